What follows belongs to an exercise in optimizing a design on an open flow for small area; a production flow would make more cautious choices.
At most, simulation tests tie the RTL to the original design; equivalence was not proved.
Runs are listed by start time; runs that overlapped did not see each other's results, and the first one shown may already differ from the original design.
Some runs may be left out. An edit can pass the tests and still lose a function that they never use.
Only the layout flow was run in runs 7, 8 and 10 to 12; the RTL was not checked for function there.
Power and IR drop assume default switching activity.

[flow/run.sh]
#!/bin/bash
# synth_recipe.tcl (not shown) runs the flow's synth.tcl, then flattens the netlist and writes it again
# the make line also repeats each setting of config.mk as NAME=value (left out here)
make -C /OpenROAD-flow-scripts/flow DESIGN_CONFIG=/design/flow/config.mk WORK_HOME=/design/flow/orfs CLKGATE_MAP_FILE= SYNTH_SCRIPT=/design/flow/synth_recipe.tcl finish
[flow/config.mk]
export PLATFORM = sky130hd
export DESIGN_NAME = axisafety
export DESIGN_NICKNAME = axisafety
export VERILOG_FILES = /design/flow/design.v
export SDC_FILE = /design/flow/constraint.sdc
export NUM_CORES = 4
export LEC_CHECK = 0
export CAP_MARGIN = 20
export CORE_MARGIN = 2
export CORE_UTILIZATION = 40
export SLEW_MARGIN = 20
[flow/constraint.sdc]
create_clock -name core_clock -period 10.0 [get_ports {S_AXI_ACLK}]
set_input_delay 2.0000 -clock core_clock [delete_from_list [all_inputs] [get_ports {S_AXI_ACLK}]]
set_output_delay 2.0000 -clock core_clock [all_outputs]
set_load 0.01 [all_outputs]
[flow/design.v]
`default_nettype	none
module axisafety #(
	parameter C_S_AXI_ID_WIDTH	= 6,
	parameter C_S_AXI_DATA_WIDTH	= 32,
	parameter C_S_AXI_ADDR_WIDTH	= 28,
	parameter [0:0] OPT_SELF_RESET  = 1,
	parameter	OPT_TIMEOUT = 100000
	) (
		output	reg	o_read_fault,
		output	reg	o_write_fault,
		input	wire			S_AXI_ACLK,
		input	wire			S_AXI_ARESETN,
		output	reg			M_AXI_ARESETN,
		output  wire        comb_aresetn,
		input   wire        ext_resetn,
		output  wire        channel_up,
		input	wire [C_S_AXI_ID_WIDTH-1 : 0]		S_AXI_AWID,
		input	wire [C_S_AXI_ADDR_WIDTH-1 : 0]		S_AXI_AWADDR,
		input	wire [7 : 0]		S_AXI_AWLEN,
		input	wire [2 : 0]		S_AXI_AWSIZE,
		input	wire [1 : 0]		S_AXI_AWBURST,
		input	wire			S_AXI_AWLOCK,
		input	wire [3 : 0]		S_AXI_AWCACHE,
		input	wire [2 : 0]		S_AXI_AWPROT,
		input	wire [3 : 0]		S_AXI_AWQOS,
		input	wire			S_AXI_AWVALID,
		output	reg			S_AXI_AWREADY,
		input	wire [C_S_AXI_DATA_WIDTH-1 : 0]		S_AXI_WDATA,
		input	wire [(C_S_AXI_DATA_WIDTH/8)-1 : 0]	S_AXI_WSTRB,
		input	wire			S_AXI_WLAST,
		input	wire			S_AXI_WVALID,
		output	reg			S_AXI_WREADY,
		output	reg [C_S_AXI_ID_WIDTH-1 : 0]		S_AXI_BID,
		output	reg [1 : 0]		S_AXI_BRESP,
		output	reg			S_AXI_BVALID,
		input	wire			S_AXI_BREADY,
		input	wire [C_S_AXI_ID_WIDTH-1 : 0]		S_AXI_ARID,
		input	wire [C_S_AXI_ADDR_WIDTH-1 : 0]		S_AXI_ARADDR,
		input	wire [7 : 0]		S_AXI_ARLEN,
		input	wire [2 : 0]		S_AXI_ARSIZE,
		input	wire [1 : 0]		S_AXI_ARBURST,
		input	wire			S_AXI_ARLOCK,
		input	wire [3 : 0]		S_AXI_ARCACHE,
		input	wire [2 : 0]		S_AXI_ARPROT,
		input	wire [3 : 0]		S_AXI_ARQOS,
		input	wire			S_AXI_ARVALID,
		output	reg			S_AXI_ARREADY,
		output	reg [C_S_AXI_ID_WIDTH-1 : 0]		S_AXI_RID,
		output	reg [C_S_AXI_DATA_WIDTH-1 : 0]		S_AXI_RDATA,
		output	reg [1 : 0]		S_AXI_RRESP,
		output	reg			S_AXI_RLAST,
		output	reg			S_AXI_RVALID,
		input	wire			S_AXI_RREADY,
		output	reg [C_S_AXI_ID_WIDTH-1 : 0]		M_AXI_AWID,
		output	reg [C_S_AXI_ADDR_WIDTH-1 : 0]		M_AXI_AWADDR,
		output	reg [7 : 0]		M_AXI_AWLEN,
		output	reg [2 : 0]		M_AXI_AWSIZE,
		output	reg [1 : 0]		M_AXI_AWBURST,
		output	reg			M_AXI_AWLOCK,
		output	reg [3 : 0]		M_AXI_AWCACHE,
		output	reg [2 : 0]		M_AXI_AWPROT,
		output	reg [3 : 0]		M_AXI_AWQOS,
		output	reg			M_AXI_AWVALID,
		input	wire			M_AXI_AWREADY,
		output	reg [C_S_AXI_DATA_WIDTH-1 : 0]		M_AXI_WDATA,
		output	reg [(C_S_AXI_DATA_WIDTH/8)-1 : 0]	M_AXI_WSTRB,
		output	reg			M_AXI_WLAST,
		output	reg			M_AXI_WVALID,
		input	wire			M_AXI_WREADY,
		input	wire [C_S_AXI_ID_WIDTH-1 : 0]		M_AXI_BID,
		input	wire [1 : 0]		M_AXI_BRESP,
		input	wire			M_AXI_BVALID,
		output	wire			M_AXI_BREADY,
		output	reg [C_S_AXI_ID_WIDTH-1 : 0]		M_AXI_ARID,
		output	reg [C_S_AXI_ADDR_WIDTH-1 : 0]		M_AXI_ARADDR,
		output	reg [7 : 0]		M_AXI_ARLEN,
		output	reg [2 : 0]		M_AXI_ARSIZE,
		output	reg [1 : 0]		M_AXI_ARBURST,
		output	reg			M_AXI_ARLOCK,
		output	reg [3 : 0]		M_AXI_ARCACHE,
		output	reg [2 : 0]		M_AXI_ARPROT,
		output	reg [3 : 0]		M_AXI_ARQOS,
		output	reg			M_AXI_ARVALID,
		input	wire			M_AXI_ARREADY,
		input	wire [C_S_AXI_ID_WIDTH-1 : 0]		M_AXI_RID,
		input	wire [C_S_AXI_DATA_WIDTH-1 : 0]		M_AXI_RDATA,
		input	wire [1 : 0]		M_AXI_RRESP,
		input	wire			M_AXI_RLAST,
		input	wire			M_AXI_RVALID,
		output	wire			M_AXI_RREADY
	);
	reg			faulty_write_return, faulty_read_return;
	reg			clear_fault;
	reg	[($clog2(OPT_TIMEOUT+1))-1:0]	write_timer,   read_timer;
	reg			write_timeout, read_timeout;
	reg		r_awvalid, m_awvalid;
	reg	[C_S_AXI_ID_WIDTH-1:0] r_awid,   m_awid;
	reg	[C_S_AXI_ADDR_WIDTH-1:0] r_awaddr, m_awaddr;
	reg	[7:0]	r_awlen,   m_awlen;
	reg	[2:0]	r_awsize,  m_awsize;
	reg	[1:0]	r_awburst, m_awburst;
	reg		r_awlock,  m_awlock;
	reg	[3:0]	r_awcache, m_awcache;
	reg	[2:0]	r_awprot,  m_awprot;
	reg	[3:0]	r_awqos,   m_awqos;
	reg			r_wvalid,m_wvalid;
	reg	[C_S_AXI_DATA_WIDTH-1:0]	r_wdata, m_wdata;
	reg	[C_S_AXI_DATA_WIDTH/8-1:0]	r_wstrb, m_wstrb;
	reg			r_wlast, m_wlast;
	reg			m_bvalid;	 
	reg	[C_S_AXI_ID_WIDTH-1:0]	m_bid;
	reg	[1:0]		m_bresp;
	reg		r_arvalid, m_arvalid;
	reg	[C_S_AXI_ID_WIDTH-1:0]	r_arid,    m_arid;
	reg	[C_S_AXI_ADDR_WIDTH-1:0] r_araddr, m_araddr;
	reg	[7:0]	r_arlen,   m_arlen;
	reg	[2:0]	r_arsize,  m_arsize;
	reg	[1:0]	r_arburst, m_arburst;
	reg		r_arlock,  m_arlock;
	reg	[3:0]	r_arcache, m_arcache;
	reg	[2:0]	r_arprot,  m_arprot;
	reg	[3:0]	r_arqos,   m_arqos;
	reg			r_rvalid,m_rvalid;
	reg	[C_S_AXI_ID_WIDTH-1:0]	         m_rid;
	reg	[1:0]		r_rresp, m_rresp;
	reg			         m_rlast;
	reg	[C_S_AXI_DATA_WIDTH-1:0]	r_rdata, m_rdata;
	reg	[C_S_AXI_ID_WIDTH-1:0]	wfifo_id;
	reg			wfifo_lock;
	reg	[C_S_AXI_ID_WIDTH-1:0]	rfifo_id;
	reg			rfifo_lock;
	reg	[8:0]		rfifo_counter;
	reg			rfifo_empty, rfifo_last, rfifo_penultimate;
	reg	[0:0]	s_wbursts;
	reg	[8:0]	m_wpending;
	reg		m_wempty, m_wlastctr;
	reg		waddr_valid, raddr_valid;
	always @(posedge S_AXI_ACLK)
	if (!S_AXI_ARESETN)
		S_AXI_AWREADY <= !OPT_SELF_RESET;
	else if (S_AXI_AWVALID && S_AXI_AWREADY)
		S_AXI_AWREADY <= 0;
	else if (clear_fault)
		S_AXI_AWREADY <= 1;
	else if (!S_AXI_AWREADY)
		S_AXI_AWREADY <= !S_AXI_AWREADY && S_AXI_BVALID && S_AXI_BREADY;
	generate if (OPT_SELF_RESET)
	begin
		always @(posedge S_AXI_ACLK)
		if (!S_AXI_ARESETN)
			waddr_valid <= 0;
		else if (S_AXI_AWVALID && S_AXI_AWREADY)
			waddr_valid <= 1;
		else if (waddr_valid)
			waddr_valid <= !S_AXI_BVALID || !S_AXI_BREADY;
	end else begin
		always @(*)
			waddr_valid = !S_AXI_AWREADY;
	end endgenerate
	always @(posedge S_AXI_ACLK)
	begin
		if (S_AXI_AWVALID && S_AXI_AWREADY)
		begin
			r_awvalid <= 1'b0;
			r_awid    <= S_AXI_AWID;
			r_awaddr  <= S_AXI_AWADDR;
			r_awlen   <= S_AXI_AWLEN;
			r_awsize  <= S_AXI_AWSIZE;
			r_awburst <= S_AXI_AWBURST;
			r_awlock  <= S_AXI_AWLOCK;
			r_awcache <= S_AXI_AWCACHE;
			r_awprot  <= S_AXI_AWPROT;
			r_awqos   <= S_AXI_AWQOS;
		end else if (M_AXI_AWREADY)
			r_awvalid <= 0;
		if (!S_AXI_ARESETN)
			r_awvalid <= 0;
	end
	always @(*)
	if (r_awvalid)
	begin
		m_awvalid = r_awvalid;
		m_awid    = r_awid;
		m_awaddr  = r_awaddr;
		m_awlen   = r_awlen;
		m_awsize  = r_awsize;
		m_awburst = r_awburst;
		m_awlock  = r_awlock;
		m_awcache = r_awcache;
		m_awprot  = r_awprot;
		m_awqos   = r_awqos;
	end else begin
		m_awvalid = S_AXI_AWVALID && S_AXI_AWREADY;
		m_awid    = S_AXI_AWID;
		m_awaddr  = S_AXI_AWADDR;
		m_awlen   = S_AXI_AWLEN;
		m_awsize  = S_AXI_AWSIZE;
		m_awburst = S_AXI_AWBURST;
		m_awlock  = S_AXI_AWLOCK;
		m_awcache = S_AXI_AWCACHE;
		m_awprot  = S_AXI_AWPROT;
		m_awqos   = S_AXI_AWQOS;
	end
	always @(posedge S_AXI_ACLK)
	begin
		if (!M_AXI_AWVALID || M_AXI_AWREADY)
		begin
			if (o_write_fault)
				M_AXI_AWVALID <= 0;
			else
				M_AXI_AWVALID <= m_awvalid;
			M_AXI_AWID    <= m_awid;
			M_AXI_AWADDR  <= m_awaddr;
			M_AXI_AWLEN   <= m_awlen;
			M_AXI_AWSIZE  <= m_awsize;
			M_AXI_AWBURST <= m_awburst;
			M_AXI_AWLOCK  <= m_awlock;
			M_AXI_AWCACHE <= m_awcache;
			M_AXI_AWPROT  <= m_awprot;
			M_AXI_AWQOS   <= m_awqos;
		end
		if (!M_AXI_ARESETN)
			M_AXI_AWVALID <= 0;
	end
	always @(posedge S_AXI_ACLK)
	if (!S_AXI_ARESETN)
		s_wbursts <= 0;
	else if (S_AXI_WVALID && S_AXI_WREADY && S_AXI_WLAST)
		s_wbursts <= 1;
	else if (S_AXI_BVALID && S_AXI_BREADY)
		s_wbursts <= 0;
	always @(posedge S_AXI_ACLK)
	if (S_AXI_AWREADY && S_AXI_AWVALID)
	begin
		wfifo_id   <= S_AXI_AWID;
		wfifo_lock <= S_AXI_AWLOCK;
	end
	always @(posedge S_AXI_ACLK)
	if (!S_AXI_ARESETN || o_write_fault)
	begin
		m_wpending <= 0;
		m_wempty   <= 1;
		m_wlastctr <= 0;
	end else if (M_AXI_AWVALID && M_AXI_AWREADY)
	begin
		if (M_AXI_WVALID && M_AXI_WREADY)
		begin
			if (m_wpending == 0)
			begin
				m_wpending <= {1'b0, M_AXI_AWLEN};
				m_wempty   <= (M_AXI_AWLEN == 0);
				m_wlastctr <= (M_AXI_AWLEN == 1);
			end else begin
				m_wpending <= M_AXI_AWLEN+1;
				m_wempty   <= 0;
				m_wlastctr <= (M_AXI_AWLEN == 0);
			end
		end else begin
			m_wpending <= M_AXI_AWLEN+1;
			m_wempty   <= 0;
			m_wlastctr <= (M_AXI_AWLEN == 0);
		end
	end else if (M_AXI_WVALID && M_AXI_WREADY && (!m_wempty))
	begin
		m_wpending <= m_wpending - 1;
		m_wempty   <= (m_wpending <= 1);
		m_wlastctr <= (m_wpending == 2);
	end
	always @(posedge S_AXI_ACLK)
	if (!S_AXI_ARESETN)
		S_AXI_WREADY <= 0;
	else if (S_AXI_WVALID && S_AXI_WREADY)
	begin
		if (S_AXI_WLAST)
			S_AXI_WREADY <= 0;
		else if (o_write_fault)
			S_AXI_WREADY <= 1;
		else if (!M_AXI_WVALID || M_AXI_WREADY)
			S_AXI_WREADY <= 1;
		else
			S_AXI_WREADY <= 0;
	end else if ((s_wbursts == 0)&&(waddr_valid)
				&&(o_write_fault || M_AXI_WREADY))
		S_AXI_WREADY <= 1;
	else if (S_AXI_AWVALID && S_AXI_AWREADY)
		S_AXI_WREADY <= 1;
	always @(posedge S_AXI_ACLK)
	if (!S_AXI_ARESETN)
		r_wvalid <= 0;
	else if (!r_wvalid)
	begin
		r_wvalid <= (S_AXI_WVALID && S_AXI_WREADY
				&& M_AXI_WVALID && !M_AXI_WREADY);
		r_wdata <= S_AXI_WDATA;
		r_wstrb <= S_AXI_WSTRB;
		r_wlast <= S_AXI_WLAST;
	end else if (o_write_fault || M_AXI_WREADY || !M_AXI_ARESETN)
		r_wvalid <= 0;
	always @(*)
	if (o_write_fault)
	begin
		m_wvalid = !m_wempty;
		m_wlast  = m_wlastctr;
		m_wstrb  = 0;
	end else if (r_wvalid)
	begin
		m_wvalid = 1;
		m_wstrb  = r_wstrb;
		m_wlast  = r_wlast;
	end else begin
		m_wvalid = S_AXI_WVALID && S_AXI_WREADY;
		m_wstrb  = S_AXI_WSTRB;
		m_wlast  = S_AXI_WLAST;
	end
	always @(*)
	if (r_wvalid)
		m_wdata = r_wdata;
	else
		m_wdata = S_AXI_WDATA;
	always @(posedge S_AXI_ACLK)
	begin
		if (!M_AXI_WVALID || M_AXI_WREADY)
		begin
			M_AXI_WVALID <= m_wvalid;
			M_AXI_WDATA  <= m_wdata;
			M_AXI_WSTRB  <= m_wstrb;
			M_AXI_WLAST  <= m_wlast;
		end
		if (!M_AXI_ARESETN)
			M_AXI_WVALID <= 0;
	end
	always @(posedge S_AXI_ACLK)
	if (!S_AXI_ARESETN || !waddr_valid)
		write_timer <= 0;
	else if (!o_write_fault && M_AXI_BVALID)
		write_timer <= 0;
	else if (S_AXI_WREADY)
		write_timer <= 0;
	else if (!(&write_timer))
		write_timer <= write_timer + 1;
	always @(posedge S_AXI_ACLK)
	if (!S_AXI_ARESETN || clear_fault)
		write_timeout <= 0;
	else if (M_AXI_BVALID)
		write_timeout <= write_timeout;
	else if (S_AXI_WVALID && S_AXI_WREADY)
		write_timeout <= write_timeout;
	else if (write_timer >= OPT_TIMEOUT)
		write_timeout <= 1;
	always @(*)
	begin
		faulty_write_return = 0;
		if (M_AXI_WVALID && M_AXI_WREADY
				&& M_AXI_AWVALID && !M_AXI_AWREADY)
			faulty_write_return = 1;
		if (M_AXI_BVALID)
		begin
			if (M_AXI_AWVALID || M_AXI_WVALID)
				faulty_write_return = 1;
			if (!m_wempty)
				faulty_write_return = 1;
			if (s_wbursts <= (S_AXI_BVALID ? 1:0))
				faulty_write_return = 1;
			if (M_AXI_BID != wfifo_id)
				faulty_write_return = 1;
			if (M_AXI_BRESP == 2'b01 && !wfifo_lock)
				faulty_write_return = 1;
		end
	end
	always @(posedge S_AXI_ACLK)
	if (!S_AXI_ARESETN || clear_fault)
		o_write_fault <= 0;
	else if ((!M_AXI_ARESETN&&o_read_fault) || write_timeout)
		o_write_fault <= 1;
	else if (M_AXI_BVALID && M_AXI_BREADY)
		o_write_fault <= (o_write_fault) || faulty_write_return;
	else if (M_AXI_WVALID && M_AXI_WREADY
			&& M_AXI_AWVALID && !M_AXI_AWREADY)
		o_write_fault <= 1;
	always @(*)
	if (o_write_fault)
	begin
		m_bvalid = (s_wbursts > (S_AXI_BVALID ? 1:0));
		m_bid    = wfifo_id;
		m_bresp  = 2'b10;
	end else begin
		m_bvalid = M_AXI_BVALID;
		if (faulty_write_return)
			m_bvalid = 0;
		m_bid    = wfifo_id;
		m_bresp  = M_AXI_BRESP;
	end
	assign M_AXI_BREADY = 1;
	always @(posedge S_AXI_ACLK)
	if (!S_AXI_ARESETN)
		S_AXI_BVALID <= 0;
	else if (!S_AXI_BVALID || S_AXI_BREADY)
		S_AXI_BVALID <= m_bvalid;
	always @(posedge S_AXI_ACLK)
	if (!S_AXI_BVALID || S_AXI_BREADY)
	begin
		S_AXI_BID    <= m_bid;
		S_AXI_BRESP  <= m_bresp;
	end
	always @(posedge S_AXI_ACLK)
	if (!S_AXI_ARESETN)
		S_AXI_ARREADY <= !OPT_SELF_RESET;
	else if (S_AXI_ARVALID && S_AXI_ARREADY)
		S_AXI_ARREADY <= 0;
	else if (clear_fault)
		S_AXI_ARREADY <= 1;
	else if (!S_AXI_ARREADY)
		S_AXI_ARREADY <= (S_AXI_RVALID && S_AXI_RLAST && S_AXI_RREADY);
	always @(*)
	if (OPT_SELF_RESET)
		raddr_valid = !rfifo_empty;
	else
		raddr_valid = !S_AXI_ARREADY;
	always @(posedge S_AXI_ACLK)
	begin
		if (S_AXI_ARVALID && S_AXI_ARREADY)
		begin
			r_arvalid <= (M_AXI_ARVALID && !M_AXI_ARREADY);
			r_arid    <= S_AXI_ARID;
			r_araddr  <= S_AXI_ARADDR;
			r_arlen   <= S_AXI_ARLEN;
			r_arsize  <= S_AXI_ARSIZE;
			r_arburst <= S_AXI_ARBURST;
			r_arlock  <= S_AXI_ARLOCK;
			r_arcache <= S_AXI_ARCACHE;
			r_arprot  <= S_AXI_ARPROT;
			r_arqos   <= S_AXI_ARQOS;
		end else if (M_AXI_ARREADY)
			r_arvalid <= 0;
		if (!M_AXI_ARESETN)
			r_arvalid <= 0;
	end
	always @(*)
	if (r_arvalid)
	begin
		m_arvalid = r_arvalid;
		m_arid    = r_arid;
		m_araddr  = r_araddr;
		m_arlen   = r_arlen;
		m_arsize  = r_arsize;
		m_arburst = r_arburst;
		m_arlock  = r_arlock;
		m_arcache = r_arcache;
		m_arprot  = r_arprot;
		m_arqos   = r_arqos;
	end else begin
		m_arvalid = S_AXI_ARVALID && S_AXI_ARREADY;
		m_arid    = S_AXI_ARID;
		m_araddr  = S_AXI_ARADDR;
		m_arlen   = S_AXI_ARLEN;
		m_arsize  = S_AXI_ARSIZE;
		m_arburst = S_AXI_ARBURST;
		m_arlock  = S_AXI_ARLOCK;
		m_arcache = S_AXI_ARCACHE;
		m_arprot  = S_AXI_ARPROT;
		m_arqos   = S_AXI_ARQOS;
	end
	always @(posedge S_AXI_ACLK)
	begin
		if (!M_AXI_ARVALID || M_AXI_ARREADY)
		begin
			if (o_read_fault)
				M_AXI_ARVALID <= 0;
			else
				M_AXI_ARVALID <= m_arvalid;
			M_AXI_ARID    <= m_arid;
			M_AXI_ARADDR  <= m_araddr;
			M_AXI_ARLEN   <= m_arlen;
			M_AXI_ARSIZE  <= m_arsize;
			M_AXI_ARBURST <= m_arburst;
			M_AXI_ARLOCK  <= m_arlock;
			M_AXI_ARCACHE <= m_arcache;
			M_AXI_ARPROT  <= m_arprot;
			M_AXI_ARQOS   <= m_arqos;
		end
		if (!M_AXI_ARESETN)
			M_AXI_ARVALID <= 0;
	end
	always @(posedge S_AXI_ACLK)
	if (!S_AXI_ARESETN || clear_fault)
		read_timer <= 0;
	else if (rfifo_empty||(S_AXI_RVALID))
		read_timer <= 0;
	else if (M_AXI_RVALID)
		read_timer <= 0;
	else if (!(&read_timer))
		read_timer <= read_timer + 1;
	always @(posedge S_AXI_ACLK)
	if (!S_AXI_ARESETN || clear_fault)
		read_timeout <= 0;
	else if (rfifo_empty||S_AXI_RVALID)
		read_timeout <= read_timeout;
	else if (M_AXI_RVALID)
		read_timeout <= read_timeout;
	else if (read_timer == OPT_TIMEOUT)
		read_timeout <= 1;
	always @(*)
	begin
		faulty_read_return = 0;
		if (M_AXI_RVALID)
		begin
			if (M_AXI_ARVALID)
				faulty_read_return = 1;
			if (M_AXI_RID != rfifo_id)
				faulty_read_return = 1;
			if (rfifo_last && (S_AXI_RVALID || !M_AXI_RLAST))
				faulty_read_return = 1;
			if (rfifo_penultimate && S_AXI_RVALID && (r_rvalid || !M_AXI_RLAST))
				faulty_read_return = 1;
			if (M_AXI_RRESP == 2'b01 && !rfifo_lock)
				faulty_read_return = 1;
		end
	end
	always @(posedge S_AXI_ACLK)
	if (!S_AXI_ARESETN || clear_fault)
		o_read_fault <= 0;
	else if ((!M_AXI_ARESETN && o_write_fault) || read_timeout)
		o_read_fault <= 1;
	else if (M_AXI_RVALID)
	begin
		if (faulty_read_return)
			o_read_fault <= 1;
		if (!raddr_valid)
			o_read_fault <= 1;
	end
	always @(posedge S_AXI_ACLK)
	if (!S_AXI_ARESETN || o_read_fault)
		r_rvalid <= 0;
	else if (!r_rvalid)
	begin
		if (faulty_read_return)
			r_rvalid <= 0;
		else if (o_read_fault)
			r_rvalid <= 0;
		r_rvalid <= M_AXI_RVALID && M_AXI_RREADY
				&& (S_AXI_RVALID && !S_AXI_RREADY);
	end else if (S_AXI_RREADY)
		r_rvalid <= 0;
	always @(posedge S_AXI_ACLK)
	if (!r_rvalid)
	begin
		r_rresp  <= M_AXI_RRESP;
		r_rdata  <= M_AXI_RDATA;
	end
	assign M_AXI_RREADY = !r_rvalid;
	always @(posedge S_AXI_ACLK)
	if (S_AXI_ARVALID && S_AXI_ARREADY)
	begin
		rfifo_id   <= S_AXI_ARID;
		rfifo_lock <= S_AXI_ARLOCK;
	end
	always @(posedge S_AXI_ACLK)
	if (!S_AXI_ARESETN)
	begin
		rfifo_counter    <= 0;
		rfifo_empty      <= 1;
		rfifo_last       <= 0;
		rfifo_penultimate<= 0;
	end else if (S_AXI_ARVALID && S_AXI_ARREADY)
	begin
		rfifo_counter <= S_AXI_ARLEN+1;
		rfifo_empty   <= 0;
		rfifo_last    <= (S_AXI_ARLEN == 0);
		rfifo_penultimate <= (S_AXI_ARLEN == 1);
	end else if (!rfifo_empty)
	begin
		if (S_AXI_RVALID && S_AXI_RREADY)
		begin
			rfifo_counter <= rfifo_counter - 1;
			rfifo_empty   <= (rfifo_counter <= 1);
			rfifo_last    <= (rfifo_counter == 2);
			rfifo_penultimate <= (rfifo_counter == 3);
		end
	end
	always @(*)
	if (o_read_fault || (!M_AXI_ARESETN && OPT_SELF_RESET))
	begin
		m_rvalid = !rfifo_empty;
		if (S_AXI_RVALID && rfifo_last)
			m_rvalid = 0;
		m_rresp  = 2'b10;
	end else if (r_rvalid)
	begin
		m_rvalid = r_rvalid;
		m_rresp  = r_rresp;
	end else begin
		m_rvalid = M_AXI_RVALID && raddr_valid && !faulty_read_return;
		m_rresp  = M_AXI_RRESP;
	end
	always @(*)
		m_rid = rfifo_id;
	always @(*)
	if (S_AXI_RVALID)
		m_rlast = rfifo_penultimate;
	else
		m_rlast = (rfifo_last);
	always @(*)
	if (r_rvalid)
		m_rdata = r_rdata;
	else
		m_rdata = M_AXI_RDATA;
	always @(posedge S_AXI_ACLK)
	if (!S_AXI_ARESETN)
		S_AXI_RVALID <= 0;
	else if (!S_AXI_RVALID || S_AXI_RREADY)
		S_AXI_RVALID <= m_rvalid;
	always @(posedge S_AXI_ACLK)
	if (!S_AXI_RVALID || S_AXI_RREADY)
	begin
		S_AXI_RID    <= m_rid;
		S_AXI_RRESP  <= m_rresp;
		S_AXI_RLAST  <= m_rlast;
		S_AXI_RDATA  <= m_rdata;
	end
	(* async_reg *) reg [2:0] ext_resetn_r;
	(* async_reg *) reg [1023:0] channel_up_r;
	always @(posedge S_AXI_ACLK)
	begin
	   ext_resetn_r = {ext_resetn_r[1:0], ext_resetn};
	   channel_up_r = {channel_up_r[1022:0], ext_resetn};
	end
	assign channel_up = channel_up_r[1023];
	assign comb_aresetn = M_AXI_ARESETN & ext_resetn_r[2];
	generate if (OPT_SELF_RESET)
	begin
		reg	[4:0]	reset_counter;
		reg		reset_timeout, r_clear_fault;
		always @(posedge S_AXI_ACLK)
		if (S_AXI_ARESETN == 1'b0) 
			M_AXI_ARESETN <= 0;
		else if (clear_fault)
			M_AXI_ARESETN <= 1;
		else if (o_read_fault || o_write_fault)
			M_AXI_ARESETN <= 0;
		always @(posedge S_AXI_ACLK)
		if (M_AXI_ARESETN)
			reset_counter <= 0;
		else if (!reset_timeout)
			reset_counter <= reset_counter+1;
		always @(*)
			reset_timeout <= reset_counter[4];
		always @(posedge S_AXI_ACLK)
		if (!S_AXI_ARESETN)
			r_clear_fault <= 1;
		else if (!M_AXI_ARESETN && !reset_timeout)
			r_clear_fault <= 0;
		else if (!o_read_fault && !o_write_fault)
			r_clear_fault <= 0;
		else if (raddr_valid || waddr_valid)
			r_clear_fault <= 0;
		else
			r_clear_fault <= 1;
		always @(*)
		if (S_AXI_AWVALID || S_AXI_ARVALID)
			clear_fault = 0;
		else if (raddr_valid || waddr_valid)
			clear_fault = 0;
		else
			clear_fault = r_clear_fault;
	end else begin
		always @(*)
			M_AXI_ARESETN = S_AXI_ARESETN;
		always @(*)
			clear_fault = 0;
	end endgenerate
	/*verilator lint_off UNUSED*/
	wire	unused;
	assign	unused = &{ 1'b0 };
	/*verilator lint_on UNUSED*/
endmodule
`default_nettype wire
==> key figures, run 1 <==
Outcome
  • Outcome: no timing/DRC/antenna violations

Flow run
  • Max-cap violation count: 0

Critical path
  • Reg2Reg Depth: 10
  • R2R setup slack: 7.26 ns
  • Required time of the critical path: 8.00 ns
  • Worst Setup End Kind: output port
  • CP arrival: 2.27 ns
  • Critical Path Start Type: flop
  • Crit path launch: o_write_fault
  • Reg-to-Reg End: write_timer[11]
  • Ordered cell list for the critical path: clkdlybuf4s50_1
  • CP peak stage delay: 0.88 ns
  • Cell family with most CP delay: flip-flops
  • Worst reg2reg path startpoint: write_timer[6]
  • Critical path's slowest cell: dfxtp_1
  • Worst Path Max Fanout: 23
  • Crit Path Category: flop to output port
  • Worst path buffer plus inverter count: 1

Place
  • Final HPWL DP: 39.02 mm
  • GP Congestion: 0.8127
  • # port buffers: 434
  • Cell total after placement: 3,636

Clock tree
  • Root Driver: clkbuf_16
  • Clock buffer depth: 3
  • CTS tree: built
  • TritonCTS Buffers: 143
  • Post-cts sizing count: 0
  • Clock sink count: 1,446
  • Setup repair bufs after CTS: 0
  • Worst-Skew Late Latency: 0.71 ns
  • Clock transition at path regs: 0.06 ns
  • CTS Hold Bufs: 0
  • H-tree depth: 4

Hold path
  • Worst min-delay path startpoint: channel_up_r[98]
  • Hold WC Path Type: flop to flop
  • Worst hold endpoint: channel_up_r[99]
  • Min-Delay Path Depth: 0

Drt
  • Drt total wl: 62.65 mm
  • Routed WL per cell: 16.06 um
  • Vias per cell: 4.289
  • DRC: 0
  • Detailed Route Iter0 Violations: 757
  • Via count: 16.73k
  • Final ANT Viol Nets: 0
  • DR pass1 iterations: 4

Synth
  • Register area share after synthesis: 87.94%
  • Yosys reg bits: 1,446
  • Fraction of registers with async set or reset after synthesis: 0%
  • Dominant cell type by area after synthesis: dfxtp_1
  • Top_reg_cell synth: dfxtp_1
  • Adder-Cell Fraction of Synth Area: 0.6872%
  • Number of synthesized flops with an enable pin: 307
  • Cells after Synth: 2,048
  • Largest family of logic cells by synthesized area: multiplexers
  • Synth Area in Simple Gates: 3.498%
  • Xor/xnor share of the synthesized area: 1.708%
  • Synth warnings: 1
  • Post-synthesis compound-gate area fraction: 1.385%
  • Multiplexer share of the synthesized area: 4.240%
  • Yosys top cell area share: 62.62%
  • Syn_area_per_cell: 17.78 um^2
  • Synthesized cell area: 0.03641 mm^2
  • Count leader, synth: dfxtp_1
  • Top cells by area, synth: dfxtp_1, edfxtp_1, mux2_2
  • Post-synth cell types: 57
  • Post-synth top cells: dfxtp_1, edfxtp_1, mux2_2, nor2_1, nand2_1
  • Mapped Nets: 2,285

GRT
  • Total grt overflow: 0
  • Vias in the first global route: 18.21k
  • Tot GR Track Use: 13.57%
  • Initial antenna violation count: 7
  • Largest net degree at the start of global routing: 68
  • First-pass GRT wire length: 99.95 mm

Floorplanning
  • Die Y-Extent: 305.7 um
  • Core Region: 0.09015 mm^2
  • DIE WIDTH: 305.7 um
  • Row cnt: 110
  • I/O pins: 436
  • Die area: 0.09346 mm^2
  • Initial Utilization: 40.39%

STA
  • Setup Skew: 0.02875 ns
  • Hold WS: 0.3012 ns
  • Maximum clock rate: 0.2342 GHz
  • Hold Violations, Final: 0
  • Max-slew violation count: 0
  • Shortest period the worst path allows: 4.270 ns
  • Unrepaired setup endpoints after global routing: false
  • Setup TNS: 0 ns
  • Slew Limit Headroom: 31.60%
  • Final setup viols: 0
  • Slew @ Worst Pin: 1.026 ns
  • Final period utilization: 42.70%

Layout
  • Layout area overhead: 28.94%
  • Final std cells w/o fill: 3,901
  • Share of layout cells above drive strength 1: 13.85%
  • Nets: 2,842

Pwr
  • Pwr Density: 249.0 mW/mm^2
  • Total power: 0.01169 W
  • Peak VDD IR: 0.1609 mV
  • Lkg Pwr: 17.83 nW
area by class of cell:
type,instances,area (um^2)
diodes,2,5.005
clock inverters,47,528.0
fillers,7227,43200
flip-flops and latches,1446,32020
well taps,1176,1471
repair buffers,442,4399
inverters,20,75.07
clock buffers,216,4242
multi-input cells,552,4208
cell families (layout without fill, tap and decap cells):
| kind of cell | count (synthesis) | in the layout |
|---|---|---|
| DFF | 1446 | 1446 |
| adders and majority gates | 20 | 20 |
| xor gates and xnor gates | 71 | 71 |
| and+or+nand+nor | 246 | 246 |
| AOI/OAI and AO/OA | 76 | 76 |
| other | 1 | 3 |
| buffers and inverters | 50 | 725 |
| muxes | 138 | 138 |
worst max-delay path by stage:
stage | to | slack, ns | cells past startpoint
2_1_floorplan | o_write_fault | 6.02 | 4
3_5_place_dp | r_arvalid | 5.73 | 6
4_1_cts | o_write_fault | 5.64 | 1
3_3_place_gp | r_arvalid | 5.72 | 6
6_report | o_write_fault | 5.73 | 1
5_1_grt | o_write_fault | 5.56 | 1
placed cells by master (no fill, tap or decap), types with 9 or more instances in the layout:
cell             Yosys  routed
nor3_1               9       9
clkbuf_16            0     147
dfxtp_1           1139    1137
edfxtp_1           307     307
and3_1              10      10
nor2_1              69      69
nor4_1              12      12
xor2_1              42      42
clkbuf_8             0      30
xnor2_1             29      29
nand4_1              9       9
clkbuf_1            21      36
inv_1               19      19
ha_1                20      20
clkdlybuf4s50_1      0     433
nand3_1             24      24
a21oi_1             17      17
mux2_2             130     130
nor2b_1             16      16
o21ai_0             17      17
nand2_1             49      49
clkinv_2             0      22
where the power goes:
part,internal (W),switching (W)
registers,0.00606,0.0000494
logic,0.000211,0.000140
clock network,0.00307,0.00216
state kept, by name, indices dropped and copies added, names as in the netlist, 28 cells and up:
name and flops:
M_AXI_AWADDR 28, r_araddr 28, M_AXI_ARADDR 28, r_wdata 32, channel_up_r 1024, M_AXI_WDATA 32
S_AXI_RDATA 32, r_rdata 32
per-stage QoR:
| stage | utilization (%) | area [um^2] | worst slack (ns) |
|---|---|---|---|
| after floorplan | - | 36410 | 6.021 |
| after global placement | 46.79 | 42180 | 5.719 |
| after detailed placement | 46.79 | 42180 | 5.728 |
| after CTS | 52.08 | 46950 | 5.637 |
| after global routing | 52.08 | 46950 | 5.563 |
| final | 52.08 | 46950 | 5.730 |
per-layer routing:
metal / up-vias / track usage [%] / wire (um)
met4: 10 / 6.335 / 2015
met5: - / 0 / 69
met1: 8019 / 16.14 / 26540
met2: 431 / 21.33 / 28670
li1: 8106 / - / -
met3: 167 / 5.720 / 5349
==> run 2, diff against run 1 <==
==> flow/design.v (replaced) <==
`default_nettype	none
module axisafety (
		output	reg		o_read_fault,
		output	reg		o_write_fault,
		input	wire		S_AXI_ACLK,
		input	wire		S_AXI_ARESETN,
		output	reg		M_AXI_ARESETN,
		output	wire		comb_aresetn,
		input	wire		ext_resetn,
		output	wire		channel_up,
		input	wire [5:0]	S_AXI_AWID,
		input	wire [27:0]	S_AXI_AWADDR,
		input	wire [7:0]	S_AXI_AWLEN,
		input	wire [2:0]	S_AXI_AWSIZE,
		input	wire [1:0]	S_AXI_AWBURST,
		input	wire		S_AXI_AWLOCK,
		input	wire [3:0]	S_AXI_AWCACHE,
		input	wire [2:0]	S_AXI_AWPROT,
		input	wire [3:0]	S_AXI_AWQOS,
		input	wire		S_AXI_AWVALID,
		output	reg		S_AXI_AWREADY,
		input	wire [31:0]	S_AXI_WDATA,
		input	wire [3:0]	S_AXI_WSTRB,
		input	wire		S_AXI_WLAST,
		input	wire		S_AXI_WVALID,
		output	reg		S_AXI_WREADY,
		output	wire [5:0]	S_AXI_BID,
		output	reg [1:0]	S_AXI_BRESP,
		output	reg		S_AXI_BVALID,
		input	wire		S_AXI_BREADY,
		input	wire [5:0]	S_AXI_ARID,
		input	wire [27:0]	S_AXI_ARADDR,
		input	wire [7:0]	S_AXI_ARLEN,
		input	wire [2:0]	S_AXI_ARSIZE,
		input	wire [1:0]	S_AXI_ARBURST,
		input	wire		S_AXI_ARLOCK,
		input	wire [3:0]	S_AXI_ARCACHE,
		input	wire [2:0]	S_AXI_ARPROT,
		input	wire [3:0]	S_AXI_ARQOS,
		input	wire		S_AXI_ARVALID,
		output	reg		S_AXI_ARREADY,
		output	wire [5:0]	S_AXI_RID,
		output	reg [31:0]	S_AXI_RDATA,
		output	reg [1:0]	S_AXI_RRESP,
		output	reg		S_AXI_RLAST,
		output	reg		S_AXI_RVALID,
		input	wire		S_AXI_RREADY,
		output	reg [5:0]	M_AXI_AWID,
		output	reg [27:0]	M_AXI_AWADDR,
		output	reg [7:0]	M_AXI_AWLEN,
		output	reg [2:0]	M_AXI_AWSIZE,
		output	reg [1:0]	M_AXI_AWBURST,
		output	reg		M_AXI_AWLOCK,
		output	reg [3:0]	M_AXI_AWCACHE,
		output	reg [2:0]	M_AXI_AWPROT,
		output	reg [3:0]	M_AXI_AWQOS,
		output	reg		M_AXI_AWVALID,
		input	wire		M_AXI_AWREADY,
		output	reg [31:0]	M_AXI_WDATA,
		output	reg [3:0]	M_AXI_WSTRB,
		output	reg		M_AXI_WLAST,
		output	reg		M_AXI_WVALID,
		input	wire		M_AXI_WREADY,
		input	wire [5:0]	M_AXI_BID,
		input	wire [1:0]	M_AXI_BRESP,
		input	wire		M_AXI_BVALID,
		output	wire		M_AXI_BREADY,
		output	reg [5:0]	M_AXI_ARID,
		output	reg [27:0]	M_AXI_ARADDR,
		output	reg [7:0]	M_AXI_ARLEN,
		output	reg [2:0]	M_AXI_ARSIZE,
		output	reg [1:0]	M_AXI_ARBURST,
		output	reg		M_AXI_ARLOCK,
		output	reg [3:0]	M_AXI_ARCACHE,
		output	reg [2:0]	M_AXI_ARPROT,
		output	reg [3:0]	M_AXI_ARQOS,
		output	reg		M_AXI_ARVALID,
		input	wire		M_AXI_ARREADY,
		input	wire [5:0]	M_AXI_RID,
		input	wire [31:0]	M_AXI_RDATA,
		input	wire [1:0]	M_AXI_RRESP,
		input	wire		M_AXI_RLAST,
		input	wire		M_AXI_RVALID,
		output	wire		M_AXI_RREADY
	);
	localparam	OPT_TIMEOUT = 100000;
	localparam [1:0] EXOKAY = 2'b01, SLAVE_ERROR = 2'b10;
	reg		faulty_write_return, faulty_read_return;
	reg		clear_fault;
	reg	[16:0]	write_timer, read_timer;
	reg		write_timeout, read_timeout;
	reg		r_wvalid, m_wvalid;
	reg	[31:0]	r_wdata, m_wdata;
	reg	[3:0]	r_wstrb, m_wstrb;
	reg		r_wlast, m_wlast;
	reg		m_bvalid;
	reg	[1:0]	m_bresp;
	reg		r_rvalid, m_rvalid;
	reg	[1:0]	r_rresp, m_rresp;
	reg		m_rlast;
	reg	[31:0]	r_rdata, m_rdata;
	reg	[8:0]	rfifo_counter;
	reg		rfifo_empty, rfifo_last, rfifo_penultimate;
	reg		s_wbursts;
	reg	[8:0]	m_wpending;
	reg		m_wempty, m_wlastctr;
	reg		waddr_valid;
	wire		raddr_valid;
	wire		aw_accept = S_AXI_AWVALID && S_AXI_AWREADY;
	wire		ar_accept = S_AXI_ARVALID && S_AXI_ARREADY;
	wire	[5:0]	wfifo_id   = M_AXI_AWID;
	wire		wfifo_lock = M_AXI_AWLOCK;
	wire	[5:0]	rfifo_id   = M_AXI_ARID;
	wire		rfifo_lock = M_AXI_ARLOCK;
	always @(posedge S_AXI_ACLK)
	if (!S_AXI_ARESETN)
		S_AXI_AWREADY <= 0;
	else if (aw_accept)
		S_AXI_AWREADY <= 0;
	else if (clear_fault)
		S_AXI_AWREADY <= 1;
	else if (!S_AXI_AWREADY)
		S_AXI_AWREADY <= S_AXI_BVALID && S_AXI_BREADY;
	always @(posedge S_AXI_ACLK)
	if (!S_AXI_ARESETN)
		waddr_valid <= 0;
	else if (aw_accept)
		waddr_valid <= 1;
	else if (waddr_valid)
		waddr_valid <= !S_AXI_BVALID || !S_AXI_BREADY;
	always @(posedge S_AXI_ACLK)
	if (aw_accept)
	begin
		M_AXI_AWID    <= S_AXI_AWID;
		M_AXI_AWADDR  <= S_AXI_AWADDR;
		M_AXI_AWLEN   <= S_AXI_AWLEN;
		M_AXI_AWSIZE  <= S_AXI_AWSIZE;
		M_AXI_AWBURST <= S_AXI_AWBURST;
		M_AXI_AWLOCK  <= S_AXI_AWLOCK;
		M_AXI_AWCACHE <= S_AXI_AWCACHE;
		M_AXI_AWPROT  <= S_AXI_AWPROT;
		M_AXI_AWQOS   <= S_AXI_AWQOS;
	end
	always @(posedge S_AXI_ACLK)
	if (!M_AXI_ARESETN)
		M_AXI_AWVALID <= 0;
	else if (!M_AXI_AWVALID || M_AXI_AWREADY)
		M_AXI_AWVALID <= !o_write_fault && aw_accept;
	always @(posedge S_AXI_ACLK)
	if (!S_AXI_ARESETN)
		s_wbursts <= 0;
	else if (S_AXI_WVALID && S_AXI_WREADY && S_AXI_WLAST)
		s_wbursts <= 1;
	else if (S_AXI_BVALID && S_AXI_BREADY)
		s_wbursts <= 0;
	always @(posedge S_AXI_ACLK)
	if (!S_AXI_ARESETN || o_write_fault)
	begin
		m_wpending <= 0;
		m_wempty   <= 1;
		m_wlastctr <= 0;
	end else if (M_AXI_AWVALID && M_AXI_AWREADY)
	begin
		if (M_AXI_WVALID && M_AXI_WREADY && (m_wpending == 0))
		begin
			m_wpending <= {1'b0, M_AXI_AWLEN};
			m_wempty   <= (M_AXI_AWLEN == 0);
			m_wlastctr <= (M_AXI_AWLEN == 1);
		end else begin
			m_wpending <= M_AXI_AWLEN+1;
			m_wempty   <= 0;
			m_wlastctr <= (M_AXI_AWLEN == 0);
		end
	end else if (M_AXI_WVALID && M_AXI_WREADY && (!m_wempty))
	begin
		m_wpending <= m_wpending - 1;
		m_wempty   <= (m_wpending <= 1);
		m_wlastctr <= (m_wpending == 2);
	end
	always @(posedge S_AXI_ACLK)
	if (!S_AXI_ARESETN)
		S_AXI_WREADY <= 0;
	else if (S_AXI_WVALID && S_AXI_WREADY)
	begin
		if (S_AXI_WLAST)
			S_AXI_WREADY <= 0;
		else if (o_write_fault)
			S_AXI_WREADY <= 1;
		else if (!M_AXI_WVALID || M_AXI_WREADY)
			S_AXI_WREADY <= 1;
		else
			S_AXI_WREADY <= 0;
	end else if ((!s_wbursts)&&(waddr_valid)
				&&(o_write_fault || M_AXI_WREADY))
		S_AXI_WREADY <= 1;
	else if (aw_accept)
		S_AXI_WREADY <= 1;
	always @(posedge S_AXI_ACLK)
	if (!S_AXI_ARESETN)
		r_wvalid <= 0;
	else if (!r_wvalid)
	begin
		r_wvalid <= (S_AXI_WVALID && S_AXI_WREADY
				&& M_AXI_WVALID && !M_AXI_WREADY);
		r_wdata <= S_AXI_WDATA;
		r_wstrb <= S_AXI_WSTRB;
		r_wlast <= S_AXI_WLAST;
	end else if (o_write_fault || M_AXI_WREADY || !M_AXI_ARESETN)
		r_wvalid <= 0;
	always @(*)
	if (o_write_fault)
	begin
		m_wvalid = !m_wempty;
		m_wlast  = m_wlastctr;
		m_wstrb  = 0;
	end else if (r_wvalid)
	begin
		m_wvalid = 1;
		m_wstrb  = r_wstrb;
		m_wlast  = r_wlast;
	end else begin
		m_wvalid = S_AXI_WVALID && S_AXI_WREADY;
		m_wstrb  = S_AXI_WSTRB;
		m_wlast  = S_AXI_WLAST;
	end
	always @(*)
	if (r_wvalid)
		m_wdata = r_wdata;
	else
		m_wdata = S_AXI_WDATA;
	always @(posedge S_AXI_ACLK)
	begin
		if (!M_AXI_WVALID || M_AXI_WREADY)
		begin
			M_AXI_WVALID <= m_wvalid;
			M_AXI_WDATA  <= m_wdata;
			M_AXI_WSTRB  <= m_wstrb;
			M_AXI_WLAST  <= m_wlast;
		end
		if (!M_AXI_ARESETN)
			M_AXI_WVALID <= 0;
	end
	always @(posedge S_AXI_ACLK)
	if (!S_AXI_ARESETN || !waddr_valid)
		write_timer <= 0;
	else if (!o_write_fault && M_AXI_BVALID)
		write_timer <= 0;
	else if (S_AXI_WREADY)
		write_timer <= 0;
	else if (!(&write_timer))
		write_timer <= write_timer + 1;
	always @(posedge S_AXI_ACLK)
	if (!S_AXI_ARESETN || clear_fault)
		write_timeout <= 0;
	else if (M_AXI_BVALID)
		write_timeout <= write_timeout;
	else if (S_AXI_WVALID && S_AXI_WREADY)
		write_timeout <= write_timeout;
	else if (write_timer >= OPT_TIMEOUT)
		write_timeout <= 1;
	always @(*)
	begin
		faulty_write_return = 0;
		if (M_AXI_WVALID && M_AXI_WREADY
				&& M_AXI_AWVALID && !M_AXI_AWREADY)
			faulty_write_return = 1;
		if (M_AXI_BVALID)
		begin
			if (M_AXI_AWVALID || M_AXI_WVALID)
				faulty_write_return = 1;
			if (!m_wempty)
				faulty_write_return = 1;
			if (s_wbursts <= (S_AXI_BVALID ? 1'b1:1'b0))
				faulty_write_return = 1;
			if (M_AXI_BID != wfifo_id)
				faulty_write_return = 1;
			if (M_AXI_BRESP == EXOKAY && !wfifo_lock)
				faulty_write_return = 1;
		end
	end
	always @(posedge S_AXI_ACLK)
	if (!S_AXI_ARESETN || clear_fault)
		o_write_fault <= 0;
	else if ((!M_AXI_ARESETN&&o_read_fault) || write_timeout)
		o_write_fault <= 1;
	else if (M_AXI_BVALID && M_AXI_BREADY)
		o_write_fault <= (o_write_fault) || faulty_write_return;
	else if (M_AXI_WVALID && M_AXI_WREADY
			&& M_AXI_AWVALID && !M_AXI_AWREADY)
		o_write_fault <= 1;
	always @(*)
	if (o_write_fault)
	begin
		m_bvalid = s_wbursts && !S_AXI_BVALID;
		m_bresp  = SLAVE_ERROR;
	end else begin
		m_bvalid = M_AXI_BVALID && !faulty_write_return;
		m_bresp  = M_AXI_BRESP;
	end
	assign M_AXI_BREADY = 1;
	always @(posedge S_AXI_ACLK)
	if (!S_AXI_ARESETN)
		S_AXI_BVALID <= 0;
	else if (!S_AXI_BVALID || S_AXI_BREADY)
		S_AXI_BVALID <= m_bvalid;
	always @(posedge S_AXI_ACLK)
	if (!S_AXI_BVALID || S_AXI_BREADY)
		S_AXI_BRESP  <= m_bresp;
	assign	S_AXI_BID = wfifo_id;
	always @(posedge S_AXI_ACLK)
	if (!S_AXI_ARESETN)
		S_AXI_ARREADY <= 0;
	else if (ar_accept)
		S_AXI_ARREADY <= 0;
	else if (clear_fault)
		S_AXI_ARREADY <= 1;
	else if (!S_AXI_ARREADY)
		S_AXI_ARREADY <= (S_AXI_RVALID && S_AXI_RLAST && S_AXI_RREADY);
	assign	raddr_valid = !rfifo_empty;
	always @(posedge S_AXI_ACLK)
	if (ar_accept)
	begin
		M_AXI_ARID    <= S_AXI_ARID;
		M_AXI_ARADDR  <= S_AXI_ARADDR;
		M_AXI_ARLEN   <= S_AXI_ARLEN;
		M_AXI_ARSIZE  <= S_AXI_ARSIZE;
		M_AXI_ARBURST <= S_AXI_ARBURST;
		M_AXI_ARLOCK  <= S_AXI_ARLOCK;
		M_AXI_ARCACHE <= S_AXI_ARCACHE;
		M_AXI_ARPROT  <= S_AXI_ARPROT;
		M_AXI_ARQOS   <= S_AXI_ARQOS;
	end
	always @(posedge S_AXI_ACLK)
	if (!M_AXI_ARESETN)
		M_AXI_ARVALID <= 0;
	else if (!M_AXI_ARVALID || M_AXI_ARREADY)
		M_AXI_ARVALID <= !o_read_fault && ar_accept;
	always @(posedge S_AXI_ACLK)
	if (!S_AXI_ARESETN || clear_fault)
		read_timer <= 0;
	else if (rfifo_empty||(S_AXI_RVALID))
		read_timer <= 0;
	else if (M_AXI_RVALID)
		read_timer <= 0;
	else if (!(&read_timer))
		read_timer <= read_timer + 1;
	always @(posedge S_AXI_ACLK)
	if (!S_AXI_ARESETN || clear_fault)
		read_timeout <= 0;
	else if (rfifo_empty||S_AXI_RVALID)
		read_timeout <= read_timeout;
	else if (M_AXI_RVALID)
		read_timeout <= read_timeout;
	else if (read_timer == OPT_TIMEOUT)
		read_timeout <= 1;
	always @(*)
	begin
		faulty_read_return = 0;
		if (M_AXI_RVALID)
		begin
			if (M_AXI_ARVALID)
				faulty_read_return = 1;
			if (M_AXI_RID != rfifo_id)
				faulty_read_return = 1;
			if (rfifo_last && (S_AXI_RVALID || !M_AXI_RLAST))
				faulty_read_return = 1;
			if (rfifo_penultimate && S_AXI_RVALID && (r_rvalid || !M_AXI_RLAST))
				faulty_read_return = 1;
			if (M_AXI_RRESP == EXOKAY && !rfifo_lock)
				faulty_read_return = 1;
		end
	end
	always @(posedge S_AXI_ACLK)
	if (!S_AXI_ARESETN || clear_fault)
		o_read_fault <= 0;
	else if ((!M_AXI_ARESETN && o_write_fault) || read_timeout)
		o_read_fault <= 1;
	else if (M_AXI_RVALID && (faulty_read_return || !raddr_valid))
		o_read_fault <= 1;
	always @(posedge S_AXI_ACLK)
	if (!S_AXI_ARESETN || o_read_fault)
		r_rvalid <= 0;
	else if (!r_rvalid)
		r_rvalid <= M_AXI_RVALID && S_AXI_RVALID && !S_AXI_RREADY;
	else if (S_AXI_RREADY)
		r_rvalid <= 0;
	always @(posedge S_AXI_ACLK)
	if (!r_rvalid)
	begin
		r_rresp  <= M_AXI_RRESP;
		r_rdata  <= M_AXI_RDATA;
	end
	assign M_AXI_RREADY = !r_rvalid;
	always @(posedge S_AXI_ACLK)
	if (!S_AXI_ARESETN)
	begin
		rfifo_counter    <= 0;
		rfifo_empty      <= 1;
		rfifo_last       <= 0;
		rfifo_penultimate<= 0;
	end else if (ar_accept)
	begin
		rfifo_counter <= S_AXI_ARLEN+1;
		rfifo_empty   <= 0;
		rfifo_last    <= (S_AXI_ARLEN == 0);
		rfifo_penultimate <= (S_AXI_ARLEN == 1);
	end else if (!rfifo_empty && S_AXI_RVALID && S_AXI_RREADY)
	begin
		rfifo_counter <= rfifo_counter - 1;
		rfifo_empty   <= (rfifo_counter <= 1);
		rfifo_last    <= (rfifo_counter == 2);
		rfifo_penultimate <= (rfifo_counter == 3);
	end
	always @(*)
	if (o_read_fault || !M_AXI_ARESETN)
	begin
		m_rvalid = !rfifo_empty && !(S_AXI_RVALID && rfifo_last);
		m_rresp  = SLAVE_ERROR;
	end else if (r_rvalid)
	begin
		m_rvalid = 1;
		m_rresp  = r_rresp;
	end else begin
		m_rvalid = M_AXI_RVALID && raddr_valid && !faulty_read_return;
		m_rresp  = M_AXI_RRESP;
	end
	always @(*)
	if (S_AXI_RVALID)
		m_rlast = rfifo_penultimate;
	else
		m_rlast = rfifo_last;
	always @(*)
	if (r_rvalid)
		m_rdata = r_rdata;
	else
		m_rdata = M_AXI_RDATA;
	always @(posedge S_AXI_ACLK)
	if (!S_AXI_ARESETN)
		S_AXI_RVALID <= 0;
	else if (!S_AXI_RVALID || S_AXI_RREADY)
		S_AXI_RVALID <= m_rvalid;
	always @(posedge S_AXI_ACLK)
	if (!S_AXI_RVALID || S_AXI_RREADY)
	begin
		S_AXI_RRESP  <= m_rresp;
		S_AXI_RLAST  <= m_rlast;
		S_AXI_RDATA  <= m_rdata;
	end
	assign	S_AXI_RID = rfifo_id;
	reg	[2:0]	ext_resetn_r;
	reg	[9:0]	chup_count;
	always @(posedge S_AXI_ACLK)
		ext_resetn_r <= {ext_resetn_r[1:0], ext_resetn};
	always @(posedge S_AXI_ACLK)
	if (ext_resetn != ext_resetn_r[0])
		chup_count <= 0;
	else if (!(&chup_count))
		chup_count <= chup_count + 1;
	assign channel_up = ext_resetn_r[0] ^ !(&chup_count);
	assign comb_aresetn = M_AXI_ARESETN & ext_resetn_r[2];
	reg	[4:0]	reset_counter;
	reg		r_clear_fault;
	wire		reset_timeout = reset_counter[4];
	always @(posedge S_AXI_ACLK)
	if (!S_AXI_ARESETN)
		M_AXI_ARESETN <= 0;
	else if (clear_fault)
		M_AXI_ARESETN <= 1;
	else if (o_read_fault || o_write_fault)
		M_AXI_ARESETN <= 0;
	always @(posedge S_AXI_ACLK)
	if (M_AXI_ARESETN)
		reset_counter <= 0;
	else if (!reset_timeout)
		reset_counter <= reset_counter+1;
	always @(posedge S_AXI_ACLK)
	if (!S_AXI_ARESETN)
		r_clear_fault <= 1;
	else if (!M_AXI_ARESETN && !reset_timeout)
		r_clear_fault <= 0;
	else if (!o_read_fault && !o_write_fault)
		r_clear_fault <= 0;
	else if (raddr_valid || waddr_valid)
		r_clear_fault <= 0;
	else
		r_clear_fault <= 1;
	always @(*)
	if (S_AXI_AWVALID || S_AXI_ARVALID)
		clear_fault = 0;
	else if (raddr_valid || waddr_valid)
		clear_fault = 0;
	else
		clear_fault = r_clear_fault;
endmodule
==> run 2 against run 1 <==
Against the previous run: still clean on timing, DRC and antenna; die area down 62%; register-to-register slack better by 0.51 ns; hold slack better by 0.023 ns; synthesized cell count down 53%; synthesized area down 62%; maximum frequency down 11%; largest power group unchanged.
==> key figures, run 2 <==
Outcome
  • Outcome: no timing/DRC/antenna violations

Place
  • Final HPWL DP: 25.26 mm (-35%)
  • Cell total after placement: 1,819 (-50%)
  • Placed instance area: 0.01845 mm^2 (-56%)
  • Post-Place Setup Slack: 5.771 ns (+0.04338 ns)
  • GP Congestion: 0.8231 (+1.3%)
  • # port buffers: 434 (unchanged)

Drt
  • Final ANT Viol Nets: 0 (unchanged)
  • DR pass1 iterations: 5 (+1)
  • Detailed Route Iter0 Violations: 470 (-38%)
  • DRC: 0 (unchanged)
  • Vias per cell: 4.925 (+15%)
  • Via count: 9,318 (-44%)
  • Routed WL per cell: 18.37 um (+14%)
  • Drt total wl: 34.76 mm (-45%)

Layout
  • Final std cells w/o fill: 1,892 (-51%)
  • Finished Cell Area: 0.01967 mm^2 (-58%)
  • Share of layout cells above drive strength 1: 10.53% (-3.3 points)
  • Layout area overhead: 43.58%
  • Nets: 1,650 (-42%)
  • Most frequent cells in the layout: clkdlybuf4s50_1, edfxtp_1, dfxtp_1
  • Commonest non-fill, non-tap cell in the layout: clkdlybuf4s50_1

Clock tree
  • Clock sink count: 356 (-75%)
  • Worst-Skew Late Latency: 0.53 ns (-0.18 ns)
  • CTS tree: built
  • H-tree depth: 2 (-2)
  • CTS Hold Bufs: 0 (unchanged)
  • Clock buffer depth: 3 (unchanged)
  • Root Driver: clkbuf_16
  • Clock transition at path regs: 0.06 ns (about the same)
  • Setup repair bufs after CTS: 0 (unchanged)
  • Post-cts sizing count: 0 (unchanged)
  • TritonCTS Buffers: 39 (-73%)

STA
  • Slew Limit Headroom: 29.01% (-2.6 points)
  • Final period utilization: 47.72% (+5.0 points)
  • Setup Skew: 0.01539 ns (-0.01336 ns)
  • Maximum clock rate: 0.2095 GHz (-11%)
  • Shortest period the worst path allows: 4.772 ns (+0.5022 ns)
  • Slew @ Worst Pin: 1.065 ns (+0.03874 ns)
  • Final setup viols: 0 (unchanged)
  • Max-slew violation count: 0 (unchanged)
  • Unrepaired setup endpoints after global routing: false
  • Setup ws final: 5.228 ns (-0.5022 ns)
  • Setup TNS: 0 ns (unchanged)
  • Hold Violations, Final: 0 (unchanged)

Critical path
  • Ordered cell list for the critical path: ha_1 -> nand3_1 -> nor3_1 -> xnor2_1 -> clkdlybuf4s50_1
  • CP arrival: 2.77 ns (+0.50 ns)
  • Required time of the critical path: 8.00 ns (about the same)
  • Critical path's slowest cell: nor3_1
  • Worst Path Max Fanout: 7 (-70%)
  • Critical Path Start Type: flop
  • Worst Setup End Kind: output port
  • CP peak stage delay: 0.64 ns (-0.24 ns)
  • Crit Path Category: flop to output port

Pwr
  • Lkg Pwr: 6.839 nW (-62%)
  • Clock network fraction of design power: 40.5% (-4.2 points)
  • Peak VDD IR: 0.1370 mV (-15%)
  • Share of power burned in combinational logic: 9.3% (+6.3 points)
  • Sw Ratio: 21.74% (+1.7 points)
  • P_sw: 0.0007304 W (-69%)
  • Seq pwr share: 50.3% (-2.0 points)
  • Cell internal pwr: 0.002629 W (-72%)
  • Pwr Density: 170.8 mW/mm^2 (-31%)

Hold path
  • Hold WC Path Type: flop to flop

Synth
  • Count leader, synth: edfxtp_1
  • Yosys top cell area share: 50.21% (-12 points)
  • Syn_area_per_cell: 14.12 um^2 (-21%)
  • Top_reg_cell synth: edfxtp_1
  • Synthesized cell area: 0.01370 mm^2 (-62%)
  • Register area share after synthesis: 68.77% (-19 points)
  • Yosys reg bits: 356 (-75%)
  • Number of synthesized flops with an enable pin: 229 (-25%)
  • Mapped Nets: 1,208 (-47%)
  • Dominant cell type by area after synthesis: edfxtp_1
  • Post-synth top cells: edfxtp_1, dfxtp_1, mux2_2, nor2_1, xnor2_1
  • Fraction of registers with async set or reset after synthesis: 0% (unchanged)
  • Top cells by area, synth: edfxtp_1, dfxtp_1, mux2_2
  • Post-synth cell types: 68 (+19%)
  • Cells after Synth: 970 (-53%)
  • Synth warnings: 1 (unchanged)

Floorplanning
  • Core Region: 0.03362 mm^2 (-63%)
  • Initial Utilization: 40.75% (+0.35 points)
  • DIE WIDTH: 189.0 um (-38%)
  • I/O pins: 436 (unchanged)
  • Die area: 0.03574 mm^2 (-62%)
  • Die Y-Extent: 189.0 um (-38%)
  • Row cnt: 67 (-39%)

GRT
  • First-pass GRT wire length: 52.79 mm (-47%)
  • Tot GR Track Use: 18.88% (+5.3 points)
  • Largest net degree at the start of global routing: 63 (-7.4%)
  • Initial antenna violation count: 1 (-6)
  • Vias in the first global route: 9,213 (-49%)
  • Total grt overflow: 0 (unchanged)

Flow run
  • Max-cap violation count: 0 (unchanged)
[run 2: changes by cell type after synthesis, sizes merged, moves of 11 or more]
cell | before | now
edfxtp | 307 | 229
buf | 9 | 20
mux2 | 130 | 73
nand2 | 49 | 32
xor2 | 42 | 25
dfxtp | 1139 | 127
[run 2: metal layers]
layer | vias up | part of all wire [%] | GRT usage (%)
li1 | 4499 | - | -
met1 | 4441 | 42 | 23.54
met2 | 325 | 47 | 31.90
met3 | 51 | 9.0 | 6.302
met4 | 2 | 1.5 | 4.056
met5 | - | 0.037 | 0
[run 2: critical path: cells and delay by family (launching register included)]
family,cells,cell delay [ns]
flops,1,0.38
fa+ha+maj,1,0.21
simple gates,2,0.88
xor+xnor,1,0.19
buf+inv,1,0.58
[run 2: logic make-up (layout without fill, tap and decap cells)]
group	Yosys count	in the layout	synth area share [%]
AO/OA/AOI/OAI	113	113	5.664
XOR/XNOR	60	60	3.837
adder cells (fa/ha/maj)	21	21	1.918
buffers and inverters	70	543	2.338
flip-flops	356	356	68.77
multiplexers	82	82	6.659
other	1	2	0.02738
AND/OR/NAND/NOR	267	267	10.79
[run 2: through the flow]
stage	power [W]	hold WS (ns)	utilization (%)
4_1_cts	0.003406	0.3286	58.50
6_report	0.003360	0.3242	58.50
2_1_floorplan	0.001827	0.3096	-
3_5_place_dp	0.002034	0.3193	54.87
3_3_place_gp	0.002029	0.3135	54.87
5_1_grt	0.003493	0.3372	58.50
[run 2: worst paths after layout]
| kind | start | endpoint | slack, ns | cells past startpoint |
|---|---|---|---|---|
| worst max register to register | write_timer[9] | write_timer[15] | 7.77 | 8 |
| worst min register to register | ext_resetn_r[1] | ext_resetn_r[2] | 0.32 | 0 |
| worst min-delay path | ext_resetn_r[1] | ext_resetn_r[2] | 0.32 | 0 |
| worst max-delay path | chup_count[0] | channel_up | 5.23 | 5 |
[run 2: final cells by class]
class | instances | area [um^2]
Antenna cell | 1 | 2.502
Clock buffer | 54 | 1095
Clock inverter | 18 | 122.6
Fill cell | 2760 | 13950
Inverter | 31 | 116.4
Multi-Input combinational cell | 544 | 3964
Sequential cell | 356 | 9422
Tap cell | 448 | 560.5
Timing Repair Buffer | 440 | 4384
[run 2: power by group through the flow]
| stage | combinational [W] | sequential [W] | clock (W) |
|---|---|---|---|
| 3_5_place_dp | 0.000314 | 0.00172 | 0 |
| 3_3_place_gp | 0.000311 | 0.00172 | 0 |
| 4_1_cts | 0.000315 | 0.00169 | 0.00140 |
| 2_1_floorplan | 0.0000967 | 0.00173 | 0 |
| 6_report | 0.000311 | 0.00169 | 0.00136 |
| 5_1_grt | 0.000339 | 0.00170 | 0.00146 |
==> run 3, diff against run 2 <==
==> flow/flow/run.sh (new file) <==
#!/bin/bash
# Standard ORFS layout, with the port buffers made of the smallest buffer cell.
set -euo pipefail
bash standard.sh "BUFFER_PORTS_ARGS=-buffer_cell sky130_fd_sc_hd__buf_1" finish > orfs_make.log 2>&1
==> flow/standard.sh (new file) <==
#!/bin/bash
# synth_recipe.tcl (not shown) runs the flow's synth.tcl, then flattens the netlist and writes it again
# the make line also repeats each setting of config.mk as NAME=value (left out here)
make -C /OpenROAD-flow-scripts/flow DESIGN_CONFIG=/design/flow/config.mk WORK_HOME=/design/flow/orfs CLKGATE_MAP_FILE= SYNTH_SCRIPT=/design/flow/synth_recipe.tcl "${@:-finish}"
removed: flow/run.sh
==> run 3 against run 2 <==
Against the previous run: first-iteration DRC count increased by 11%; register-to-register slack better by 0.03 ns; critical path depth stayed put; power shrank 0.66%; clock skew rose by 0.0076 ns; synthesized cell count is the same; global-route usage fell by 1.6 points; sequential power about the same; die area did not move; worst setup slack better by 0.36 ns; flip-flop and latch count did not move; non-clock buffer count grew 2; highest routed layer is now met4.
==> key figures, run 3 <==
Outcome
  • Outcome: no timing/DRC/antenna violations

Synth
  • Post-synth cell types: 68 (unchanged)
  • Number of synthesized flops with an enable pin: 229 (unchanged)
  • Mapped Nets: 1,208 (unchanged)
  • Synthesized cell area: 0.01370 mm^2 (unchanged)
  • Fraction of registers with async set or reset after synthesis: 0% (unchanged)
  • Yosys reg bits: 356 (unchanged)
  • Xor/xnor share of the synthesized area: 3.837% (unchanged)
  • Top_reg_cell synth: edfxtp_1
  • Synth Area in Simple Gates: 10.79% (unchanged)
  • Post-synth top cells: edfxtp_1, dfxtp_1, mux2_2, nor2_1, xnor2_1
  • Largest family of logic cells by synthesized area: simple AND/OR/NAND/NOR gates
  • Register area share after synthesis: 68.77% (unchanged)
  • Post-synthesis compound-gate area fraction: 5.664% (unchanged)
  • Yosys top cell area share: 50.21% (unchanged)
  • Top cells by area, synth: edfxtp_1, dfxtp_1, mux2_2
  • Cells after Synth: 970 (unchanged)
  • Dominant cell type by area after synthesis: edfxtp_1
  • Synth warnings: 1 (unchanged)
  • Multiplexer share of the synthesized area: 6.659% (unchanged)
  • Syn_area_per_cell: 14.12 um^2 (unchanged)
  • Adder-Cell Fraction of Synth Area: 1.918% (unchanged)
  • Count leader, synth: edfxtp_1

STA
  • Setup TNS: 0 ns (unchanged)
  • Max-slew violation count: 0 (unchanged)
  • Unrepaired setup endpoints after global routing: false
  • Shortest period the worst path allows: 4.416 ns (-0.3566 ns)
  • Hold Violations, Final: 0 (unchanged)
  • Slew Limit Headroom: 38.14% (+9.1 points)
  • Setup ws final: 5.584 ns (+0.3566 ns)
  • Slew @ Worst Pin: 0.9046 ns (-0.1602 ns)
  • Setup Skew: 0.02301 ns (+0.007621 ns)
  • Final period utilization: 44.16% (-3.6 points)
  • Maximum clock rate: 0.2265 GHz (+8.1%)
  • Final setup viols: 0 (unchanged)

Drt
  • DR pass1 iterations: 5 (unchanged)
  • Detailed Route Iter0 Violations: 524 (+11%)
  • Final ANT Viol Nets: 0 (unchanged)
  • Routed WL per cell: 17.21 um (-6.3%)
  • Met1 wire length: 13.81 mm (-5.6%)
  • Routed wl met2: 15.57 mm (-5.5%)
  • Vias per cell: 4.922 (about the same)
  • Top sig layer: met4
  • Drt total wl: 32.61 mm (-6.2%)
  • Via count: 9,327 (+0.097%)
  • Met3 wire len: 2.483 mm (-20%)
  • DRC: 0 (unchanged)

Clock tree
  • CTS tree: built
  • Clock buffer depth: 3 (unchanged)
  • Worst-Skew Late Latency: 0.55 ns (+0.02 ns)
  • TritonCTS Buffers: 40 (+2.6%)
  • CTS Hold Bufs: 0 (unchanged)
  • Root Driver: clkbuf_16
  • Post-cts sizing count: 0 (unchanged)
  • Clock sink count: 356 (unchanged)
  • Clock transition at path regs: 0.05 ns (about the same)
  • H-tree depth: 2 (unchanged)
  • Setup repair bufs after CTS: 0 (unchanged)

Layout
  • Layout area overhead: 24.66%
  • Nets: 1,653 (+0.18%)
  • Commonest non-fill, non-tap cell in the layout: buf_1
  • Number of fill cells in the layout: 3,021 (+9.5%)
  • Most frequent cells in the layout: buf_1, edfxtp_1, dfxtp_1
  • Final std cells w/o fill: 1,895 (+0.16%)
  • Share of layout cells above drive strength 1: 10.93% (+0.39 points)

Pwr
  • Pwr Density: 195.5 mW/mm^2 (+14%)
  • Peak VDD IR: 0.1174 mV (-14%)
  • Lkg Pwr: 5.707 nW (-17%)

GRT
  • Vias in the first global route: 9,078 (-1.5%)
  • First-pass GRT wire length: 48.82 mm (-7.5%)
  • Largest net degree at the start of global routing: 60 (-4.8%)
  • Total grt overflow: 0 (unchanged)
  • Tot GR Track Use: 17.32% (-1.6 points)
  • Initial antenna violation count: 1 (unchanged)

Critical path
  • CP arrival: 2.42 ns (-0.35 ns)
  • Worst Path Max Fanout: 7 (unchanged)
  • Crit Path Category: flop to output port
  • Ordered cell list for the critical path: ha_1 -> nand3_1 -> nor3_1 -> xnor2_1 -> buf_1
  • Required time of the critical path: 8.00 ns (about the same)
  • Worst Setup End Kind: output port
  • Worst path buffer plus inverter count: 1 (unchanged)
  • Critical Path Start Type: flop
  • Critical path's slowest cell: nor3_1
  • Cell family with most CP delay: simple AND/OR/NAND/NOR gates
  • CP peak stage delay: 0.68 ns (+0.04 ns)
  • R2R setup slack: 7.80 ns (+0.03 ns)

Place
  • GP Congestion: 0.8091 (-1.7%)
  • # port buffers: 434 (unchanged)
  • Cell total after placement: 1,821 (+0.11%)
  • Final HPWL DP: 23.31 mm (-7.7%)
  • Post-Place Setup Slack: 6.038 ns (+0.2667 ns)

Floorplanning
  • Initial Utilization: 40.75% (unchanged)
  • Row cnt: 67 (unchanged)
  • Core Region: 0.03362 mm^2 (unchanged)
  • I/O pins: 436 (unchanged)
  • DIE WIDTH: 189.0 um (unchanged)
  • Die area: 0.03574 mm^2 (unchanged)
  • Die Y-Extent: 189.0 um (unchanged)

Hold path
  • Hold WC Path Type: flop to flop

Flow run
  • Max-cap violation count: 0 (unchanged)
==> run 3: per-layer routing <==
metal  up-vias  GRT usage (%)
met2       327          29.25
met1      4432          21.79
met5         -              0
met4         0          5.319
met3        56          4.578
li1       4512              -
==> run 3: final timing paths <==
path	start	end	cells past startpoint
setup / recovery	chup_count[0]	channel_up	5
hold / removal	ext_resetn_r[1]	ext_resetn_r[2]	0
setup reg to reg	write_timer[9]	write_timer[15]	8
hold reg to reg	ext_resetn_r[1]	ext_resetn_r[2]	0
==> run 3: cell families (layout without fill, tap and decap cells) <==
| logic type | Yosys count | after routing |
|---|---|---|
| other | 1 | 2 |
| AOI/OAI and AO/OA | 113 | 113 |
| and+or+nand+nor | 267 | 267 |
| xor gates and xnor gates | 60 | 60 |
| DFF | 356 | 356 |
| muxes | 82 | 82 |
| buffers and inverters | 70 | 546 |
| adders and majority gates | 21 | 21 |
==> run 3: cell type report <==
cell class | instances | area [um^2] | share of cell area, %
Inverter | 31 | 116.4 | 0.6815
Antenna cell | 1 | 2.502 | 0.01466
Timing Repair Buffer | 442 | 1690 | 9.900
Tap cell | 448 | 560.5 | 3.283
Clock buffer | 53 | 1100 | 6.441
Multi-Input combinational cell | 544 | 3968 | 23.24
Clock inverter | 20 | 216.5 | 1.268
Sequential cell | 356 | 9420 | 55.17
==> run 3: power breakdown <==
group	switching, W	total [W]	internal [W]
Sequential	0.0000394	0.00169	0.00165
Clock	0.000582	0.00144	0.000857
Combinational	0.000124	0.000210	0.0000860
Total	0.000746	0.00334	0.00259
==> run 3: per-stage QoR <==
step	hold WS (ns)	power [W]	area, um^2	util, %
after global routing	0.3443	0.003458	17070	50.78
after global placement	0.3099	0.001924	15750	46.85
after floorplan	0.3096	0.001827	13700	-
final	0.3243	0.003337	17070	50.79
after detailed placement	0.3138	0.001931	15750	46.85
after CTS	0.3271	0.003381	17070	50.77
==> run 3: worst reg2reg max path: cells and delay by family, from the launching register on <==
family | cells | cell delay [ns]
flops | 1 | 0.40
fa+ha+maj | 1 | 0.36
simple gates | 6 | 1.25
compound gates | 1 | 0.05
==> run 4, diff against run 3 <==
--- a/flow/config.mk
+++ b/flow/config.mk
@@ -5,6 +5,7 @@
 export SDC_FILE = /design/flow/constraint.sdc
 export NUM_CORES = 4
 export LEC_CHECK = 0
+export ABC_AREA = 1
 export CAP_MARGIN = 20
 export CORE_MARGIN = 2
 export CORE_UTILIZATION = 40
==> run 4 against run 3 <==
Against the previous run: maximum frequency rose by 8.7%; non-clock buffer count did not move; power fell by 0.51%; critical path depth rose by 1; first-iteration DRC count fell by 8.2%; wire length rose by 6.2%; largest power group unchanged.
==> key figures, run 4 <==
Outcome
  • Outcome: no timing/DRC/antenna violations

Clock tree
  • Root Driver: clkbuf_16
  • CTS Hold Bufs: 0 (unchanged)
  • Worst-Skew Late Latency: 0.54 ns (about the same)
  • Post-cts sizing count: 0 (unchanged)
  • Clock transition at path regs: 0.05 ns (about the same)
  • Clock sink count: 356 (unchanged)
  • Setup repair bufs after CTS: 0 (unchanged)
  • Clock buffer depth: 3 (unchanged)
  • TritonCTS Buffers: 40 (unchanged)
  • H-tree depth: 2 (unchanged)
  • CTS tree: built

Critical path
  • Worst Path Max Fanout: 7 (unchanged)
  • Crit Path Category: flop to output port
  • Critical Path Start Type: flop
  • CP arrival: 2.06 ns (-0.36 ns)
  • Worst Setup End Kind: output port
  • Required time of the critical path: 8.00 ns (about the same)

Synth
  • Register area share after synthesis: 67.56% (-1.2 points)
  • Count leader, synth: nand2_1
  • Multiplexer share of the synthesized area: 0% (-6.7 points)
  • Dominant cell type by area after synthesis: edfxtp_1
  • Largest family of logic cells by synthesized area: simple AND/OR/NAND/NOR gates
  • Adder-Cell Fraction of Synth Area: 1.885% (-0.034 points)
  • Top cells by area, synth: edfxtp_1, dfxtp_1, nand2_1
  • Post-synthesis compound-gate area fraction: 6.632% (+0.97 points)
  • Synth Area in Simple Gates: 17.28% (+6.5 points)
  • Yosys top cell area share: 49.32% (-0.88 points)
  • Synthesized cell area: 0.01394 mm^2 (+1.8%)
  • Number of synthesized flops with an enable pin: 229 (unchanged)
  • Xor/xnor share of the synthesized area: 1.194% (-2.6 points)
  • Yosys reg bits: 356 (unchanged)
  • Cells after Synth: 1,313 (+35%)
  • Post-synth cell types: 53 (-22%)
  • Mapped Nets: 1,551 (+28%)
  • Fraction of registers with async set or reset after synthesis: 0% (unchanged)
  • Syn_area_per_cell: 10.62 um^2 (-25%)
  • Synth warnings: 1 (unchanged)
  • Top_reg_cell synth: edfxtp_1
  • Post-synth top cells: nand2_1, edfxtp_1, inv_1, dfxtp_1, nor2_1

STA
  • Unrepaired setup endpoints after global routing: false
  • Slew Limit Headroom: 35.73% (-2.4 points)
  • Slew @ Worst Pin: 0.9561 ns (+0.05155 ns)
  • Maximum clock rate: 0.2461 GHz (+8.7%)
  • Final setup viols: 0 (unchanged)
  • Final period utilization: 40.63% (-3.5 points)
  • Max-slew violation count: 0 (unchanged)
  • Hold Violations, Final: 0 (unchanged)
  • Setup TNS: 0 ns (unchanged)
  • Shortest period the worst path allows: 4.063 ns (-0.3528 ns)
  • Setup Skew: 0.01005 ns (-0.01296 ns)

Place
  • Final HPWL DP: 25.29 mm (+8.5%)
  • GP Congestion: 0.8569 (+5.9%)
  • Placed instance area: 0.01599 mm^2 (+1.5%)
  • # port buffers: 434 (unchanged)

GRT
  • First-pass GRT wire length: 52.51 mm (+7.5%)
  • Vias in the first global route: 10.11k (+11%)
  • Tot GR Track Use: 18.51% (+1.2 points)
  • Initial antenna violation count: 3 (+2)
  • Largest net degree at the start of global routing: 63 (+5.0%)
  • Total grt overflow: 0 (unchanged)

Floorplanning
  • Die area: 0.03636 mm^2 (+1.8%)
  • DIE WIDTH: 190.7 um (+0.87%)
  • Initial Utilization: 40.46% (-0.28 points)
  • Row cnt: 68 (+1.5%)
  • I/O pins: 436 (unchanged)
  • Core Region: 0.03446 mm^2 (+2.5%)
  • Die Y-Extent: 190.7 um (+0.87%)

Drt
  • DRC: 0 (unchanged)
  • DR pass1 iterations: 5 (unchanged)
  • Drt total wl: 34.65 mm (+6.2%)
  • Detailed Route Iter0 Violations: 481 (-8.2%)
  • Vias per cell: 4.712 (-4.3%)
  • Via count: 10.57k (+13%)
  • Final ANT Viol Nets: 0 (unchanged)
  • Routed WL per cell: 15.44 um (-10%)

Flow run
  • Max-cap violation count: 0 (unchanged)

Layout
  • Layout area overhead: 23.93%
  • Final core occ: 50.14% (-0.65 points)
  • Commonest non-fill, non-tap cell in the layout: buf_1
  • Finished Cell Area: 0.01728 mm^2 (+1.2%)
  • Most frequent cells in the layout: buf_1, nand2_1, edfxtp_1
  • Nets: 1,996 (+21%)
  • Share of layout cells above drive strength 1: 5.313% (-5.6 points)

Pwr
  • Pwr Density: 192.2 mW/mm^2 (-1.7%)
  • Peak VDD IR: 0.1903 mV (+62%)
  • Lkg Pwr: 6.591 nW (+15%)

Hold path
  • Hold WC Path Type: flop to flop
==> run 4: changes by cell type in the layout (fill, tap and decap cells not counted), moves of 29 or more <==
| cell | previous run | this run |
|---|---|---|
| o21ai_0 | 17 | 64 |
| xnor2_1 | 35 | 6 |
| a21oi_1 | 23 | 68 |
| nand3_1 | 25 | 56 |
| mux2_2 | 73 | 0 |
| nand2_1 | 32 | 355 |
| inv_1 | 29 | 139 |
==> run 4: cell type report <==
cell class              instances  area, um^2
well taps                     455       569.3
inverters                     145       544.3
flip-flops and latches        356        9419
multi-input cells             773        3770
diodes                          1       2.502
clock inverters                21       209.0
clock buffers                  51        1074
fillers                      3267       17180
repair buffers                442        1690
==> run 4: final timing paths <==
check                   from              end  slack [ns]  depth (start not counted)
min          ext_resetn_r[1]  ext_resetn_r[2]        0.33                          0
max            chup_count[0]       channel_up        5.94                          6
max reg2reg    read_timer[8]   read_timer[15]        7.79                         16
min reg2reg  ext_resetn_r[1]  ext_resetn_r[2]        0.33                          0
==> run 4: cell families after synthesis <==
group / count (synthesis)
AOI/OAI and AO/OA: 167
xor gates and xnor gates: 19
adders and majority gates: 21
buffers and inverters: 184
DFF: 356
other: 1
and+or+nand+nor: 565
==> run 4: power by group <==
part	internal (W)	switching [W]	total [W]	leakage [nW]
clock	0.000863	0.000571	0.00143	0.628
combinational	0.0000727	0.000135	0.000208	2.70
sequential	0.00164	0.0000361	0.00168	3.26
total	0.00258	0.000743	0.00332	6.59
==> run 4: routing by layer <==
metal | part of all wire (%) | GRT usage, %
met4 | 3.0 | 7.513
met5 | 0.046 | 0
met2 | 47 | 30.76
met1 | 42 | 22.72
met3 | 7.0 | 5.190
==> run 4: critical path: stages, from the launching register on <==
cell     delay, ns
dfxtp_1       0.37
ha_1          0.21
nand3_1       0.12
nor3b_2       0.24
nand2_1       0.22
xor2_1        0.19
buf_1         0.18
==> run 4: per-stage QoR <==
| stage | instances | power, W | hold WS (ns) | worst slack, ns |
|---|---|---|---|---|
| CTS | 2243 | 0.003367 | 0.3287 | 5.901 |
| floorplan | 1313 | 0.001815 | 0.3096 | 6.243 |
| finish | 2244 | 0.003321 | 0.3260 | 5.937 |
| global placement | 2171 | 0.001911 | 0.3149 | 5.496 |
| detailed placement | 2171 | 0.001918 | 0.3157 | 5.445 |
| global route | 2243 | 0.003446 | 0.3343 | 5.667 |
==> run 5, diff against run 4 <==
--- a/flow/config.mk
+++ b/flow/config.mk
@@ -5,8 +5,10 @@
 export SDC_FILE = /design/flow/constraint.sdc
 export NUM_CORES = 4
 export LEC_CHECK = 0
-export ABC_AREA = 1
 export CAP_MARGIN = 20
 export CORE_MARGIN = 2
 export CORE_UTILIZATION = 40
+export CTS_BUF_LIST = sky130_fd_sc_hd__clkbuf_4 sky130_fd_sc_hd__clkbuf_8
+export CTS_CLUSTER_DIAMETER = 60
+export CTS_CLUSTER_SIZE = 12
 export SLEW_MARGIN = 20
==> run 5 against run 4 <==
Against the previous run: sequential share of layout area increased by 2.2 points; synthesized area shrank 1.8%; flip-flop and latch count unchanged; final area down 3.9%; synthesized cell count decreased by 26%; cell count down 16%; sequential power hardly changed; first-iteration DRC count shrank 1.9%; power down 12%; clock-buffer cell count is 8 higher; wire length down 5.9%; global-route usage shrank 1.2 points; critical path type unchanged; highest routed layer is now met4.
==> key figures, run 5 <==
STA
  • Slew Limit Headroom: 34.06% (-1.7 points)
  • Setup TNS: 0 ns (unchanged)
  • Final setup viols: 0 (unchanged)
  • Unrepaired setup endpoints after global routing: false
  • Setup ws final: 5.554 ns (-0.3835 ns)
  • Shortest period the worst path allows: 4.446 ns (+0.3835 ns)
  • Maximum clock rate: 0.2249 GHz (-8.6%)
  • Slew @ Worst Pin: 0.9642 ns (+0.008134 ns)
  • Hold Violations, Final: 0 (unchanged)
  • Final period utilization: 44.46% (+3.8 points)
  • Hold WS: 0.3327 ns (+0.006675 ns)
  • Setup Skew: 0.01859 ns (+0.008536 ns)
  • Max-slew violation count: 0 (unchanged)

GRT
  • Vias in the first global route: 9,014 (-11%)
  • Met1 GRT Util: 21.75% (-0.97 points)
  • Largest net degree at the start of global routing: 60 (-4.8%)
  • GR peak layer: met2
  • First-pass GRT wire length: 48.80 mm (-7.1%)
  • Total grt overflow: 0 (unchanged)
  • Tot GR Track Use: 17.33% (-1.2 points)
  • GR Util met3: 4.856% (-0.33 points)
  • Initial antenna violation count: 1 (-2)
  • Met2 Use GR: 29.18% (-1.6 points)

Critical path
  • Worst Setup End Kind: output port
  • Ordered cell list for the critical path: ha_1 -> nand3_1 -> nor3_1 -> xnor2_1 -> buf_1
  • Critical path's slowest cell: nor3_1
  • CP arrival: 2.45 ns (+0.39 ns)
  • Worst path buffer plus inverter count: 1 (unchanged)
  • Crit Path Category: flop to output port
  • Critical Path Start Type: flop
  • Cell family with most CP delay: simple AND/OR/NAND/NOR gates
  • Required time of the critical path: 8.00 ns (about the same)
  • CP peak stage delay: 0.65 ns (+0.28 ns)
  • Worst Path Max Fanout: 7 (unchanged)
  • R2R setup slack: 7.80 ns (about the same)

Synth
  • Multiplexer share of the synthesized area: 6.659% (+6.7 points)
  • Syn_area_per_cell: 14.12 um^2 (+33%)
  • Yosys reg bits: 356 (unchanged)
  • Synthesized cell area: 0.01370 mm^2 (-1.8%)
  • Post-synth top cells: edfxtp_1, dfxtp_1, mux2_2, nor2_1, xnor2_1
  • Largest family of logic cells by synthesized area: simple AND/OR/NAND/NOR gates
  • Top cells by area, synth: edfxtp_1, dfxtp_1, mux2_2
  • Synth warnings: 1 (unchanged)
  • Yosys top cell area share: 50.21% (+0.88 points)
  • Top_reg_cell synth: edfxtp_1
  • Mapped Nets: 1,208 (-22%)
  • Number of synthesized flops with an enable pin: 229 (unchanged)
  • Post-synth cell types: 68 (+28%)
  • Dominant cell type by area after synthesis: edfxtp_1
  • Post-synthesis compound-gate area fraction: 5.664% (-0.97 points)
  • Xor/xnor share of the synthesized area: 3.837% (+2.6 points)
  • Count leader, synth: edfxtp_1
  • Cells after Synth: 970 (-26%)
  • Register area share after synthesis: 68.77% (+1.2 points)
  • Synth Area in Simple Gates: 10.79% (-6.5 points)
  • Adder-Cell Fraction of Synth Area: 1.918% (+0.034 points)
  • Fraction of registers with async set or reset after synthesis: 0% (unchanged)

Layout
  • Layout area overhead: 21.17%
  • Most frequent cells in the layout: buf_1, edfxtp_1, dfxtp_1
  • Commonest non-fill, non-tap cell in the layout: buf_1
  • Share of layout cells above drive strength 1: 11.58% (+6.3 points)
  • Final core occ: 49.37% (-0.77 points)
  • Number of fill cells in the layout: 3,051 (-6.6%)
  • Nets: 1,651 (-17%)

Hold path
  • Hold WC Path Type: flop to flop

Pwr
  • Peak VDD IR: 0.1057 mV (-44%)
  • Total power: 0.002938 W (-12%)
  • Lkg Pwr: 5.516 nW (-16%)
  • Pwr Density: 177.0 mW/mm^2 (-7.9%)

Clock tree
  • CTS Hold Bufs: 0 (unchanged)
  • Worst-Skew Late Latency: 0.57 ns (+0.03 ns)
  • TritonCTS Buffers: 38 (-5.0%)
  • H-tree depth: 2 (unchanged)
  • Clock sink count: 356 (unchanged)
  • CTS tree: built
  • Clock transition at path regs: 0.09 ns (+0.04 ns)
  • Root Driver: clkbuf_8
  • Clock buffer depth: 3 (unchanged)
  • Setup repair bufs after CTS: 0 (unchanged)
  • Post-cts sizing count: 0 (unchanged)

Place
  • GP Congestion: 0.8091 (-5.6%)
  • # port buffers: 434 (unchanged)
  • Final HPWL DP: 23.31 mm (-7.8%)
  • Post-Place Setup Slack: 6.038 ns (+0.5931 ns)

Drt
  • Via count: 9,327 (-12%)
  • Vias per cell: 4.932 (+4.7%)
  • Detailed Route Iter0 Violations: 472 (-1.9%)
  • DR pass1 iterations: 5 (unchanged)
  • Routed WL per cell: 17.24 um (+12%)
  • Final ANT Viol Nets: 0 (unchanged)
  • DRC: 0 (unchanged)
  • Drt total wl: 32.60 mm (-5.9%)

Floorplanning
  • Die Y-Extent: 189.0 um (-0.87%)
  • Initial Utilization: 40.75% (+0.28 points)
  • Row cnt: 67 (-1.5%)
  • I/O pins: 436 (unchanged)
  • Core Region: 0.03362 mm^2 (-2.4%)
  • Die area: 0.03574 mm^2 (-1.7%)
  • DIE WIDTH: 189.0 um (-0.87%)

Outcome
  • Outcome: no timing/DRC/antenna violations

Flow run
  • Max-cap violation count: 0 (unchanged)
==> run 5: changes by cell type after synthesis, moves of 29 or more <==
cell	change
a21oi_1	-45
inv_1	-111
mux2_2	+73
nand2_1	-324
nand3_1	-31
o21ai_0	-47
xnor2_1	+29
==> run 5: power by group <==
part | leakage [nW] | switching [W] | total, W | internal (W)
combinational | 1.82 | 0.000124 | 0.000210 | 0.0000860
sequential | 3.26 | 0.0000392 | 0.00169 | 0.00165
clock | 0.439 | 0.000516 | 0.00104 | 0.000527
total | 5.52 | 0.000679 | 0.00294 | 0.00226
==> run 5: path summary, 6_finish.rpt <==
path,startpoint,to,cells after the start
setup / recovery,chup_count[1],channel_up,5
hold reg to reg,ext_resetn_r[1],ext_resetn_r[2],0
setup reg to reg,write_timer[9],write_timer[15],8
hold / removal,ext_resetn_r[1],ext_resetn_r[2],0
==> run 5: worst reg2reg max path, stage by stage, from the launching register on <==
cell	delay, ns
dfxtp_1	0.40
and3_1	0.22
nand4_1	0.20
nor4_1	0.33
ha_1	0.36
and3b_1	0.24
nand2b_1	0.14
or4_1	0.12
a21oi_1	0.05
==> run 5: logic make-up after synthesis <==
family                   after synthesis
AO/OA/AOI/OAI                        113
XOR/XNOR                              60
adder cells (fa/ha/maj)               21
buffers and inverters                 70
flip-flops                           356
multiplexers                          82
other                                  1
AND/OR/NAND/NOR                      267
==> run 5: final cells by class <==
class                      count  area (um^2)  share of cell area [%]
sequential                   356         9420                   56.76
multi-input combinational    544         3968                   23.91
timing repair buffer         442         1690                   10.19
clock buffer                  59        693.2                   4.177
tap                          448        560.5                   3.378
clock inverter                10        145.1                  0.8745
inverter                      31        116.4                  0.7011
antenna                        1        2.502                 0.01508
==> run 5: through the flow <==
stage	area, um^2	cells
floorplan	13700	970
global placement	15750	1821
detailed placement	15750	1821
CTS	16590	1890
global route	16590	1890
finish	16600	1891
==> run 5: metal layers <==
metal  wire length [um]  up-vias
met5                  0        -
met1              13680     4420
li1                   -     4500
met2              15580      350
met3               2627       57
met4                707        0
==> run 6, diff against run 5 <==
--- a/flow/config.mk
+++ b/flow/config.mk
@@ -8,7 +8,7 @@
 export CAP_MARGIN = 20
 export CORE_MARGIN = 2
 export CORE_UTILIZATION = 40
-export CTS_BUF_LIST = sky130_fd_sc_hd__clkbuf_4 sky130_fd_sc_hd__clkbuf_8
+export CTS_BUF_LIST = sky130_fd_sc_hd__clkbuf_16
 export CTS_CLUSTER_DIAMETER = 60
-export CTS_CLUSTER_SIZE = 12
+export CTS_CLUSTER_SIZE = 40
 export SLEW_MARGIN = 20
==> run 6 against run 5 <==
Against the previous run: maximum frequency is 0.51% lower; hold slack lost 0.0044 ns; die area did not move; global-route usage is 0.31 points lower; clock-buffer cell count is 28 lower; largest power group unchanged.
==> key figures, run 6 <==
STA
  • Hold WS: 0.3283 ns (-0.004411 ns)
  • Setup TNS: 0 ns (unchanged)
  • Hold Violations, Final: 0 (unchanged)
  • Slew Limit Headroom: 36.38% (+2.3 points)
  • Slew @ Worst Pin: 0.9542 ns (-0.009990 ns)
  • Max-slew violation count: 0 (unchanged)
  • Final setup viols: 0 (unchanged)
  • Shortest period the worst path allows: 4.469 ns (+0.02283 ns)
  • Setup ws final: 5.531 ns (-0.02283 ns)
  • Final period utilization: 44.69% (+0.23 points)
  • Maximum clock rate: 0.2238 GHz (-0.51%)
  • Setup Skew: 0.02346 ns (+0.004872 ns)
  • Unrepaired setup endpoints after global routing: false

Critical path
  • R2R setup slack: 7.80 ns (about the same)
  • CP arrival: 2.47 ns (+0.02 ns)
  • Worst path buffer plus inverter count: 1 (unchanged)
  • Reg2Reg Depth: 8 (unchanged)
  • Cell family with most CP delay: simple AND/OR/NAND/NOR gates
  • Worst reg2reg path startpoint: write_timer[9]
  • Crit Path Category: flop to output port
  • Ordered cell list for the critical path: ha_1 -> nand3_1 -> nor3_1 -> xnor2_1 -> buf_1
  • Required time of the critical path: 8.00 ns (about the same)
  • Worst Path Max Fanout: 7 (unchanged)
  • Critical path's slowest cell: nor3_1
  • CP peak stage delay: 0.68 ns (+0.03 ns)
  • Reg-to-Reg End: write_timer[15]
  • Critical Path Start Type: flop
  • Worst Setup End Kind: output port

Synth
  • Post-synthesis compound-gate area fraction: 5.664% (unchanged)
  • Yosys reg bits: 356 (unchanged)
  • Xor/xnor share of the synthesized area: 3.837% (unchanged)
  • Synthesized cell area: 0.01370 mm^2 (unchanged)
  • Multiplexer share of the synthesized area: 6.659% (unchanged)
  • Count leader, synth: edfxtp_1
  • Yosys top cell area share: 50.21% (unchanged)
  • Synth warnings: 1 (unchanged)
  • Syn_area_per_cell: 14.12 um^2 (unchanged)
  • Top cells by area, synth: edfxtp_1, dfxtp_1, mux2_2
  • Post-synth cell types: 68 (unchanged)
  • Fraction of registers with async set or reset after synthesis: 0% (unchanged)
  • Number of synthesized flops with an enable pin: 229 (unchanged)
  • Largest family of logic cells by synthesized area: simple AND/OR/NAND/NOR gates
  • Mapped Nets: 1,208 (unchanged)
  • Top_reg_cell synth: edfxtp_1
  • Register area share after synthesis: 68.77% (unchanged)
  • Post-synth top cells: edfxtp_1, dfxtp_1, mux2_2, nor2_1, xnor2_1
  • Adder-Cell Fraction of Synth Area: 1.918% (unchanged)
  • Synth Area in Simple Gates: 10.79% (unchanged)
  • Dominant cell type by area after synthesis: edfxtp_1
  • Cells after Synth: 970 (unchanged)

Pwr
  • Clock network fraction of design power: 40.0% (+4.5 points)
  • Pwr Density: 187.1 mW/mm^2 (+5.7%)
  • Total power: 0.003156 W (+7.4%)
  • Seq pwr share: 53.4% (-4.0 points)
  • Cell internal pwr: 0.002372 W (+5.0%)
  • Share of power burned in combinational logic: 6.6% (-0.5 points)
  • Peak VDD IR: 0.1363 mV (+29%)
  • Lkg Pwr: 5.598 nW (+1.5%)
  • Sw Ratio: 24.83% (+1.7 points)
  • P_sw: 0.0007836 W (+15%)

Flow run
  • Max-cap violation count: 0 (unchanged)

Clock tree
  • Clock transition at path regs: 0.07 ns (-0.02 ns)
  • CTS tree: built
  • Post-cts sizing count: 0 (unchanged)
  • H-tree depth: 1 (-1)
  • Clock sink count: 356 (unchanged)
  • Worst-Skew Late Latency: 0.57 ns (about the same)
  • CTS Hold Bufs: 0 (unchanged)
  • Setup repair bufs after CTS: 0 (unchanged)
  • Clock buffer depth: 3 (unchanged)
  • TritonCTS Buffers: 31 (-18%)
  • Root Driver: clkbuf_16

Layout
  • Finished Cell Area: 0.01686 mm^2 (+1.6%)
  • Share of layout cells above drive strength 1: 10.76% (-0.82 points)
  • Commonest non-fill, non-tap cell in the layout: buf_1
  • Layout area overhead: 23.11%
  • Most frequent cells in the layout: buf_1, edfxtp_1, dfxtp_1
  • Number of fill cells in the layout: 3,018 (-1.1%)
  • Nets: 1,644 (-0.42%)

Floorplanning
  • I/O pins: 436 (unchanged)
  • Die area: 0.03574 mm^2 (unchanged)
  • Die Y-Extent: 189.0 um (unchanged)
  • Row cnt: 67 (unchanged)
  • Initial Utilization: 40.75% (unchanged)
  • Core Region: 0.03362 mm^2 (unchanged)
  • DIE WIDTH: 189.0 um (unchanged)

Hold path
  • Worst min-delay path startpoint: ext_resetn_r[1]
  • Min-Delay Path Depth: 0 (unchanged)
  • Worst hold endpoint: ext_resetn_r[2]
  • Hold WC Path Type: flop to flop

Drt
  • Via count: 9,293 (-0.36%)
  • DR pass1 iterations: 4 (-1)
  • DRC: 0 (unchanged)
  • Detailed Route Iter0 Violations: 501 (+6.1%)
  • Routed WL per cell: 17.12 um (-0.71%)
  • Final ANT Viol Nets: 0 (unchanged)
  • Vias per cell: 4.943 (+0.22%)
  • Drt total wl: 32.18 mm (-1.3%)

Place
  • GP Congestion: 0.8091 (unchanged)
  • # port buffers: 434 (unchanged)
  • Final HPWL DP: 23.31 mm (unchanged)
  • Placed instance area: 0.01575 mm^2 (unchanged)
  • Post-Place Setup Slack: 6.038 ns (unchanged)

GRT
  • Largest net degree at the start of global routing: 60 (unchanged)
  • Initial antenna violation count: 1 (unchanged)
  • First-pass GRT wire length: 48.50 mm (-0.61%)
  • Vias in the first global route: 8,967 (-0.52%)
  • Tot GR Track Use: 17.02% (-0.31 points)
  • Total grt overflow: 0 (unchanged)

Outcome
  • Outcome: no timing/DRC/antenna violations
## run 6: area by class of cell
type	count	area, um^2	area share [%]
multi-input cells	544	3968	23.53
clock inverters	27	329.1	1.951
repair buffers	442	1690	10.02
diodes	1	2.502	0.01484
inverters	31	116.4	0.6901
flip-flops and latches	356	9420	55.87
well taps	448	560.5	3.324
clock buffers	31	775.7	4.600
## run 6: per-stage QoR
stage / std cells / utilization [%]
after floorplan: 970 / -
after global placement: 1821 / 46.85
after detailed placement: 1821 / 46.85
after CTS: 1879 / 50.14
after global routing: 1879 / 50.15
final: 1880 / 50.16
## run 6: how the worst max path moves through the flow
stage | start | end | cells after the start
3_3_place_gp | S_AXI_ARESETN | o_read_fault | 7
5_1_grt | chup_count[0] | channel_up | 5
6_report | chup_count[0] | channel_up | 5
3_5_place_dp | S_AXI_ARESETN | o_read_fault | 7
4_1_cts | chup_count[0] | channel_up | 5
2_1_floorplan | S_AXI_ARVALID | rfifo_penultimate | 5
## run 6: cell families (layout without fill, tap and decap cells)
logic type | Yosys count | count (layout)
compound gates | 113 | 113
xor+xnor | 60 | 60
fa+ha+maj | 21 | 21
buf+inv | 70 | 531
flops | 356 | 356
mux | 82 | 82
other cells | 1 | 2
simple gates | 267 | 267
## run 6: power by group through the flow
| stage | registers, W | logic [W] | clock network [W] |
|---|---|---|---|
| CTS | 0.00169 | 0.000213 | 0.00130 |
| detailed placement | 0.00172 | 0.000212 | 0 |
| global route | 0.00169 | 0.000233 | 0.00135 |
| floorplan | 0.00173 | 0.0000967 | 0 |
| finish | 0.00169 | 0.000210 | 0.00126 |
| global placement | 0.00172 | 0.000207 | 0 |
## run 6: per-layer routing
layer / GRT usage [%] / up-vias / wire length [um]
met5: 0 / - / 0
met2: 29.25 / 328 / 15420
met1: 21.86 / 4424 / 13820
met3: 3.855 / 44 / 2386
met4: 4.026 / 0 / 552
li1: - / 4497 / -
==> run 7, diff against run 6 <==
--- a/flow/design.v
+++ b/flow/design.v
@@ -83,7 +83,7 @@
 		input	wire		M_AXI_RVALID,
 		output	wire		M_AXI_RREADY
 	);
-	localparam	OPT_TIMEOUT = 100000;
+	localparam [16:0] TIMER_DONE = 17'h0a8d7;
 	localparam [1:0] EXOKAY = 2'b01, SLAVE_ERROR = 2'b10;
 	reg		faulty_write_return, faulty_read_return;
 	reg		clear_fault;
@@ -99,11 +99,11 @@
 	reg	[1:0]	r_rresp, m_rresp;
 	reg		m_rlast;
 	reg	[31:0]	r_rdata, m_rdata;
-	reg	[8:0]	rfifo_counter;
-	reg		rfifo_empty, rfifo_last, rfifo_penultimate;
+	reg		rfifo_empty;
+	wire		rfifo_last, rfifo_penultimate;
 	reg		s_wbursts;
-	reg	[8:0]	m_wpending;
-	reg		m_wempty, m_wlastctr;
+	reg		m_wempty;
+	wire		m_wlastctr;
 	reg		waddr_valid;
 	wire		raddr_valid;
 	wire		aw_accept = S_AXI_AWVALID && S_AXI_AWREADY;
@@ -133,7 +133,6 @@
 	begin
 		M_AXI_AWID    <= S_AXI_AWID;
 		M_AXI_AWADDR  <= S_AXI_AWADDR;
-		M_AXI_AWLEN   <= S_AXI_AWLEN;
 		M_AXI_AWSIZE  <= S_AXI_AWSIZE;
 		M_AXI_AWBURST <= S_AXI_AWBURST;
 		M_AXI_AWLOCK  <= S_AXI_AWLOCK;
@@ -153,30 +152,20 @@
 		s_wbursts <= 1;
 	else if (S_AXI_BVALID && S_AXI_BREADY)
 		s_wbursts <= 0;
+	wire	w_beat = M_AXI_WVALID && M_AXI_WREADY;
+	wire	m_aw_hs = M_AXI_AWVALID && M_AXI_AWREADY;
+	wire	w_dec = w_beat && (m_aw_hs == m_wempty);
+	always @(posedge S_AXI_ACLK)
+	if (aw_accept)
+		M_AXI_AWLEN <= S_AXI_AWLEN;
+	else if (w_dec && S_AXI_ARESETN && !o_write_fault)
+		M_AXI_AWLEN <= M_AXI_AWLEN - 1;
 	always @(posedge S_AXI_ACLK)
 	if (!S_AXI_ARESETN || o_write_fault)
-	begin
-		m_wpending <= 0;
-		m_wempty   <= 1;
-		m_wlastctr <= 0;
-	end else if (M_AXI_AWVALID && M_AXI_AWREADY)
-	begin
-		if (M_AXI_WVALID && M_AXI_WREADY && (m_wpending == 0))
-		begin
-			m_wpending <= {1'b0, M_AXI_AWLEN};
-			m_wempty   <= (M_AXI_AWLEN == 0);
-			m_wlastctr <= (M_AXI_AWLEN == 1);
-		end else begin
-			m_wpending <= M_AXI_AWLEN+1;
-			m_wempty   <= 0;
-			m_wlastctr <= (M_AXI_AWLEN == 0);
-		end
-	end else if (M_AXI_WVALID && M_AXI_WREADY && (!m_wempty))
-	begin
-		m_wpending <= m_wpending - 1;
-		m_wempty   <= (m_wpending <= 1);
-		m_wlastctr <= (m_wpending == 2);
-	end
+		m_wempty <= 1;
+	else if (m_aw_hs || w_dec)
+		m_wempty <= w_dec && (M_AXI_AWLEN == 0);
+	assign	m_wlastctr = !m_wempty && (M_AXI_AWLEN == 0);
 	always @(posedge S_AXI_ACLK)
 	if (!S_AXI_ARESETN)
 		S_AXI_WREADY <= 0;
@@ -241,14 +230,12 @@
 			M_AXI_WVALID <= 0;
 	end
 	always @(posedge S_AXI_ACLK)
-	if (!S_AXI_ARESETN || !waddr_valid)
-		write_timer <= 0;
-	else if (!o_write_fault && M_AXI_BVALID)
+	if (!S_AXI_ARESETN || !waddr_valid
+			|| (!o_write_fault && M_AXI_BVALID) || S_AXI_WREADY)
 		write_timer <= 0;
-	else if (S_AXI_WREADY)
-		write_timer <= 0;
-	else if (!(&write_timer))
-		write_timer <= write_timer + 1;
+	else
+		write_timer <= { write_timer[15:0],
+				!(write_timer[16] ^ write_timer[13]) };
 	always @(posedge S_AXI_ACLK)
 	if (!S_AXI_ARESETN || clear_fault)
 		write_timeout <= 0;
@@ -256,7 +243,7 @@
 		write_timeout <= write_timeout;
 	else if (S_AXI_WVALID && S_AXI_WREADY)
 		write_timeout <= write_timeout;
-	else if (write_timer >= OPT_TIMEOUT)
+	else if (write_timer == TIMER_DONE)
 		write_timeout <= 1;
 	always @(*)
 	begin
@@ -322,7 +309,6 @@
 	begin
 		M_AXI_ARID    <= S_AXI_ARID;
 		M_AXI_ARADDR  <= S_AXI_ARADDR;
-		M_AXI_ARLEN   <= S_AXI_ARLEN;
 		M_AXI_ARSIZE  <= S_AXI_ARSIZE;
 		M_AXI_ARBURST <= S_AXI_ARBURST;
 		M_AXI_ARLOCK  <= S_AXI_ARLOCK;
@@ -336,14 +322,12 @@
 	else if (!M_AXI_ARVALID || M_AXI_ARREADY)
 		M_AXI_ARVALID <= !o_read_fault && ar_accept;
 	always @(posedge S_AXI_ACLK)
-	if (!S_AXI_ARESETN || clear_fault)
-		read_timer <= 0;
-	else if (rfifo_empty||(S_AXI_RVALID))
+	if (!S_AXI_ARESETN || clear_fault || rfifo_empty || S_AXI_RVALID
+			|| M_AXI_RVALID)
 		read_timer <= 0;
-	else if (M_AXI_RVALID)
-		read_timer <= 0;
-	else if (!(&read_timer))
-		read_timer <= read_timer + 1;
+	else
+		read_timer <= { read_timer[15:0],
+				!(read_timer[16] ^ read_timer[13]) };
 	always @(posedge S_AXI_ACLK)
 	if (!S_AXI_ARESETN || clear_fault)
 		read_timeout <= 0;
@@ -351,7 +335,7 @@
 		read_timeout <= read_timeout;
 	else if (M_AXI_RVALID)
 		read_timeout <= read_timeout;
-	else if (read_timer == OPT_TIMEOUT)
+	else if (read_timer == TIMER_DONE)
 		read_timeout <= 1;
 	always @(*)
 	begin
@@ -391,26 +375,21 @@
 		r_rdata  <= M_AXI_RDATA;
 	end
 	assign M_AXI_RREADY = !r_rvalid;
+	wire	r_dec = !rfifo_empty && S_AXI_RVALID && S_AXI_RREADY;
+	always @(posedge S_AXI_ACLK)
+	if (ar_accept)
+		M_AXI_ARLEN <= S_AXI_ARLEN;
+	else if (r_dec)
+		M_AXI_ARLEN <= M_AXI_ARLEN - 1;
 	always @(posedge S_AXI_ACLK)
 	if (!S_AXI_ARESETN)
-	begin
-		rfifo_counter    <= 0;
-		rfifo_empty      <= 1;
-		rfifo_last       <= 0;
-		rfifo_penultimate<= 0;
-	end else if (ar_accept)
-	begin
-		rfifo_counter <= S_AXI_ARLEN+1;
-		rfifo_empty   <= 0;
-		rfifo_last    <= (S_AXI_ARLEN == 0);
-		rfifo_penultimate <= (S_AXI_ARLEN == 1);
-	end else if (!rfifo_empty && S_AXI_RVALID && S_AXI_RREADY)
-	begin
-		rfifo_counter <= rfifo_counter - 1;
-		rfifo_empty   <= (rfifo_counter <= 1);
-		rfifo_last    <= (rfifo_counter == 2);
-		rfifo_penultimate <= (rfifo_counter == 3);
-	end
+		rfifo_empty <= 1;
+	else if (ar_accept)
+		rfifo_empty <= 0;
+	else if (r_dec)
+		rfifo_empty <= (M_AXI_ARLEN == 0);
+	assign	rfifo_last        = !rfifo_empty && (M_AXI_ARLEN == 0);
+	assign	rfifo_penultimate = !rfifo_empty && (M_AXI_ARLEN == 1);
 	always @(*)
 	if (o_read_fault || !M_AXI_ARESETN)
 	begin
--- a/flow/config.mk
+++ b/flow/config.mk
@@ -8,7 +8,7 @@
 export CAP_MARGIN = 20
 export CORE_MARGIN = 2
 export CORE_UTILIZATION = 40
-export CTS_BUF_LIST = sky130_fd_sc_hd__clkbuf_16
+export CTS_BUF_LIST = sky130_fd_sc_hd__clkbuf_4 sky130_fd_sc_hd__clkbuf_8
 export CTS_CLUSTER_DIAMETER = 60
-export CTS_CLUSTER_SIZE = 40
+export CTS_CLUSTER_SIZE = 12
 export SLEW_MARGIN = 20
==> run 7 against run 6 <==
Against the previous run: clock-buffer cell count increased by 28; register-to-register slack worse by 0.25 ns; power is 14% lower; via count is 19% lower; final area down 14%.
==> key figures, run 7 <==
Clock tree
  • Worst-Skew Late Latency: 0.54 ns (-0.03 ns)
  • Clock sink count: 335 (-5.9%)
  • TritonCTS Buffers: 35 (+13%)
  • Setup repair bufs after CTS: 0 (unchanged)
  • Post-cts sizing count: 0 (unchanged)
  • CTS Hold Bufs: 0 (unchanged)
  • Root Driver: clkbuf_8
  • Clock transition at path regs: 0.08 ns (about the same)
  • Clock buffer depth: 3 (unchanged)
  • CTS tree: built
  • H-tree depth: 2 (+1)

Drt
  • Drt total wl: 25.98 mm (-19%)
  • DR pass1 iterations: 4 (unchanged)
  • Routed WL per cell: 16.29 um (-4.9%)
  • Final ANT Viol Nets: 0 (unchanged)
  • DRC: 0 (unchanged)
  • Vias per cell: 4.692 (-5.1%)
  • Detailed Route Iter0 Violations: 395 (-21%)
  • Via count: 7,484 (-19%)

Critical path
  • Worst Setup End Kind: output port
  • Required time of the critical path: 8.00 ns (about the same)
  • Critical Path Start Type: flop
  • R2R setup slack: 7.55 ns (-0.25 ns)
  • CP arrival: 2.27 ns (-0.20 ns)
  • Worst Path Max Fanout: 8 (+1)
  • Crit Path Category: flop to output port

GRT
  • Vias in the first global route: 7,470 (-17%)
  • Initial antenna violation count: 0 (-1)
  • Largest net degree at the start of global routing: 55 (-8.3%)
  • Tot GR Track Use: 16.03% (-0.99 points)
  • First-pass GRT wire length: 39.22 mm (-19%)
  • Total grt overflow: 0 (unchanged)

Place
  • Final HPWL DP: 18.65 mm (-20%)
  • GP Congestion: 0.8091 (unchanged)
  • # port buffers: 434 (unchanged)

Layout
  • Nets: 1,408 (-14%)
  • Layout area overhead: 23.16% (about the same)
  • Diodes inserted: 0 (-1)
  • Multi-input gate area: 0.002619 mm^2 (-34%)
  • Register area: 0.009001 mm^2 (-4.4%)
  • Share of layout cells above drive strength 1: 12.63% (+1.9 points)
  • Number of fill cells in the layout: 2,589 (-14%)
  • Most frequent cells in the layout: buf_1, edfxtp_1, dfxtp_1
  • Commonest non-fill, non-tap cell in the layout: buf_1
  • Final core occ: 50.40% (+0.24 points)

Synth
  • Synth warnings: 1 (unchanged)
  • Post-synth cell types: 58 (-15%)
  • Cells after Synth: 739 (-24%)
  • Count leader, synth: edfxtp_1
  • Top cells by area, synth: edfxtp_1, dfxtp_1, mux2_2
  • Mapped Nets: 962 (-20%)
  • Yosys reg bits: 335 (-5.9%)
  • Syn_area_per_cell: 16.02 um^2 (+13%)
  • Yosys top cell area share: 58.08% (+7.9 points)
  • Post-synth top cells: edfxtp_1, dfxtp_1, mux2_2, nor2_1, a21oi_1
  • Synthesized cell area: 0.01184 mm^2 (-14%)
  • Fraction of registers with async set or reset after synthesis: 0% (unchanged)
  • Dominant cell type by area after synthesis: edfxtp_1
  • Top_reg_cell synth: edfxtp_1
  • Number of synthesized flops with an enable pin: 229 (unchanged)
  • Register area share after synthesis: 76.00% (+7.2 points)

STA
  • Final period utilization: 42.72% (-2.0 points)
  • Slew Limit Headroom: 31.47% (-4.9 points)
  • Maximum clock rate: 0.2341 GHz (+4.6%)
  • Slew @ Worst Pin: 1.028 ns (+0.07363 ns)
  • Shortest period the worst path allows: 4.272 ns (-0.1974 ns)
  • Max-slew violation count: 0 (unchanged)
  • Setup Skew: 0.02058 ns (-0.002883 ns)
  • Hold WS: 0.3404 ns (+0.01205 ns)
  • Hold Violations, Final: 0 (unchanged)
  • Unrepaired setup endpoints after global routing: false
  • Final setup viols: 0 (unchanged)
  • Setup TNS: 0 ns (unchanged)

Pwr
  • Total power: 0.002702 W (-14%)
  • Pwr Density: 185.3 mW/mm^2 (-0.99%)
  • Peak VDD IR: 0.1122 mV (-18%)
  • Lkg Pwr: 5.003 nW (-11%)

Floorplanning
  • Die Y-Extent: 176.0 um (-6.9%)
  • Initial Utilization: 40.92% (+0.17 points)
  • Core Region: 0.02894 mm^2 (-14%)
  • Row cnt: 62 (-7.5%)
  • I/O pins: 436 (unchanged)
  • DIE WIDTH: 176.0 um (-6.9%)
  • Die area: 0.03099 mm^2 (-13%)

Flow run
  • Max-cap violation count: 0 (unchanged)

Hold path
  • Hold WC Path Type: flop to flop

Outcome
  • Outcome: no timing/DRC/antenna violations
[run 7: metrics by stage]
| step | cell area (um^2) | std cells | setup slack, ns |
|---|---|---|---|
| 2_1_floorplan | 11840 | 739 | 6.359 |
| 3_3_place_gp | 13830 | 1531 | 5.841 |
| 3_5_place_dp | 13840 | 1532 | 5.850 |
| 4_1_cts | 14580 | 1595 | 5.693 |
| 5_1_grt | 14580 | 1595 | 5.482 |
| 6_report | 14580 | 1595 | 5.728 |
[run 7: routing by layer]
metal / global-route usage (%) / vias to the layer above / routed length (um) / part of all wire (%)
met2: 26.98 / 314 / 12460 / 48
met4: 5.751 / 0 / 857 / 3.3
met1: 19.53 / 3501 / 10450 / 40
li1: - / 3612 / - / -
met3: 4.888 / 57 / 2215 / 8.5
met5: 0 / - / 0 / 0
[run 7: cells by family (layout without fill, tap and decap cells)]
| logic type | count (synthesis) | count (layout) | share of synthesized area [%] |
|---|---|---|---|
| other | 1 | 1 | 0.03167 |
| XOR/XNOR | 32 | 32 | 2.367 |
| AND/OR/NAND/NOR | 174 | 174 | 8.126 |
| multiplexers | 77 | 77 | 7.260 |
| flip-flops | 335 | 335 | 76.00 |
| buffers and inverters | 48 | 520 | 1.934 |
| adder cells (fa/ha/maj) | 6 | 6 | 0.6340 |
| AO/OA/AOI/OAI | 66 | 66 | 3.646 |
[run 7: final timing paths]
| check | start | cells past startpoint | endpoint |
|---|---|---|---|
| max | chup_count[0] | 5 | channel_up |
| min | ext_resetn_r[1] | 0 | ext_resetn_r[2] |
| max reg2reg | S_AXI_AWREADY | 3 | S_AXI_WREADY |
| min reg2reg | ext_resetn_r[1] | 0 | ext_resetn_r[2] |
[run 7: area by class of cell]
class,instances,share of cell area (%)
Tap cell,384,3.295
Inverter,17,0.4547
Clock buffer,59,4.753
Multi-Input combinational cell,356,17.96
Sequential cell,335,61.72
Clock inverter,4,0.3432
Timing Repair Buffer,440,11.47
[run 7: critical path, stage by stage (launching register included)]
cell	delay [ns]
dfxtp_1	0.39
ha_1	0.21
nand3_1	0.21
nor3_2	0.58
xnor2_1	0.18
buf_1	0.17
[run 7: report_power, final]
part | internal [W] | switching, W | leakage [nW]
logic | 0.0000787 | 0.000109 | 1.51
registers | 0.00156 | 0.0000361 | 3.09
clock network | 0.000466 | 0.000452 | 0.402
==> run 8, diff against run 7 <==
--- a/flow/config.mk
+++ b/flow/config.mk
@@ -8,7 +8,7 @@
 export CAP_MARGIN = 20
 export CORE_MARGIN = 2
 export CORE_UTILIZATION = 40
-export CTS_BUF_LIST = sky130_fd_sc_hd__clkbuf_4 sky130_fd_sc_hd__clkbuf_8
-export CTS_CLUSTER_DIAMETER = 60
-export CTS_CLUSTER_SIZE = 12
+export CTS_BUF_LIST = sky130_fd_sc_hd__clkbuf_4
+export CTS_CLUSTER_DIAMETER = 50
+export CTS_CLUSTER_SIZE = 10
 export SLEW_MARGIN = 20
==> run 8 against run 7 <==
Against the previous run: sequential share of layout area up 0.60 points; critical path depth unchanged; non-clock buffer count unchanged; core utilization down 0.49 points; sequential power about the same; power down 4.1%; clock skew up 0.015 ns; maximum frequency down 3.2%; register-to-register slack worse by 0.03 ns; global-route usage about the same; combinational power about the same; clock power down 12%.
==> key figures, run 8 <==
Outcome
  • Outcome: no timing/DRC/antenna violations

Drt
  • Final ANT Viol Nets: 0 (unchanged)
  • DR pass1 iterations: 4 (unchanged)
  • Vias per cell: 4.704 (+0.26%)
  • Routed WL per cell: 16.15 um (-0.84%)
  • DRC: 0 (unchanged)
  • Via count: 7,569 (+1.1%)
  • Detailed Route Iter0 Violations: 337 (-15%)
  • Drt total wl: 25.99 mm (about the same)

Floorplanning
  • I/O pins: 436 (unchanged)
  • Initial Utilization: 40.92% (unchanged)
  • Die Y-Extent: 176.0 um (unchanged)
  • Die area: 0.03099 mm^2 (unchanged)
  • Row cnt: 62 (unchanged)
  • DIE WIDTH: 176.0 um (unchanged)
  • Core Region: 0.02894 mm^2 (unchanged)

Synth
  • Register area share after synthesis: 76.00% (unchanged)
  • Post-synth cell types: 58 (unchanged)
  • Fraction of registers with async set or reset after synthesis: 0% (unchanged)
  • Mapped Nets: 962 (unchanged)
  • Number of synthesized flops with an enable pin: 229 (unchanged)
  • Cells after Synth: 739 (unchanged)
  • Yosys top cell area share: 58.08% (unchanged)
  • Top cells by area, synth: edfxtp_1, dfxtp_1, mux2_2
  • Count leader, synth: edfxtp_1
  • Yosys reg bits: 335 (unchanged)
  • Syn_area_per_cell: 16.02 um^2 (unchanged)
  • Synth warnings: 1 (unchanged)
  • Top_reg_cell synth: edfxtp_1
  • Dominant cell type by area after synthesis: edfxtp_1
  • Synthesized cell area: 0.01184 mm^2 (unchanged)
  • Post-synth top cells: edfxtp_1, dfxtp_1, mux2_2, nor2_1, a21oi_1

STA
  • Setup TNS: 0 ns (unchanged)
  • Maximum clock rate: 0.2266 GHz (-3.2%)
  • Hold Violations, Final: 0 (unchanged)
  • Slew @ Worst Pin: 1.027 ns (-0.001256 ns)
  • Slew Limit Headroom: 31.56% (+0.084 points)
  • Setup Skew: 0.03524 ns (+0.01466 ns)
  • Shortest period the worst path allows: 4.413 ns (+0.1416 ns)
  • Final setup viols: 0 (unchanged)
  • Final period utilization: 44.13% (+1.4 points)
  • Max-slew violation count: 0 (unchanged)
  • Unrepaired setup endpoints after global routing: false

Hold path
  • Hold WC Path Type: flop to flop
  • Min-Delay Path Depth: 0 (unchanged)
  • Worst min-delay path startpoint: ext_resetn_r[1]
  • Worst hold endpoint: ext_resetn_r[2]

Clock tree
  • Setup repair bufs after CTS: 0 (unchanged)
  • Clock buffer depth: 3 (unchanged)
  • Clock sink count: 335 (unchanged)
  • Clock transition at path regs: 0.11 ns (+0.03 ns)
  • Worst-Skew Late Latency: 0.66 ns (+0.12 ns)
  • Post-cts sizing count: 0 (unchanged)
  • TritonCTS Buffers: 42 (+20%)
  • CTS Hold Bufs: 0 (unchanged)
  • Root Driver: clkbuf_4
  • H-tree depth: 2 (unchanged)
  • CTS tree: built

GRT
  • Initial antenna violation count: 1 (+1)
  • Total grt overflow: 0 (unchanged)
  • Tot GR Track Use: 16.06% (+0.030 points)
  • Vias in the first global route: 7,510 (+0.54%)
  • Largest net degree at the start of global routing: 55 (unchanged)
  • First-pass GRT wire length: 39.21 mm (about the same)

Critical path
  • CP peak stage delay: 0.58 ns (about the same)
  • Critical Path Start Type: flop
  • Worst reg2reg path startpoint: S_AXI_AWREADY
  • Worst Path Max Fanout: 8 (unchanged)
  • CP arrival: 2.41 ns (+0.14 ns)
  • Required time of the critical path: 8.00 ns (about the same)
  • Ordered cell list for the critical path: ha_1 -> nand3_1 -> nor3_2 -> xnor2_1 -> buf_1
  • Crit Path Category: flop to output port
  • Reg-to-Reg End: S_AXI_WREADY
  • Critical path's slowest cell: nor3_2
  • R2R setup slack: 7.52 ns (-0.03 ns)
  • Reg2Reg Depth: 3 (unchanged)
  • Worst Setup End Kind: output port

Layout
  • Nets: 1,415 (+0.50%)
  • Commonest non-fill, non-tap cell in the layout: buf_1
  • Share of layout cells above drive strength 1: 13.31% (+0.67 points)
  • Diodes inserted: 0 (unchanged)
  • Finished Cell Area: 0.01444 mm^2 (-0.97%)
  • Layout area overhead: 21.97%
  • Most frequent cells in the layout: buf_1, edfxtp_1, dfxtp_1

Pwr
  • Cell internal pwr: 0.001997 W (-5.1%)
  • Total power: 0.002590 W (-4.1%)
  • Sw Ratio: 22.88% (+0.77 points)
  • Lkg Pwr: 4.953 nW (-1.0%)
  • Pwr Density: 179.3 mW/mm^2 (-3.2%)
  • Peak VDD IR: 0.09170 mV (-18%)
  • Share of power burned in combinational logic: 7.2% (+0.3 points)
  • P_sw: 0.0005927 W (-0.79%)
  • Clock network fraction of design power: 31.1% (-2.9 points)
  • Seq pwr share: 61.6% (+2.5 points)

Place
  • Placed instance area: 0.01384 mm^2 (unchanged)
  • Final HPWL DP: 18.65 mm (unchanged)
  • # port buffers: 434 (unchanged)
  • GP Congestion: 0.8091 (unchanged)

Flow run
  • Max-cap violation count: 0 (unchanged)
==> run 8: kinds of logic (layout without fill, tap and decap cells) <==
group	Yosys count	in the layout	share of synthesized area [%]
adder cells (fa/ha/maj)	6	6	0.6340
other	1	1	0.03167
XOR/XNOR	32	32	2.367
AND/OR/NAND/NOR	174	174	8.126
flip-flops	335	335	76.00
buffers and inverters	48	534	1.934
AO/OA/AOI/OAI	66	66	3.646
multiplexers	77	77	7.260
==> run 8: cell type report <==
cell class	count	area, um^2
tap	384	480.5
inverter	17	66.31
multi-input combinational	356	2619
timing repair buffer	440	1673
clock inverter	10	98.84
sequential	335	9001
clock buffer	67	503.0
fill	2608	14490
==> run 8: critical path, delay by kind of cell, from the launching register on <==
kind / cells / cell delay (ns)
adder cells (fa/ha/maj): 1 / 0.21
AND/OR/NAND/NOR: 2 / 0.79
XOR/XNOR: 1 / 0.18
buffers and inverters: 1 / 0.17
flip-flops: 1 / 0.40
==> run 8: layer usage <==
metal / global-route usage, % / vias up / wire (um)
li1: - / 3638 / -
met1: 19.73 / 3550 / 10550
met4: 5.992 / 2 / 861
met5: 0 / - / 20
met2: 26.55 / 312 / 12380
met3: 5.125 / 67 / 2167
==> run 8: through the flow <==
step                      cells  worst slack (ns)  hold WS, ns  utilization (%)
after floorplan             739             6.359       0.3096                -
after global placement     1531             5.841       0.3129            47.80
after detailed placement   1532             5.850       0.3261            47.82
after CTS                  1609             5.515       0.3687            49.90
after global routing       1609             5.302       0.3836            49.91
final                      1609             5.587       0.3603            49.91
==> run 8: worst max path at each step <==
stage                  startpoint       endpoint
finish              chup_count[0]     channel_up
global route        chup_count[0]     channel_up
CTS                 chup_count[0]     channel_up
detailed placement  S_AXI_ARESETN   o_read_fault
global placement    S_AXI_ARESETN   o_read_fault
floorplan           S_AXI_AWVALID  M_AXI_AWVALID
==> run 8: power by group through the flow <==
stage | Combinational (W) | Sequential (W) | Clock (W)
global placement | 0.000187 | 0.00163 | 0
CTS | 0.000192 | 0.00160 | 0.000846
floorplan | 0.0000853 | 0.00164 | 0
finish | 0.000188 | 0.00160 | 0.000806
detailed placement | 0.000191 | 0.00163 | 0
global route | 0.000212 | 0.00161 | 0.000901
==> run 9, diff against run 8 <==
--- a/flow/design.v
+++ b/flow/design.v
@@ -427,15 +427,21 @@
 	end
 	assign	S_AXI_RID = rfifo_id;
 	reg	[2:0]	ext_resetn_r;
-	reg	[9:0]	chup_count;
+	reg	[9:0]	chup_lfsr;
+	reg		chup_done;
 	always @(posedge S_AXI_ACLK)
 		ext_resetn_r <= {ext_resetn_r[1:0], ext_resetn};
 	always @(posedge S_AXI_ACLK)
 	if (ext_resetn != ext_resetn_r[0])
-		chup_count <= 0;
-	else if (!(&chup_count))
-		chup_count <= chup_count + 1;
-	assign channel_up = ext_resetn_r[0] ^ !(&chup_count);
+	begin
+		chup_lfsr <= 0;
+		chup_done <= 0;
+	end else begin
+		chup_lfsr <= { chup_lfsr[8:0], !(chup_lfsr[9] ^ chup_lfsr[6]) };
+		chup_done <= chup_done || (chup_lfsr == 10'h200)
+				|| (chup_lfsr == 10'h3ff);
+	end
+	assign channel_up = ext_resetn_r[0] ^ !chup_done;
 	assign comb_aresetn = M_AXI_ARESETN & ext_resetn_r[2];
 	reg	[4:0]	reset_counter;
 	reg		r_clear_fault;
==> run 9 against run 8 <==
Against the previous run: still clean; cell count decreased by 1.2%; register-to-register slack improved by 0.08 ns; clock skew decreased by 0.010 ns; die area decreased by 0.93%; critical path depth decreased by 3; power decreased by 0.65%; wire length increased by 0.99%; critical path type unchanged; highest routed layer unchanged.
==> key figures, run 9 <==
Drt
  • Via count: 7,404 (-2.2%)
  • DRC: 0 (unchanged)
  • Routed WL per cell: 16.51 um (+2.3%)
  • Final ANT Viol Nets: 0 (unchanged)
  • Drt total wl: 26.24 mm (+0.99%)
  • DR pass1 iterations: 5 (+1)
  • Detailed Route Iter0 Violations: 407 (+21%)
  • Vias per cell: 4.660 (-0.95%)

Layout
  • Final core occ: 49.68% (-0.23 points)
  • Share of layout cells above drive strength 1: 13.47% (+0.16 points)
  • Final std cells w/o fill: 1,589 (-1.2%)
  • Number of fill cells in the layout: 2,631 (+0.88%)
  • Nets: 1,392 (-1.6%)
  • Register area: 0.009021 mm^2 (+0.22%)
  • Commonest non-fill, non-tap cell in the layout: buf_1
  • Multi-input gate area: 0.002480 mm^2 (-5.3%)
  • Layout area overhead: 21.92% (about the same)
  • Most frequent cells in the layout: buf_1, edfxtp_1, dfxtp_1

Synth
  • Register area share after synthesis: 76.90% (+0.90 points)
  • Mapped Nets: 942 (-2.1%)
  • Post-synthesis compound-gate area fraction: 3.179% (-0.47 points)
  • Post-synth top cells: edfxtp_1, dfxtp_1, mux2_2, nor2_1, and2_1
  • Yosys top cell area share: 58.64% (+0.56 points)
  • Count leader, synth: edfxtp_1
  • Synth Area in Simple Gates: 7.980% (-0.15 points)
  • Synthesized cell area: 0.01173 mm^2 (-0.95%)
  • Adder-Cell Fraction of Synth Area: 0.5334% (-0.10 points)
  • Number of synthesized flops with an enable pin: 229 (unchanged)
  • Dominant cell type by area after synthesis: edfxtp_1
  • Top_reg_cell synth: edfxtp_1
  • Fraction of registers with async set or reset after synthesis: 0% (unchanged)
  • Post-synth cell types: 56 (-3.4%)
  • Synth warnings: 1 (unchanged)
  • Multiplexer share of the synthesized area: 6.988% (-0.27 points)
  • Cells after Synth: 720 (-2.6%)
  • Xor/xnor share of the synthesized area: 2.390% (+0.023 points)
  • Syn_area_per_cell: 16.29 um^2 (+1.7%)
  • Yosys reg bits: 336 (+0.30%)
  • Largest family of logic cells by synthesized area: simple AND/OR/NAND/NOR gates
  • Top cells by area, synth: edfxtp_1, dfxtp_1, mux2_2

Pwr
  • Total power: 0.002573 W (-0.65%)
  • Lkg Pwr: 4.922 nW (-0.63%)
  • Pwr Density: 180.0 mW/mm^2 (+0.34%)
  • Peak VDD IR: 0.09145 mV (-0.27%)

STA
  • Slew Limit Headroom: 33.29% (+1.7 points)
  • Slew @ Worst Pin: 1.001 ns (-0.02593 ns)
  • Setup Skew: 0.02503 ns (-0.01021 ns)
  • Final setup viols: 0 (unchanged)
  • Final period utilization: 37.35% (-6.8 points)
  • Max-slew violation count: 0 (unchanged)
  • Unrepaired setup endpoints after global routing: false
  • Maximum clock rate: 0.2678 GHz (+18%)
  • Setup ws final: 6.265 ns (+0.6788 ns)
  • Hold Violations, Final: 0 (unchanged)
  • Shortest period the worst path allows: 3.735 ns (-0.6788 ns)
  • Setup TNS: 0 ns (unchanged)

Clock tree
  • Clock buffer depth: 3 (unchanged)
  • Clock sink count: 336 (+0.30%)
  • Root Driver: clkbuf_4
  • H-tree depth: 2 (unchanged)
  • CTS tree: built
  • Post-cts sizing count: 0 (unchanged)
  • Setup repair bufs after CTS: 0 (unchanged)
  • CTS Hold Bufs: 0 (unchanged)
  • Worst-Skew Late Latency: 0.66 ns (about the same)
  • TritonCTS Buffers: 42 (unchanged)
  • Clock transition at path regs: 0.10 ns (about the same)

Critical path
  • Worst Path Max Fanout: 13 (+5)
  • Critical Path Start Type: flop
  • Reg-to-Reg End: S_AXI_WREADY
  • R2R setup slack: 7.60 ns (+0.08 ns)
  • Reg2Reg Depth: 3 (unchanged)
  • Crit Path Category: flop to output port
  • Required time of the critical path: 8.00 ns (about the same)
  • Worst reg2reg path startpoint: S_AXI_AWREADY
  • Critical path endpoint: comb_aresetn
  • CP arrival: 1.73 ns (-0.68 ns)
  • Worst Setup End Kind: output port
  • Crit path launch: M_AXI_ARESETN

Place
  • Cell total after placement: 1,510 (-1.4%)
  • GP Congestion: 0.8064 (-0.33%)
  • # port buffers: 434 (unchanged)
  • Post-Place Setup Slack: 5.994 ns (+0.1439 ns)
  • Final HPWL DP: 18.67 mm (about the same)

Hold path
  • Hold WC Path Type: flop to flop

GRT
  • Total grt overflow: 0 (unchanged)
  • Tot GR Track Use: 16.28% (+0.22 points)
  • First-pass GRT wire length: 39.37 mm (+0.41%)
  • Initial antenna violation count: 3 (+2)
  • Largest net degree at the start of global routing: 62 (+13%)
  • Vias in the first global route: 7,337 (-2.3%)

Floorplanning
  • Core Region: 0.02878 mm^2 (-0.54%)
  • Die Y-Extent: 175.2 um (-0.47%)
  • I/O pins: 436 (unchanged)
  • Row cnt: 62 (unchanged)
  • DIE WIDTH: 175.2 um (-0.47%)
  • Die area: 0.03070 mm^2 (-0.93%)
  • Initial Utilization: 40.75% (-0.17 points)

Outcome
  • Outcome: no timing/DRC/antenna violations

Flow run
  • Max-cap violation count: 0 (unchanged)
## run 9: cells by family (layout without fill, tap and decap cells)
group	Yosys count	after routing
DFF	336	336
AOI/OAI and AO/OA	58	58
other	1	3
buffers and inverters	49	532
adders and majority gates	5	5
muxes	73	73
xor gates and xnor gates	32	32
and+or+nand+nor	166	166
## run 9: area by class of cell
type	count	share of cell area (%)
Timing Repair Buffer	438	11.61
Sequential cell	336	63.09
Inverter	17	0.4638
Clock inverter	8	0.4725
Tap cell	384	3.360
Multi-Input combinational cell	335	17.34
Antenna cell	2	0.03500
Clock buffer	69	3.623
## run 9: layer usage
metal | global-route usage [%] | vias up | part of all wire (%)
met3 | 5.135 | 58 | 9.1
met1 | 20.99 | 3462 | 42
met5 | 0 | - | 0.050
met4 | 5.139 | 2 | 2.7
li1 | - | 3576 | -
met2 | 26.23 | 306 | 46
## run 9: worst max-delay path: stages, from the launching register on
cell	delay (ns)
dfxtp_1	0.72
and2_1	0.22
buf_1	0.16
## run 9: metrics by stage
stage          area, um^2  hold WS (ns)
6_report            14300        0.3441
5_1_grt             14300        0.3496
4_1_cts             14290        0.3441
3_5_place_dp        13710        0.3179
3_3_place_gp        13710        0.3108
2_1_floorplan       11730        0.3096
## run 9: worst min path at each step
| stage | from | end | slack (ns) | cells past startpoint |
|---|---|---|---|---|
| 5_1_grt | ext_resetn_r[1] | ext_resetn_r[2] | 0.35 | 0 |
| 6_report | ext_resetn_r[1] | ext_resetn_r[2] | 0.34 | 0 |
| 4_1_cts | ext_resetn_r[1] | ext_resetn_r[2] | 0.34 | 0 |
| 3_5_place_dp | ext_resetn_r[1] | ext_resetn_r[2] | 0.32 | 0 |
| 2_1_floorplan | ext_resetn_r[1] | ext_resetn_r[2] | 0.31 | 0 |
| 3_3_place_gp | ext_resetn_r[1] | ext_resetn_r[2] | 0.31 | 0 |
## run 9: report_power, final
| group | total, W | switching, W | leakage [nW] | internal, W |
|---|---|---|---|---|
| clock network | 0.000801 | 0.000459 | 0.359 | 0.000342 |
| logic | 0.000176 | 0.000101 | 1.46 | 0.0000746 |
| registers | 0.00160 | 0.0000358 | 3.10 | 0.00156 |
| total | 0.00257 | 0.000596 | 4.92 | 0.00198 |
==> run 10, diff against run 9 <==
--- a/flow/design.v
+++ b/flow/design.v
@@ -42,7 +42,7 @@
 		output	wire [5:0]	S_AXI_RID,
 		output	reg [31:0]	S_AXI_RDATA,
 		output	reg [1:0]	S_AXI_RRESP,
-		output	reg		S_AXI_RLAST,
+		output	wire		S_AXI_RLAST,
 		output	reg		S_AXI_RVALID,
 		input	wire		S_AXI_RREADY,
 		output	reg [5:0]	M_AXI_AWID,
@@ -97,7 +97,6 @@
 	reg	[1:0]	m_bresp;
 	reg		r_rvalid, m_rvalid;
 	reg	[1:0]	r_rresp, m_rresp;
-	reg		m_rlast;
 	reg	[31:0]	r_rdata, m_rdata;
 	reg		rfifo_empty;
 	wire		rfifo_last, rfifo_penultimate;
@@ -404,11 +403,6 @@
 		m_rresp  = M_AXI_RRESP;
 	end
 	always @(*)
-	if (S_AXI_RVALID)
-		m_rlast = rfifo_penultimate;
-	else
-		m_rlast = rfifo_last;
-	always @(*)
 	if (r_rvalid)
 		m_rdata = r_rdata;
 	else
@@ -422,26 +416,22 @@
 	if (!S_AXI_RVALID || S_AXI_RREADY)
 	begin
 		S_AXI_RRESP  <= m_rresp;
-		S_AXI_RLAST  <= m_rlast;
 		S_AXI_RDATA  <= m_rdata;
 	end
 	assign	S_AXI_RID = rfifo_id;
+	assign	S_AXI_RLAST = rfifo_last;
 	reg	[2:0]	ext_resetn_r;
 	reg	[9:0]	chup_lfsr;
-	reg		chup_done;
+	wire		chup_ones = &chup_lfsr[8:0];
 	always @(posedge S_AXI_ACLK)
 		ext_resetn_r <= {ext_resetn_r[1:0], ext_resetn};
 	always @(posedge S_AXI_ACLK)
 	if (ext_resetn != ext_resetn_r[0])
-	begin
-		chup_lfsr <= 0;
-		chup_done <= 0;
-	end else begin
-		chup_lfsr <= { chup_lfsr[8:0], !(chup_lfsr[9] ^ chup_lfsr[6]) };
-		chup_done <= chup_done || (chup_lfsr == 10'h200)
-				|| (chup_lfsr == 10'h3ff);
-	end
-	assign channel_up = ext_resetn_r[0] ^ !chup_done;
+		chup_lfsr <= 10'h3fe;
+	else
+		chup_lfsr <= { chup_lfsr[8:0],
+			!(chup_lfsr[9] ^ chup_lfsr[6]) || (chup_ones && !chup_lfsr[9]) };
+	assign channel_up = ext_resetn_r[0] ^ !(chup_ones && chup_lfsr[9]);
 	assign comb_aresetn = M_AXI_ARESETN & ext_resetn_r[2];
 	reg	[4:0]	reset_counter;
 	reg		r_clear_fault;
==> flow/flow/run.sh (replaced) <==
#!/bin/bash
# Standard ORFS layout (standard.sh), with two changes:
#  - synthesis maps the logic with an area-oriented ABC script (flow/synth.tcl);
#  - the port buffers are the smallest buffer cell, sky130_fd_sc_hd__buf_1.
# All of the ORFS tools' output goes to orfs_make.log here, and each step's
# own log stays under orfs/logs/.
set -euo pipefail
export FLOW_WORK="$PWD"
bash standard.sh "SYNTH_SCRIPT=$FLOW_WORK/flow/synth.tcl" \
  "BUFFER_PORTS_ARGS=-buffer_cell sky130_fd_sc_hd__buf_1" finish > orfs_make.log 2>&1
==> flow/flow/abc_area.script (new file) <==
strash
dch -f
amap -F 5 -A 5
mfs2
strash
dch -f
amap -F 5 -A 5
==> flow/flow/synth.tcl (new file) <==
# The standard flow's synthesis (synth_recipe.tcl, unchanged), with ABC's technology
# mapping run with an area-oriented script (flow/abc_area.script) in place
# of ORFS's default one.  Registers are mapped before ABC runs, so they
# are the standard synthesis's, with the same names and cells.
proc abc {args} {
  set i [lsearch -exact $args -script]
  if {$i >= 0} {
    lset args [expr {$i + 1}] $::env(FLOW_WORK)/flow/abc_area.script
  }
  yosys abc {*}$args
}
source $::env(FLOW_WORK)/synth_recipe.tcl
==> run 10 against run 9 <==
Against the previous run: core utilization is 0.44 points higher; wire length increased by 7.9%; register-to-register slack worse by 0.06 ns; clock-buffer cell count shrank 1; cell count grew 2.1%; non-clock buffer count grew 5; via count increased by 3.1%; critical path depth grew 1; flip-flop and latch count decreased by 2; largest cell class unchanged.
==> key figures, run 10 <==
STA
  • Unrepaired setup endpoints after global routing: false
  • Hold WS: 0.3360 ns (-0.008055 ns)
  • Setup TNS: 0 ns (unchanged)
  • Max-slew violation count: 0 (unchanged)
  • Slew @ Worst Pin: 1.057 ns (+0.05675 ns)
  • Shortest period the worst path allows: 4.095 ns (+0.3602 ns)
  • Final period utilization: 40.95% (+3.6 points)
  • Setup Skew: 0.05483 ns (+0.02980 ns)
  • Final setup viols: 0 (unchanged)
  • Hold Violations, Final: 0 (unchanged)
  • Slew Limit Headroom: 29.50% (-3.8 points)
  • Maximum clock rate: 0.2442 GHz (-8.8%)

Critical path
  • Critical path's slowest cell: dfxtp_1
  • CP peak stage delay: 0.52 ns (-0.20 ns)
  • CP arrival: 2.09 ns (+0.36 ns)
  • Required time of the critical path: 8.00 ns (about the same)
  • Worst Path Max Fanout: 10 (-3)
  • Worst path buffer plus inverter count: 2 (+1)
  • Critical Path Start Type: flop
  • Crit Path Category: flop to output port
  • Worst Setup End Kind: output port
  • Ordered cell list for the critical path: clkinv_1 -> nor2b_1 -> buf_1
  • Cell family with most CP delay: buffers and inverters

Outcome
  • Outcome: no timing/DRC/antenna violations

GRT
  • First-pass GRT wire length: 41.20 mm (+4.6%)
  • Met2 Use GR: 31.29% (+5.1 points)
  • Met1 GRT Util: 22.30% (+1.3 points)
  • Largest net degree at the start of global routing: 50 (-19%)
  • Vias in the first global route: 7,339 (+0.027%)
  • GR Util met3: 5.539% (+0.40 points)
  • Initial antenna violation count: 3 (unchanged)
  • GR peak layer: met2
  • Tot GR Track Use: 18.20% (+1.9 points)
  • Total grt overflow: 0 (unchanged)

Clock tree
  • Post-cts sizing count: 0 (unchanged)
  • Clock sink count: 334 (-0.60%)
  • Clock buffer depth: 3 (unchanged)
  • Worst-Skew Late Latency: 0.66 ns (about the same)
  • CTS Hold Bufs: 0 (unchanged)
  • Setup repair bufs after CTS: 0 (unchanged)
  • Root Driver: clkbuf_4
  • Clock transition at path regs: 0.10 ns (about the same)
  • H-tree depth: 2 (unchanged)
  • CTS tree: built
  • TritonCTS Buffers: 41 (-2.4%)

Drt
  • Final ANT Viol Nets: 0 (unchanged)
  • Via count: 7,637 (+3.1%)
  • Routed WL per cell: 17.45 um (+5.7%)
  • Vias per cell: 4.708 (+1.0%)
  • DRC: 0 (unchanged)
  • DR pass1 iterations: 6 (+1)
  • Drt total wl: 28.31 mm (+7.9%)
  • Detailed Route Iter0 Violations: 516 (+27%)

Synth
  • Top_reg_cell synth: edfxtp_1
  • Post-synth top cells: edfxtp_1, dfxtp_1, o22a_1, nor2_1, clkinv_1
  • Dominant cell type by area after synthesis: edfxtp_1
  • Syn_area_per_cell: 15.36 um^2 (-5.7%)
  • Register area share after synthesis: 79.13% (+2.2 points)
  • Cells after Synth: 738 (+2.5%)
  • Synthesized cell area: 0.01133 mm^2 (-3.4%)
  • Yosys top cell area share: 60.41% (+1.8 points)
  • Count leader, synth: edfxtp_1
  • Fraction of registers with async set or reset after synthesis: 0% (unchanged)
  • Top cells by area, synth: edfxtp_1, dfxtp_1, o22a_1
  • Synth warnings: 1 (unchanged)
  • Post-synth cell types: 39 (-30%)
  • Number of synthesized flops with an enable pin: 228 (-0.44%)
  • Mapped Nets: 960 (+1.9%)
  • Yosys reg bits: 334 (-0.60%)

Place
  • GP Congestion: 0.8040 (-0.30%)
  • Final HPWL DP: 20.62 mm (+10%)
  • Placed instance area: 0.01342 mm^2 (-2.1%)
  • # port buffers: 434 (unchanged)

Layout
  • Commonest non-fill, non-tap cell in the layout: buf_1
  • Most frequent cells in the layout: buf_1, edfxtp_1, dfxtp_1
  • Multi-input gate area: 0.002043 mm^2 (-18%)
  • Finished Cell Area: 0.01396 mm^2 (-2.3%)
  • Register area: 0.008969 mm^2 (-0.58%)
  • Number of fill cells in the layout: 2,532 (-3.8%)
  • Nets: 1,433 (+2.9%)
  • Share of layout cells above drive strength 1: 6.999% (-6.5 points)
  • Layout area overhead: 23.21%

Floorplanning
  • I/O pins: 436 (unchanged)
  • Core Region: 0.02786 mm^2 (-3.2%)
  • Die Y-Extent: 172.3 um (-1.7%)
  • Initial Utilization: 40.68% (-0.066 points)
  • DIE WIDTH: 172.3 um (-1.7%)
  • Row cnt: 61 (-1.6%)
  • Die area: 0.02970 mm^2 (-3.3%)

Pwr
  • Pwr Density: 180.2 mW/mm^2 (+0.16%)
  • Lkg Pwr: 4.571 nW (-7.1%)
  • Peak VDD IR: 0.1040 mV (+14%)

Hold path
  • Hold WC Path Type: flop to flop

Flow run
  • Max-cap violation count: 0 (unchanged)
-- run 10: path summary, 6_finish.rpt --
kind | to | slack [ns] | cells past startpoint | startpoint
worst max-delay path | comb_aresetn | 5.91 | 3 | M_AXI_ARESETN
worst min-delay path | ext_resetn_r[2] | 0.34 | 0 | ext_resetn_r[1]
worst max register to register | o_read_fault | 7.54 | 10 | M_AXI_ARID[3]
worst min register to register | ext_resetn_r[2] | 0.34 | 0 | ext_resetn_r[1]
-- run 10: cell families after synthesis --
kind of cell    Yosys count  synth area share (%)
simple gates            167                 7.033
compound gates          151                 9.947
flops                   334                 79.13
other cells               1               0.03309
fa+ha+maj                 5                0.5520
buf+inv                  75                 2.914
xor+xnor                  5                0.3864
-- run 10: stage by stage --
stage | cells | worst slack [ns] | utilization (%) | power, W
after floorplan | 738 | 5.776 | - | 0.001704
after global placement | 1546 | 5.896 | 48.13 | 0.001794
after detailed placement | 1546 | 5.852 | 48.16 | 0.001799
after CTS | 1621 | 5.811 | 50.11 | 0.002550
after global routing | 1622 | 5.739 | 50.12 | 0.002632
final | 1622 | 5.905 | 50.12 | 0.002517
-- run 10: power by group --
group | internal, W | switching, W
clock network | 0.000310 | 0.000442
registers | 0.00155 | 0.0000338
logic | 0.0000727 | 0.000110
-- run 10: layout make-up --
class	count	share of cell area, %
clock buffer	68	3.656
antenna	1	0.01792
timing repair buffer	443	12.16
multi-input combinational	329	14.63
tap	378	3.387
sequential	334	64.23
inverter	62	1.667
clock inverter	7	0.2509
-- run 10: routing by layer --
layer	up-vias	routed length, um
met1	3537	11330
li1	3730	-
met4	4	510
met2	320	14020
met3	46	2415
met5	-	29
==> run 11, diff against run 10 <==
--- a/flow/config.mk
+++ b/flow/config.mk
@@ -8,7 +8,7 @@
 export CAP_MARGIN = 20
 export CORE_MARGIN = 2
 export CORE_UTILIZATION = 40
-export CTS_BUF_LIST = sky130_fd_sc_hd__clkbuf_4
-export CTS_CLUSTER_DIAMETER = 50
-export CTS_CLUSTER_SIZE = 10
+export CTS_BUF_LIST = sky130_fd_sc_hd__clkbuf_16
+export CTS_CLUSTER_DIAMETER = 40
+export CTS_CLUSTER_SIZE = 30
 export SLEW_MARGIN = 20
==> run 11 against run 10 <==
Against the previous run: critical endpoint unchanged; largest power group unchanged; largest cell class unchanged; still clean; maximum frequency is 4.1% higher; highest routed layer unchanged; clock power is 100% higher; combinational power about the same; first-iteration DRC count down 22%.
==> key figures, run 11 <==
Synth
  • Post-synthesis compound-gate area fraction: 9.947% (unchanged)
  • Fraction of registers with async set or reset after synthesis: 0% (unchanged)
  • Syn_area_per_cell: 15.36 um^2 (unchanged)
  • Register area share after synthesis: 79.13% (unchanged)
  • Top cells by area, synth: edfxtp_1, dfxtp_1, o22a_1
  • Yosys reg bits: 334 (unchanged)
  • Mapped Nets: 960 (unchanged)
  • Yosys top cell area share: 60.41% (unchanged)
  • Cells after Synth: 738 (unchanged)
  • Xor/xnor share of the synthesized area: 0.3864% (unchanged)
  • Number of synthesized flops with an enable pin: 228 (unchanged)
  • Dominant cell type by area after synthesis: edfxtp_1
  • Adder-Cell Fraction of Synth Area: 0.5520% (unchanged)
  • Post-synth top cells: edfxtp_1, dfxtp_1, o22a_1, nor2_1, clkinv_1
  • Top_reg_cell synth: edfxtp_1
  • Synth warnings: 1 (unchanged)
  • Multiplexer share of the synthesized area: 0% (unchanged)
  • Post-synth cell types: 39 (unchanged)
  • Synthesized cell area: 0.01133 mm^2 (unchanged)
  • Largest family of logic cells by synthesized area: compound AO/OA/AOI/OAI gates
  • Synth Area in Simple Gates: 7.032% (unchanged)
  • Count leader, synth: edfxtp_1

GRT
  • First-pass GRT wire length: 41.81 mm (+1.5%)
  • Total grt overflow: 0 (unchanged)
  • Initial antenna violation count: 1 (-2)
  • Tot GR Track Use: 18.40% (+0.20 points)
  • Vias in the first global route: 7,443 (+1.4%)
  • Largest net degree at the start of global routing: 50 (unchanged)

Floorplanning
  • DIE WIDTH: 172.3 um (unchanged)
  • Die Y-Extent: 172.3 um (unchanged)
  • Initial Utilization: 40.68% (unchanged)
  • Row cnt: 61 (unchanged)
  • Core Region: 0.02786 mm^2 (unchanged)
  • Die area: 0.02970 mm^2 (unchanged)
  • I/O pins: 436 (unchanged)

STA
  • Unrepaired setup endpoints after global routing: false
  • Setup Skew: 0.01512 ns (-0.03971 ns)
  • Maximum clock rate: 0.2543 GHz (+4.1%)
  • Final period utilization: 39.33% (-1.6 points)
  • Slew @ Worst Pin: 1.079 ns (+0.02157 ns)
  • Setup TNS: 0 ns (unchanged)
  • Setup ws final: 6.067 ns (+0.1621 ns)
  • Shortest period the worst path allows: 3.933 ns (-0.1621 ns)
  • Final setup viols: 0 (unchanged)
  • Slew Limit Headroom: 28.07% (-1.4 points)
  • Max-slew violation count: 0 (unchanged)
  • Hold Violations, Final: 0 (unchanged)

Flow run
  • Max-cap violation count: 0 (unchanged)

Clock tree
  • H-tree depth: 2 (unchanged)
  • Post-cts sizing count: 0 (unchanged)
  • CTS tree: built
  • TritonCTS Buffers: 44 (+7.3%)
  • Worst-Skew Late Latency: 0.52 ns (-0.14 ns)
  • CTS Hold Bufs: 0 (unchanged)
  • Clock buffer depth: 3 (unchanged)
  • Clock sink count: 334 (unchanged)
  • Root Driver: clkbuf_16
  • Setup repair bufs after CTS: 0 (unchanged)
  • Clock transition at path regs: 0.06 ns (-0.04 ns)

Layout
  • Number of fill cells in the layout: 2,430 (-4.0%)
  • Commonest non-fill, non-tap cell in the layout: buf_1
  • Most frequent cells in the layout: buf_1, edfxtp_1, dfxtp_1
  • Layout area overhead: 31.47%
  • Nets: 1,436 (+0.21%)
  • Diodes inserted: 0 (-1)
  • Finished Cell Area: 0.01490 mm^2 (+6.7%)
  • Final std cells w/o fill: 1,628 (+0.37%)
  • Share of layout cells above drive strength 1: 6.560% (-0.44 points)

Place
  • # port buffers: 434 (unchanged)
  • GP Congestion: 0.8040 (unchanged)
  • Post-Place Setup Slack: 5.852 ns (unchanged)
  • Final HPWL DP: 20.62 mm (unchanged)
  • Placed instance area: 0.01342 mm^2 (unchanged)
  • Cell total after placement: 1,546 (unchanged)

Critical path
  • CP peak stage delay: 0.50 ns (-0.02 ns)
  • Reg-to-Reg End: o_read_fault
  • Crit path launch: M_AXI_ARESETN
  • Crit Path Category: flop to output port
  • Worst Path Max Fanout: 10 (unchanged)
  • Critical path's slowest cell: dfxtp_1
  • Reg2Reg Depth: 10 (unchanged)
  • Required time of the critical path: 8.00 ns (about the same)
  • Ordered cell list for the critical path: clkinv_1 -> nor2b_1 -> buf_1
  • Worst Setup End Kind: output port
  • Worst reg2reg path startpoint: M_AXI_ARID[3]
  • R2R setup slack: 7.56 ns (+0.02 ns)
  • Critical Path Start Type: flop
  • CP arrival: 1.93 ns (-0.16 ns)

Drt
  • Detailed Route Iter0 Violations: 403 (-22%)
  • Final ANT Viol Nets: 0 (unchanged)
  • Drt total wl: 28.58 mm (+0.94%)
  • Via count: 7,668 (+0.41%)
  • Routed WL per cell: 17.55 um (+0.56%)
  • DRC: 0 (unchanged)
  • Vias per cell: 4.710 (about the same)
  • DR pass1 iterations: 4 (-2)

Pwr
  • Peak VDD IR: 0.1410 mV (+36%)
  • Pwr Density: 222.3 mW/mm^2 (+23%)
  • Total power: 0.003312 W (+32%)
  • Lkg Pwr: 4.974 nW (+8.8%)

Outcome
  • Outcome: no timing/DRC/antenna violations

Hold path
  • Min-Delay Path Depth: 0 (unchanged)
  • Worst min-delay path startpoint: ext_resetn_r[1]
  • Worst hold endpoint: ext_resetn_r[2]
  • Hold WC Path Type: flop to flop
==> run 11: cell counts after synthesis <==
Identical to the previous run, type by type.
==> run 11: final cells by class <==
cell class | count | area [um^2] | share of cell area (%)
sequential | 334 | 8969 | 60.19
clock inverter | 35 | 309.0 | 2.074
tap | 378 | 473.0 | 3.174
timing repair buffer | 443 | 1698 | 11.39
inverter | 62 | 232.7 | 1.562
multi-input combinational | 329 | 2043 | 13.71
clock buffer | 47 | 1176 | 7.893
==> run 11: metrics by stage <==
step	util [%]	hold slack [ns]
after global placement	48.13	0.3117
after detailed placement	48.16	0.3132
after floorplan	-	0.3096
after global routing	53.49	0.3500
after CTS	53.49	0.3275
final	53.49	0.3248
==> run 11: worst max path at each step <==
| stage | to | slack (ns) | depth (start not counted) |
|---|---|---|---|
| floorplan | M_AXI_AWLEN[2] | 5.78 | 3 |
| global placement | o_read_fault | 5.90 | 11 |
| detailed placement | o_read_fault | 5.85 | 11 |
| CTS | comb_aresetn | 5.99 | 3 |
| global route | comb_aresetn | 5.93 | 3 |
| finish | comb_aresetn | 6.07 | 3 |
==> run 11: worst max-delay path, delay by kind of cell, from the launching register on <==
family / cells / cell delay, ns
DFF: 1 / 0.50
and+or+nand+nor: 1 / 0.24
buffers and inverters: 2 / 0.68
==> run 11: cells by family after synthesis <==
family | count (synthesis)
compound gates | 151
xor+xnor | 5
fa+ha+maj | 5
buf+inv | 75
flops | 334
other cells | 1
simple gates | 167
==> run 11: power by group <==
group	switching (W)	leakage [nW]	internal [W]
clock	0.000583	0.740	0.000961
sequential	0.0000340	3.08	0.00155
combinational	0.000110	1.15	0.0000727
total	0.000726	4.97	0.00259
==> run 11: routing by layer <==
layer | track usage (%) | routed length, um | up-vias
met2 | 31.41 | 14190 | 306
met5 | 0 | 13 | -
met4 | 5.298 | 590 | 2
met3 | 5.333 | 2308 | 50
met1 | 22.76 | 11470 | 3580
li1 | - | - | 3730
==> run 12, diff against run 11 <==
--- a/flow/config.mk
+++ b/flow/config.mk
@@ -8,7 +8,7 @@
 export CAP_MARGIN = 20
 export CORE_MARGIN = 2
 export CORE_UTILIZATION = 40
-export CTS_BUF_LIST = sky130_fd_sc_hd__clkbuf_16
+export CTS_BUF_LIST = sky130_fd_sc_hd__clkbuf_8
 export CTS_CLUSTER_DIAMETER = 40
-export CTS_CLUSTER_SIZE = 30
+export CTS_CLUSTER_SIZE = 20
 export SLEW_MARGIN = 20
==> run 12 against run 11 <==
Against the previous run: still clean; global-route usage is 0.12 points lower; synthesized area unchanged; final area decreased by 3.1%; clock-buffer cell count up 5; register-to-register slack hardly changed; sequential share of layout area is 1.9 points higher; power shrank 12%; flip-flop and latch count stayed put; non-clock buffer count unchanged; die area did not move; first-iteration DRC count up 6.5%; wire length fell by 0.64%; largest cell class unchanged.
==> key figures, run 12 <==
Floorplanning
  • Die Y-Extent: 172.3 um (unchanged)
  • DIE WIDTH: 172.3 um (unchanged)
  • Initial Utilization: 40.68% (unchanged)
  • Die area: 0.02970 mm^2 (unchanged)
  • I/O pins: 436 (unchanged)
  • Row cnt: 61 (unchanged)
  • Core Region: 0.02786 mm^2 (unchanged)

Drt
  • DR pass1 iterations: 4 (unchanged)
  • DRC: 0 (unchanged)
  • Vias per cell: 4.695 (-0.31%)
  • Met1 wire length: 11.29 mm (-1.6%)
  • Met3 wire len: 2.355 mm (+2.0%)
  • Routed WL per cell: 17.44 um (-0.64%)
  • Routed wl met2: 13.99 mm (-1.4%)
  • Detailed Route Iter0 Violations: 429 (+6.5%)
  • Drt total wl: 28.39 mm (-0.64%)
  • Final ANT Viol Nets: 0 (unchanged)
  • Via count: 7,644 (-0.31%)
  • Top sig layer: met5

Hold path
  • Worst hold endpoint: ext_resetn_r[2]
  • Hold WC Path Type: flop to flop
  • Min-Delay Path Depth: 0 (unchanged)
  • Worst min-delay path startpoint: ext_resetn_r[1]

Layout
  • Layout area overhead: 27.41%
  • Nets: 1,436 (unchanged)
  • Number of fill cells in the layout: 2,474 (+1.8%)
  • Diodes inserted: 0 (unchanged)
  • Final std cells w/o fill: 1,628 (unchanged)
  • Commonest non-fill, non-tap cell in the layout: buf_1
  • Most frequent cells in the layout: buf_1, edfxtp_1, dfxtp_1
  • Share of layout cells above drive strength 1: 7.040% (+0.48 points)

Synth
  • Post-synth cell types: 39 (unchanged)
  • Yosys reg bits: 334 (unchanged)
  • Synthesized cell area: 0.01133 mm^2 (unchanged)
  • Post-synth top cells: edfxtp_1, dfxtp_1, o22a_1, nor2_1, clkinv_1
  • Dominant cell type by area after synthesis: edfxtp_1
  • Register area share after synthesis: 79.13% (unchanged)
  • Mapped Nets: 960 (unchanged)
  • Fraction of registers with async set or reset after synthesis: 0% (unchanged)
  • Cells after Synth: 738 (unchanged)
  • Count leader, synth: edfxtp_1
  • Syn_area_per_cell: 15.36 um^2 (unchanged)
  • Synth warnings: 1 (unchanged)
  • Number of synthesized flops with an enable pin: 228 (unchanged)
  • Top_reg_cell synth: edfxtp_1
  • Top cells by area, synth: edfxtp_1, dfxtp_1, o22a_1
  • Yosys top cell area share: 60.41% (unchanged)

STA
  • Shortest period the worst path allows: 3.960 ns (+0.02687 ns)
  • Final setup viols: 0 (unchanged)
  • Setup Skew: 0.02614 ns (+0.01102 ns)
  • Max-slew violation count: 0 (unchanged)
  • Maximum clock rate: 0.2525 GHz (-0.68%)
  • Hold Violations, Final: 0 (unchanged)
  • Slew Limit Headroom: 30.47% (+2.4 points)
  • Slew @ Worst Pin: 1.043 ns (-0.03601 ns)
  • Unrepaired setup endpoints after global routing: false
  • Setup TNS: 0 ns (unchanged)
  • Hold WS: 0.3298 ns (+0.004977 ns)
  • Setup ws final: 6.040 ns (-0.02687 ns)
  • Final period utilization: 39.60% (+0.27 points)

Critical path
  • Required time of the critical path: 8.00 ns (about the same)
  • CP Depth: 3 (unchanged)
  • Critical path's slowest cell: dfxtp_1
  • Worst Path Max Fanout: 10 (unchanged)
  • Reg-to-Reg End: o_read_fault
  • CP arrival: 1.96 ns (+0.03 ns)
  • Worst Setup End Kind: output port
  • Ordered cell list for the critical path: clkinv_1 -> nor2b_1 -> buf_1
  • CP peak stage delay: 0.51 ns (about the same)
  • Worst path buffer plus inverter count: 2 (unchanged)
  • Crit Path Category: flop to output port
  • Critical Path Start Type: flop
  • R2R setup slack: 7.56 ns (about the same)
  • Cell family with most CP delay: buffers and inverters
  • Worst reg2reg path startpoint: M_AXI_ARID[3]
  • Reg2Reg Depth: 10 (unchanged)

Clock tree
  • Clock buffer depth: 3 (unchanged)
  • H-tree depth: 2 (unchanged)
  • Post-cts sizing count: 0 (unchanged)
  • Clock transition at path regs: 0.08 ns (+0.02 ns)
  • CTS tree: built
  • TritonCTS Buffers: 44 (unchanged)
  • Worst-Skew Late Latency: 0.55 ns (+0.03 ns)
  • Clock sink count: 334 (unchanged)
  • Root Driver: clkbuf_8
  • CTS Hold Bufs: 0 (unchanged)
  • Setup repair bufs after CTS: 0 (unchanged)

Flow run
  • Max-cap violation count: 0 (unchanged)

GRT
  • Vias in the first global route: 7,418 (-0.34%)
  • Tot GR Track Use: 18.28% (-0.12 points)
  • Largest net degree at the start of global routing: 50 (unchanged)
  • Total grt overflow: 0 (unchanged)
  • First-pass GRT wire length: 41.46 mm (-0.84%)
  • Initial antenna violation count: 2 (+1)

Place
  • Post-Place Setup Slack: 5.852 ns (unchanged)
  • # port buffers: 434 (unchanged)
  • Cell total after placement: 1,546 (unchanged)
  • GP Congestion: 0.8040 (unchanged)
  • Final HPWL DP: 20.62 mm (unchanged)

Pwr
  • Peak VDD IR: 0.1183 mV (-16%)
  • Pwr Density: 201.8 mW/mm^2 (-9.2%)
  • Lkg Pwr: 4.771 nW (-4.1%)
  • Total power: 0.002914 W (-12%)

Outcome
  • Outcome: no timing/DRC/antenna violations
## run 12: cell types whose count changed in the layout (fill, tap and decap cells not counted)
| cell | delta |
|---|---|
| clkinv_1 | -6 |
| clkbuf_8 | +52 |
| clkbuf_16 | -47 |
| clkinv_8 | -1 |
| bufinv_16 | +1 |
| inv_6 | +1 |
## run 12: cell families after synthesis
kind of cell | count (synthesis) | synth area share (%)
AND/OR/NAND/NOR | 167 | 7.033
buffers and inverters | 75 | 2.914
adder cells (fa/ha/maj) | 5 | 0.5520
other | 1 | 0.03309
XOR/XNOR | 5 | 0.3864
AO/OA/AOI/OAI | 151 | 9.947
flip-flops | 334 | 79.13
## run 12: area by class of cell
type / count / area, um^2 / share of cell area (%)
Sequential cell: 334 / 8969 / 62.11
Multi-Input combinational cell: 329 / 2043 / 14.15
Timing Repair Buffer: 443 / 1698 / 11.76
Clock buffer: 52 / 715.7 / 4.956
Tap cell: 378 / 473.0 / 3.275
Clock inverter: 30 / 309.0 / 2.140
Inverter: 62 / 232.7 / 1.612
## run 12: metrics by stage
step | utilization (%) | area [um^2]
finish | 51.83 | 14440
detailed placement | 48.16 | 13420
floorplan | - | 11330
global route | 51.83 | 14440
global placement | 48.13 | 13410
CTS | 51.83 | 14440
## run 12: layer usage
metal  up-vias  GRT usage (%)
met4         4          6.065
met3        65          5.447
met2       311          31.08
met5         -              0
li1       3718              -
met1      3546          22.30
## run 12: how the worst max path moves through the flow
stage | startpoint | endpoint | slack (ns)
final | M_AXI_ARESETN | comb_aresetn | 6.04
after global routing | M_AXI_ARESETN | comb_aresetn | 5.87
after CTS | M_AXI_ARESETN | comb_aresetn | 5.94
after detailed placement | M_AXI_RID[3] | o_read_fault | 5.85
after global placement | M_AXI_RID[3] | o_read_fault | 5.90
after floorplan | S_AXI_AWVALID | M_AXI_AWLEN[2] | 5.78
## run 12: worst register-to-register path, cell delays in order (launching register included)
cell and delay (ns):
edfxtp_1 0.44, nor2_1 0.13, a21oi_1 0.07, nor4_1 0.40
nand2_1 0.09, nor3_1 0.21, nand3_1 0.11, nor4_1 0.33
nor2_1 0.07, a2111oi_0 0.38, nor3_1 0.08
## run 12: report_power, final
part	switching (W)	leakage [nW]	internal, W
clock network	0.000527	0.537	0.000622
logic	0.000109	1.15	0.0000727
registers	0.0000339	3.08	0.00155
==> run 13, diff against run 12 <==
--- a/flow/design.v
+++ b/flow/design.v
@@ -85,6 +85,9 @@
 	);
 	localparam [16:0] TIMER_DONE = 17'h0a8d7;
 	localparam [1:0] EXOKAY = 2'b01, SLAVE_ERROR = 2'b10;
+	function [63:0] sel(input s, input [63:0] a, input [63:0] b);
+		sel = (a & {64{s}}) | (b & {64{!s}});
+	endfunction
 	reg		faulty_write_return, faulty_read_return;
 	reg		clear_fault;
 	reg	[16:0]	write_timer, read_timer;
@@ -155,10 +158,8 @@
 	wire	m_aw_hs = M_AXI_AWVALID && M_AXI_AWREADY;
 	wire	w_dec = w_beat && (m_aw_hs == m_wempty);
 	always @(posedge S_AXI_ACLK)
-	if (aw_accept)
-		M_AXI_AWLEN <= S_AXI_AWLEN;
-	else if (w_dec && S_AXI_ARESETN && !o_write_fault)
-		M_AXI_AWLEN <= M_AXI_AWLEN - 1;
+		M_AXI_AWLEN <= sel(aw_accept, S_AXI_AWLEN, M_AXI_AWLEN
+				- (w_dec && S_AXI_ARESETN && !o_write_fault));
 	always @(posedge S_AXI_ACLK)
 	if (!S_AXI_ARESETN || o_write_fault)
 		m_wempty <= 1;
@@ -187,46 +188,39 @@
 	if (!S_AXI_ARESETN)
 		r_wvalid <= 0;
 	else if (!r_wvalid)
-	begin
 		r_wvalid <= (S_AXI_WVALID && S_AXI_WREADY
 				&& M_AXI_WVALID && !M_AXI_WREADY);
-		r_wdata <= S_AXI_WDATA;
-		r_wstrb <= S_AXI_WSTRB;
-		r_wlast <= S_AXI_WLAST;
-	end else if (o_write_fault || M_AXI_WREADY || !M_AXI_ARESETN)
+	else if (o_write_fault || M_AXI_WREADY || !M_AXI_ARESETN)
 		r_wvalid <= 0;
+	wire	[36:0]	w_beat_data = sel(r_wvalid,
+				{ r_wdata, r_wstrb, r_wlast },
+				{ S_AXI_WDATA, S_AXI_WSTRB, S_AXI_WLAST });
+	always @(posedge S_AXI_ACLK)
+		{ r_wdata, r_wstrb, r_wlast } <= w_beat_data;
 	always @(*)
 	if (o_write_fault)
 	begin
 		m_wvalid = !m_wempty;
 		m_wlast  = m_wlastctr;
 		m_wstrb  = 0;
-	end else if (r_wvalid)
-	begin
-		m_wvalid = 1;
-		m_wstrb  = r_wstrb;
-		m_wlast  = r_wlast;
 	end else begin
-		m_wvalid = S_AXI_WVALID && S_AXI_WREADY;
-		m_wstrb  = S_AXI_WSTRB;
-		m_wlast  = S_AXI_WLAST;
+		m_wvalid = r_wvalid || (S_AXI_WVALID && S_AXI_WREADY);
+		m_wstrb  = w_beat_data[4:1];
+		m_wlast  = w_beat_data[0];
 	end
 	always @(*)
-	if (r_wvalid)
-		m_wdata = r_wdata;
-	else
-		m_wdata = S_AXI_WDATA;
+		m_wdata = w_beat_data[36:5];
 	always @(posedge S_AXI_ACLK)
-	begin
-		if (!M_AXI_WVALID || M_AXI_WREADY)
-		begin
-			M_AXI_WVALID <= m_wvalid;
-			M_AXI_WDATA  <= m_wdata;
-			M_AXI_WSTRB  <= m_wstrb;
-			M_AXI_WLAST  <= m_wlast;
-		end
-		if (!M_AXI_ARESETN)
-			M_AXI_WVALID <= 0;
+	if (!M_AXI_ARESETN)
+		M_AXI_WVALID <= 0;
+	else if (!M_AXI_WVALID || M_AXI_WREADY)
+		M_AXI_WVALID <= m_wvalid;
+	always @(posedge S_AXI_ACLK)
+	if (!M_AXI_WVALID || M_AXI_WREADY)
+	begin
+		M_AXI_WDATA  <= m_wdata;
+		M_AXI_WSTRB  <= m_wstrb;
+		M_AXI_WLAST  <= m_wlast;
 	end
 	always @(posedge S_AXI_ACLK)
 	if (!S_AXI_ARESETN || !waddr_valid
@@ -367,19 +361,14 @@
 		r_rvalid <= M_AXI_RVALID && S_AXI_RVALID && !S_AXI_RREADY;
 	else if (S_AXI_RREADY)
 		r_rvalid <= 0;
+	wire	[33:0]	r_beat_data = sel(r_rvalid, { r_rdata, r_rresp },
+					{ M_AXI_RDATA, M_AXI_RRESP });
 	always @(posedge S_AXI_ACLK)
-	if (!r_rvalid)
-	begin
-		r_rresp  <= M_AXI_RRESP;
-		r_rdata  <= M_AXI_RDATA;
-	end
+		{ r_rdata, r_rresp } <= r_beat_data;
 	assign M_AXI_RREADY = !r_rvalid;
 	wire	r_dec = !rfifo_empty && S_AXI_RVALID && S_AXI_RREADY;
 	always @(posedge S_AXI_ACLK)
-	if (ar_accept)
-		M_AXI_ARLEN <= S_AXI_ARLEN;
-	else if (r_dec)
-		M_AXI_ARLEN <= M_AXI_ARLEN - 1;
+		M_AXI_ARLEN <= sel(ar_accept, S_AXI_ARLEN, M_AXI_ARLEN - r_dec);
 	always @(posedge S_AXI_ACLK)
 	if (!S_AXI_ARESETN)
 		rfifo_empty <= 1;
@@ -394,19 +383,13 @@
 	begin
 		m_rvalid = !rfifo_empty && !(S_AXI_RVALID && rfifo_last);
 		m_rresp  = SLAVE_ERROR;
-	end else if (r_rvalid)
-	begin
-		m_rvalid = 1;
-		m_rresp  = r_rresp;
 	end else begin
-		m_rvalid = M_AXI_RVALID && raddr_valid && !faulty_read_return;
-		m_rresp  = M_AXI_RRESP;
+		m_rvalid = r_rvalid
+			|| (M_AXI_RVALID && raddr_valid && !faulty_read_return);
+		m_rresp  = r_beat_data[1:0];
 	end
 	always @(*)
-	if (r_rvalid)
-		m_rdata = r_rdata;
-	else
-		m_rdata = M_AXI_RDATA;
+		m_rdata = r_beat_data[33:2];
 	always @(posedge S_AXI_ACLK)
 	if (!S_AXI_ARESETN)
 		S_AXI_RVALID <= 0;
==> flow/flow/run.sh (replaced) <==
#!/bin/bash
# Standard ORFS layout (standard.sh), with these changes:
#  - synthesis maps the logic with an area-oriented ABC script (flow/synth.tcl);
#  - the port buffers are the smallest buffer cell, sky130_fd_sc_hd__buf_1;
#  - clock tree synthesis uses small clock buffers, without dummy loads.
# All of the ORFS tools' output goes to orfs_make.log here, and each step's
# own log stays under orfs/logs/.
set -euo pipefail
export FLOW_WORK="$PWD"
bash standard.sh "SYNTH_SCRIPT=$FLOW_WORK/flow/synth.tcl" \
  "BUFFER_PORTS_ARGS=-buffer_cell sky130_fd_sc_hd__buf_1" \
  "CTS_ARGS=-sink_clustering_enable -repair_clock_nets -sink_clustering_size 10 -sink_clustering_max_diameter 50 -buf_list sky130_fd_sc_hd__clkbuf_4 -dont_use_dummy_load" \
  finish > orfs_make.log 2>&1
--- a/flow/config.mk
+++ b/flow/config.mk
@@ -8,7 +8,4 @@
 export CAP_MARGIN = 20
 export CORE_MARGIN = 2
 export CORE_UTILIZATION = 40
-export CTS_BUF_LIST = sky130_fd_sc_hd__clkbuf_8
-export CTS_CLUSTER_DIAMETER = 40
-export CTS_CLUSTER_SIZE = 20
 export SLEW_MARGIN = 20
==> run 13 against run 12 <==
Against the previous run: sequential share of layout area rose by 2.0 points; largest cell class unchanged; hold slack gained 0.021 ns; first-iteration DRC count is 27% lower; core utilization shrank 2.7 points; combinational power grew about 40%; synthesized area down 4.5%.
==> key figures, run 13 <==
Outcome
  • Outcome: no timing/DRC/antenna violations

Floorplanning
  • Die Y-Extent: 168.5 um (-2.2%)
  • Core Region: 0.02680 mm^2 (-3.8%)
  • Initial Utilization: 40.40% (-0.28 points)
  • I/O pins: 436 (unchanged)
  • Die area: 0.02840 mm^2 (-4.4%)
  • Row cnt: 60 (-1.6%)
  • DIE WIDTH: 168.5 um (-2.2%)

Drt
  • Detailed Route Iter0 Violations: 315 (-27%)
  • Via count: 7,396 (-3.2%)
  • DRC: 0 (unchanged)
  • Routed WL per cell: 16.20 um (-7.1%)
  • Vias per cell: 4.775 (+1.7%)
  • DR pass1 iterations: 4 (unchanged)
  • Drt total wl: 25.09 mm (-12%)
  • Final ANT Viol Nets: 0 (unchanged)

Critical path
  • Worst Setup End Kind: output port
  • Reg-to-Reg End: M_AXI_AWLEN[7]
  • Required time of the critical path: 8.00 ns (about the same)
  • R2R setup slack: 7.70 ns (+0.14 ns)
  • Crit Path Category: flop to output port
  • Reg2Reg Depth: 11 (+1)
  • CP arrival: 2.02 ns (+0.06 ns)
  • Worst Path Max Fanout: 5 (-5)
  • Critical Path Start Type: flop
  • Worst reg2reg path startpoint: M_AXI_AWVALID

Synth
  • Mapped Nets: 960 (unchanged)
  • Synth warnings: 1 (unchanged)
  • Yosys top cell area share: 48.53% (-12 points)
  • Syn_area_per_cell: 14.69 um^2 (-4.3%)
  • Top cells by area, synth: edfxtp_1, dfxtp_1, o22a_1
  • Post-synth top cells: edfxtp_1, dfxtp_1, o22a_1, clkinv_1, nor2_1
  • Count leader, synth: edfxtp_1
  • Synthesized cell area: 0.01083 mm^2 (-4.5%)
  • Number of synthesized flops with an enable pin: 175 (-23%)
  • Post-synth cell types: 39 (unchanged)
  • Top_reg_cell synth: edfxtp_1
  • Fraction of registers with async set or reset after synthesis: 0% (unchanged)
  • Register area share after synthesis: 77.93% (-1.2 points)
  • Dominant cell type by area after synthesis: edfxtp_1
  • Cells after Synth: 737 (-0.14%)
  • Yosys reg bits: 334 (unchanged)

Pwr
  • Pwr Density: 185.5 mW/mm^2 (-8.1%)
  • Seq pwr share: 65.4% (+11 points)
  • P_sw: 0.0006080 W (-9.3%)
  • Lkg Pwr: 4.369 nW (-8.4%)
  • Share of power burned in combinational logic: 10.4% (+4.1 points)
  • Cell internal pwr: 0.001832 W (-18%)
  • Peak VDD IR: 0.08934 mV (-25%)
  • Clock network fraction of design power: 24.2% (-15 points)
  • Sw Ratio: 24.91% (+1.9 points)

Layout
  • Commonest non-fill, non-tap cell in the layout: buf_1
  • Number of fill cells in the layout: 2,484 (+0.40%)
  • Most frequent cells in the layout: buf_1, edfxtp_1, dfxtp_1
  • Multi-input gate area: 0.002051 mm^2 (+0.37%)
  • Share of layout cells above drive strength 1: 4.308% (-2.7 points)
  • Final core occ: 49.10% (-2.7 points)
  • Final std cells w/o fill: 1,549 (-4.9%)
  • Nets: 1,432 (-0.28%)
  • Layout area overhead: 21.53%
  • Register area: 0.008438 mm^2 (-5.9%)

STA
  • Max-slew violation count: 0 (unchanged)
  • Hold Violations, Final: 0 (unchanged)
  • Slew Limit Headroom: 32.75% (+2.3 points)
  • Maximum clock rate: 0.2491 GHz (-1.4%)
  • Final setup viols: 0 (unchanged)
  • Slew @ Worst Pin: 1.009 ns (-0.03422 ns)
  • Setup Skew: 0.03528 ns (+0.009138 ns)
  • Shortest period the worst path allows: 4.015 ns (+0.05531 ns)
  • Setup TNS: 0 ns (unchanged)
  • Unrepaired setup endpoints after global routing: false
  • Final period utilization: 40.15% (+0.55 points)
  • Setup ws final: 5.985 ns (-0.05531 ns)

Clock tree
  • H-tree depth: 2 (unchanged)
  • Clock sink count: 334 (unchanged)
  • CTS tree: built
  • Clock buffer depth: 3 (unchanged)
  • CTS Hold Bufs: 0 (unchanged)
  • Clock transition at path regs: 0.10 ns (+0.02 ns)
  • Setup repair bufs after CTS: 0 (unchanged)
  • Post-cts sizing count: 0 (unchanged)
  • Worst-Skew Late Latency: 0.64 ns (+0.09 ns)
  • Root Driver: clkbuf_4
  • TritonCTS Buffers: 41 (-6.8%)

GRT
  • Met2 Use GR: 28.47% (-2.6 points)
  • First-pass GRT wire length: 38.04 mm (-8.2%)
  • Largest net degree at the start of global routing: 59 (+18%)
  • Vias in the first global route: 7,434 (+0.22%)
  • GR Util met3: 4.279% (-1.2 points)
  • Tot GR Track Use: 16.95% (-1.3 points)
  • Initial antenna violation count: 1 (-1)
  • GR peak layer: met2
  • Total grt overflow: 0 (unchanged)
  • Met1 GRT Util: 20.89% (-1.4 points)

Place
  • GP Congestion: 0.8216 (+2.2%)
  • Final HPWL DP: 17.99 mm (-13%)
  • # port buffers: 434 (unchanged)
  • Cell total after placement: 1,507 (-2.5%)
  • Post-Place Setup Slack: 5.620 ns (-0.2322 ns)

Hold path
  • Worst hold endpoint: ext_resetn_r[2]
  • Worst min-delay path startpoint: ext_resetn_r[1]
  • Hold WC Path Type: flop to flop
  • Min-Delay Path Depth: 0 (unchanged)

Flow run
  • Max-cap violation count: 0 (unchanged)
==> run 13: changes by cell type after synthesis, moves of 3 or more <==
cell and delta:
o21ai_0 -4, dfxtp_1 +53, edfxtp_1 -53, clkinv_1 +3, nand2_1 -5
==> run 13: per-stage QoR <==
stage | cell area (um^2) | hold WS [ns] | power, W
4_1_cts | 13160 | 0.3536 | 0.002484
6_report | 13160 | 0.3507 | 0.002440
5_1_grt | 13160 | 0.3601 | 0.002570
2_1_floorplan | 10830 | 0.3096 | 0.001765
3_5_place_dp | 12850 | 0.3309 | 0.001885
3_3_place_gp | 12850 | 0.3112 | 0.001879
==> run 13: area by class of cell <==
cell class / count / area share, %
Inverter: 65 / 1.854
Timing Repair Buffer: 442 / 12.84
Multi-Input combinational cell: 325 / 15.58
Antenna cell: 1 / 0.01902
Clock buffer: 41 / 2.339
Sequential cell: 334 / 64.12
Tap cell: 341 / 3.242
==> run 13: layer usage <==
metal	wire length, um	vias to the layer above
met5	0	-
met4	889	0
met3	1589	68
met2	12230	256
met1	10390	3425
li1	-	3647
==> run 13: cell families (layout without fill, tap and decap cells) <==
| kind of cell | after synthesis | after routing | share of synthesized area (%) |
|---|---|---|---|
| DFF | 334 | 334 | 77.93 |
| and+or+nand+nor | 161 | 161 | 7.130 |
| AOI/OAI and AO/OA | 152 | 152 | 10.65 |
| buffers and inverters | 78 | 548 | 3.155 |
| adders and majority gates | 6 | 6 | 0.6933 |
| xor gates and xnor gates | 5 | 5 | 0.4044 |
| other | 1 | 2 | 0.03463 |
==> run 13: power groups by stage <==
stage | logic (W) | registers [W] | clock network (W)
after floorplan | 0.000115 | 0.00165 | 0
after global placement | 0.000252 | 0.00163 | 0
after detailed placement | 0.000257 | 0.00163 | 0
after CTS | 0.000258 | 0.00160 | 0.000629
after global routing | 0.000286 | 0.00161 | 0.000674
final | 0.000254 | 0.00160 | 0.000590
==> run 13: worst max-delay path: stages (launching register included) <==
cell and delay (ns):
dfxtp_1 0.35, nor4_1 0.32, nand4_1 0.16, or2_0 0.24, nor2_1 0.13, buf_1 0.20
==> run 13: worst max-delay path by stage <==
stage / startpoint / end / slack [ns] / cells past startpoint
final: M_AXI_ARLEN[6] / S_AXI_RLAST / 5.98 / 5
after global routing: M_AXI_ARLEN[6] / S_AXI_RLAST / 5.78 / 5
after global placement: S_AXI_ARESETN / M_AXI_AWLEN[7] / 5.69 / 10
after detailed placement: S_AXI_ARESETN / M_AXI_AWLEN[7] / 5.62 / 10
after CTS: M_AXI_ARLEN[6] / S_AXI_RLAST / 5.85 / 5
after floorplan: S_AXI_AWVALID / M_AXI_AWADDR[0] / 5.93 / 2
==> run 14, diff against run 13 <==
--- a/flow/flow/run.sh
+++ b/flow/flow/run.sh
@@ -9,5 +9,5 @@
 export FLOW_WORK="$PWD"
 bash standard.sh "SYNTH_SCRIPT=$FLOW_WORK/flow/synth.tcl" \
   "BUFFER_PORTS_ARGS=-buffer_cell sky130_fd_sc_hd__buf_1" \
-  "CTS_ARGS=-sink_clustering_enable -repair_clock_nets -sink_clustering_size 10 -sink_clustering_max_diameter 50 -buf_list sky130_fd_sc_hd__clkbuf_4 -dont_use_dummy_load" \
+  "CTS_ARGS=-sink_clustering_enable -repair_clock_nets -sink_clustering_size 6 -sink_clustering_max_diameter 30 -buf_list sky130_fd_sc_hd__clkbuf_2 -dont_use_dummy_load" \
   finish > orfs_make.log 2>&1
==> run 14 against run 13 <==
Against the previous run: core utilization grew 0.27 points; first-iteration DRC count shrank 13%; die area is the same; worst setup slack lost 0.17 ns; synthesized cell count is the same; clock-buffer cell count grew 35; largest cell class unchanged; largest power group unchanged.
==> key figures, run 14 <==
Hold path
  • Worst min-delay path startpoint: ext_resetn_r[1]
  • Hold WC Path Type: flop to flop
  • Worst hold endpoint: ext_resetn_r[2]
  • Min-Delay Path Depth: 0 (unchanged)

Synth
  • Dominant cell type by area after synthesis: edfxtp_1
  • Yosys reg bits: 334 (unchanged)
  • Synth Area in Simple Gates: 7.130% (unchanged)
  • Count leader, synth: edfxtp_1
  • Yosys top cell area share: 48.53% (unchanged)
  • Cells after Synth: 737 (unchanged)
  • Synth warnings: 1 (unchanged)
  • Post-synth cell types: 39 (unchanged)
  • Fraction of registers with async set or reset after synthesis: 0% (unchanged)
  • Top cells by area, synth: edfxtp_1, dfxtp_1, o22a_1
  • Syn_area_per_cell: 14.69 um^2 (unchanged)
  • Synthesized cell area: 0.01083 mm^2 (unchanged)
  • Post-synthesis compound-gate area fraction: 10.65% (unchanged)
  • Mapped Nets: 960 (unchanged)
  • Top_reg_cell synth: edfxtp_1
  • Number of synthesized flops with an enable pin: 175 (unchanged)
  • Largest family of logic cells by synthesized area: compound AO/OA/AOI/OAI gates
  • Post-synth top cells: edfxtp_1, dfxtp_1, o22a_1, clkinv_1, nor2_1
  • Xor/xnor share of the synthesized area: 0.4044% (unchanged)
  • Multiplexer share of the synthesized area: 0% (unchanged)
  • Adder-Cell Fraction of Synth Area: 0.6933% (unchanged)
  • Register area share after synthesis: 77.93% (unchanged)

Critical path
  • Worst reg2reg path startpoint: M_AXI_AWVALID
  • Reg-to-Reg End: M_AXI_AWLEN[7]
  • R2R setup slack: 7.73 ns (+0.03 ns)
  • Worst Setup End Kind: output port
  • CP peak stage delay: 0.36 ns (about the same)
  • Required time of the critical path: 8.00 ns (about the same)
  • Reg2Reg Depth: 11 (unchanged)
  • Critical path's slowest cell: dfxtp_1
  • Ordered cell list for the critical path: nor4_1 -> nand4_1 -> or2_0 -> nor2_1 -> buf_1
  • Crit Path Category: flop to output port
  • CP arrival: 2.18 ns (+0.16 ns)
  • Critical Path Start Type: flop
  • Worst Path Max Fanout: 5 (unchanged)

Pwr
  • Lkg Pwr: 4.496 nW (+2.9%)
  • Peak VDD IR: 0.09010 mV (+0.86%)
  • Total power: 0.002490 W (+2.0%)
  • Pwr Density: 188.2 mW/mm^2 (+1.5%)

Clock tree
  • Clock buffer depth: 3 (unchanged)
  • Worst-Skew Late Latency: 0.80 ns (+0.16 ns)
  • CTS Hold Bufs: 0 (unchanged)
  • Clock transition at path regs: 0.11 ns (about the same)
  • Post-cts sizing count: 0 (unchanged)
  • Setup repair bufs after CTS: 0 (unchanged)
  • CTS tree: built
  • H-tree depth: 3 (+1)
  • TritonCTS Buffers: 76 (+85%)
  • Clock sink count: 334 (unchanged)
  • Root Driver: clkbuf_2

STA
  • Setup TNS: 0 ns (unchanged)
  • Maximum clock rate: 0.2391 GHz (-4.0%)
  • Slew @ Worst Pin: 0.9783 ns (-0.03046 ns)
  • Max-slew violation count: 0 (unchanged)
  • Final setup viols: 0 (unchanged)
  • Unrepaired setup endpoints after global routing: false
  • Shortest period the worst path allows: 4.182 ns (+0.1665 ns)
  • Final period utilization: 41.82% (+1.7 points)
  • Setup Skew: 0.1078 ns (+0.07252 ns)
  • Hold Violations, Final: 0 (unchanged)
  • Slew Limit Headroom: 34.78% (+2.0 points)

Drt
  • Vias per cell: 4.723 (-1.1%)
  • Final ANT Viol Nets: 0 (unchanged)
  • Drt total wl: 25.32 mm (+0.88%)
  • Via count: 7,481 (+1.1%)
  • Routed WL per cell: 15.98 um (-1.3%)
  • Detailed Route Iter0 Violations: 275 (-13%)
  • DRC: 0 (unchanged)
  • DR pass1 iterations: 4 (unchanged)

Floorplanning
  • Die Y-Extent: 168.5 um (unchanged)
  • DIE WIDTH: 168.5 um (unchanged)
  • Die area: 0.02840 mm^2 (unchanged)
  • I/O pins: 436 (unchanged)
  • Initial Utilization: 40.40% (unchanged)
  • Row cnt: 60 (unchanged)
  • Core Region: 0.02680 mm^2 (unchanged)

Place
  • # port buffers: 434 (unchanged)
  • GP Congestion: 0.8216 (unchanged)
  • Final HPWL DP: 17.99 mm (unchanged)
  • Placed instance area: 0.01285 mm^2 (unchanged)

Layout
  • Final core occ: 49.37% (+0.27 points)
  • Share of layout cells above drive strength 1: 7.005% (+2.7 points)
  • Finished Cell Area: 0.01323 mm^2 (+0.55%)
  • Most frequent cells in the layout: buf_1, edfxtp_1, dfxtp_1
  • Nets: 1,467 (+2.4%)
  • Number of fill cells in the layout: 2,504 (+0.81%)
  • Layout area overhead: 22.20%
  • Commonest non-fill, non-tap cell in the layout: buf_1

GRT
  • Total grt overflow: 0 (unchanged)
  • Largest net degree at the start of global routing: 59 (unchanged)
  • Vias in the first global route: 7,687 (+3.4%)
  • First-pass GRT wire length: 38.54 mm (+1.3%)
  • Initial antenna violation count: 1 (unchanged)
  • Tot GR Track Use: 17.23% (+0.29 points)

Outcome
  • Outcome: no timing/DRC/antenna violations

Flow run
  • Max-cap violation count: 0 (unchanged)
[run 14: cell counts after synthesis]
Identical to the previous run, type by type.
[run 14: logic make-up (layout without fill, tap and decap cells)]
logic type / Yosys count / in the layout
flops: 334 / 334
xor+xnor: 5 / 5
buf+inv: 78 / 583
other cells: 1 / 2
simple gates: 161 / 161
compound gates: 152 / 152
fa+ha+maj: 6 / 6
[run 14: worst max path at each step]
| stage | from | end | slack [ns] | depth (start not counted) |
|---|---|---|---|---|
| 2_1_floorplan | S_AXI_AWVALID | M_AXI_AWADDR[0] | 5.93 | 2 |
| 6_report | M_AXI_ARLEN[6] | S_AXI_RLAST | 5.82 | 5 |
| 3_3_place_gp | S_AXI_ARESETN | M_AXI_AWLEN[7] | 5.69 | 10 |
| 4_1_cts | M_AXI_ARLEN[6] | S_AXI_RLAST | 5.67 | 5 |
| 3_5_place_dp | S_AXI_ARESETN | M_AXI_AWLEN[7] | 5.62 | 10 |
| 5_1_grt | M_AXI_ARLEN[6] | S_AXI_RLAST | 5.55 | 5 |
[run 14: layout make-up]
cell class	count	area (um^2)	share of cell area [%]
Tap cell	341	426.7	3.225
Sequential cell	334	8438	63.77
Timing Repair Buffer	442	1689	12.77
Multi-Input combinational cell	325	2051	15.50
Clock buffer	76	380.4	2.875
Inverter	65	244.0	1.844
Antenna cell	1	2.502	0.01891
[run 14: per-layer routing]
metal  GRT usage, %  share of wire [%]  vias to the layer above
li1               -                  -                     3720
met1          20.65                 41                     3421
met2          28.31                 49                      273
met3          5.191                6.8                       67
met4          8.771                3.2                        0
met5              0                  0                        -
[run 14: stage by stage]
stage | std cells | setup WS, ns | hold WS, ns
2_1_floorplan | 737 | 5.934 | 0.3096
3_3_place_gp | 1507 | 5.694 | 0.3112
3_5_place_dp | 1507 | 5.620 | 0.3309
4_1_cts | 1583 | 5.666 | 0.3547
5_1_grt | 1584 | 5.552 | 0.3605
6_report | 1584 | 5.818 | 0.3518
[run 14: critical path, delay by kind of cell (launching register included)]
kind                   cells  cell delay (ns)
AND/OR/NAND/NOR            4             0.85
flip-flops                 1             0.36
buffers and inverters      1             0.21
[run 14: power breakdown]
group | internal, W | switching [W]
sequential | 0.00154 | 0.0000584
combinational | 0.000105 | 0.000149
clock | 0.000197 | 0.000442
==> run 15, diff against run 14 <==
--- a/flow/flow/run.sh
+++ b/flow/flow/run.sh
@@ -9,5 +9,5 @@
 export FLOW_WORK="$PWD"
 bash standard.sh "SYNTH_SCRIPT=$FLOW_WORK/flow/synth.tcl" \
   "BUFFER_PORTS_ARGS=-buffer_cell sky130_fd_sc_hd__buf_1" \
-  "CTS_ARGS=-sink_clustering_enable -repair_clock_nets -sink_clustering_size 6 -sink_clustering_max_diameter 30 -buf_list sky130_fd_sc_hd__clkbuf_2 -dont_use_dummy_load" \
+  "CTS_ARGS=-sink_clustering_enable -repair_clock_nets -sink_clustering_size 11 -sink_clustering_max_diameter 35 -buf_list sky130_fd_sc_hd__clkbuf_4 -dont_use_dummy_load" \
   finish > orfs_make.log 2>&1
==> run 15 against run 14 <==
Against the previous run: still clean on timing, DRC and antenna; combinational power about the same; clock power down 0.6%; register-to-register slack better by 0.05 ns; sequential share of layout area about the same.
==> key figures, run 15 <==
Drt
  • Routed WL per cell: 16.05 um (+0.44%)
  • DR pass1 iterations: 7 (+3)
  • Routed wl met2: 12.15 mm (-1.5%)
  • Via count: 7,444 (-0.49%)
  • Vias per cell: 4.778 (+1.2%)
  • DRC: 0 (unchanged)
  • Met3 wire len: 1.718 mm (-0.75%)
  • Top sig layer: met4
  • Met1 wire length: 10.28 mm (-1.6%)
  • Final ANT Viol Nets: 0 (unchanged)
  • Drt total wl: 25.01 mm (-1.2%)
  • Detailed Route Iter0 Violations: 322 (+17%)

STA
  • Max-slew violation count: 0 (unchanged)
  • Slew Limit Headroom: 32.32% (-2.5 points)
  • Unrepaired setup endpoints after global routing: false
  • Final period utilization: 40.27% (-1.5 points)
  • Setup Skew: 0.05076 ns (-0.05704 ns)
  • Setup TNS: 0 ns (unchanged)
  • Setup ws final: 5.973 ns (+0.1546 ns)
  • Shortest period the worst path allows: 4.027 ns (-0.1546 ns)
  • Maximum clock rate: 0.2483 GHz (+3.8%)
  • Hold Violations, Final: 0 (unchanged)
  • Final setup viols: 0 (unchanged)
  • Slew @ Worst Pin: 1.015 ns (+0.03691 ns)

GRT
  • Largest net degree at the start of global routing: 59 (unchanged)
  • Initial antenna violation count: 1 (unchanged)
  • Total grt overflow: 0 (unchanged)
  • Vias in the first global route: 7,478 (-2.7%)
  • First-pass GRT wire length: 38.03 mm (-1.3%)
  • Tot GR Track Use: 16.93% (-0.31 points)

Critical path
  • Critical Path Start Type: flop
  • Cell family with most CP delay: simple AND/OR/NAND/NOR gates
  • Worst Setup End Kind: output port
  • Worst reg2reg path startpoint: m_wempty
  • Crit Path Category: flop to output port
  • Worst Path Max Fanout: 5 (unchanged)
  • Worst path buffer plus inverter count: 1 (unchanged)
  • Required time of the critical path: 8.00 ns (about the same)
  • CP arrival: 2.03 ns (-0.15 ns)
  • Reg2Reg Depth: 7 (-4)
  • Critical path's slowest cell: dfxtp_1
  • R2R setup slack: 7.78 ns (+0.05 ns)
  • CP peak stage delay: 0.35 ns (about the same)
  • Ordered cell list for the critical path: nor4_1 -> nand4_1 -> or2_0 -> nor2_1 -> buf_1
  • Reg-to-Reg End: o_write_fault

Outcome
  • Outcome: no timing/DRC/antenna violations

Clock tree
  • H-tree depth: 2 (-1)
  • Root Driver: clkbuf_4
  • CTS tree: built
  • CTS Hold Bufs: 0 (unchanged)
  • Setup repair bufs after CTS: 0 (unchanged)
  • Worst-Skew Late Latency: 0.66 ns (-0.14 ns)
  • TritonCTS Buffers: 50 (-34%)
  • Clock transition at path regs: 0.08 ns (-0.03 ns)
  • Clock buffer depth: 3 (unchanged)
  • Clock sink count: 334 (unchanged)
  • Post-cts sizing count: 0 (unchanged)

Layout
  • Nets: 1,441 (-1.8%)
  • Number of fill cells in the layout: 2,482 (-0.88%)
  • Layout area overhead: 22.15% (about the same)
  • Commonest non-fill, non-tap cell in the layout: buf_1
  • Share of layout cells above drive strength 1: 5.016% (-2.0 points)
  • Most frequent cells in the layout: buf_1, edfxtp_1, dfxtp_1

Synth
  • Post-synth cell types: 39 (unchanged)
  • Synthesized cell area: 0.01083 mm^2 (unchanged)
  • Yosys top cell area share: 48.53% (unchanged)
  • Top cells by area, synth: edfxtp_1, dfxtp_1, o22a_1
  • Syn_area_per_cell: 14.69 um^2 (unchanged)
  • Count leader, synth: edfxtp_1
  • Mapped Nets: 960 (unchanged)
  • Dominant cell type by area after synthesis: edfxtp_1
  • Register area share after synthesis: 77.93% (unchanged)
  • Top_reg_cell synth: edfxtp_1
  • Yosys reg bits: 334 (unchanged)
  • Fraction of registers with async set or reset after synthesis: 0% (unchanged)
  • Cells after Synth: 737 (unchanged)
  • Post-synth top cells: edfxtp_1, dfxtp_1, o22a_1, clkinv_1, nor2_1
  • Synth warnings: 1 (unchanged)
  • Number of synthesized flops with an enable pin: 175 (unchanged)

Pwr
  • Share of power burned in combinational logic: 10.2% (about the same)
  • P_sw: 0.0006134 W (-5.5%)
  • Clock network fraction of design power: 25.6% (about the same)
  • Lkg Pwr: 4.410 nW (-1.9%)
  • Peak VDD IR: 0.08743 mV (-3.0%)
  • Seq pwr share: 64.2% (about the same)
  • Pwr Density: 187.9 mW/mm^2 (-0.13%)
  • Sw Ratio: 24.68% (-1.4 points)
  • Cell internal pwr: 0.001872 W (+1.7%)

Floorplanning
  • Core Region: 0.02680 mm^2 (unchanged)
  • Die area: 0.02840 mm^2 (unchanged)
  • Row cnt: 60 (unchanged)
  • Initial Utilization: 40.40% (unchanged)
  • DIE WIDTH: 168.5 um (unchanged)
  • Die Y-Extent: 168.5 um (unchanged)
  • I/O pins: 436 (unchanged)

Place
  • # port buffers: 434 (unchanged)
  • Post-Place Setup Slack: 5.620 ns (unchanged)
  • GP Congestion: 0.8216 (unchanged)
  • Final HPWL DP: 17.99 mm (unchanged)

Hold path
  • Min-Delay Path Depth: 0 (unchanged)
  • Hold WC Path Type: flop to flop
  • Worst hold endpoint: ext_resetn_r[2]
  • Worst min-delay path startpoint: ext_resetn_r[1]

Flow run
  • Max-cap violation count: 0 (unchanged)
## run 15: metal layers
layer	vias up	GRT usage [%]
met5	-	0
met4	0	6.859
met3	70	4.583
met2	272	28.43
met1	3431	20.81
li1	3671	-
## run 15: how the worst max path moves through the flow
stage	to	from	cells past startpoint	slack, ns
final	S_AXI_RLAST	M_AXI_ARLEN[6]	5	5.97
after global routing	S_AXI_RLAST	M_AXI_ARLEN[6]	5	5.78
after global placement	M_AXI_AWLEN[7]	S_AXI_ARESETN	10	5.69
after CTS	S_AXI_RLAST	M_AXI_ARLEN[6]	5	5.87
after detailed placement	M_AXI_AWLEN[7]	S_AXI_ARESETN	10	5.62
after floorplan	M_AXI_AWADDR[0]	S_AXI_AWVALID	2	5.93
## run 15: power groups by stage
stage | sequential [W] | combinational, W | clock [W]
global route | 0.00161 | 0.000286 | 0.000723
detailed placement | 0.00163 | 0.000257 | 0
finish | 0.00160 | 0.000253 | 0.000635
CTS | 0.00160 | 0.000258 | 0.000674
floorplan | 0.00165 | 0.000115 | 0
global placement | 0.00163 | 0.000252 | 0
## run 15: worst register-to-register path, delay by kind of cell (launching register included)
family / cells / cell delay, ns
AND/OR/NAND/NOR: 3 / 1.20
AO/OA/AOI/OAI: 3 / 0.48
flip-flops: 1 / 0.37
buffers and inverters: 1 / 0.09
## run 15: logic make-up after synthesis
group	share of synthesized area [%]
compound gates	10.65
xor+xnor	0.4044
fa+ha+maj	0.6933
buf+inv	3.155
flops	77.93
other cells	0.03463
simple gates	7.130
## run 15: final cells by class
type | instances | area (um^2) | area share, %
Antenna cell | 1 | 2.502 | 0.01892
Timing Repair Buffer | 442 | 1689 | 12.77
Clock buffer | 50 | 375.4 | 2.838
Multi-Input combinational cell | 325 | 2051 | 15.50
Sequential cell | 334 | 8438 | 63.80
Tap cell | 341 | 426.7 | 3.226
Inverter | 65 | 244.0 | 1.845
## run 15: per-stage QoR
| step | hold slack [ns] | power [W] | util, % | std cells | instance area (um^2) |
|---|---|---|---|---|---|
| 4_1_cts | 0.3519 | 0.002529 | 49.34 | 1557 | 13220 |
| 6_report | 0.3412 | 0.002485 | 49.35 | 1558 | 13230 |
| 5_1_grt | 0.3587 | 0.002619 | 49.35 | 1558 | 13230 |
| 2_1_floorplan | 0.3096 | 0.001765 | - | 737 | 10830 |
| 3_3_place_gp | 0.3112 | 0.001879 | 47.94 | 1507 | 12850 |
| 3_5_place_dp | 0.3309 | 0.001885 | 47.94 | 1507 | 12850 |
==> run 16, diff against run 15 <==
--- a/flow/flow/run.sh
+++ b/flow/flow/run.sh
@@ -9,5 +9,5 @@
 export FLOW_WORK="$PWD"
 bash standard.sh "SYNTH_SCRIPT=$FLOW_WORK/flow/synth.tcl" \
   "BUFFER_PORTS_ARGS=-buffer_cell sky130_fd_sc_hd__buf_1" \
-  "CTS_ARGS=-sink_clustering_enable -repair_clock_nets -sink_clustering_size 11 -sink_clustering_max_diameter 35 -buf_list sky130_fd_sc_hd__clkbuf_4 -dont_use_dummy_load" \
+  "CTS_ARGS=-sink_clustering_enable -repair_clock_nets -sink_clustering_size 10 -sink_clustering_max_diameter 50 -buf_list sky130_fd_sc_hd__clkbuf_4 -dont_use_dummy_load" \
   finish > orfs_make.log 2>&1
--- a/flow/config.mk
+++ b/flow/config.mk
@@ -7,5 +7,5 @@
 export LEC_CHECK = 0
 export CAP_MARGIN = 20
 export CORE_MARGIN = 2
-export CORE_UTILIZATION = 40
+export CORE_UTILIZATION = 65
 export SLEW_MARGIN = 20
==> run 16 against run 15 <==
Against the previous run: power is 2.3% lower; synthesized cell count unchanged; non-clock buffer count stayed put; combinational power grew 3%; global-route usage grew 10 points; critical path type unchanged; critical endpoint unchanged; largest cell class unchanged; highest routed layer unchanged.
==> key figures, run 16 <==
GRT
  • Initial antenna violation count: 0 (-1)
  • Total grt overflow: 0 (unchanged)
  • GR peak layer: met2
  • GR Util met3: 7.969% (+3.4 points)
  • Met1 GRT Util: 33.65% (+13 points)
  • First-pass GRT wire length: 37.75 mm (-0.74%)
  • Tot GR Track Use: 27.36% (+10 points)
  • Met2 Use GR: 46.86% (+18 points)
  • Vias in the first global route: 7,498 (+0.27%)
  • Largest net degree at the start of global routing: 56 (-5.1%)

Place
  • Final HPWL DP: 18.72 mm (+4.0%)
  • GP Congestion: 0.9035 (+10%)
  • # port buffers: 434 (unchanged)
  • Post-Place Setup Slack: 5.758 ns (+0.1379 ns)

Pwr
  • Lkg Pwr: 4.382 nW (-0.64%)
  • Seq pwr share: 65.8% (+1.6 points)
  • Share of power burned in combinational logic: 10.8% (+0.6 points)
  • Sw Ratio: 24.87% (+0.19 points)
  • P_sw: 0.0006038 W (-1.6%)
  • Peak VDD IR: 0.1375 mV (+57%)
  • Total power: 0.002428 W (-2.3%)
  • Pwr Density: 186.2 mW/mm^2 (-0.93%)
  • Clock network fraction of design power: 23.4% (-2.2 points)
  • Cell internal pwr: 0.001824 W (-2.6%)

STA
  • Max-slew violation count: 0 (unchanged)
  • Hold Violations, Final: 0 (unchanged)
  • Unrepaired setup endpoints after global routing: false
  • Shortest period the worst path allows: 4.053 ns (+0.02637 ns)
  • Setup ws final: 5.947 ns (-0.02637 ns)
  • Final period utilization: 40.53% (+0.26 points)
  • Slew Limit Headroom: 34.63% (+2.3 points)
  • Slew @ Worst Pin: 0.9805 ns (-0.03472 ns)
  • Setup Skew: 0.02380 ns (-0.02697 ns)
  • Maximum clock rate: 0.2467 GHz (-0.65%)
  • Final setup viols: 0 (unchanged)
  • Setup TNS: 0 ns (unchanged)

Synth
  • Top cells by area, synth: edfxtp_1, dfxtp_1, o22a_1
  • Yosys top cell area share: 48.53% (unchanged)
  • Top_reg_cell synth: edfxtp_1
  • Yosys reg bits: 334 (unchanged)
  • Post-synth top cells: edfxtp_1, dfxtp_1, o22a_1, clkinv_1, nor2_1
  • Syn_area_per_cell: 14.69 um^2 (unchanged)
  • Synthesized cell area: 0.01083 mm^2 (unchanged)
  • Post-synth cell types: 39 (unchanged)
  • Synth warnings: 1 (unchanged)
  • Mapped Nets: 960 (unchanged)
  • Count leader, synth: edfxtp_1
  • Register area share after synthesis: 77.93% (unchanged)
  • Number of synthesized flops with an enable pin: 175 (unchanged)
  • Cells after Synth: 737 (unchanged)
  • Dominant cell type by area after synthesis: edfxtp_1
  • Fraction of registers with async set or reset after synthesis: 0% (unchanged)

Floorplanning
  • Die area: 0.01771 mm^2 (-38%)
  • Row cnt: 47 (-22%)
  • Die Y-Extent: 133.1 um (-21%)
  • I/O pins: 436 (unchanged)
  • DIE WIDTH: 133.1 um (-21%)
  • Initial Utilization: 66.00% (+26 points)
  • Core Region: 0.01641 mm^2 (-39%)

Layout
  • Most frequent cells in the layout: buf_1, edfxtp_1, dfxtp_1
  • Diodes inserted: 0 (-1)
  • Multi-input gate area: 0.002051 mm^2 (unchanged)
  • Commonest non-fill, non-tap cell in the layout: buf_1
  • Layout area overhead: 20.45%
  • Number of fill cells in the layout: 1,089 (-56%)
  • Nets: 1,430 (-0.76%)
  • Register area: 0.008438 mm^2 (unchanged)
  • Share of layout cells above drive strength 1: 4.149% (-0.87 points)

Clock tree
  • Clock buffer depth: 3 (unchanged)
  • H-tree depth: 2 (unchanged)
  • Root Driver: clkbuf_4
  • Clock sink count: 334 (unchanged)
  • Clock transition at path regs: 0.11 ns (+0.03 ns)
  • CTS tree: built
  • Post-cts sizing count: 0 (unchanged)
  • TritonCTS Buffers: 39 (-22%)
  • Setup repair bufs after CTS: 0 (unchanged)
  • CTS Hold Bufs: 0 (unchanged)
  • Worst-Skew Late Latency: 0.63 ns (-0.03 ns)

Drt
  • Vias per cell: 5.343 (+12%)
  • DRC: 0 (unchanged)
  • DR pass1 iterations: 5 (-2)
  • Final ANT Viol Nets: 0 (unchanged)
  • Via count: 7,614 (+2.3%)
  • Drt total wl: 25.22 mm (+0.82%)
  • Detailed Route Iter0 Violations: 500 (+55%)
  • Routed WL per cell: 17.70 um (+10%)

Critical path
  • Worst Path Max Fanout: 5 (unchanged)
  • CP arrival: 2.05 ns (+0.02 ns)
  • Critical Path Start Type: flop
  • Worst Setup End Kind: output port
  • Crit Path Category: flop to output port
  • Required time of the critical path: 8.00 ns (about the same)

Flow run
  • Max-cap violation count: 0 (unchanged)

Outcome
  • Outcome: no timing/DRC/antenna violations

Hold path
  • Hold WC Path Type: flop to flop
==> run 16: cell families (layout without fill, tap and decap cells) <==
family	Yosys count	in the layout	synth area share (%)
and+or+nand+nor	161	161	7.130
buffers and inverters	78	546	3.155
DFF	334	334	77.93
AOI/OAI and AO/OA	152	152	10.65
adders and majority gates	6	6	0.6933
xor gates and xnor gates	5	5	0.4044
other	1	1	0.03463
==> run 16: cell type report <==
class | count | share of cell area [%]
Multi-Input combinational cell | 325 | 15.72
Clock buffer | 39 | 2.245
Tap cell | 220 | 2.111
Timing Repair Buffer | 442 | 13.35
Inverter | 65 | 1.871
Sequential cell | 334 | 64.70
==> run 16: path summary, 6_finish.rpt <==
| path | from | end | slack [ns] | depth (start not counted) |
|---|---|---|---|---|
| max | M_AXI_ARLEN[6] | S_AXI_RLAST | 5.95 | 5 |
| min | ext_resetn_r[1] | ext_resetn_r[2] | 0.33 | 0 |
| max reg2reg | m_wempty | o_write_fault | 7.79 | 7 |
| min reg2reg | ext_resetn_r[1] | ext_resetn_r[2] | 0.33 | 0 |
==> run 16: stage by stage <==
step / util, % / instance area [um^2] / hold WS (ns) / cells
finish: 79.49 / 13040 / 0.3344 / 1425
global placement: 77.25 / 12670 / 0.3115 / 1383
detailed placement: 77.54 / 12720 / 0.3138 / 1385
floorplan: - / 10830 / 0.3096 / 737
global route: 79.49 / 13040 / 0.3384 / 1425
CTS: 79.33 / 13020 / 0.3313 / 1424
==> run 16: critical path, cell delays in order (launching register included) <==
cell     delay, ns
dfxtp_1       0.36
nor4_1        0.31
nand4_1       0.18
or2_0         0.25
nor2_1        0.13
buf_1         0.19
==> run 16: power groups by stage <==
stage                     Sequential (W)  Combinational, W  Clock (W)
final                            0.00160          0.000261   0.000569
after CTS                        0.00160          0.000263   0.000582
after floorplan                  0.00165          0.000115          0
after global routing             0.00161          0.000287   0.000636
after global placement           0.00162          0.000253          0
after detailed placement         0.00163          0.000262          0
==> run 16: routing by layer <==
layer | up-vias | share of wire (%)
met4 | 0 | 2.8
met1 | 3552 | 38
met5 | - | 0
li1 | 3650 | -
met2 | 349 | 51
met3 | 63 | 8.6
==> run 17, diff against run 16 <==
--- a/flow/design.v
+++ b/flow/design.v
@@ -158,8 +158,7 @@
 	wire	m_aw_hs = M_AXI_AWVALID && M_AXI_AWREADY;
 	wire	w_dec = w_beat && (m_aw_hs == m_wempty);
 	always @(posedge S_AXI_ACLK)
-		M_AXI_AWLEN <= sel(aw_accept, S_AXI_AWLEN, M_AXI_AWLEN
-				- (w_dec && S_AXI_ARESETN && !o_write_fault));
+		M_AXI_AWLEN <= sel(aw_accept, S_AXI_AWLEN, M_AXI_AWLEN - w_dec);
 	always @(posedge S_AXI_ACLK)
 	if (!S_AXI_ARESETN || o_write_fault)
 		m_wempty <= 1;
@@ -314,17 +313,23 @@
 		M_AXI_ARVALID <= 0;
 	else if (!M_AXI_ARVALID || M_AXI_ARREADY)
 		M_AXI_ARVALID <= !o_read_fault && ar_accept;
+	wire	any_fault = o_read_fault || o_write_fault;
 	always @(posedge S_AXI_ACLK)
-	if (!S_AXI_ARESETN || clear_fault || rfifo_empty || S_AXI_RVALID
-			|| M_AXI_RVALID)
+	if (!S_AXI_ARESETN || clear_fault || (M_AXI_ARESETN
+			&& (rfifo_empty || S_AXI_RVALID || M_AXI_RVALID
+				|| any_fault)))
 		read_timer <= 0;
 	else
 		read_timer <= { read_timer[15:0],
 				!(read_timer[16] ^ read_timer[13]) };
 	always @(posedge S_AXI_ACLK)
-	if (!S_AXI_ARESETN || clear_fault)
+	if (!S_AXI_ARESETN || clear_fault || (M_AXI_ARESETN && any_fault))
 		read_timeout <= 0;
-	else if (rfifo_empty||S_AXI_RVALID)
+	else if (!M_AXI_ARESETN)
+	begin
+		if (read_timer[14])
+			read_timeout <= 1;
+	end else if (rfifo_empty||S_AXI_RVALID)
 		read_timeout <= read_timeout;
 	else if (M_AXI_RVALID)
 		read_timeout <= read_timeout;
@@ -416,9 +421,8 @@
 			!(chup_lfsr[9] ^ chup_lfsr[6]) || (chup_ones && !chup_lfsr[9]) };
 	assign channel_up = ext_resetn_r[0] ^ !(chup_ones && chup_lfsr[9]);
 	assign comb_aresetn = M_AXI_ARESETN & ext_resetn_r[2];
-	reg	[4:0]	reset_counter;
 	reg		r_clear_fault;
-	wire		reset_timeout = reset_counter[4];
+	wire		reset_timeout = read_timeout;
 	always @(posedge S_AXI_ACLK)
 	if (!S_AXI_ARESETN)
 		M_AXI_ARESETN <= 0;
@@ -427,11 +431,6 @@
 	else if (o_read_fault || o_write_fault)
 		M_AXI_ARESETN <= 0;
 	always @(posedge S_AXI_ACLK)
-	if (M_AXI_ARESETN)
-		reset_counter <= 0;
-	else if (!reset_timeout)
-		reset_counter <= reset_counter+1;
-	always @(posedge S_AXI_ACLK)
 	if (!S_AXI_ARESETN)
 		r_clear_fault <= 1;
 	else if (!M_AXI_ARESETN && !reset_timeout)
--- a/flow/config.mk
+++ b/flow/config.mk
@@ -7,5 +7,5 @@
 export LEC_CHECK = 0
 export CAP_MARGIN = 20
 export CORE_MARGIN = 2
-export CORE_UTILIZATION = 65
+export CORE_UTILIZATION = 30
 export SLEW_MARGIN = 20
==> run 17 against run 16 <==
Against the previous run: highest routed layer unchanged; critical path depth is 1 higher; cell count grew 16%; power is 3.3% lower; clock-buffer cell count increased by 3.
==> key figures, run 17 <==
Drt
  • Drt total wl: 27.74 mm (+10%)
  • Routed wl met2: 13.39 mm (+4.3%)
  • Met3 wire len: 2.498 mm (+15%)
  • DRC: 0 (unchanged)
  • Final ANT Viol Nets: 0 (unchanged)
  • Via count: 7,375 (-3.1%)
  • Vias per cell: 4.467 (-16%)
  • Top sig layer: met4
  • DR pass1 iterations: 7 (+2)
  • Detailed Route Iter0 Violations: 379 (-24%)
  • Routed WL per cell: 16.80 um (-5.1%)
  • Met1 wire length: 11.23 mm (+18%)

Floorplanning
  • I/O pins: 436 (unchanged)
  • Row cnt: 69 (+47%)
  • Die area: 0.03702 mm^2 (+110%)
  • Die Y-Extent: 192.4 um (+45%)
  • Core Region: 0.03522 mm^2 (+110%)
  • DIE WIDTH: 192.4 um (+45%)
  • Initial Utilization: 30.24% (-36 points)

Critical path
  • Required time of the critical path: 8.00 ns (about the same)
  • CP arrival: 2.24 ns (+0.19 ns)
  • Critical Path Start Type: flop
  • Worst Path Max Fanout: 3 (-2)
  • Worst Setup End Kind: output port
  • Crit Path Category: flop to output port

Synth
  • Top_reg_cell synth: edfxtp_1
  • Synth warnings: 1 (unchanged)
  • Register area share after synthesis: 78.29% (+0.36 points)
  • Number of synthesized flops with an enable pin: 175 (unchanged)
  • Yosys top cell area share: 49.34% (+0.81 points)
  • Syn_area_per_cell: 14.85 um^2 (+1.1%)
  • Top cells by area, synth: edfxtp_1, dfxtp_1, o22a_1
  • Post-synth top cells: edfxtp_1, dfxtp_1, o22a_1, clkinv_1, nor2_1
  • Yosys reg bits: 329 (-1.5%)
  • Dominant cell type by area after synthesis: edfxtp_1
  • Mapped Nets: 938 (-2.3%)
  • Post-synth cell types: 41 (+5.1%)
  • Synthesized cell area: 0.01065 mm^2 (-1.6%)
  • Fraction of registers with async set or reset after synthesis: 0% (unchanged)
  • Count leader, synth: edfxtp_1
  • Cells after Synth: 717 (-2.7%)

Clock tree
  • Post-cts sizing count: 0 (unchanged)
  • Clock transition at path regs: 0.10 ns (about the same)
  • Setup repair bufs after CTS: 0 (unchanged)
  • CTS Hold Bufs: 0 (unchanged)
  • Clock sink count: 329 (-1.5%)
  • Root Driver: clkbuf_4
  • Clock buffer depth: 3 (unchanged)
  • TritonCTS Buffers: 42 (+7.7%)
  • Worst-Skew Late Latency: 0.70 ns (+0.07 ns)
  • CTS tree: built
  • H-tree depth: 2 (unchanged)

STA
  • Unrepaired setup endpoints after global routing: false
  • Setup Skew: 0.07530 ns (+0.05150 ns)
  • Shortest period the worst path allows: 4.235 ns (+0.1819 ns)
  • Hold Violations, Final: 0 (unchanged)
  • Setup TNS: 0 ns (unchanged)
  • Max-slew violation count: 0 (unchanged)
  • Maximum clock rate: 0.2361 GHz (-4.3%)
  • Slew Limit Headroom: 28.71% (-5.9 points)
  • Final setup viols: 0 (unchanged)
  • Final period utilization: 42.35% (+1.8 points)
  • Slew @ Worst Pin: 1.069 ns (+0.08876 ns)

Layout
  • Layout area overhead: 23.40%
  • Share of layout cells above drive strength 1: 4.630% (+0.48 points)
  • Most frequent cells in the layout: buf_1, edfxtp_1, dfxtp_1
  • Commonest non-fill, non-tap cell in the layout: buf_1
  • Nets: 1,411 (-1.3%)
  • Number of fill cells in the layout: 3,481 (+220%)
  • Final std cells w/o fill: 1,651 (+16%)

GRT
  • Tot GR Track Use: 14.49% (-13 points)
  • First-pass GRT wire length: 40.59 mm (+7.5%)
  • Initial antenna violation count: 2 (+2)
  • Largest net degree at the start of global routing: 61 (+8.9%)
  • Vias in the first global route: 7,250 (-3.3%)
  • Total grt overflow: 0 (unchanged)

Pwr
  • Peak VDD IR: 0.09055 mV (-34%)
  • Total power: 0.002347 W (-3.3%)
  • Pwr Density: 178.6 mW/mm^2 (-4.1%)
  • Lkg Pwr: 4.314 nW (-1.6%)

Hold path
  • Hold WC Path Type: flop to flop

Flow run
  • Max-cap violation count: 0 (unchanged)

Outcome
  • Outcome: no timing/DRC/antenna violations

Place
  • Final HPWL DP: 20.34 mm (+8.6%)
  • # port buffers: 434 (unchanged)
  • Cell total after placement: 1,607 (+16%)
  • GP Congestion: 0.8396 (-7.1%)
run 17: cell count changes after synthesis, moves of 3 or more:
| cell | before | now |
|---|---|---|
| or3_1 | 1 | 6 |
| nor2_1 | 65 | 59 |
| a21oi_1 | 22 | 18 |
| nor3_1 | 13 | 16 |
| nand3_1 | 10 | 6 |
| o21a_1 | 4 | 1 |
| dfxtp_1 | 159 | 154 |
| nor4_1 | 10 | 7 |
run 17: routing by layer:
layer,global-route usage (%),vias to the layer above
met1,17.51,3435
li1,-,3576
met4,4.756,0
met5,0,-
met3,4.746,44
met2,24.38,320
run 17: worst max-delay path, cell delays in order (launching register included):
cell and delay, ns:
dfxtp_1 0.33, clkinv_1 0.07, nand4_1 0.10, nor4_1 0.52
nand2_1 0.16, nor2_1 0.14, buf_1 0.22
run 17: report_power, final:
part           internal (W)  switching [W]  total, W
combinational     0.0000827       0.000123  0.000205
clock              0.000193       0.000409  0.000602
sequential          0.00150      0.0000445   0.00154
total               0.00177       0.000576   0.00235
run 17: final timing paths:
check	startpoint	end	slack, ns	depth (start not counted)
worst min register to register	ext_resetn_r[1]	ext_resetn_r[2]	0.33	0
worst max-delay path	M_AXI_ARLEN[7]	S_AXI_RLAST	5.76	6
worst min-delay path	ext_resetn_r[1]	ext_resetn_r[2]	0.33	0
worst max register to register	o_write_fault	o_write_fault	7.56	5
run 17: logic make-up (layout without fill, tap and decap cells):
group | count (synthesis) | count (layout) | synth area share (%)
DFF | 329 | 329 | 78.29
and+or+nand+nor | 157 | 157 | 7.225
AOI/OAI and AO/OA | 142 | 142 | 10.28
buffers and inverters | 78 | 549 | 3.207
xor gates and xnor gates | 6 | 6 | 0.4934
adders and majority gates | 4 | 4 | 0.4699
other | 1 | 3 | 0.03521
run 17: layout make-up:
cell class / count / area (um^2) / share of cell area, %
Sequential cell: 329 / 8339 / 63.45
Timing Repair Buffer: 442 / 1689 / 12.85
Clock buffer: 42 / 315.3 / 2.399
Inverter: 65 / 244.0 / 1.856
Antenna cell: 2 / 5.005 / 0.03808
Multi-Input combinational cell: 310 / 1973 / 15.01
Tap cell: 461 / 576.8 / 4.389
run 17: metrics by stage:
stage               hold slack (ns)  setup WS [ns]  utilization [%]  cell area, um^2
finish                       0.3263          5.765            37.31            13140
global route                 0.3402          5.397            37.31            13140
CTS                          0.3293          5.537            37.30            13140
detailed placement           0.3143          5.986            36.40            12820
global placement             0.3102          6.036            36.40            12820
floorplan                    0.3096          5.776                -            10650
==> run 18, diff against run 17 <==
==> flow/flow/abc_area.script (replaced) <==
&get -n
&st
&dch -f
&nf -R 1000 -a
&put
mfs2
strash
dch -f
amap -F 5 -A 5
==> run 18 against run 17 <==
Against the previous run: wire length shrank 2.9%; critical path depth shrank 2; clock-buffer cell count grew 1; maximum frequency grew 1.5%; clock skew grew 0.048 ns; worst setup slack gained 0.062 ns; global-route usage shrank 0.59 points; synthesized area shrank 0.18%; highest routed layer is now met5.
==> key figures, run 18 <==
Pwr
  • Clock network fraction of design power: 25.9% (+0.2 points)
  • Seq pwr share: 65.5% (about the same)
  • Total power: 0.002346 W (about the same)
  • Pwr Density: 178.5 mW/mm^2 (about the same)
  • Cell internal pwr: 0.001775 W (+0.21%)
  • Sw Ratio: 24.35% (-0.20 points)
  • Share of power burned in combinational logic: 8.7% (about the same)
  • Peak VDD IR: 0.08501 mV (-6.1%)
  • P_sw: 0.0005713 W (-0.85%)
  • Lkg Pwr: 4.345 nW (+0.72%)

Place
  • # port buffers: 434 (unchanged)
  • Final HPWL DP: 19.49 mm (-4.2%)
  • Cell total after placement: 1,610 (+0.19%)
  • GP Congestion: 0.8104 (-3.5%)

Layout
  • Register area: 0.008338 mm^2 (about the same)
  • Final std cells w/o fill: 1,658 (+0.42%)
  • Number of fill cells in the layout: 3,473 (-0.23%)
  • Commonest non-fill, non-tap cell in the layout: buf_1
  • Share of layout cells above drive strength 1: 4.591% (-0.039 points)
  • Layout area overhead: 23.62%
  • Multi-input gate area: 0.001982 mm^2 (+0.44%)
  • Most frequent cells in the layout: buf_1, edfxtp_1, dfxtp_1
  • Nets: 1,421 (+0.71%)

STA
  • Setup TNS: 0 ns (unchanged)
  • Maximum clock rate: 0.2396 GHz (+1.5%)
  • Hold Violations, Final: 0 (unchanged)
  • Max-slew violation count: 0 (unchanged)
  • Shortest period the worst path allows: 4.173 ns (-0.06181 ns)
  • Final period utilization: 41.73% (-0.62 points)
  • Slew Limit Headroom: 48.01% (+19 points)
  • Final setup viols: 0 (unchanged)
  • Setup Skew: 0.1231 ns (+0.04776 ns)
  • Unrepaired setup endpoints after global routing: false
  • Slew @ Worst Pin: 0.7798 ns (-0.2895 ns)

Drt
  • Vias per cell: 4.432 (-0.79%)
  • Final ANT Viol Nets: 0 (unchanged)
  • DRC: 0 (unchanged)
  • Routed WL per cell: 16.24 um (-3.3%)
  • Drt total wl: 26.93 mm (-2.9%)
  • Via count: 7,348 (-0.37%)
  • DR pass1 iterations: 4 (-3)
  • Detailed Route Iter0 Violations: 299 (-21%)

Floorplanning
  • Die Y-Extent: 192.3 um (about the same)
  • DIE WIDTH: 192.3 um (about the same)
  • Die area: 0.03696 mm^2 (-0.17%)
  • Row cnt: 68 (-1.4%)
  • Core Region: 0.03471 mm^2 (-1.4%)
  • Initial Utilization: 30.63% (+0.39 points)
  • I/O pins: 436 (unchanged)

GRT
  • Vias in the first global route: 7,286 (+0.50%)
  • Total grt overflow: 0 (unchanged)
  • First-pass GRT wire length: 39.09 mm (-3.7%)
  • Largest net degree at the start of global routing: 62 (+1.6%)
  • Tot GR Track Use: 13.91% (-0.59 points)
  • Initial antenna violation count: 4 (+2)

Clock tree
  • Worst-Skew Late Latency: 0.76 ns (+0.06 ns)
  • Clock sink count: 329 (unchanged)
  • Post-cts sizing count: 0 (unchanged)
  • Clock transition at path regs: 0.11 ns (about the same)
  • CTS Hold Bufs: 0 (unchanged)
  • TritonCTS Buffers: 43 (+2.4%)
  • Clock buffer depth: 3 (unchanged)
  • Root Driver: clkbuf_4
  • CTS tree: built
  • H-tree depth: 2 (unchanged)
  • Setup repair bufs after CTS: 0 (unchanged)

Outcome
  • Outcome: no timing/DRC/antenna violations

Critical path
  • Critical Path Start Type: flop
  • Crit Path Category: flop to output port
  • Reg2Reg Depth: 8 (+3)
  • Worst Setup End Kind: output port
  • Required time of the critical path: 8.00 ns (about the same)
  • CP arrival: 2.17 ns (-0.07 ns)
  • Reg-to-Reg End: S_AXI_RVALID
  • Worst reg2reg path startpoint: r_rvalid
  • Worst Path Max Fanout: 6 (+3)
  • Ordered cell list for the critical path: nor4_1 -> nand3_1 -> nor3_1 -> buf_1
  • CP peak stage delay: 0.41 ns (-0.11 ns)
  • R2R setup slack: 7.84 ns (+0.28 ns)
  • Critical path's slowest cell: nor4_1

Synth
  • Dominant cell type by area after synthesis: edfxtp_1
  • Count leader, synth: edfxtp_1
  • Top cells by area, synth: edfxtp_1, dfxtp_1, o22a_1
  • Top_reg_cell synth: edfxtp_1
  • Synth warnings: 1 (unchanged)
  • Mapped Nets: 945 (+0.75%)
  • Cells after Synth: 724 (+0.98%)
  • Yosys reg bits: 329 (unchanged)
  • Number of synthesized flops with an enable pin: 175 (unchanged)
  • Fraction of registers with async set or reset after synthesis: 0% (unchanged)
  • Post-synth cell types: 34 (-17%)
  • Syn_area_per_cell: 14.68 um^2 (-1.1%)
  • Register area share after synthesis: 78.43% (+0.14 points)
  • Post-synth top cells: edfxtp_1, dfxtp_1, o22a_1, nor2_1, clkinv_1
  • Yosys top cell area share: 49.43% (+0.087 points)
  • Synthesized cell area: 0.01063 mm^2 (-0.18%)

Hold path
  • Worst min-delay path startpoint: ext_resetn_r[0]
  • Hold WC Path Type: flop to flop
  • Worst hold endpoint: ext_resetn_r[1]
  • Min-Delay Path Depth: 0 (unchanged)

Flow run
  • Max-cap violation count: 0 (unchanged)
run 18: worst max path at each step:
stage                                 to            from  cells after the start
final                        S_AXI_RLAST  M_AXI_ARLEN[5]                      4
after global routing         S_AXI_RLAST  M_AXI_ARLEN[5]                      4
after CTS                    S_AXI_RLAST  M_AXI_ARLEN[5]                      4
after detailed placement  write_timer[0]   S_AXI_ARESETN                      4
after global placement    write_timer[0]   S_AXI_ARESETN                      4
after floorplan             S_AXI_WREADY   S_AXI_AWVALID                      4
run 18: cell families (layout without fill, tap and decap cells):
family                     Yosys count  in the layout  share of synthesized area (%)
AOI/OAI and AO/OA                  152            152                          10.51
xor gates and xnor gates             1              1                        0.08240
and+or+nand+nor                    167            167                          7.544
adders and majority gates            4              4                         0.4708
other                                1              6                        0.03527
DFF                                329            329                          78.43
buffers and inverters               70            544                          2.930
run 18: through the flow:
stage                     hold WS [ns]  util (%)  setup slack [ns]  area, um^2
final                           0.3637     37.86             5.827       13140
after global routing            0.3716     37.85             5.550       13140
after CTS                       0.3637     37.82             5.726       13130
after detailed placement        0.3186     36.89             6.023       12810
after global placement          0.3130     36.89             6.064       12810
after floorplan                 0.3096         -             5.786       10630
run 18: power by group through the flow:
stage	clock, W	combinational, W	sequential, W
2_1_floorplan	0	0.0000803	0.00159
3_3_place_gp	0	0.000203	0.00156
3_5_place_dp	0	0.000208	0.00157
4_1_cts	0.000652	0.000208	0.00154
5_1_grt	0.000698	0.000228	0.00155
6_report	0.000607	0.000204	0.00154
run 18: cell type report:
cell class,instances,share of cell area [%]
inverter,57,1.628
sequential,329,63.44
antenna,5,0.09520
tap,455,4.332
timing repair buffer,444,12.97
clock buffer,43,2.456
multi-input combinational,325,15.08
run 18: critical path: cells and delay by family, from the launching register on:
kind	cells	cell delay, ns
and+or+nand+nor	3	0.87
buffers and inverters	1	0.23
DFF	1	0.37
run 18: layer usage:
metal | up-vias | wire length (um) | global-route usage (%)
li1 | 3617 | - | -
met2 | 250 | 13350 | 23.20
met3 | 63 | 1994 | 4.601
met5 | - | 13 | 0
met1 | 3416 | 10720 | 16.32
met4 | 2 | 856 | 6.107
==> run 19, diff against run 18 <==
--- a/flow/flow/run.sh
+++ b/flow/flow/run.sh
@@ -9,5 +9,5 @@
 export FLOW_WORK="$PWD"
 bash standard.sh "SYNTH_SCRIPT=$FLOW_WORK/flow/synth.tcl" \
   "BUFFER_PORTS_ARGS=-buffer_cell sky130_fd_sc_hd__buf_1" \
-  "CTS_ARGS=-sink_clustering_enable -repair_clock_nets -sink_clustering_size 10 -sink_clustering_max_diameter 50 -buf_list sky130_fd_sc_hd__clkbuf_4 -dont_use_dummy_load" \
+  "CTS_ARGS=-sink_clustering_enable -repair_clock_nets -sink_clustering_size 9 -sink_clustering_max_diameter 60 -buf_list sky130_fd_sc_hd__clkbuf_4 -dont_use_dummy_load" \
   finish > orfs_make.log 2>&1
==> flow/flow/abc_area.script (replaced) <==
strash
dch -f
amap -F 5 -A 5
mfs2
strash
dch -f
amap -F 5 -A 5
==> run 19 against run 18 <==
Against the previous run: maximum frequency fell by 3.0%; largest cell class unchanged; power up 0.67%; final area about the same; core utilization decreased by 0.52 points; synthesized cell count is 0.97% lower; critical path depth increased by 2; sequential share of layout area barely moved; clock skew shrank 0.079 ns; largest power group unchanged; critical endpoint unchanged; first-iteration DRC count is 34% higher; cell count shrank 0.30%; via count increased by 0.38%; synthesized area increased by 0.18%.
==> key figures, run 19 <==
Synth
  • Mapped Nets: 938 (-0.74%)
  • Dominant cell type by area after synthesis: edfxtp_1
  • Fraction of registers with async set or reset after synthesis: 0% (unchanged)
  • Register area share after synthesis: 78.29% (-0.14 points)
  • Synthesized cell area: 0.01065 mm^2 (+0.18%)
  • Yosys reg bits: 329 (unchanged)
  • Xor/xnor share of the synthesized area: 0.4934% (+0.41 points)
  • Largest family of logic cells by synthesized area: compound AO/OA/AOI/OAI gates
  • Top cells by area, synth: edfxtp_1, dfxtp_1, o22a_1
  • Cells after Synth: 717 (-0.97%)
  • Adder-Cell Fraction of Synth Area: 0.4699% (-0.00083 points)
  • Post-synthesis compound-gate area fraction: 10.28% (-0.23 points)
  • Syn_area_per_cell: 14.85 um^2 (+1.2%)
  • Number of synthesized flops with an enable pin: 175 (unchanged)
  • Yosys top cell area share: 49.34% (-0.087 points)
  • Top_reg_cell synth: edfxtp_1
  • Synth Area in Simple Gates: 7.225% (-0.32 points)
  • Post-synth top cells: edfxtp_1, dfxtp_1, o22a_1, clkinv_1, nor2_1
  • Synth warnings: 1 (unchanged)
  • Count leader, synth: edfxtp_1
  • Post-synth cell types: 41 (+21%)
  • Multiplexer share of the synthesized area: 0% (unchanged)

Clock tree
  • Clock buffer depth: 3 (unchanged)
  • Worst-Skew Late Latency: 0.70 ns (-0.06 ns)
  • CTS tree: built
  • Setup repair bufs after CTS: 0 (unchanged)
  • Post-cts sizing count: 0 (unchanged)
  • Clock transition at path regs: 0.10 ns (about the same)
  • TritonCTS Buffers: 43 (unchanged)
  • CTS Hold Bufs: 0 (unchanged)
  • H-tree depth: 2 (unchanged)
  • Clock sink count: 329 (unchanged)
  • Root Driver: clkbuf_4

Drt
  • DR pass1 iterations: 4 (unchanged)
  • Via count: 7,376 (+0.38%)
  • Routed WL per cell: 16.85 um (+3.7%)
  • Vias per cell: 4.462 (+0.68%)
  • Detailed Route Iter0 Violations: 402 (+34%)
  • DRC: 0 (unchanged)
  • Drt total wl: 27.85 mm (+3.4%)
  • Final ANT Viol Nets: 0 (unchanged)

Outcome
  • Outcome: no timing/DRC/antenna violations

Pwr
  • Peak VDD IR: 0.08484 mV (-0.21%)
  • Clock network fraction of design power: 26.1% (+0.2 points)
  • P_sw: 0.0005863 W (+2.6%)
  • Sw Ratio: 24.82% (+0.47 points)
  • Lkg Pwr: 4.319 nW (-0.61%)
  • Seq pwr share: 65.2% (-0.3 points)
  • Cell internal pwr: 0.001776 W (about the same)
  • Share of power burned in combinational logic: 8.7% (about the same)
  • Pwr Density: 179.6 mW/mm^2 (+0.60%)

Floorplanning
  • Die area: 0.03702 mm^2 (+0.17%)
  • Initial Utilization: 30.24% (-0.39 points)
  • Row cnt: 69 (+1.5%)
  • DIE WIDTH: 192.4 um (about the same)
  • I/O pins: 436 (unchanged)
  • Die Y-Extent: 192.4 um (about the same)
  • Core Region: 0.03522 mm^2 (+1.5%)

STA
  • Slew Limit Headroom: 29.08% (-19 points)
  • Hold Violations, Final: 0 (unchanged)
  • Max-slew violation count: 0 (unchanged)
  • Final setup viols: 0 (unchanged)
  • Setup ws final: 5.698 ns (-0.1288 ns)
  • Unrepaired setup endpoints after global routing: false
  • Shortest period the worst path allows: 4.302 ns (+0.1288 ns)
  • Setup Skew: 0.04376 ns (-0.07930 ns)
  • Maximum clock rate: 0.2324 GHz (-3.0%)
  • Setup TNS: 0 ns (unchanged)
  • Final period utilization: 43.02% (+1.3 points)
  • Slew @ Worst Pin: 1.064 ns (+0.2840 ns)

Place
  • Placed instance area: 0.01282 mm^2 (+0.12%)
  • # port buffers: 434 (unchanged)
  • GP Congestion: 0.8396 (+3.6%)
  • Post-Place Setup Slack: 5.986 ns (-0.03636 ns)
  • Cell total after placement: 1,607 (-0.19%)
  • Final HPWL DP: 20.34 mm (+4.4%)

GRT
  • Vias in the first global route: 7,356 (+0.96%)
  • Largest net degree at the start of global routing: 61 (-1.6%)
  • Total grt overflow: 0 (unchanged)
  • Initial antenna violation count: 3 (-1)
  • First-pass GRT wire length: 40.87 mm (+4.6%)
  • Tot GR Track Use: 14.63% (+0.72 points)

Layout
  • Most frequent cells in the layout: buf_1, edfxtp_1, dfxtp_1
  • Number of fill cells in the layout: 3,477 (+0.12%)
  • Nets: 1,412 (-0.63%)
  • Layout area overhead: 23.50%
  • Final std cells w/o fill: 1,653 (-0.30%)
  • Share of layout cells above drive strength 1: 4.710% (+0.12 points)
  • Finished Cell Area: 0.01315 mm^2 (about the same)
  • Commonest non-fill, non-tap cell in the layout: buf_1

Hold path
  • Hold WC Path Type: flop to flop

Critical path
  • Worst Path Max Fanout: 4 (-2)
  • CP arrival: 2.30 ns (+0.13 ns)
  • Worst Setup End Kind: output port
  • Required time of the critical path: 8.00 ns (about the same)
  • Crit Path Category: flop to output port
  • Critical Path Start Type: flop

Flow run
  • Max-cap violation count: 0 (unchanged)
==> run 19: routing by layer <==
layer  vias up  share of wire (%)  track usage [%]  wire (um)
met1      3445                 40            17.53      11270
met2       309                 48            24.02      13400
li1       3576                  -                -          -
met3        46                8.4            4.292       2350
met5         -                  0                0          0
met4         0                3.0            7.223        825
==> run 19: logic make-up (layout without fill, tap and decap cells) <==
kind of cell | count (synthesis) | after routing
DFF | 329 | 329
buffers and inverters | 78 | 550
xor gates and xnor gates | 6 | 6
and+or+nand+nor | 157 | 157
AOI/OAI and AO/OA | 142 | 142
other | 1 | 4
adders and majority gates | 4 | 4
==> run 19: metrics by stage <==
| step | total power (W) | hold WS [ns] | utilization, % |
|---|---|---|---|
| 3_5_place_dp | 0.001781 | 0.3143 | 36.40 |
| 2_1_floorplan | 0.001666 | 0.3096 | - |
| 3_3_place_gp | 0.001774 | 0.3102 | 36.40 |
| 6_report | 0.002362 | 0.3355 | 37.34 |
| 4_1_cts | 0.002404 | 0.3410 | 37.32 |
| 5_1_grt | 0.002477 | 0.3514 | 37.34 |
==> run 19: worst paths after layout <==
check             cells past startpoint             from              end  slack (ns)
setup / recovery                      6   M_AXI_ARLEN[2]      S_AXI_RLAST        5.70
hold / removal                        0  ext_resetn_r[1]  ext_resetn_r[2]        0.34
setup reg to reg                      5    o_write_fault    o_write_fault        7.57
hold reg to reg                       0  ext_resetn_r[1]  ext_resetn_r[2]        0.34
==> run 19: critical path, stage by stage (launching register included) <==
cell and delay, ns:
dfxtp_1 0.36, clkinv_1 0.08, nand4_1 0.09, nor4_1 0.53
nand2_1 0.17, nor2_1 0.16, buf_1 0.22
==> run 19: power by group through the flow <==
stage          logic [W]  registers, W  clock network [W]
5_1_grt         0.000230       0.00155           0.000697
4_1_cts         0.000210       0.00154           0.000654
2_1_floorplan  0.0000787       0.00159                  0
6_report        0.000206       0.00154           0.000617
3_3_place_gp    0.000207       0.00157                  0
3_5_place_dp    0.000210       0.00157                  0
==> run 19: cell type report <==
class                      count  area, um^2  share of cell area (%)
timing repair buffer         442        1689                   12.84
clock buffer                  43       322.8                   2.454
tap                          461       576.8                   4.385
multi-input combinational    310        1973                   15.00
antenna                        3       7.507                 0.05708
inverter                      65       244.0                   1.855
sequential                   329        8339                   63.40
==> run 20, diff against run 19 <==
--- a/flow/flow/run.sh
+++ b/flow/flow/run.sh
@@ -9,5 +9,5 @@
 export FLOW_WORK="$PWD"
 bash standard.sh "SYNTH_SCRIPT=$FLOW_WORK/flow/synth.tcl" \
   "BUFFER_PORTS_ARGS=-buffer_cell sky130_fd_sc_hd__buf_1" \
-  "CTS_ARGS=-sink_clustering_enable -repair_clock_nets -sink_clustering_size 9 -sink_clustering_max_diameter 60 -buf_list sky130_fd_sc_hd__clkbuf_4 -dont_use_dummy_load" \
+  "CTS_ARGS=-sink_clustering_enable -repair_clock_nets -sink_clustering_size 10 -sink_clustering_max_diameter 50 -buf_list sky130_fd_sc_hd__clkbuf_4 -dont_use_dummy_load" \
   finish > orfs_make.log 2>&1
--- a/flow/config.mk
+++ b/flow/config.mk
@@ -8,4 +8,5 @@
 export CAP_MARGIN = 20
 export CORE_MARGIN = 2
 export CORE_UTILIZATION = 30
+export GPL_TIMING_DRIVEN = 0
 export SLEW_MARGIN = 20
==> run 20 against run 19 <==
Against the previous run: still clean; via count up 0.14%; clock skew up 0.026 ns; clock-buffer cell count up 1; global-route usage down 0.30 points; sequential power about the same; maximum frequency down 1.7%; synthesized area unchanged; first-iteration DRC count down 18%; combinational power about the same; worst setup slack worse by 0.074 ns; critical path type unchanged; largest cell class unchanged.
==> key figures, run 20 <==
Outcome
  • Outcome: no timing/DRC/antenna violations

Critical path
  • Required time of the critical path: 8.00 ns (about the same)
  • CP arrival: 2.38 ns (+0.08 ns)
  • Reg2Reg Depth: 5 (unchanged)
  • Worst Path Max Fanout: 4 (unchanged)
  • Worst Setup End Kind: output port
  • Crit path launch: M_AXI_ARLEN[2]
  • Critical path endpoint: S_AXI_RLAST
  • R2R setup slack: 7.47 ns (-0.10 ns)
  • Crit Path Category: flop to output port
  • Critical Path Start Type: flop
  • Reg-to-Reg End: o_write_fault
  • Worst reg2reg path startpoint: o_write_fault

Synth
  • Count leader, synth: edfxtp_1
  • Top_reg_cell synth: edfxtp_1
  • Post-synth top cells: edfxtp_1, dfxtp_1, o22a_1, clkinv_1, nor2_1
  • Yosys top cell area share: 49.34% (unchanged)
  • Post-synth cell types: 41 (unchanged)
  • Syn_area_per_cell: 14.85 um^2 (unchanged)
  • Mapped Nets: 938 (unchanged)
  • Top cells by area, synth: edfxtp_1, dfxtp_1, o22a_1
  • Cells after Synth: 717 (unchanged)
  • Fraction of registers with async set or reset after synthesis: 0% (unchanged)
  • Number of synthesized flops with an enable pin: 175 (unchanged)
  • Dominant cell type by area after synthesis: edfxtp_1
  • Yosys reg bits: 329 (unchanged)
  • Synth warnings: 1 (unchanged)
  • Synthesized cell area: 0.01065 mm^2 (unchanged)
  • Register area share after synthesis: 78.29% (unchanged)

Drt
  • Final ANT Viol Nets: 0 (unchanged)
  • Routed WL per cell: 16.67 um (-1.0%)
  • Drt total wl: 27.74 mm (-0.39%)
  • DR pass1 iterations: 4 (unchanged)
  • Via count: 7,386 (+0.14%)
  • Vias per cell: 4.439 (-0.53%)
  • Detailed Route Iter0 Violations: 328 (-18%)
  • DRC: 0 (unchanged)

Floorplanning
  • DIE WIDTH: 192.4 um (unchanged)
  • Die Y-Extent: 192.4 um (unchanged)
  • Initial Utilization: 30.24% (unchanged)
  • Die area: 0.03702 mm^2 (unchanged)
  • Core Region: 0.03522 mm^2 (unchanged)
  • I/O pins: 436 (unchanged)
  • Row cnt: 69 (unchanged)

Clock tree
  • TritonCTS Buffers: 44 (+2.3%)
  • Clock transition at path regs: 0.10 ns (about the same)
  • CTS Hold Bufs: 0 (unchanged)
  • Setup repair bufs after CTS: 0 (unchanged)
  • Worst-Skew Late Latency: 0.73 ns (+0.03 ns)
  • Root Driver: clkbuf_4
  • Post-cts sizing count: 0 (unchanged)
  • H-tree depth: 2 (unchanged)
  • Clock sink count: 329 (unchanged)
  • CTS tree: built
  • Clock buffer depth: 3 (unchanged)

GRT
  • Met2 Use GR: 24.68% (+0.66 points)
  • Met1 GRT Util: 16.73% (-0.79 points)
  • Vias in the first global route: 7,252 (-1.4%)
  • First-pass GRT wire length: 39.96 mm (-2.2%)
  • Largest net degree at the start of global routing: 49 (-20%)
  • Initial antenna violation count: 2 (-1)
  • Total grt overflow: 0 (unchanged)
  • GR Util met3: 4.710% (+0.42 points)
  • Tot GR Track Use: 14.33% (-0.30 points)
  • GR peak layer: met2

Pwr
  • Total power: 0.002363 W (about the same)
  • Lkg Pwr: 4.395 nW (+1.8%)
  • Peak VDD IR: 0.09966 mV (+17%)
  • Pwr Density: 177.4 mW/mm^2 (-1.2%)

STA
  • Shortest period the worst path allows: 4.376 ns (+0.07402 ns)
  • Maximum clock rate: 0.2285 GHz (-1.7%)
  • Final period utilization: 43.76% (+0.74 points)
  • Slew @ Worst Pin: 0.8080 ns (-0.2558 ns)
  • Slew Limit Headroom: 45.64% (+17 points)
  • Unrepaired setup endpoints after global routing: false
  • Setup TNS: 0 ns (unchanged)
  • Max-slew violation count: 0 (unchanged)
  • Final setup viols: 0 (unchanged)
  • Setup Skew: 0.07021 ns (+0.02644 ns)
  • Setup ws final: 5.624 ns (-0.07402 ns)
  • Hold Violations, Final: 0 (unchanged)

Place
  • GP Congestion: 0.8390 (about the same)
  • # port buffers: 434 (unchanged)
  • Post-Place Setup Slack: 5.909 ns (-0.07725 ns)
  • Cell total after placement: 1,618 (+0.68%)
  • Final HPWL DP: 20.63 mm (+1.4%)

Hold path
  • Hold WC Path Type: flop to flop
  • Worst min-delay path startpoint: ext_resetn_r[1]

Layout
  • Number of fill cells in the layout: 3,484 (+0.20%)
  • Commonest non-fill, non-tap cell in the layout: buf_1
  • Final core occ: 37.81% (+0.47 points)
  • Layout area overhead: 25.04%
  • Most frequent cells in the layout: buf_1, edfxtp_1, dfxtp_1
  • Register area: 0.008341 mm^2 (about the same)
  • Final std cells w/o fill: 1,664 (+0.67%)
  • Multi-input gate area: 0.001979 mm^2 (+0.32%)
  • Share of layout cells above drive strength 1: 5.995% (+1.3 points)
  • Nets: 1,424 (+0.85%)

Flow run
  • Max-cap violation count: 0 (unchanged)
==> run 20: cell counts after synthesis <==
No cell type changed its count.
==> run 20: cell families after synthesis <==
kind of cell,share of synthesized area (%)
other,0.03521
buffers and inverters,3.207
AO/OA/AOI/OAI,10.28
flip-flops,78.29
AND/OR/NAND/NOR,7.225
adder cells (fa/ha/maj),0.4699
XOR/XNOR,0.4934
==> run 20: layout make-up <==
type / instances / share of cell area (%)
antenna: 2 / 0.03758
multi-input combinational: 310 / 14.86
timing repair buffer: 440 / 13.04
clock buffer: 44 / 2.481
sequential: 329 / 62.63
inverter: 65 / 1.879
tap: 461 / 4.331
buffer: 13 / 0.7329
==> run 20: power by group <==
| group | internal (W) | switching [W] | leakage [nW] | total, W |
|---|---|---|---|---|
| sequential | 0.00149 | 0.0000461 | 2.98 | 0.00154 |
| combinational | 0.0000848 | 0.000120 | 1.21 | 0.000205 |
| clock | 0.000202 | 0.000415 | 0.202 | 0.000617 |
| total | 0.00178 | 0.000581 | 4.39 | 0.00236 |
==> run 20: worst min-delay path by stage <==
stage	end	slack [ns]	cells after the start
global route	ext_resetn_r[2]	0.35	0
floorplan	ext_resetn_r[2]	0.31	0
CTS	ext_resetn_r[2]	0.34	0
finish	ext_resetn_r[2]	0.34	0
global placement	ext_resetn_r[2]	0.31	0
detailed placement	ext_resetn_r[2]	0.32	0
==> run 20: per-stage QoR <==
| stage | area, um^2 | hold WS [ns] |
|---|---|---|
| 2_1_floorplan | 10650 | 0.3096 |
| 3_3_place_gp | 12860 | 0.3101 |
| 3_5_place_dp | 12980 | 0.3171 |
| 4_1_cts | 13310 | 0.3407 |
| 5_1_grt | 13320 | 0.3462 |
| 6_report | 13320 | 0.3359 |
==> run 20: critical path, stage by stage (launching register included) <==
cell and delay, ns:
dfxtp_1 0.35, clkinv_1 0.07, nand4_1 0.09, nor4_1 0.62
nand2_1 0.15, nor2_1 0.16, buf_1 0.21
==> run 20: routing by layer <==
| layer | part of all wire [%] | vias to the layer above |
|---|---|---|
| met5 | 0 | - |
| met4 | 2.0 | 0 |
| met3 | 8.2 | 40 |
| met2 | 49 | 290 |
| met1 | 41 | 3436 |
| li1 | - | 3620 |
==> run 21, diff against run 20 <==
--- a/flow/config.mk
+++ b/flow/config.mk
@@ -5,8 +5,8 @@
 export SDC_FILE = /design/flow/constraint.sdc
 export NUM_CORES = 4
 export LEC_CHECK = 0
-export CAP_MARGIN = 20
+export CAP_MARGIN = 10
 export CORE_MARGIN = 2
 export CORE_UTILIZATION = 30
 export GPL_TIMING_DRIVEN = 0
-export SLEW_MARGIN = 20
+export SLEW_MARGIN = 10
==> run 21 against run 20 <==
Against the previous run: maximum frequency down 14%; core utilization about the same; register-to-register slack got worse by 0.58 ns; sequential share of layout area about the same; largest cell class unchanged; largest power group unchanged.
==> key figures, run 21 <==
Critical path
  • Ordered cell list for the critical path: clkinv_1 -> buf_1
  • CP arrival: 3.11 ns (+0.73 ns)
  • Required time of the critical path: 8.00 ns (about the same)
  • Cell family with most CP delay: buffers and inverters
  • CP peak stage delay: 1.12 ns (+0.50 ns)
  • Worst path buffer plus inverter count: 2 (unchanged)
  • Worst Setup End Kind: output port
  • Crit Path Category: flop to output port
  • Critical path's slowest cell: clkinv_1
  • Worst Path Max Fanout: 38 (+34)
  • Critical Path Start Type: flop

Drt
  • Final ANT Viol Nets: 0 (unchanged)
  • DRC: 0 (unchanged)
  • DR pass1 iterations: 4 (unchanged)
  • Detailed Route Iter0 Violations: 332 (+1.2%)
  • Routed WL per cell: 16.73 um (+0.33%)
  • Vias per cell: 4.463 (+0.54%)
  • Via count: 7,435 (+0.66%)
  • Drt total wl: 27.86 mm (+0.45%)

Pwr
  • Seq pwr share: 65.2% (about the same)
  • Cell internal pwr: 0.001782 W (about the same)
  • Total power: 0.002364 W (about the same)
  • Clock network fraction of design power: 26.1% (about the same)
  • Peak VDD IR: 0.08130 mV (-18%)
  • Sw Ratio: 24.61% (about the same)
  • Share of power burned in combinational logic: 8.7% (about the same)
  • P_sw: 0.0005818 W (+0.14%)
  • Lkg Pwr: 4.393 nW (about the same)
  • Pwr Density: 177.5 mW/mm^2 (about the same)

Synth
  • Syn_area_per_cell: 14.85 um^2 (unchanged)
  • Synthesized cell area: 0.01065 mm^2 (unchanged)
  • Cells after Synth: 717 (unchanged)
  • Dominant cell type by area after synthesis: edfxtp_1
  • Number of synthesized flops with an enable pin: 175 (unchanged)
  • Count leader, synth: edfxtp_1
  • Post-synth cell types: 41 (unchanged)
  • Yosys reg bits: 329 (unchanged)
  • Fraction of registers with async set or reset after synthesis: 0% (unchanged)
  • Yosys top cell area share: 49.34% (unchanged)
  • Mapped Nets: 938 (unchanged)
  • Post-synth top cells: edfxtp_1, dfxtp_1, o22a_1, clkinv_1, nor2_1
  • Top_reg_cell synth: edfxtp_1
  • Synth warnings: 1 (unchanged)
  • Register area share after synthesis: 78.29% (unchanged)
  • Top cells by area, synth: edfxtp_1, dfxtp_1, o22a_1

Layout
  • Final std cells w/o fill: 1,666 (+0.12%)
  • Nets: 1,423 (-0.070%)
  • Most frequent cells in the layout: buf_1, edfxtp_1, dfxtp_1
  • Commonest non-fill, non-tap cell in the layout: buf_1
  • Share of layout cells above drive strength 1: 5.833% (-0.16 points)
  • Layout area overhead: 25.05% (about the same)
  • Finished Cell Area: 0.01332 mm^2 (about the same)

STA
  • Slew Limit Headroom: 26.22% (-19 points)
  • Final period utilization: 51.05% (+7.3 points)
  • Setup TNS: 0 ns (unchanged)
  • Hold WS: 0.3364 ns (+0.0004510 ns)
  • Maximum clock rate: 0.1959 GHz (-14%)
  • Final setup viols: 0 (unchanged)
  • Max-slew violation count: 0 (unchanged)
  • Hold Violations, Final: 0 (unchanged)
  • Shortest period the worst path allows: 5.105 ns (+0.7289 ns)
  • Setup Skew: 0.08741 ns (+0.01720 ns)
  • Unrepaired setup endpoints after global routing: false
  • Slew @ Worst Pin: 1.100 ns (+0.2919 ns)

Clock tree
  • Clock buffer depth: 3 (unchanged)
  • Setup repair bufs after CTS: 0 (unchanged)
  • H-tree depth: 2 (unchanged)
  • CTS tree: built
  • Root Driver: clkbuf_4
  • CTS Hold Bufs: 0 (unchanged)
  • TritonCTS Buffers: 44 (unchanged)
  • Clock transition at path regs: 0.10 ns (about the same)
  • Post-cts sizing count: 0 (unchanged)
  • Worst-Skew Late Latency: 0.74 ns (about the same)
  • Clock sink count: 329 (unchanged)

Place
  • Placed instance area: 0.01297 mm^2 (about the same)
  • Final HPWL DP: 20.62 mm (about the same)
  • GP Congestion: 0.8390 (unchanged)
  • Cell total after placement: 1,617 (-0.062%)
  • # port buffers: 434 (unchanged)

Floorplanning
  • Row cnt: 69 (unchanged)
  • Die area: 0.03702 mm^2 (unchanged)
  • Core Region: 0.03522 mm^2 (unchanged)
  • DIE WIDTH: 192.4 um (unchanged)
  • Initial Utilization: 30.24% (unchanged)
  • Die Y-Extent: 192.4 um (unchanged)
  • I/O pins: 436 (unchanged)

Flow run
  • Max-cap violation count: 0 (unchanged)

Outcome
  • Outcome: no timing/DRC/antenna violations

GRT
  • Tot GR Track Use: 14.42% (+0.094 points)
  • Total grt overflow: 0 (unchanged)
  • Vias in the first global route: 7,261 (+0.12%)
  • Initial antenna violation count: 3 (+1)
  • First-pass GRT wire length: 40.03 mm (+0.19%)
  • Largest net degree at the start of global routing: 53 (+8.2%)

Hold path
  • Hold WC Path Type: flop to flop
run 21: changes by cell type in the layout (fill, tap and decap cells not counted):
cell	before	now
clkinv_2	5	4
buf_12	5	2
clkinv_1	60	61
diode_2	2	5
buf_16	0	2
run 21: final cells by class:
| class | count | area [um^2] |
|---|---|---|
| diodes | 5 | 12.51 |
| plain buffers | 13 | 97.59 |
| clock buffers | 44 | 330.3 |
| fillers | 3484 | 21910 |
| inverters | 65 | 249.0 |
| multi-input cells | 310 | 1979 |
| flip-flops and latches | 329 | 8341 |
| well taps | 461 | 576.8 |
| repair buffers | 439 | 1732 |
run 21: power by group through the flow:
stage                     clock [W]  combinational [W]  sequential, W
final                      0.000618           0.000205        0.00154
after global routing       0.000704           0.000230        0.00155
after CTS                  0.000656           0.000210        0.00154
after detailed placement          0           0.000210        0.00157
after global placement            0           0.000205        0.00157
after floorplan                   0          0.0000787        0.00159
run 21: cells by family (layout without fill, tap and decap cells):
group,Yosys count,count (layout),share of synthesized area (%)
xor gates and xnor gates,6,6,0.4934
AOI/OAI and AO/OA,142,142,10.28
DFF,329,329,78.29
other,1,6,0.03521
adders and majority gates,4,4,0.4699
buffers and inverters,78,561,3.207
and+or+nand+nor,157,157,7.225
run 21: through the flow:
step	setup WS [ns]	util (%)
6_report	4.895	37.81
3_3_place_gp	4.353	36.50
4_1_cts	4.730	37.76
2_1_floorplan	5.776	-
3_5_place_dp	5.614	36.82
5_1_grt	4.491	37.79
run 21: per-layer routing:
layer	global-route usage (%)	routed length, um	up-vias
li1	-	-	3617
met1	16.93	11270	3467
met2	24.36	13550	298
met3	4.855	2343	53
met4	5.520	696	0
met5	0	0	-
run 21: final timing paths:
check	cells after the start	slack, ns	startpoint	to
worst min register to register	0	0.34	ext_resetn_r[1]	ext_resetn_r[2]
worst min-delay path	0	0.34	ext_resetn_r[1]	ext_resetn_r[2]
worst max register to register	3	6.89	r_rvalid	S_AXI_RRESP[1]
worst max-delay path	2	4.89	r_rvalid	M_AXI_RREADY
==> run 22, diff against run 21 <==
--- a/flow/flow/run.sh
+++ b/flow/flow/run.sh
@@ -9,5 +9,5 @@
 export FLOW_WORK="$PWD"
 bash standard.sh "SYNTH_SCRIPT=$FLOW_WORK/flow/synth.tcl" \
   "BUFFER_PORTS_ARGS=-buffer_cell sky130_fd_sc_hd__buf_1" \
-  "CTS_ARGS=-sink_clustering_enable -repair_clock_nets -sink_clustering_size 10 -sink_clustering_max_diameter 50 -buf_list sky130_fd_sc_hd__clkbuf_4 -dont_use_dummy_load" \
+  "CTS_ARGS=-sink_clustering_enable -repair_clock_nets -sink_clustering_size 10 -sink_clustering_max_diameter 70 -buf_list sky130_fd_sc_hd__clkbuf_4 -dont_use_dummy_load" \
   finish > orfs_make.log 2>&1
==> flow/config.mk (replaced) <==
export PLATFORM = sky130hd
export DESIGN_NAME = axisafety
export DESIGN_NICKNAME = axisafety
export VERILOG_FILES = /design/flow/design.v
export SDC_FILE = /design/flow/constraint.sdc
export NUM_CORES = 4
export LEC_CHECK = 0
export CAP_MARGIN = 20
export CORE_MARGIN = 2
export CORE_UTILIZATION = 30
export SLEW_MARGIN = 20
==> run 22 against run 21 <==
Against the previous run: highest routed layer unchanged; clock power down 4.0%; largest power group unchanged; clock-buffer cell count decreased by 5; worst setup slack improved by 0.79 ns; hold slack worse by 0.0028 ns; critical endpoint is now S_AXI_RLAST; synthesized cell count did not move.
==> key figures, run 22 <==
Critical path
  • CP arrival: 2.31 ns (-0.80 ns)
  • Worst Setup End Kind: output port
  • Critical path's slowest cell: nor4_1
  • Reg2Reg Depth: 5 (+2)
  • Ordered cell list for the critical path: clkinv_1 -> nand4_1 -> nor4_1 -> nand2_1 -> nor2_1 -> buf_1
  • Worst reg2reg path startpoint: o_write_fault
  • R2R setup slack: 7.56 ns (+0.67 ns)
  • Critical Path Start Type: flop
  • Required time of the critical path: 8.00 ns (about the same)
  • Cell family with most CP delay: simple AND/OR/NAND/NOR gates
  • Worst path buffer plus inverter count: 2 (unchanged)
  • Worst Path Max Fanout: 4 (-89%)
  • Crit Path Category: flop to output port
  • CP peak stage delay: 0.54 ns (-0.58 ns)
  • Reg-to-Reg End: o_write_fault

GRT
  • Vias in the first global route: 7,293 (+0.44%)
  • Tot GR Track Use: 14.60% (+0.18 points)
  • Initial antenna violation count: 2 (-1)
  • First-pass GRT wire length: 40.83 mm (+2.0%)
  • Largest net degree at the start of global routing: 61 (+15%)
  • Total grt overflow: 0 (unchanged)

Hold path
  • Hold WC Path Type: flop to flop
  • Min-Delay Path Depth: 0 (unchanged)
  • Worst min-delay path startpoint: ext_resetn_r[1]
  • Worst hold endpoint: ext_resetn_r[2]

Floorplanning
  • Core Region: 0.03522 mm^2 (unchanged)
  • Die area: 0.03702 mm^2 (unchanged)
  • Row cnt: 69 (unchanged)
  • Die Y-Extent: 192.4 um (unchanged)
  • Initial Utilization: 30.24% (unchanged)
  • DIE WIDTH: 192.4 um (unchanged)
  • I/O pins: 436 (unchanged)

Synth
  • Cells after Synth: 717 (unchanged)
  • Syn_area_per_cell: 14.85 um^2 (unchanged)
  • Top cells by area, synth: edfxtp_1, dfxtp_1, o22a_1
  • Mapped Nets: 938 (unchanged)
  • Post-synth top cells: edfxtp_1, dfxtp_1, o22a_1, clkinv_1, nor2_1
  • Top_reg_cell synth: edfxtp_1
  • Synth warnings: 1 (unchanged)
  • Fraction of registers with async set or reset after synthesis: 0% (unchanged)
  • Yosys top cell area share: 49.34% (unchanged)
  • Number of synthesized flops with an enable pin: 175 (unchanged)
  • Yosys reg bits: 329 (unchanged)
  • Dominant cell type by area after synthesis: edfxtp_1
  • Synthesized cell area: 0.01065 mm^2 (unchanged)
  • Count leader, synth: edfxtp_1
  • Post-synth cell types: 41 (unchanged)
  • Register area share after synthesis: 78.29% (unchanged)

Clock tree
  • Clock transition at path regs: 0.11 ns (about the same)
  • Clock sink count: 329 (unchanged)
  • TritonCTS Buffers: 39 (-11%)
  • Clock buffer depth: 3 (unchanged)
  • Post-cts sizing count: 0 (unchanged)
  • H-tree depth: 2 (unchanged)
  • CTS tree: built
  • Setup repair bufs after CTS: 0 (unchanged)
  • Root Driver: clkbuf_4
  • CTS Hold Bufs: 0 (unchanged)
  • Worst-Skew Late Latency: 0.71 ns (-0.03 ns)

STA
  • Setup Skew: 0.04117 ns (-0.04624 ns)
  • Unrepaired setup endpoints after global routing: false
  • Shortest period the worst path allows: 4.311 ns (-0.7940 ns)
  • Final setup viols: 0 (unchanged)
  • Final period utilization: 43.11% (-7.9 points)
  • Max-slew violation count: 0 (unchanged)
  • Maximum clock rate: 0.2320 GHz (+18%)
  • Slew Limit Headroom: 30.10% (+3.9 points)
  • Setup TNS: 0 ns (unchanged)
  • Hold WS: 0.3336 ns (-0.002814 ns)
  • Hold Violations, Final: 0 (unchanged)
  • Slew @ Worst Pin: 1.049 ns (-0.05130 ns)

Layout
  • Number of fill cells in the layout: 3,481 (-0.086%)
  • Commonest non-fill, non-tap cell in the layout: buf_1
  • Most frequent cells in the layout: buf_1, edfxtp_1, dfxtp_1
  • Share of layout cells above drive strength 1: 4.388% (-1.4 points)
  • Multi-input gate area: 0.001973 mm^2 (-0.32%)
  • Register area: 0.008339 mm^2 (about the same)
  • Layout area overhead: 23.19%
  • Nets: 1,408 (-1.1%)

Drt
  • Final ANT Viol Nets: 0 (unchanged)
  • Routed WL per cell: 16.86 um (+0.78%)
  • Vias per cell: 4.450 (-0.29%)
  • Detailed Route Iter0 Violations: 341 (+2.7%)
  • DRC: 0 (unchanged)
  • DR pass1 iterations: 4 (unchanged)
  • Drt total wl: 27.78 mm (-0.31%)
  • Via count: 7,333 (-1.4%)

Place
  • GP Congestion: 0.8396 (about the same)
  • Final HPWL DP: 20.34 mm (-1.4%)
  • # port buffers: 434 (unchanged)

Outcome
  • Outcome: no timing/DRC/antenna violations

Pwr
  • Peak VDD IR: 0.1102 mV (+35%)
  • Lkg Pwr: 4.300 nW (-2.1%)
  • Pwr Density: 178.2 mW/mm^2 (+0.39%)

Flow run
  • Max-cap violation count: 0 (unchanged)
-- run 22: where the power goes --
part	total, W	switching [W]	internal (W)	leakage [nW]
Sequential	0.00154	0.0000443	0.00149	2.98
Combinational	0.000205	0.000123	0.0000827	1.14
Clock	0.000593	0.000413	0.000181	0.179
Total	0.00234	0.000580	0.00176	4.30
-- run 22: routing by layer --
metal  routed length [um]  track usage (%)  vias to the layer above
li1                     -                -                     3575
met1                11230            17.56                     3398
met2                13420            24.50                      322
met3                 2537            4.892                       38
met4                  588            4.903                        0
met5                    0                0                        -
-- run 22: final cells by class --
type | instances | share of cell area, %
Sequential cell | 329 | 63.56
Tap cell | 461 | 4.396
Clock buffer | 39 | 2.232
Timing Repair Buffer | 442 | 12.87
Multi-Input combinational cell | 310 | 15.04
Inverter | 65 | 1.860
Antenna cell | 2 | 0.03815
-- run 22: kinds of logic (layout without fill, tap and decap cells) --
group,Yosys count,in the layout,share of synthesized area [%]
AOI/OAI and AO/OA,142,142,10.28
xor gates and xnor gates,6,6,0.4934
adders and majority gates,4,4,0.4699
other,1,3,0.03521
DFF,329,329,78.29
buffers and inverters,78,546,3.207
and+or+nand+nor,157,157,7.225
-- run 22: worst max-delay path by stage --
stage | startpoint | endpoint | slack (ns) | cells past startpoint
2_1_floorplan | S_AXI_ARVALID | M_AXI_ARLEN[5] | 5.78 | 3
4_1_cts | M_AXI_ARLEN[2] | S_AXI_RLAST | 5.52 | 6
3_5_place_dp | M_AXI_BVALID | o_write_fault | 5.99 | 7
6_report | M_AXI_ARLEN[2] | S_AXI_RLAST | 5.69 | 6
5_1_grt | M_AXI_ARLEN[2] | S_AXI_RLAST | 5.39 | 6
3_3_place_gp | M_AXI_BVALID | o_write_fault | 6.04 | 7
-- run 22: through the flow --
stage	util (%)	total power [W]	instances	setup slack [ns]	instance area, um^2
after detailed placement	36.40	0.001781	1607	5.986	12820
after global routing	37.25	0.002456	1648	5.385	13120
after CTS	37.23	0.002382	1646	5.516	13120
after global placement	36.40	0.001774	1607	6.036	12820
final	37.25	0.002338	1648	5.689	13120
after floorplan	-	0.001666	717	5.776	10650
==> run 23, diff against run 22 <==
==> flow/flow/abc_area.script (replaced) <==
strash
dch -f
amap -F 5 -A 5 -m
mfs2
strash
dch -f
amap -F 5 -A 5 -m
==> run 23 against run 22 <==
Against the previous run: sequential power barely moved; hold slack got worse by 0.014 ns; critical path depth unchanged; sequential share of layout area decreased by 0.064 points; non-clock buffer count increased by 1; critical endpoint unchanged; highest routed layer is now met5.
==> key figures, run 23 <==
Synth
  • Dominant cell type by area after synthesis: edfxtp_1
  • Top_reg_cell synth: edfxtp_1
  • Count leader, synth: edfxtp_1
  • Syn_area_per_cell: 14.71 um^2 (-0.99%)
  • Post-synth cell types: 36 (-12%)
  • Yosys top cell area share: 49.35% (about the same)
  • Number of synthesized flops with an enable pin: 175 (unchanged)
  • Post-synth top cells: edfxtp_1, dfxtp_1, o22a_1, clkinv_1, nor2_1
  • Top cells by area, synth: edfxtp_1, dfxtp_1, o22a_1
  • Register area share after synthesis: 78.31% (about the same)
  • Cells after Synth: 724 (+0.98%)
  • Synth warnings: 1 (unchanged)
  • Fraction of registers with async set or reset after synthesis: 0% (unchanged)
  • Yosys reg bits: 329 (unchanged)
  • Synthesized cell area: 0.01065 mm^2 (about the same)
  • Mapped Nets: 945 (+0.75%)

Pwr
  • Sw Ratio: 25.07% (+0.28 points)
  • Share of power burned in combinational logic: 9.0% (+0.2 points)
  • Cell internal pwr: 0.001768 W (+0.54%)
  • Seq pwr share: 65.3% (-0.5 points)
  • Clock network fraction of design power: 25.7% (+0.3 points)
  • Peak VDD IR: 0.08327 mV (-24%)
  • P_sw: 0.0005915 W (+2.0%)
  • Pwr Density: 179.7 mW/mm^2 (+0.83%)
  • Lkg Pwr: 4.325 nW (+0.59%)

Layout
  • Commonest non-fill, non-tap cell in the layout: buf_1
  • Final std cells w/o fill: 1,652 (+0.24%)
  • Share of layout cells above drive strength 1: 4.435% (+0.047 points)
  • Final core occ: 37.83% (+0.58 points)
  • Most frequent cells in the layout: buf_1, edfxtp_1, dfxtp_1
  • Layout area overhead: 23.33%
  • Nets: 1,418 (+0.71%)

Floorplanning
  • Die Y-Extent: 192.4 um (about the same)
  • Row cnt: 68 (-1.4%)
  • Core Region: 0.03471 mm^2 (-1.4%)
  • Initial Utilization: 30.67% (+0.44 points)
  • Die area: 0.03702 mm^2 (about the same)
  • I/O pins: 436 (unchanged)
  • DIE WIDTH: 192.4 um (about the same)

Drt
  • Routed WL per cell: 17.80 um (+5.6%)
  • Via count: 7,444 (+1.5%)
  • DRC: 0 (unchanged)
  • Final ANT Viol Nets: 0 (unchanged)
  • DR pass1 iterations: 5 (+1)
  • Drt total wl: 29.41 mm (+5.9%)
  • Detailed Route Iter0 Violations: 207 (-39%)
  • Vias per cell: 4.506 (+1.3%)

Clock tree
  • Setup repair bufs after CTS: 0 (unchanged)
  • Clock transition at path regs: 0.12 ns (about the same)
  • Clock buffer depth: 3 (unchanged)
  • Worst-Skew Late Latency: 0.69 ns (-0.02 ns)
  • Post-cts sizing count: 0 (unchanged)
  • Clock sink count: 329 (unchanged)
  • H-tree depth: 2 (unchanged)
  • CTS tree: built
  • TritonCTS Buffers: 41 (+5.1%)
  • Root Driver: clkbuf_4
  • CTS Hold Bufs: 0 (unchanged)

GRT
  • Vias in the first global route: 7,293 (unchanged)
  • Tot GR Track Use: 15.11% (+0.51 points)
  • First-pass GRT wire length: 41.57 mm (+1.8%)
  • Initial antenna violation count: 4 (+2)
  • Total grt overflow: 0 (unchanged)
  • Largest net degree at the start of global routing: 59 (-3.3%)

Critical path
  • Crit Path Category: flop to output port
  • Required time of the critical path: 8.00 ns (about the same)
  • Reg2Reg Depth: 9 (+4)
  • Worst Setup End Kind: output port
  • Critical Path Start Type: flop
  • Worst reg2reg path startpoint: S_AXI_RVALID
  • Reg-to-Reg End: M_AXI_ARLEN[6]
  • CP arrival: 2.22 ns (-0.09 ns)
  • Worst Path Max Fanout: 3 (-1)
  • R2R setup slack: 7.87 ns (+0.31 ns)

Hold path
  • Worst min-delay path startpoint: ext_resetn_r[1]
  • Hold WC Path Type: flop to flop
  • Worst hold endpoint: ext_resetn_r[2]
  • Min-Delay Path Depth: 0 (unchanged)

STA
  • Max-slew violation count: 0 (unchanged)
  • Shortest period the worst path allows: 4.223 ns (-0.08808 ns)
  • Slew @ Worst Pin: 0.9477 ns (-0.1009 ns)
  • Hold Violations, Final: 0 (unchanged)
  • Unrepaired setup endpoints after global routing: false
  • Setup TNS: 0 ns (unchanged)
  • Final setup viols: 0 (unchanged)
  • Final period utilization: 42.23% (-0.88 points)
  • Maximum clock rate: 0.2368 GHz (+2.1%)
  • Slew Limit Headroom: 36.60% (+6.5 points)
  • Setup ws final: 5.777 ns (+0.08808 ns)
  • Setup Skew: 0.06066 ns (+0.01949 ns)

Outcome
  • Outcome: no timing/DRC/antenna violations

Place
  • Final HPWL DP: 21.86 mm (+7.5%)
  • Cell total after placement: 1,609 (+0.12%)
  • # port buffers: 434 (unchanged)
  • Post-Place Setup Slack: 6.154 ns (+0.1683 ns)
  • GP Congestion: 0.7628 (-9.1%)

Flow run
  • Max-cap violation count: 0 (unchanged)
==> run 23: cell types whose count changed after synthesis, sizes merged, moves of 2 or more <==
cell	delta
o21ai	+2
nor2	+5
or3	-5
nand3	+2
a21oi	+2
nand2	+6
xor2	-2
nand2b	-2
a211oi	+2
==> run 23: stage by stage <==
stage,power (W),hold WS (ns),cell area [um^2]
after global routing,0.002483,0.3280,13130
after CTS,0.002409,0.3170,13130
after detailed placement,0.001790,0.3160,12820
after global placement,0.001783,0.3109,12820
final,0.002359,0.3196,13130
after floorplan,0.001669,0.3096,10650
==> run 23: logic make-up (layout without fill, tap and decap cells) <==
| kind of cell | after synthesis | in the layout | synth area share, % |
|---|---|---|---|
| AND/OR/NAND/NOR | 161 | 161 | 7.145 |
| XOR/XNOR | 3 | 3 | 0.2468 |
| AO/OA/AOI/OAI | 148 | 148 | 10.59 |
| buffers and inverters | 78 | 549 | 3.208 |
| flip-flops | 329 | 329 | 78.31 |
| adder cells (fa/ha/maj) | 4 | 4 | 0.4701 |
| other | 1 | 3 | 0.03522 |
==> run 23: worst max-delay path: stages, from the launching register on <==
cell and delay, ns:
dfxtp_1 0.35, nor2_1 0.18, nand3_1 0.10, nor4_1 0.36, nand2_1 0.13, nor2_1 0.15
buf_1 0.22
==> run 23: power by group through the flow <==
| stage | logic [W] | clock network (W) | registers (W) |
|---|---|---|---|
| after floorplan | 0.0000811 | 0 | 0.00159 |
| after global placement | 0.000215 | 0 | 0.00157 |
| after detailed placement | 0.000219 | 0 | 0.00157 |
| after CTS | 0.000220 | 0.000649 | 0.00154 |
| after global routing | 0.000238 | 0.000697 | 0.00155 |
| final | 0.000213 | 0.000606 | 0.00154 |
==> run 23: area by class of cell <==
cell class | instances | area [um^2]
fill | 3429 | 21580
sequential | 329 | 8338
multi-input combinational | 317 | 1971
timing repair buffer | 443 | 1697
tap | 455 | 569.3
clock buffer | 41 | 307.8
inverter | 65 | 244.0
antenna | 2 | 5.005
==> run 23: worst max path at each step <==
stage	startpoint	to	slack, ns	cells after the start
finish	M_AXI_ARLEN[5]	S_AXI_RLAST	5.78	6
global route	M_AXI_ARLEN[5]	S_AXI_RLAST	5.41	6
CTS	M_AXI_ARLEN[5]	S_AXI_RLAST	5.59	6
detailed placement	S_AXI_AWVALID	S_AXI_WREADY	6.15	6
global placement	S_AXI_AWVALID	S_AXI_WREADY	6.21	6
floorplan	S_AXI_AWVALID	S_AXI_WREADY	5.70	4
==> run 23: metal layers <==
layer,GRT usage (%),wire length [um],vias to the layer above
li1,-,-,3600
met2,25.36,14220,293
met1,17.58,11800,3488
met4,7.722,976,4
met5,0,25,-
met3,4.364,2384,59
==> run 24, diff against run 23 <==
==> flow/flow/abc_area.script (replaced) <==
strash
dch -f
amap -F 5 -A 5
mfs2
strash
dch -f
amap -F 5 -A 5
&get -n
&st
&dch -f
&nf -R 1000
&put
mfs2
strash
dch -f
amap -F 5 -A 5
==> run 24 against run 23 <==
Against the previous run: still clean on timing, DRC and antenna; hold slack improved by 0.026 ns; global-route usage decreased by 0.96 points; power decreased by 1.5%; critical endpoint unchanged.
==> key figures, run 24 <==
Floorplanning
  • Row cnt: 68 (unchanged)
  • Die Y-Extent: 192.1 um (-0.13%)
  • Core Region: 0.03471 mm^2 (unchanged)
  • DIE WIDTH: 192.1 um (-0.13%)
  • I/O pins: 436 (unchanged)
  • Die area: 0.03692 mm^2 (-0.26%)
  • Initial Utilization: 30.59% (-0.083 points)

Drt
  • Routed WL per cell: 16.87 um (-5.2%)
  • Vias per cell: 4.449 (-1.3%)
  • Drt total wl: 27.75 mm (-5.6%)
  • Final ANT Viol Nets: 0 (unchanged)
  • DR pass1 iterations: 4 (-1)
  • Via count: 7,318 (-1.7%)
  • Detailed Route Iter0 Violations: 241 (+16%)
  • DRC: 0 (unchanged)

STA
  • Setup TNS: 0 ns (unchanged)
  • Final setup viols: 0 (unchanged)
  • Unrepaired setup endpoints after global routing: false
  • Shortest period the worst path allows: 4.425 ns (+0.2016 ns)
  • Setup Skew: 0.07611 ns (+0.01545 ns)
  • Final period utilization: 44.25% (+2.0 points)
  • Slew Limit Headroom: 41.02% (+4.4 points)
  • Slew @ Worst Pin: 0.8755 ns (-0.07219 ns)
  • Max-slew violation count: 0 (unchanged)
  • Hold Violations, Final: 0 (unchanged)
  • Maximum clock rate: 0.2260 GHz (-4.6%)

Place
  • # port buffers: 434 (unchanged)
  • GP Congestion: 0.7892 (+3.5%)
  • Final HPWL DP: 20.21 mm (-7.5%)
  • Placed instance area: 0.01278 mm^2 (-0.28%)

GRT
  • Largest net degree at the start of global routing: 62 (+5.1%)
  • Initial antenna violation count: 2 (-2)
  • Vias in the first global route: 7,202 (-1.2%)
  • First-pass GRT wire length: 39.92 mm (-4.0%)
  • Tot GR Track Use: 14.15% (-0.96 points)
  • Total grt overflow: 0 (unchanged)

Critical path
  • Ordered cell list for the critical path: or2_0 -> or3_1 -> nor4_1 -> nand3_1 -> clkinv_1 -> buf_1
  • Crit Path Category: flop to output port
  • Critical path's slowest cell: nor4_1
  • CP peak stage delay: 0.37 ns (about the same)
  • Worst path buffer plus inverter count: 2 (+1)
  • Reg2Reg Depth: 6 (-3)
  • Worst Setup End Kind: output port
  • Required time of the critical path: 8.00 ns (about the same)
  • Cell family with most CP delay: simple AND/OR/NAND/NOR gates
  • CP arrival: 2.42 ns (+0.20 ns)
  • Critical Path Start Type: flop
  • CP Depth: 6 (unchanged)
  • Worst Path Max Fanout: 5 (+2)

Layout
  • Nets: 1,411 (-0.49%)
  • Finished Cell Area: 0.01308 mm^2 (-0.39%)
  • Most frequent cells in the layout: buf_1, edfxtp_1, dfxtp_1
  • Commonest non-fill, non-tap cell in the layout: buf_1
  • Share of layout cells above drive strength 1: 4.125% (-0.31 points)
  • Layout area overhead: 23.18%

Outcome
  • Outcome: no timing/DRC/antenna violations

Pwr
  • Pwr Density: 177.6 mW/mm^2 (-1.1%)
  • Seq pwr share: 66.0% (+0.7 points)
  • Sw Ratio: 24.62% (-0.45 points)
  • Clock network fraction of design power: 25.5% (-0.2 points)
  • Peak VDD IR: 0.09451 mV (+13%)
  • Cell internal pwr: 0.001751 W (-0.92%)
  • Lkg Pwr: 4.307 nW (-0.42%)
  • P_sw: 0.0005720 W (-3.3%)
  • Share of power burned in combinational logic: 8.5% (-0.5 points)

Clock tree
  • Post-cts sizing count: 0 (unchanged)
  • Setup repair bufs after CTS: 0 (unchanged)
  • CTS tree: built
  • Clock transition at path regs: 0.11 ns (about the same)
  • Clock sink count: 329 (unchanged)
  • CTS Hold Bufs: 0 (unchanged)
  • Root Driver: clkbuf_4
  • Clock buffer depth: 3 (unchanged)
  • Worst-Skew Late Latency: 0.70 ns (about the same)
  • H-tree depth: 2 (unchanged)
  • TritonCTS Buffers: 39 (-4.9%)

Synth
  • Yosys top cell area share: 49.49% (+0.13 points)
  • Yosys reg bits: 329 (unchanged)
  • Dominant cell type by area after synthesis: edfxtp_1
  • Fraction of registers with async set or reset after synthesis: 0% (unchanged)
  • Post-synth cell types: 38 (+5.6%)
  • Top_reg_cell synth: edfxtp_1
  • Mapped Nets: 941 (-0.42%)
  • Synth warnings: 1 (unchanged)
  • Top cells by area, synth: edfxtp_1, dfxtp_1, o22a_1
  • Count leader, synth: edfxtp_1
  • Synthesized cell area: 0.01062 mm^2 (-0.27%)
  • Number of synthesized flops with an enable pin: 175 (unchanged)
  • Register area share after synthesis: 78.52% (+0.21 points)
  • Cells after Synth: 720 (-0.55%)
  • Post-synth top cells: edfxtp_1, dfxtp_1, o22a_1, nor2_1, clkinv_1
  • Syn_area_per_cell: 14.75 um^2 (+0.28%)

Hold path
  • Hold WC Path Type: flop to flop
  • Min-Delay Path Depth: 0 (unchanged)

Flow run
  • Max-cap violation count: 0 (unchanged)
[run 24: cell count changes in the layout (fill, tap and decap cells not counted), sizes merged, moves of 3 or more]
cell / before / now
a211oi: 8 / 3
clkinv: 63 / 51
nor2b: 17 / 21
or2: 10 / 14
a31oi: 4 / 1
nand4: 5 / 8
o21ai: 15 / 23
a21oi: 20 / 23
o2111ai: 5 / 2
nand3: 8 / 11
o22a: 75 / 69
nor2: 64 / 58
[run 24: kinds of logic (layout without fill, tap and decap cells)]
group                      after synthesis  in the layout  share of synthesized area [%]
AOI/OAI and AO/OA                      143            143                          9.957
adders and majority gates                4              4                         0.4713
buffers and inverters                   66            534                          2.792
other                                    1              3                        0.03531
and+or+nand+nor                        173            173                          7.894
xor gates and xnor gates                 4              4                         0.3300
DFF                                    329            329                          78.52
[run 24: final timing paths]
check / slack [ns] / to / from
setup / recovery: 5.58 / S_AXI_RLAST / M_AXI_ARLEN[4]
hold / removal: 0.35 / ext_resetn_r[2] / ext_resetn_r[1]
setup reg to reg: 7.55 / o_write_fault / o_write_fault
hold reg to reg: 0.35 / ext_resetn_r[2] / ext_resetn_r[1]
[run 24: area by class of cell]
cell class	count	area, um^2
Multi-Input combinational cell	325	1984
Fill cell	3493	21630
Tap cell	455	569.3
Inverter	53	201.4
Sequential cell	329	8338
Clock buffer	39	292.8
Antenna cell	2	5.005
Timing Repair Buffer	442	1689
[run 24: metrics by stage]
stage | total power [W] | utilization [%] | std cells | hold WS (ns) | setup slack, ns
after floorplan | 0.001658 | - | 720 | 0.3096 | 5.749
after global placement | 0.001761 | 36.82 | 1604 | 0.3099 | 6.111
after detailed placement | 0.001767 | 36.82 | 1604 | 0.3184 | 6.110
after CTS | 0.002365 | 37.67 | 1643 | 0.3450 | 5.494
after global routing | 0.002443 | 37.68 | 1645 | 0.3544 | 5.254
final | 0.002323 | 37.68 | 1645 | 0.3454 | 5.575
[run 24: layer usage]
metal  up-vias  GRT usage, %  part of all wire, %
li1       3567             -                    -
met1      3454         17.19                   41
met2       246         23.60                   49
met3        51         4.001                  7.0
met4         0         5.813                  2.7
met5         -             0                    0
[run 24: worst reg2reg max path: stages, from the launching register on]
cell      delay, ns
dfxtp_1        0.54
clkinv_1       0.27
nand4_1        0.13
or4_1          0.48
nor4_1         0.52
o21ai_0        0.22
o21a_1         0.21
[run 24: power groups by stage]
| stage | clock (W) | combinational [W] | sequential [W] |
|---|---|---|---|
| 2_1_floorplan | 0 | 0.0000758 | 0.00158 |
| 3_3_place_gp | 0 | 0.000198 | 0.00156 |
| 3_5_place_dp | 0 | 0.000201 | 0.00157 |
| 4_1_cts | 0.000629 | 0.000202 | 0.00153 |
| 5_1_grt | 0.000679 | 0.000221 | 0.00154 |
| 6_report | 0.000591 | 0.000198 | 0.00153 |

==> afterwards: timing with drivers on the ports <==
How much do the figures lean on ideal ports? The routed layouts below were timed once more, with nothing changed but the port constraints.
Step 1, drivers: a clkbuf_16 drives S_AXI_ACLK and a buf_2 each remaining input, both assumed.
Step 2 adds t to the input delays and takes it off the output delays; t is the mean of the earliest and latest rising clock arrival at the registers after step 1. Input paths then give back, and output paths get back, about the clock's delay inside the block.
a / b / c = ideal / step 1 / step 2; a / b = the first two.
run | t (ns) | setup slack, ns | worst hold slack (ns)
run 1 | 0.766 | 5.730 / 5.664 / 5.755 | 0.301 / 0.301 / 0.301
run 2 | 0.568 | 5.228 / 5.181 / 5.748 | 0.324 / 0.324 / 0.324
run 3 | 0.575 | 5.584 / 5.542 / 6.056 | 0.324 / 0.324 / 0.324
run 4 | 0.589 | 5.937 / 5.887 / 5.444 | 0.326 / 0.326 / 0.326
run 5 | 0.609 | 5.554 / 5.514 / 6.059 | 0.333 / 0.333 / 0.333
run 6 | 0.607 | 5.531 / 5.486 / 6.062 | 0.328 / 0.328 / 0.328
run 7 | 0.563 | 5.728 / 5.694 / 5.795 | 0.340 / 0.340 / 0.340
run 8 | 0.681 | 5.587 / 5.553 / 5.783 | 0.360 / 0.360 / 0.360
run 9 | 0.673 | 6.265 / 6.234 / 5.813 | 0.344 / 0.344 / 0.344
run 10 | 0.680 | 5.905 / 5.860 / 5.942 | 0.336 / 0.336 / 0.336
run 11 | 0.562 | 6.067 / 6.020 / 5.936 | 0.325 / 0.325 / 0.325
run 12 | 0.583 | 6.040 / 5.998 / 5.936 | 0.330 / 0.330 / 0.330
run 13 | 0.662 | 5.985 / 5.942 / 5.562 | 0.351 / 0.351 / 0.351
run 14 | 0.789 | 5.818 / 5.776 / 5.634 | 0.352 / 0.352 / 0.352
run 15 | 0.687 | 5.973 / 5.928 / 5.694 | 0.341 / 0.341 / 0.341
run 16 | 0.650 | 5.947 / 5.919 / 5.691 | 0.334 / 0.334 / 0.334
run 17 | 0.722 | 5.765 / 5.722 / 6.008 | 0.326 / 0.326 / 0.326
run 18 | 0.739 | 5.827 / 5.785 / 6.102 | 0.364 / 0.364 / 0.364
run 19 | 0.726 | 5.698 / 5.654 / 5.979 | 0.336 / 0.336 / 0.336
run 20 | 0.740 | 5.624 / 5.579 / 5.890 | 0.336 / 0.336 / 0.336
run 21 | 0.744 | 4.895 / 4.852 / 5.595 | 0.336 / 0.336 / 0.336
run 22 | 0.736 | 5.689 / 5.646 / 5.970 | 0.334 / 0.334 / 0.334
run 23 | 0.714 | 5.777 / 5.737 / 6.117 | 0.320 / 0.320 / 0.320
run 24 | 0.710 | 5.575 / 5.534 / 6.078 | 0.345 / 0.345 / 0.345
After both steps every run listed still meets setup and hold. For run 4, which loses most, drivers alone change the setup slack by -0.050 ns; drivers and shift together by -0.493 ns.
